This design comes from an exercise in tuning for small area, a short achievable clock period and few clock cycles on the open sky130 flow, not from production work.
Where RTL was checked, it was by simulation tests only, not by an equivalence proof against the original.
The runs stand in the order in which they began. Some may have run side by side, so a run need not build on the results above it, and the first need not be the original design.
Some runs may be left out. An edit can pass the tests and still lose a function that they never use.
No functional check of the RTL was part of runs 4, 12, 15, 16, 20 and 23.

[flow/run.sh]
#!/bin/bash
# synth_recipe.tcl (not shown) runs the flow's synth.tcl, then flattens the netlist and writes it again
# the make line also repeats each setting of config.mk as NAME=value (left out here)
make -C /OpenROAD-flow-scripts/flow DESIGN_CONFIG=/design/flow/config.mk WORK_HOME=/design/flow/orfs CLKGATE_MAP_FILE= SYNTH_SCRIPT=/design/flow/synth_recipe.tcl finish
[flow/config.mk]
export PLATFORM = sky130hd
export DESIGN_NAME = core
export DESIGN_NICKNAME = core
export VERILOG_FILES = /design/flow/design.v
export SDC_FILE = /design/flow/constraint.sdc
export NUM_CORES = 8
export LEC_CHECK = 0
export CAP_MARGIN = 20
export CORE_MARGIN = 2
export CORE_UTILIZATION = 40
export SLEW_MARGIN = 20
[flow/constraint.sdc]
create_clock -name core_clock -period 13.0 [get_ports {CLK}]
set_input_delay 2.6000 -clock core_clock [delete_from_list [all_inputs] [get_ports {CLK}]]
set_output_delay 2.6000 -clock core_clock [all_outputs]
set_load 0.01 [all_outputs]
[flow/design.v]
module ctrl(
	input RST,
	input stallreq_from_if,
	input stallreq_from_id,
	input stallreq_from_ex,
	input stallreq_from_mem,
	output reg[5:0] stall
);
	always @ (*) begin
		if(RST == 1) begin
			stall <= 6'b000000;
		end else if (stallreq_from_mem == 1) begin
			stall <= 6'b011111;  
		end else if (stallreq_from_ex == 1) begin
			stall <= 6'b001111;
		end else if (stallreq_from_id == 1) begin
			stall <= 6'b000111;
		end else if (stallreq_from_if == 1) begin
			stall <= 6'b000011;
		end else begin
			stall <= 6'b000000;
		end
	end
endmodule
`timescale 1ns / 1ps
module pc_reg(
	input CLK,
	input RST,
	input wire[5:0] stall,
	input wire          branch_flag,
	input wire[31:0] branch_target_address,
	output reg[31:0] PC
);
	always @ (posedge CLK or posedge RST) begin
		if (RST) begin
			PC <= 32'h00000000;
		end else begin
			if(!stall[0]) begin
				if(branch_flag == 1) begin
					PC  <= branch_target_address;
				end else begin
					PC <= PC + 4;
				end
			end
		end
	end
endmodule
`timescale 1ns / 1ps
module IF_ID(
    input CLK,
    input RST,
    input [5:0] stall,
    input jmp_flag,
    input [31:0] if_pc,
    input [31:0] if_inst,
    output reg[31:0] id_pc,
    output reg[31:0] id_inst
);
    always @ (posedge CLK or posedge RST) begin
        if (RST) begin
            id_pc <= 32'h00000000;
            id_inst <= 32'h00000000;
        end else if((stall[1] == 1 && stall[2] == 0)) begin
            id_pc <= 32'h00000000;
            id_inst <= 32'h00000000;    
        end else if (stall[1] == 0 && jmp_flag) begin
            id_pc <= 32'h00000000;
            id_inst <= 32'h00000000;    
        end else if (stall[1] == 0) begin
            id_pc <= if_pc;
            id_inst <= if_inst;
        end
    end
endmodule
`timescale 1ns / 1ps
module ID
(
    input RST,
    input [31:0] addr, 
    input [31:0] inst_i,
    input [31:0] reg1_data, 
    input [31:0] reg2_data,
    input [4:0] ex_aluop,
    input               ex_reg_op,
	input [31:0] ex_data,
	input [4:0]  ex_rd,
    input               mem_reg_op,
	input [31:0] mem_data,
	input [4:0]  mem_rd,
    input is_in_delayslot_i,
    output reg [1:0]        reg1_op,                
    output reg [1:0]        reg2_op,
    output reg [4:0] reg1_addr,
    output reg [4:0] reg2_addr,
    output reg [4:0] ALU_op,
    output reg [31:0]   src_1,
    output reg [31:0]   src_2,
    output reg [4:0]    rd,
    output reg                 write_op,
    output wire[31:0]   inst_o,
    output reg [31:0]   mem_wdata,
    output reg                 next_inst_in_delayslot,
	output reg                 branch_flag,
	output reg [31:0]   branch_target_address,       
	output reg [31:0]   link_addr,
	output reg                 is_in_delayslot_o,
	output wire                stallreq
);
    reg instvalid;
    wire[31:0] pc_plus_8;
    wire[31:0] pc_plus_4;
    wire[31:0] imm_JAL;
    wire[31:0] imm_BRANCH;
    reg [31:0] imm;
    wire [6:0] funct7 = inst_i[31:25];
    wire [2:0] funct3 = inst_i[14:12];
    wire [6:0] opcode = inst_i[6:0];
    wire [4:0] rs1 = inst_i[19:15];
    wire [4:0] rs2 = inst_i[24:20];
    wire [4:0] rd_ = inst_i[11:7];
    reg stallreq_for_reg1_loadrelate;
    reg stallreq_for_reg2_loadrelate;
    wire pre_inst_is_load;
    assign pc_plus_8 = addr + 8;
    assign pc_plus_4 = addr + 4;
    assign imm_JAL = {{11{inst_i[31]}}, inst_i[31], inst_i[19:12], inst_i[20], inst_i[30:21], 1'b0};
    assign imm_BRANCH = {{19{inst_i[31]}}, inst_i[31], inst_i[7], inst_i[30:25], inst_i[11:8], 1'b0};
    assign stallreq = stallreq_for_reg1_loadrelate | stallreq_for_reg2_loadrelate;
    assign pre_inst_is_load = (ex_aluop == 5 || ex_aluop == 6 || ex_aluop == 7 || ex_aluop == 8 || ex_aluop == 9) ? 1 : 0;
    assign inst_o = inst_i;
    always @(*) begin
        ALU_op                 <= 0;
        rd                     <= 5'b00000;
        write_op               <= 1'b0;
        instvalid              <= 1'b0;
        reg1_op                <= 2'b00;
        reg2_op                <= 2'b00;
        reg1_addr              <= 5'b00000;
        reg2_addr              <= 5'b00000;
        imm                    <= 32'h0;
        link_addr              <= 32'h00000000;
        branch_target_address  <= 32'h00000000;
        branch_flag            <= 1'b0;
        next_inst_in_delayslot <= 1'b0;
        mem_wdata              <= 32'h00000000;
        if (RST) begin
            ALU_op                 <= 0;
			rd                     <= 5'b00000;
			write_op               <= 1'b0;
			instvalid              <= 1;
			reg1_op                <= 2'b00;
			reg2_op                <= 2'b00;
			reg1_addr              <= 5'b00000;
			reg2_addr              <= 5'b00000;
			imm                    <= 32'h0;	
			link_addr              <= 32'h00000000;
			branch_target_address  <= 32'h00000000;
			branch_flag            <= 1'b0;
			next_inst_in_delayslot <= 1'b0;	
            mem_wdata              <= 32'h00000000;
        end else begin
            case (opcode)
                7'b0110111: begin
                    ALU_op                 <= 1;
			        rd                     <= rd_;
			        write_op               <= 1'b1;
			        instvalid              <= 1;
			        reg1_op                <= 2'b10;
			        reg2_op                <= 2'b00;
			        reg1_addr              <= 5'b00000;
			        reg2_addr              <= 5'b00000;
			        imm                    <= {inst_i[31:12], 12'd0};	
			        link_addr              <= 32'h00000000;
			        branch_target_address  <= 32'h00000000;
			        branch_flag            <= 1'b0;
			        next_inst_in_delayslot <= 1'b0;
                    mem_wdata              <= 32'h00000000;
                end
                7'b0010111: begin
                    ALU_op                 <= 2;
			        rd                     <= rd_;
			        write_op               <= 1'b1;
			        instvalid              <= 1;
			        reg1_op                <= 2'b10;
			        reg2_op                <= 2'b11;
			        reg1_addr              <= 5'b00000;
			        reg2_addr              <= 5'b00000;
			        imm                    <= {inst_i[31:12], 12'd0};	
			        link_addr              <= 32'h00000000;
			        branch_target_address  <= 32'h00000000;
			        branch_flag            <= 1'b0;
			        next_inst_in_delayslot <= 1'b0;
                    mem_wdata              <= 32'h00000000;
                end
                7'b1101111: begin
                    ALU_op                 <= 3;
			        rd                     <= rd_;
			        write_op               <= 1'b1;
			        instvalid              <= 1;
			        reg1_op                <= 2'b00;
			        reg2_op                <= 2'b00;
			        reg1_addr              <= 5'b00000;
			        reg2_addr              <= 5'b00000;
			        imm                    <= 32'h00000000;	
			        link_addr              <= pc_plus_4;
			        branch_target_address  <= addr + imm_JAL;
			        branch_flag            <= 1'b1;
			        next_inst_in_delayslot <= 1'b0;
                    mem_wdata              <= 32'h00000000;
                end
                7'b1100111: begin
                    ALU_op                 <= 3;
			        rd                     <= rd_;
			        write_op               <= 1'b1;
			        instvalid              <= 1;
			        reg1_op                <= 2'b01;
			        reg2_op                <= 2'b00;
			        reg1_addr              <= rs1;
			        reg2_addr              <= 5'b00000;
			        imm                    <= 32'h00000000;	
			        link_addr              <= pc_plus_4;
			        branch_target_address  <= (src_1 + {{20{inst_i[31]}}, inst_i[31:20]}) & 32'hfffffffe;
			        branch_flag            <= 1'b1;
			        next_inst_in_delayslot <= 1'b0;
                    mem_wdata              <= 32'h00000000;
                end
                7'b1100011: begin
                    ALU_op                 <= 4;
			        rd                     <= rd_;
			        write_op               <= 1'b0;
			        instvalid              <= 1;
			        reg1_op                <= 2'b01;
			        reg2_op                <= 2'b01;
			        reg1_addr              <= rs1;
			        reg2_addr              <= rs2;
			        imm                    <= 32'h00000000;	
			        link_addr              <= 32'h00000000;
                    branch_target_address  <= addr + imm_BRANCH;
			        next_inst_in_delayslot <= 1'b0;
                    mem_wdata              <= 32'h00000000;
                    case (funct3)
                        3'b000: begin
                            branch_flag <= (src_1 == src_2) ? 1'b1 : 1'b0;
                        end
                        3'b001: begin
                            branch_flag <= (src_1 != src_2) ? 1'b1 : 1'b0;
                        end
                        3'b100: begin
                            branch_flag <= ($signed(src_1) < $signed(src_2)) ? 1'b1 : 1'b0;
                        end
                        3'b110: begin
                            branch_flag <= (src_1 < src_2) ? 1'b1 : 1'b0;
                        end
                        3'b101: begin
                            branch_flag <= ($signed(src_1) >= $signed(src_2)) ? 1'b1 : 1'b0;
                        end
                        3'b111: begin
                            branch_flag <= (src_1 >= src_2) ? 1'b1 : 1'b0;
                        end
                    endcase
                end
                7'b0000011: begin
			        write_op               <= 1'b1;
                    rd                     <= rd_;
			        instvalid              <= 1;
			        reg1_op                <= 2'b01;
			        reg2_op                <= 2'b00;
			        reg1_addr              <= rs1;
			        reg2_addr              <= 5'b00000;
			        imm                    <= 32'h00000000;
			        link_addr              <= 32'h00000000;
			        branch_target_address  <= 32'h00000000;
			        branch_flag            <= 1'b0;
			        next_inst_in_delayslot <= 1'b0;
                    mem_wdata              <= 32'h00000000;
                    case(funct3)
                        3'b000: begin
                            ALU_op  <= 5;
                        end
                        3'b001: begin
                            ALU_op  <= 6;
                        end
                        3'b010: begin
                            ALU_op  <= 7;
                        end
                        3'b100: begin
                            ALU_op  <= 8;
                        end
                        3'b101: begin
                            ALU_op  <= 9;
                        end
                    endcase
                end
                7'b0100011: begin
			        write_op               <= 1'b0;
                    rd                     <= rd_;
			        instvalid              <= 1;
			        reg1_op                <= 2'b01;
			        reg2_op                <= 2'b01;
			        reg1_addr              <= rs1;
			        reg2_addr              <= rs2;
			        imm                    <= 32'h00000000;
			        link_addr              <= 32'h00000000;
			        branch_target_address  <= 32'h00000000;
			        branch_flag            <= 1'b0;
			        next_inst_in_delayslot <= 1'b0;
                    mem_wdata              <= 32'h00000000;
                    case(funct3)
                        3'b000: begin
                            ALU_op  <= 10;
                        end
                        3'b001: begin
                            ALU_op  <= 11;
                        end
                        3'b010: begin
                            ALU_op  <= 12;
                        end
                    endcase
                end
                7'b0010011: begin
                    rd                     <= rd_;
			        write_op               <= 1'b1;
			        instvalid              <= 1;
			        reg1_op                <= 2'b01;
			        reg2_op                <= 2'b10;
			        reg1_addr              <= rs1;
			        reg2_addr              <= 5'b00000;
			        link_addr              <= 32'h00000000;
			        branch_target_address  <= 32'h00000000;
			        branch_flag            <= 1'b0;
			        next_inst_in_delayslot <= 1'b0;
                    mem_wdata              <= 32'h00000000;
                    case (funct3)
                        3'b000: begin
                            ALU_op                 <= 15;
                            imm                    <= {{20{inst_i[31]}}, inst_i[31:20]};	
                        end
                        3'b010: begin
                            ALU_op                 <= 22;
                            imm                    <= {{20{inst_i[31]}}, inst_i[31:20]};	
                        end
                        3'b011: begin
                            ALU_op                 <= 23;
                            imm                    <= {{20{inst_i[31]}}, inst_i[31:20]};	
                        end
                        3'b100: begin
                            ALU_op                 <= 16;
                            imm                    <= {{20{inst_i[31]}}, inst_i[31:20]};	
                        end
                        3'b110: begin
                            ALU_op                 <= 14;
                            imm                    <= {{20{inst_i[31]}}, inst_i[31:20]};	
                        end
                        3'b111: begin
                            ALU_op                 <= 13;
                            imm                    <= {{20{inst_i[31]}}, inst_i[31:20]};	
                        end
                        3'b001: begin
                            ALU_op                 <= 17;
                            imm                    <= {{20{inst_i[31]}}, inst_i[24:20]};	
                        end
                        3'b101: begin
                            case (funct7)
                                7'b0000000 :     ALU_op <= 18;
                                7'b0100000 :     ALU_op <= 19;
                            endcase
                            imm                    <= {27'd0, inst_i[24:20]};
                        end
                    endcase
                end
                7'b0110011: begin
                    rd                     <= rd_;
			        write_op               <= 1'b1;
			        instvalid              <= 1;
			        reg1_op                <= 2'b01;
			        reg2_op                <= 2'b01;
			        reg1_addr              <= rs1;
			        reg2_addr              <= rs2;
                    imm                    <= 32'h00000000;
			        link_addr              <= 32'h00000000;
			        branch_target_address  <= 32'h00000000;
			        branch_flag            <= 1'b0;
			        next_inst_in_delayslot <= 1'b0;
                    mem_wdata              <= 32'h00000000;
                    case (funct3)
                        3'b000: begin
                            case (funct7)
                                7'b0000000 :     ALU_op <= 15;
                                7'b0100000 :     ALU_op <= 20;
                            endcase
                        end
                        3'b001: begin
                            ALU_op                 <= 17;
                        end
                        3'b010: begin
                            ALU_op                 <= 22;
                        end
                        3'b011: begin
                            ALU_op                 <= 23;
                        end
                        3'b100: begin
                            ALU_op                 <= 16;
                        end
                        3'b110: begin
                            ALU_op                 <= 14;
                        end
                        3'b111: begin
                            ALU_op                 <= 13;
                        end
                        3'b101: begin
                            case (funct7)
                                7'b0000000 :     ALU_op <= 18;
                                7'b0100000 :     ALU_op <= 19;
                            endcase
                        end
                    endcase
                end
                default: begin
                    ALU_op                 <= 0;
                    rd                     <= 5'b00000;
                    write_op               <= 1'b0;
                    instvalid              <= 1'b0;
                    reg1_op                <= 2'b00;
                    reg2_op                <= 2'b00;
                    reg1_addr              <= 5'b00000;
                    reg2_addr              <= 5'b00000;
                    imm                    <= 32'h0;    
                    link_addr              <= 32'h00000000;
                    branch_target_address  <= 32'h00000000;
                    branch_flag            <= 1'b0;
                    next_inst_in_delayslot <= 1'b0;    
                end    
            endcase
        end
    end
    always @(*) begin
        stallreq_for_reg1_loadrelate <= 1'b0;
        src_1 <= reg1_data;
        if (RST) begin
            src_1 <= 5'b00000;
        end else begin
            case (reg1_op)
                2'b00: begin
                    src_1 <= 32'h00000000;
                end
                2'b01: begin
                    if (pre_inst_is_load && ex_reg_op && ex_rd == reg1_addr) begin
                        stallreq_for_reg1_loadrelate <= 1'b1;
                    end else if (ex_reg_op && (ex_rd == reg1_addr)&& (reg1_addr != 5'b00000)) begin
                        src_1 <= ex_data;
                    end else if (mem_reg_op && (mem_rd == reg1_addr)&& (reg1_addr != 5'b00000)) begin
                        src_1 <= mem_data;
                    end else begin
                        src_1 <= reg1_data;
                    end
                end
                2'b10: begin
                    src_1 <= imm;
                end
                2'b11: begin
                    src_1 <= addr;
                end
            endcase
		end
    end
    always @(*) begin
        stallreq_for_reg2_loadrelate <= 1'b0;
        src_2 <= reg2_data;
        if (RST) begin
            src_2 <= 5'b00000;
        end else begin
            case (reg2_op)
                2'b00: begin
                    src_2 <= 32'h00000000;
                end
                2'b01: begin
                    if (pre_inst_is_load && ex_reg_op && ex_rd == reg2_addr) begin
                        stallreq_for_reg2_loadrelate <= 1'b1;
                    end else if (ex_reg_op && (ex_rd == reg2_addr) && (reg2_addr != 5'b00000)) begin
                        src_2 <= ex_data;
                    end else if (mem_reg_op && (mem_rd == reg2_addr)&& (reg2_addr != 5'b00000)) begin
                        src_2 <= mem_data;
                    end else begin
                        src_2 <= reg2_data;
                    end
                end
                2'b10: begin
                    src_2 <= imm;
                end
                2'b11: begin
                    src_2 <= addr;
                end
            endcase
		end
    end
    always @(*) begin
		if(RST) begin
			is_in_delayslot_o <= 1'b0;
		end else begin
		    is_in_delayslot_o <= is_in_delayslot_i;		
	  end
	end
endmodule
`timescale 1ns / 1ps
module regist
(
    input CLK,
    input RST,
    input [1:0] read_op1, 
    input [1:0] read_op2,
    input [4:0] read_addr1, 
    input [4:0] read_addr2,
    input write_op,
    input [4:0] write_addr,
    input [31:0] write_data,
    output reg [31:0] read_data1, 
    output reg [31:0] read_data2
);
    reg [31:0] reg_val[31:0];
    integer i;
    always @(posedge CLK or posedge RST) begin
        if (RST) begin
            for (i = 0; i < 32; i = i + 1) begin
                reg_val[i] <= 32'h00000000;
            end
        end else begin
            if (write_op && write_addr != 5'b00000) begin
                reg_val[write_addr] <= write_data;
            end
        end
    end
    always @(*) begin
        if (RST) begin
            read_data1 <= 32'h00000000;
        end else begin
            if (read_op1 != 2'b00) begin
                if (write_op && write_addr == read_addr1 && write_addr != 5'b00000) begin
                    read_data1 <= write_data;
                end else begin
                    read_data1 <= reg_val[read_addr1];
                end
            end else begin
                read_data1 <= 32'h00000000;
            end
        end
    end
    always @(*) begin
        if (RST) begin
            read_data2 <= 32'h00000000;
        end else begin
            if (read_op2 != 2'b00) begin
                if (write_op && write_addr == read_addr2 && write_addr != 5'b00000) begin
                    read_data2 <= write_data;
                end else begin
                    read_data2 <= reg_val[read_addr2];
                end
            end else begin
                read_data2 <= 32'h00000000;
            end
        end
    end
endmodule
module ID_EX(
	input CLK,
	input RST,
	input [5:0] stall,
	input [4:0]          id_AluOp,
	input [31:0]            id_reg1,
	input [31:0]            id_reg2,
	input [4:0]             id_rd,
	input                          id_rd_op,
	input [31:0]            id_link_address,
	input                          id_delayslot,
	input                          next_delayslot,		
	input [31:0]            id_inst,
	input [31:0]            id_mem_wdata,
	output reg [4:0]     ex_AluOp,
	output reg [31:0]       ex_reg1,
	output reg [31:0]       ex_reg2,
	output reg [4:0]        ex_rd,
	output reg                     ex_rd_op,
	output reg [31:0]       ex_link_address,
    output reg                     ex_is_in_delayslot,
	output reg                     is_in_delayslot,
	output reg [31:0]       ex_inst,
	output reg [31:0]       ex_mem_wdata
);
	always @ (posedge CLK) begin
		if (RST) begin
			ex_AluOp           <= 0;
			ex_reg1            <= 32'h00000000;
			ex_reg2            <= 32'h00000000;
			ex_rd              <= 5'd0;
			ex_rd_op           <= 0;
			ex_link_address    <= 32'h00000000;
			ex_is_in_delayslot <= 0;
	        is_in_delayslot    <= 0;
	        ex_inst            <= 32'h00000000;
			ex_mem_wdata           <= 32'h00000000;
		end else if(stall[2] && !stall[3]) begin
			ex_AluOp           <= 0;
			ex_reg1            <= 32'h00000000;
			ex_reg2            <= 32'h00000000;
			ex_rd              <= 5'd0;
			ex_rd_op           <= 0;
			ex_link_address    <= 32'h00000000;
			ex_is_in_delayslot <= 0;
	        ex_inst            <= 32'h00000000;
			ex_mem_wdata           <= 32'h00000000;
		end else if(!stall[2]) begin
            ex_AluOp           <= id_AluOp;
			ex_reg1            <= id_reg1;
			ex_reg2            <= id_reg2;
			ex_rd              <= id_rd;
			ex_rd_op           <= id_rd_op;
			ex_link_address    <= id_link_address;
			ex_is_in_delayslot <= id_delayslot;
            is_in_delayslot    <= next_delayslot;
	        ex_inst            <= id_inst;
			ex_mem_wdata           <= id_mem_wdata;		
		end
	end
endmodule
`timescale 1ns / 1ps
module EX(
    input RST,
    input [4:0] AluOP,
    input [31:0]   src1,
    input [31:0]   src2,
    input [4:0]    rd,
    input                 rd_op,
    input [31:0]   inst_i,
    input [31:0]   mem_wdata_i,
    input [31:0]   link_address_i,
    input                 is_in_delayslot_i,    
    output reg[4:0]     rd_o,
    output reg                 rd_op_o,
    output reg[31:0]    rd_data,
    output wire[31:0]   mem_wdata_o,
    output wire[4:0] AluOP_o,
    output reg[31:0]    mem_addr_o,
    output reg                 stallreq  
    );
    assign AluOP_o = AluOP;
    assign mem_wdata_o = src2;
    wire [31:0] load_addr;
    wire [31:0] store_addr;
    assign load_addr = {{20{inst_i[31]}}, inst_i[31:20]};
    assign store_addr = {{20{inst_i[31]}}, inst_i[31:25], inst_i[11:7]};
    always @(*) begin
        rd_data    <= 32'h00000000;
        mem_addr_o <= 32'h00000000;
        stallreq   <= 1'b0;
        if(RST) begin
            rd_o       <= 5'b00000;
            rd_op_o    <= 1'b0;
            rd_data    <= 32'h00000000;
            mem_addr_o <= 32'h00000000;
        end else begin
            rd_o     <= rd;
            rd_op_o  <= rd_op;
            stallreq <= 1'b0;
            case(AluOP)
                1  :   rd_data <= src1;
                2:   rd_data <= src1 + src2;
                15  :   rd_data <= src1 + src2;
                20  :   rd_data <= src1 - src2;
                13  :   rd_data <= src1 & src2;
                14   :   rd_data <= src1 | src2;
                16  :   rd_data <= src1 ^ src2;
                17  :   rd_data <= src1 << src2[4:0];
                18  :   rd_data <= src1 >> src2[4:0];
                19  :   rd_data <= $signed(src1) >>> src2[4:0];
                21  :   rd_data <= src1 == src2 ? 32'b1 : 32'b0;
                22  :   rd_data <= $signed(src1) < $signed(src2) ? 32'b1 : 32'b0;
                23 :   rd_data <= src1 < src2 ? 32'b1 : 32'b0;
                5   :   mem_addr_o <= src1 + load_addr;
                6   :   mem_addr_o <= src1 + load_addr;
                7   :   mem_addr_o <= src1 + load_addr;
                8  :   mem_addr_o <= src1 + load_addr;
                9  :   mem_addr_o <= src1 + load_addr;
                10   :   mem_addr_o <= src1 + store_addr;
                11   :   mem_addr_o <= src1 + store_addr;
                12   :   mem_addr_o <= src1 + store_addr;
                default   :   rd_data <= link_address_i;
            endcase
        end
    end
endmodule
`timescale 1ns / 1ps
module EX_MEM(
	input CLK,
	input RST,
	input [5:0]	stall,	
	input [4:0]    ex_rd,
	input                 ex_rd_op,
	input [31:0]	  ex_rd_data, 	
    input [4:0] ex_aluop,
	input [31:0]   ex_mem_addr,
	input [31:0]   ex_mem_wdata,
	output reg[4:0]    mem_rd,
	output reg                mem_rd_op,
	output reg[31:0]   mem_rd_data,
    output reg[4:0] mem_aluop,
	output reg[31:0]   mem_mem_addr,
	output reg[31:0]   mem_mem_wdata
);
	always @ (posedge CLK or posedge RST) begin
		if(RST) begin
            mem_rd        <= 5'b00000;
			mem_rd_op     <= 1'b0;
		    mem_rd_data   <= 32'h00000000;	
  		    mem_aluop     <= 0;
			mem_mem_addr  <= 32'h00000000;
			mem_mem_wdata <= 32'h00000000;
		end else if(stall[3] && !stall[4]) begin
			mem_rd        <= 5'b00000;
			mem_rd_op     <= 1'b0;
		    mem_rd_data   <= 32'h00000000;
  		    mem_aluop     <= 0;
			mem_mem_addr  <= 32'h00000000;
			mem_mem_wdata <= 32'h00000000;
		end else if(!stall[3]) begin
			mem_rd        <= ex_rd;
			mem_rd_op     <= ex_rd_op;
			mem_rd_data   <= ex_rd_data;	
  		    mem_aluop     <= ex_aluop;
			mem_mem_addr  <= ex_mem_addr;
			mem_mem_wdata <= ex_mem_wdata;
	    end
	end
endmodule
module mem(
    input RST,
    input [4:0]      rd,
    input                   rd_op,
    input [31:0]     rd_data,
    input [4:0]   AluOP,
    input [31:0]     mem_addr,
    input [31:0]     mem_wdata_i,
    input [31:0]     mem_data,
    input busy,
    output reg[4:0]  rd_o,
    output reg              rd_op_o,
    output reg[31:0] rd_data_o,
    output reg[31:0] mem_addr_o,
    output reg              mem_write,
    output reg              mem_read,
    output reg[3:0]         mem_mask,
    output reg[31:0] mem_wdata,
    output reg              stallreq
);
    always @(*) begin
        rd_data_o <= 32'h00000000;
        if (RST) begin
            rd_o       <= 5'b00000;
            rd_op_o    <= 1'b0;
            rd_data_o  <= 32'h00000000;
            mem_addr_o <= 32'h00000000;
            mem_write  <= 1'b0;
            mem_read   <= 1'b0;
            mem_mask   <= 4'b0000;
            mem_wdata  <= 32'h00000000;
            stallreq   <= 1'b0;
        end
        else begin
            stallreq <= busy;
            rd_o     <= rd;
            rd_op_o  <= rd_op;
            case (AluOP)
                5: begin
                    mem_addr_o <= {mem_addr[31:2], 2'b00};
                    mem_write  <= 1'b0;
                    mem_read   <= 1'b1;
                    mem_mask   <= 4'b0000;
                    mem_wdata  <= 32'h00000000;
                    case (mem_addr[1:0])
                        2'b00: rd_data_o  <= {{24{mem_data[7]}}, mem_data[7:0]};
                        2'b01: rd_data_o  <= {{24{mem_data[15]}}, mem_data[15:8]};
                        2'b10: rd_data_o  <= {{24{mem_data[23]}}, mem_data[23:16]};
                        2'b11: rd_data_o  <= {{24{mem_data[31]}}, mem_data[31:24]};
                    endcase
                end
                8: begin
                    mem_addr_o <= {mem_addr[31:2], 2'b00};
                    mem_write  <= 1'b0;
                    mem_read   <= 1'b1;
                    mem_mask   <= 4'b0000;
                    mem_wdata  <= 32'h00000000;
                    case (mem_addr[1:0])
                        2'b00: rd_data_o  <= {24'b0, mem_data[7:0]};
                        2'b01: rd_data_o  <= {24'b0, mem_data[15:8]};
                        2'b10: rd_data_o  <= {24'b0, mem_data[23:16]};
                        2'b11: rd_data_o  <= {24'b0, mem_data[31:24]};
                    endcase
                end
                6: begin
                    mem_addr_o <= {mem_addr[31:2], 2'b00};
                    mem_write  <= 1'b0;
                    mem_read   <= 1'b1;
                    mem_mask   <= 4'b0000;
                    mem_wdata  <= 32'h00000000;
                    case (mem_addr[1:0])
                        2'b00: rd_data_o  <= {{16{mem_data[15]}}, mem_data[15:0]};
                        2'b10: rd_data_o  <= {{16{mem_data[31]}}, mem_data[31:16]};
                    endcase
                end
                9: begin
                    mem_addr_o <= {mem_addr[31:2], 2'b00};
                    mem_write  <= 1'b0;
                    mem_read   <= 1'b1;
                    mem_mask   <= 4'b0000;
                    mem_wdata  <= 32'h00000000;
                    case (mem_addr[1:0])
                        2'b00: rd_data_o  <= {16'b0, mem_data[15:0]};
                        2'b10: rd_data_o  <= {16'b0, mem_data[31:16]};
                    endcase
                end
                7: begin
                    mem_addr_o <= {mem_addr[31:2], 2'b00};
                    mem_write  <= 1'b0;
                    mem_read   <= 1'b1;
                    mem_mask   <= 4'b0000;
                    mem_wdata  <= 32'h00000000;
                    rd_data_o  <= mem_data;
                end
                10: begin
                    mem_addr_o <= {mem_addr[31:2], 2'b00};
                    mem_write  <= 1'b1;
                    mem_read   <= 1'b0;
                    mem_mask   <= 1'b1 << mem_addr[1:0];
                    mem_wdata  <= mem_wdata_i << (8 * mem_addr[1:0]);
                    rd_data_o  <= 32'h00000000;
                end
                11: begin
                    mem_addr_o <= {mem_addr[31:2], 2'b00};
                    mem_write  <= 1'b1;
                    mem_read   <= 1'b0;
                    mem_mask   <= 2'b11 << mem_addr[1:0];
                    mem_wdata  <= mem_wdata_i << (8 * mem_addr[1:0]);
                    rd_data_o  <= 32'h00000000;
                end
                12: begin
                    mem_addr_o <= {mem_addr[31:2], 2'b00};
                    mem_write  <= 1'b1;
                    mem_read   <= 1'b0;
                    mem_mask   <= 4'b1111;
                    mem_wdata  <= mem_wdata_i;
                    rd_data_o  <= 32'h00000000;
                end
                default: begin
                    rd_data_o  <= rd_data;
                    mem_addr_o <= 32'h00000000;
                    mem_write  <= 1'b0;
                    mem_read   <= 1'b0;
                    mem_mask   <= 4'b0000;
                    mem_wdata  <= 32'h00000000;
                end
            endcase
        end
    end
endmodule
module mem_wb(
	input CLK,
	input RST,
	input [5:0]             stall,	
	input [4:0]      mem_rd,
	input                   mem_rd_op,
	input [31:0]	    mem_rd_data,
	output reg[4:0]  wb_rd,
	output reg              wb_rd_op,
	output reg[31:0]	wb_rd_data
);
	always @ (posedge CLK) begin
		if(RST) begin
			wb_rd      <= 5'b00000;
			wb_rd_op   <= 1'b0;
		  	wb_rd_data <= 32'h00000000;
		end else if(stall[4] && !stall[5]) begin
			wb_rd      <= 5'b00000;
			wb_rd_op   <= 1'b0;
		  	wb_rd_data <= 32'h00000000;
		end else if(!stall[4]) begin
			wb_rd      <= mem_rd;
			wb_rd_op   <= mem_rd_op;
		  	wb_rd_data <= mem_rd_data;		
		end
	end
endmodule
`timescale 1ns / 1ps
module core(
	input CLK,
	input RST,
	output wire [31:0]   imem_addr,
	input       [31:0]   imem_data,
	output wire                 dmem_read,
	output wire                 dmem_write,
	output wire [31:0]   dmem_addr,
	output wire [31:0]   dmem_wdata,
	output wire [3:0]           dmem_mask,
	input       [31:0]   dmem_rdata
);
	wire[31:0] pc;
	wire[31:0] id_pc_i;
	wire[31:0] id_inst_i;
	wire[4:0] id_aluop_o;
	wire[31:0] id_reg1_o;
	wire[31:0] id_reg2_o;
	wire id_reg_op_o;
	wire[4:0] id_rd_o;
	wire id_is_in_delayslot_o;
	wire[31:0] id_link_address_o;
	wire[31:0] id_inst_o;
	wire[31:0] id_mem_wdata_o;
	wire[4:0] ex_aluop_i;
	wire[31:0] ex_reg1_i;
	wire[31:0] ex_reg2_i;
	wire ex_reg_op_i;
	wire[4:0] ex_rd_i;
	wire ex_is_in_delayslot_i;
	wire[31:0] ex_link_address_i;
	wire[31:0] ex_inst_i;
	wire[31:0] ex_mem_wdata_i;
	wire ex_reg_op_o;
	wire[4:0] ex_rd_o;
	wire[31:0] ex_data_o;
	wire[31:0] ex_mem_wdata_o;
	wire[4:0] ex_aluop_o;
	wire[31:0] ex_mem_addr_o;
	wire mem_reg_op_i;
	wire[4:0] mem_rd_i;
	wire[31:0] mem_data_i;
	wire[31:0] mem_mem_wdata_i;
	wire[4:0] mem_aluop_i;
	wire[31:0] mem_mem_addr_i;
	wire mem_reg_op_o;
	wire[4:0] mem_rd_o;
	wire[31:0] mem_data_o;
	wire wb_reg_op_i;
	wire[4:0] wb_rd_i;
	wire[31:0] wb_data_i;
	wire[1:0] reg1_read;
	wire[1:0] reg2_read;
	wire[31:0] reg1_data;
	wire[31:0] reg2_data;
	wire[4:0] reg1_addr;
	wire[4:0] reg2_addr;
	wire is_in_delayslot_i;
	wire next_inst_in_delayslot_o;
	wire id_branch_flag_o;
	wire[31:0] branch_target_address;
	wire [5:0] stall;
	wire stallreq_from_id;
	wire stallreq_from_ex;
	wire stallreq_from_mem;
	pc_reg pc_reg0(
		.CLK(CLK),
		.RST(RST),
		.stall(stall),
		.branch_flag(id_branch_flag_o),
		.branch_target_address(branch_target_address),
		.PC(pc)
	);
	assign imem_addr = pc;
	IF_ID if_id0(
		.CLK(CLK),
		.RST(RST),
		.stall(stall),
		.jmp_flag(id_branch_flag_o),
		.if_pc(pc),
		.if_inst(imem_data),
		.id_pc(id_pc_i),
		.id_inst(id_inst_i)
	);
	ID id0(
		.RST(RST),
		.addr(id_pc_i),
		.inst_i(id_inst_i),
		.reg1_data(reg1_data),
		.reg2_data(reg2_data),
		.ex_aluop(ex_aluop_o),
		.ex_reg_op(ex_reg_op_o),
		.ex_data(ex_data_o),
		.ex_rd(ex_rd_o),
		.mem_reg_op(mem_reg_op_o),
		.mem_data(mem_data_o),
		.mem_rd(mem_rd_o),
		.is_in_delayslot_i(is_in_delayslot_i),
		.reg1_op(reg1_read),
		.reg2_op(reg2_read),
		.reg1_addr(reg1_addr),
		.reg2_addr(reg2_addr),
		.ALU_op(id_aluop_o),
		.src_1(id_reg1_o),
		.src_2(id_reg2_o),
		.rd(id_rd_o),
		.write_op(id_reg_op_o),
		.inst_o(id_inst_o),
		.mem_wdata(id_mem_wdata_o),
		.next_inst_in_delayslot(next_inst_in_delayslot_o),
		.branch_flag(id_branch_flag_o),
		.branch_target_address(branch_target_address),
		.link_addr(id_link_address_o),
		.is_in_delayslot_o(id_is_in_delayslot_o),
		.stallreq(stallreq_from_id)
	);
	regist regfile(
		.CLK (CLK),
		.RST (RST),
		.write_op   (wb_reg_op_i),
		.write_addr (wb_rd_i),
		.write_data (wb_data_i),
		.read_op1   (reg1_read),
		.read_addr1 (reg1_addr),
		.read_data1 (reg1_data),
		.read_op2   (reg2_read),
		.read_addr2 (reg2_addr),
		.read_data2 (reg2_data)
	);
	ID_EX id_ex0(
		.CLK(CLK),
		.RST(RST),
		.stall(stall),
		.id_AluOp(id_aluop_o),
		.id_reg1(id_reg1_o),
		.id_reg2(id_reg2_o),
		.id_rd(id_rd_o),
		.id_rd_op(id_reg_op_o),
		.id_link_address(id_link_address_o),
		.id_delayslot(id_is_in_delayslot_o),
		.next_delayslot(next_inst_in_delayslot_o),
		.id_inst(id_inst_o),
		.id_mem_wdata(id_mem_wdata_o),
		.ex_AluOp(ex_aluop_i),
		.ex_reg1(ex_reg1_i),
		.ex_reg2(ex_reg2_i),
		.ex_rd(ex_rd_i),
		.ex_rd_op(ex_reg_op_i),
		.ex_link_address(ex_link_address_i),
		.ex_is_in_delayslot(ex_is_in_delayslot_i),
		.is_in_delayslot(is_in_delayslot_i),
		.ex_inst(ex_inst_i),
		.ex_mem_wdata(ex_mem_wdata_i)
	);
	EX ex0(
		.RST(RST),
		.AluOP(ex_aluop_i),
		.src1(ex_reg1_i),
		.src2(ex_reg2_i),
		.rd(ex_rd_i),
		.rd_op(ex_reg_op_i),
		.inst_i(ex_inst_i),
		.mem_wdata_i(ex_mem_wdata_i),
		.link_address_i(ex_link_address_i),
		.is_in_delayslot_i(ex_is_in_delayslot_i),
		.rd_o(ex_rd_o),
		.rd_op_o(ex_reg_op_o),
		.rd_data(ex_data_o),
		.mem_wdata_o(ex_mem_wdata_o),
		.AluOP_o(ex_aluop_o),
		.mem_addr_o(ex_mem_addr_o),
		.stallreq(stallreq_from_ex)
	);
	EX_MEM ex_mem0(
		.CLK(CLK),
		.RST(RST),
		.stall(stall),
		.ex_rd(ex_rd_o),
		.ex_rd_op(ex_reg_op_o),
		.ex_rd_data(ex_data_o),
		.ex_aluop(ex_aluop_o),
		.ex_mem_addr(ex_mem_addr_o),
		.ex_mem_wdata(ex_mem_wdata_o),
		.mem_rd(mem_rd_i),
		.mem_rd_op(mem_reg_op_i),
		.mem_rd_data(mem_data_i),
		.mem_aluop(mem_aluop_i),
		.mem_mem_addr(mem_mem_addr_i),
		.mem_mem_wdata(mem_mem_wdata_i)
	);
	mem mem0(
		.RST(RST),
		.rd(mem_rd_i),
		.rd_op(mem_reg_op_i),
		.rd_data(mem_data_i),
		.AluOP(mem_aluop_i),
		.mem_addr(mem_mem_addr_i),
		.mem_wdata_i(mem_mem_wdata_i),
		.mem_data(dmem_rdata),
		.busy(1'b0),
		.rd_o(mem_rd_o),
		.rd_op_o(mem_reg_op_o),
		.rd_data_o(mem_data_o),
		.mem_addr_o(dmem_addr),
		.mem_write(dmem_write),
		.mem_read(dmem_read),
		.mem_mask(dmem_mask),
		.mem_wdata(dmem_wdata),
		.stallreq(stallreq_from_mem)
	);
	mem_wb mem_wb0(
		.CLK(CLK),
		.RST(RST),
		.stall(stall),
		.mem_rd(mem_rd_o),
		.mem_rd_op(mem_reg_op_o),
		.mem_rd_data(mem_data_o),
		.wb_rd(wb_rd_i),
		.wb_rd_op(wb_reg_op_i),
		.wb_rd_data(wb_data_i)
	);
	ctrl ctrl0(
		.RST(RST),
		.stallreq_from_if(1'b0),
		.stallreq_from_id(stallreq_from_id),
		.stallreq_from_ex(stallreq_from_ex),
		.stallreq_from_mem(stallreq_from_mem),
		.stall(stall)
	);
endmodule
==> notes.md, run 1 <==
- fin worst setup slack: 2.022 ns
- post-route antenna net violation count: 0
- detail-routed net length per standard cell: 38.94 µm
- post-synth top area share: 37.05%
- routed wire length: 438600 µm
- worst rel slew slack: 12.05%
- detailed placement HPWL: 292400 µm
- fraction of final layout cells sized beyond drive strength 1: 22.03%
- number of synthesized flops with an enable pin: 0
- most frequent cell on the critical path: a21o_1
- total of cells resized after clock tree synthesis: 0
- full die area: 210800 µm²
- number of I/O port buffers: 165
- outcome: no timing/DRC/antenna violations
- final max-slew violation count: 0
- peak per-stage delay on the critical path: 1.02 ns
- final worst-path cycle share: 84.45%
- Critical Path Start: RST
- drt via density: 7.211
- worst-path maximum fanout: 50
- Worst Clk Skew: 0.07791 ns
- Setup-failing EPs final: 0
- proportion of synthesized flip-flops having asynchronous set or reset: 88.34%
- worst r2r src: id_ex0.ex_reg2[0]$_SDFFE_PP0N_
- critical path capture point: pc_reg0.PC[27]$_DFFE_PP0N_
- most numerous cell in the Yosys netlist: dfrtp_1
- endpoint class of the critical path: flip-flop
- Post-CTS Hold Fix Bufs: 0
- H-tree depth: 4
- number of flip-flops and latches in the synthesized netlist: 1389
- required time of the critical path: 13.74 ns
- top area cells in the synthesized netlist: dfrtp_1 (37%), mux2_2 (14%), a22oi_1 (4.1%), dfxtp_1 (3.9%), ha_1 (3.3%)
- iteration-0 DRC count of the detailed router: 15.17k
- startpoint kind of the worst setup timing path: input port
- per-instance average area after synthesis: 9.757 µm²
- starting density of the core: 40.14%
- layout overhead on the synthesized area: 13.72%
- upper clock frequency limit: 91.09 MHz
- netlist area before placement: 82870 µm²
- total track usage: 40.27%
- initial antenna violation count: 25
- synth warn: 11
- HP Class: reg2reg
- Die Span Y: 459.2 µm
- register clock-pin slew on the reported worst setup and hold paths: 0.06 ns
- maximum number of pins on one net before global-route repair: 196
- total number of nets in the final design: 8703
- post-route cell area: 94250 µm²
- standard cell area after detailed placement: 88610 µm²
- wire length of the first global-routing pass: 607300 µm
- leading register cell type out of synthesis: dfrtp_1
- clock insertion delay at the later pin of the skew report: 0.86 ns
- via count of the first global-routing pass: 77.59k
- fin crit period: 10.98 ns
- TritonCTS Buffers: 157
- Cell Rows: 167
- total number of clock tree sinks: 1389
- total count of hold-check failures in the final report: 0
- number of cells on the worst reg-to-reg path: 33
- unrepaired setup endpoints after global routing: no
- number of distinct library cell variants in the gate-level netlist after synthesis: 115
- top cell types by occurrence after synthesis: dfrtp_1 (1227), mux2_2 (1007), nand2_1 (667), clkbuf_1 (638), nor2_1 (605)
- final core utilization: 45.65%
- class of the most critical setup path: in2reg
- worst setup slack for register-to-register paths: 2.31 ns
- number of maximum-capacitance constraint violations: 0
- GP Congestion: 1.019
- RR Endpoint: pc_reg0.PC[27]$_DFFE_PP0N_
- portion of the post-synthesis area used by sequential elements: 40.96%
- synthesized netlist cell count: 8494
- maximum clock path buffer count: 3
- standard cell with the maximum stage delay on the critical path: nor3_1
- total iterations of the first detailed-routing run: 17
- transition at the pin with the smallest max-transition slack: 1.319 ns
- Setup WS pre-CTS: 1.761 ns
- setup TNS after final layout: 0 ns
- number of post-CTS setup repair buffers: 0
- root buffer selected by CTS: clkbuf_16
- die extent in x: 459.2 µm
- DRC violation count after routing: 0
- sum of overflow across all layers after global routing: 0
- library cell occupying the most area in the post-synthesis netlist: dfrtp_1
- crit path DAT: 11.72 ns
- floorplan core area: 206400 µm²
- Hold Crit Depth: 0
- # IOs: 168
- total via count in the routed design: 81.23k
- clock tree from TritonCTS: built
flip-flops by register name (all words and copies together), names as in the netlist, 17 cells and up:
signal	count
regfile.reg_val	1024
ex_mem0.mem_mem_addr	32
ex_mem0.mem_mem_wdata	32
ex_mem0.mem_rd_data	32
id_ex0.ex_link_address	32
id_ex0.ex_reg1	32
id_ex0.ex_reg2	32
if_id0.id_inst	32
if_id0.id_pc	32
mem_wb0.wb_rd_data	32
pc_reg0.PC	32
id_ex0.ex_inst	17
metrics by stage:
step / cells / hold slack [ns]
2_1_floorplan: 8495 / 0.3310
6_report: 11264 / 0.3710
4_1_cts: 11249 / 0.3736
3_3_place_gp: 10955 / 0.3664
5_1_grt: 11255 / 0.3823
3_5_place_dp: 10956 / 0.3652
cell type report:
cell class	count	area, µm²
multi-input combinational	6151	46040
clock inverter	78	1015
tap	2704	3383
timing repair buffer	532	4623
antenna	12	30.03
clock buffer	215	4491
inverter	183	694.4
fill	19545	112200
sequential	1389	33970
worst max-delay path, delay by kind of cell:
family          cells  cell delay [ns]
compound gates     16             4.17
fa+ha+maj           1             0.43
buf+inv             3             0.85
simple gates       11             3.57
worst min path at each step:
stage	from	to	slack, ns
floorplan	id_ex0.ex_AluOp[4]$_SDFFE_PP0N_	ex_mem0.mem_aluop[4]$_DFF_PP0_	0.33
global placement	id_ex0.ex_reg2[20]$_SDFFE_PP0N_	ex_mem0.mem_mem_wdata[20]$_DFF_PP0_	0.37
detailed placement	id_ex0.ex_reg2[20]$_SDFFE_PP0N_	ex_mem0.mem_mem_wdata[20]$_DFF_PP0_	0.37
CTS	id_ex0.ex_reg2[20]$_SDFFE_PP0N_	ex_mem0.mem_mem_wdata[20]$_DFF_PP0_	0.37
global route	id_ex0.ex_reg2[20]$_SDFFE_PP0N_	ex_mem0.mem_mem_wdata[20]$_DFF_PP0_	0.38
finish	id_ex0.ex_reg2[20]$_SDFFE_PP0N_	ex_mem0.mem_mem_wdata[20]$_DFF_PP0_	0.37
placed cells by master (no fill, tap or decap), types with 49 or more instances in the layout:
master	count
nand2_1	658
and2_1	107
o22ai_1	54
a21o_1	80
clkbuf_16	160
a22o_1	131
nor2_1	553
xor2_1	50
a221o_1	51
buf_4	350
dfrtp_1	1225
nand4_1	152
xnor2_1	67
dfxtp_1	148
o211ai_1	95
a21oi_1	338
nor3_1	124
a31oi_1	49
ha_1	219
a221oi_1	242
a22oi_1	453
mux2i_1	76
nand2b_1	50
nand3_1	229
a211oi_1	65
a222oi_1	131
nor2_4	50
mux2_2	1007
nor2b_1	64
clkdlybuf4s50_1	164
and3_1	53
o21ai_0	361
inv_1	178
cells by family after synthesis:
kind of cell             Yosys count  share of synthesized area [%]
flip-flops                      1389                          40.96
AND/OR/NAND/NOR                 2263                          12.96
AO/OA/AOI/OAI                   2426                          21.42
XOR/XNOR                         117                          1.236
other                              1                       0.004525
adder cells (fa/ha/maj)          224                          3.415
multiplexers                    1119                          15.58
buffers and inverters            955                          4.421
routing by layer:
layer / track usage [%] / vias to the layer above / wire length (µm)
li1: - / 31957 / -
met2: 60.28 / 6638 / 186600
met5: 0.9185 / - / 460
met1: 48.20 / 40358 / 157600
met4: 29.25 / 30 / 40910
met3: 13.50 / 2242 / 53090
Power of run 1 is not shown: the default activity estimate is doubtful for this run.
==> run 2, diff against run 1 <==
==> flow/design.v (replaced) <==
`timescale 1ns / 1ps
module core(
	input CLK,
	input RST,
	output wire [31:0]  imem_addr,
	input       [31:0]  imem_data,
	output wire         dmem_read,
	output wire         dmem_write,
	output wire [31:0]  dmem_addr,
	output wire [31:0]  dmem_wdata,
	output wire [3:0]   dmem_mask,
	input       [31:0]  dmem_rdata
);
	reg  [31:2] pc_f;              
	reg  [31:0] ir;                
	reg  [31:2] pc_d;              
	reg         v_d;               
	reg         x_v;               
	reg  [31:0] x_a, x_b, x_c;     
	reg         x_fa, x_fb, x_fc;  
	reg  [4:0]  x_rd;
	reg         x_we, x_ld, x_st, x_br, x_jalr, x_link, x_pred;
	reg  [2:0]  x_f3;              
	reg  [2:0]  x_rsel;            
	reg         x_sub, x_sra;
	reg  [31:0] m_res;             
	reg  [31:0] m_wd;              
	reg  [3:0]  m_mask;
	reg  [4:0]  m_rd;
	reg         m_we, m_ld, m_st;
	reg  [2:0]  m_f3;
	reg  [31:0] rf [1:31];
	assign imem_addr = {pc_f, 2'b00};
	assign dmem_read  = m_ld;
	assign dmem_write = m_st;
	assign dmem_addr  = {m_res[31:2], 2'b00};
	assign dmem_wdata = m_wd;
	assign dmem_mask  = m_mask;
	wire [7:0]  ld_b = m_res[1] ? (m_res[0] ? dmem_rdata[31:24] : dmem_rdata[23:16])
	                            : (m_res[0] ? dmem_rdata[15:8]  : dmem_rdata[7:0]);
	wire [15:0] ld_h = m_res[1] ? dmem_rdata[31:16] : dmem_rdata[15:0];
	wire [31:0] ld_v = m_f3[1] ? dmem_rdata :
	                   m_f3[0] ? {{16{~m_f3[2] & ld_h[15]}}, ld_h} :
	                             {{24{~m_f3[2] & ld_b[7]}}, ld_b};
	wire [31:0] wb = m_ld ? ld_v : m_res;
	always @(posedge CLK) begin
		if (m_we) rf[m_rd] <= wb;
	end
	wire [4:0] rs1 = ir[19:15];
	wire [4:0] rs2 = ir[24:20];
	wire [4:0] rd  = ir[11:7];
	wire [2:0] f3  = ir[14:12];
	wire d_jal  = ir[6] & ir[3];
	wire d_jalr = ir[6] & ir[2] & ~ir[3];
	wire d_br   = ir[6] & ~ir[2];
	wire d_u    = ~ir[6] & ir[2];
	wire d_lui  = d_u & ir[5];
	wire d_alu  = ~ir[6] & ~ir[2] & ir[4];
	wire d_op   = d_alu & ir[5];
	wire d_mem  = ~ir[6] & ~ir[2] & ~ir[4];
	wire d_st   = d_mem & ir[5];
	wire d_ld   = d_mem & ~ir[5];
	wire use1 = ~d_u & ~d_jal;
	wire use2 = d_br | d_st | d_op;
	wire d_we = ~d_br & ~d_st & (rd != 5'd0);
	reg [31:0] rf1, rf2;
	integer k;
	always @(*) begin
		rf1 = 32'd0;
		rf2 = 32'd0;
		for (k = 1; k < 32; k = k + 1) begin
			if (rs1 == k) rf1 = rf1 | rf[k];
			if (rs2 == k) rf2 = rf2 | rf[k];
		end
	end
	wire [31:0] r1 = (m_we && m_rd == rs1) ? wb : rf1;
	wire [31:0] r2 = (m_we && m_rd == rs2) ? wb : rf2;
	wire [31:0] imm_b = d_u  ? {ir[31:12], 12'd0} :
	                    d_st ? {{20{ir[31]}}, ir[31:25], ir[11:7]} :
	                           {{20{ir[31]}}, ir[31:20]};
	wire [31:2] imm_t = d_jal ? {{12{ir[31]}}, ir[19:12], ir[20], ir[30:22]}
	                          : {{20{ir[31]}}, ir[7], ir[30:25], ir[11:9]};
	wire [31:2] tgt_d = pc_d + imm_t;
	wire d_pred = d_br & ir[31];
	wire ld_use = x_v & x_ld & x_we & ((use1 & rs1 == x_rd) | (use2 & rs2 == x_rd));
	wire stall  = v_d & ld_use;
	wire [31:0] xa = x_fa ? m_res : x_a;
	wire [31:0] xb = x_fb ? m_res : x_b;
	wire [31:0] xc = x_fc ? m_res : x_c;
	wire [31:0] bb  = x_sub ? ~xb : xb;
	wire [32:0] sum = {1'b0, xa} + {1'b0, bb} + {32'd0, x_sub};
	wire ltu = ~sum[32];
	wire lt  = (xa[31] ^ xb[31]) ? xa[31] : sum[31];
	wire eq  = (xa == xb);
	wire left = ~x_rsel[2];
	reg [31:0] a_rev, s_rev;
	integer j;
	always @(*) for (j = 0; j < 32; j = j + 1) a_rev[j] = xa[31 - j];
	wire [31:0] s_in = left ? a_rev : xa;
	wire [32:0] s_ext = {x_sra & xa[31], s_in};
	wire [32:0] s_out = $signed(s_ext) >>> xb[4:0];
	always @(*) for (j = 0; j < 32; j = j + 1) s_rev[j] = s_out[31 - j];
	wire [31:0] shv = left ? s_rev : s_out[31:0];
	reg [31:0] res;
	always @(*) begin
		case (x_rsel)
			3'b000: res = sum[31:0];
			3'b001: res = shv;
			3'b010: res = {31'd0, lt};
			3'b011: res = {31'd0, ltu};
			3'b100: res = xa ^ xb;
			3'b101: res = shv;
			3'b110: res = xa | xb;
			default: res = xa & xb;
		endcase
		if (x_link) res = x_c;
	end
	wire cond  = x_f3[2] ? (x_f3[1] ? ltu : lt) : eq;
	wire taken = cond ^ x_f3[0];
	wire redirect_x = x_v & ((x_br & (taken ^ x_pred)) | x_jalr);
	wire [31:2] tgt_x = x_jalr ? sum[31:2] : x_c[31:2];
	wire redirect_d = v_d & (d_jal | d_pred) & ~stall & ~redirect_x;
	wire [1:0] lo = sum[1:0];
	wire [3:0] mask = x_f3[1] ? 4'b1111 :
	                  x_f3[0] ? (lo[1] ? 4'b1100 : 4'b0011) :
	                  (4'b0001 << lo);
	wire [31:0] wd = x_f3[1] ? xc : x_f3[0] ? {2{xc[15:0]}} : {4{xc[7:0]}};
	always @(posedge CLK or posedge RST) begin
		if (RST) begin
			pc_f <= 30'd0;
			v_d  <= 1'b0;
			x_v  <= 1'b0;
			m_we <= 1'b0;
			m_ld <= 1'b0;
			m_st <= 1'b0;
		end else begin
			if (redirect_x)      pc_f <= tgt_x;
			else if (stall)      pc_f <= pc_d;
			else if (redirect_d) pc_f <= tgt_d;
			else                 pc_f <= pc_f + 30'd1;
			v_d  <= ~(redirect_x | stall | redirect_d);
			x_v  <= v_d & ~stall & ~redirect_x;
			m_we <= x_v & x_we;
			m_ld <= x_v & x_ld;
			m_st <= x_v & x_st;
		end
	end
	always @(posedge CLK) begin
		ir   <= imem_data;
		pc_d <= pc_f;
		x_a    <= d_u ? (d_lui ? 32'd0 : {pc_d, 2'b00}) : r1;
		x_b    <= (d_op | d_br) ? r2 : imm_b;
		x_c    <= d_st ? r2 : ((d_br & ~ir[31]) ? {tgt_d, 2'b00} : {pc_f, 2'b00});
		x_fa   <= use1 & x_v & x_we & (rs1 == x_rd);
		x_fb   <= (d_op | d_br) & x_v & x_we & (rs2 == x_rd);
		x_fc   <= d_st & x_v & x_we & (rs2 == x_rd);
		x_rd   <= rd;
		x_we   <= d_we;
		x_ld   <= d_ld;
		x_st   <= d_st;
		x_br   <= d_br;
		x_jalr <= d_jalr;
		x_link <= d_jal | d_jalr;
		x_pred <= d_pred;
		x_f3   <= f3;
		x_rsel <= d_alu ? f3 : 3'b000;
		x_sub  <= d_br | (d_alu & f3[2:1] == 2'b01) | (d_op & f3 == 3'b000 & ir[30]);
		x_sra  <= ir[30];
		m_res  <= res;
		m_wd   <= wd;
		m_mask <= mask;
		m_rd   <= x_rd;
		m_f3   <= x_f3;
	end
endmodule
==> notes.md, run 2 <==
- top cell types by occurrence after synthesis: edfxtp_1 (992), a22oi_1 (461), nor2_1 (370), clkbuf_1 (342), nand2_1 (267)
- worst hold margin: 0.3973 ns, +0.02625 ns
- Reg with most FFs: rf
- number of maximum-capacitance constraint violations: 0, unchanged
- Setup-failing EPs final: 0, unchanged
- total via count in the routed design: 54.55k, -33%
- commonest non-fill, non-tap cell in the layout: edfxtp_1
- number of flip-flops and latches in the synthesized netlist: 1282, -7.7%
- sum of overflow across all layers after global routing: 0, unchanged
- transition at the pin with the smallest max-transition slack: 1.294 ns, -0.02484 ns
- synth warn: 1, -10
- Synth Area in Compound Gates: 20.40%, -1.0 points
- number of distinct library cell variants in the gate-level netlist after synthesis: 87, -24%
- netlist area before placement: 62130 µm², -25%
- # IOs: 168, unchanged
- post-synth top area share: 47.95%, +11 points
- final max-slew violation count: 0, unchanged
- total number of clock tree sinks: 1282, -7.7%
- most numerous cell in the Yosys netlist: edfxtp_1
- fraction of the mapped netlist area in adder cells: 2.582%, -0.83 points
- root buffer selected by CTS: clkbuf_16
- setup TNS after final layout: 0 ns, unchanged
- ordered cell list for the critical path: buf_4 > mux2i_1 > inv_1 > ha_1 > nand2_1 > o41ai_4 > a31oi_2 > o2111a_1 > o31ai_1 > a2111oi_0 > a41oi_1 > a31oi_1 > mux2_1
- full die area: 158500 µm², -25%
- number of cells on the worst reg-to-reg path: 13, -61%
- Setup WS pre-CTS: 6.934 ns, +5.173 ns
- total track usage: 38.71%, -1.6 points
- maximum clock path buffer count: 3, unchanged
- worst-path maximum fanout: 28, -44%
- peak per-stage delay on the critical path: 0.81 ns, -0.21 ns
- DRC violation count after routing: 0, unchanged
- GP Congestion: 1.016, -0.25%
- leading register cell type out of synthesis: edfxtp_1
- Cell Rows: 144, -14%
- total count of hold-check failures in the final report: 0, unchanged
- register clock-pin slew on the reported worst setup and hold paths: 0.06 ns, about the same
- detailed placement HPWL: 185500 µm, -37%
- crit path DAT: 6.91 ns, -4.81 ns
- endpoint class of the critical path: flip-flop
- detail-routed net length per standard cell: 42.59 µm, +9.4%
- number of flip-flops in the largest register: 992, -3.1%
- XOR/XNOR Fraction of Synth Area: 1.903%, +0.67 points
- die extent in x: 398.1 µm, -13%
- unrepaired setup endpoints after global routing: no
- per-instance average area after synthesis: 11.95 µm², +23%
- synthesized netlist cell count: 5197, -39%
- final core utilization: 46.38%, +0.73 points
- drt via density: 7.338, +1.8%
- routed wire length: 316600 µm, -28%
- initial antenna violation count: 15, -40%
- Post-CTS Hold Fix Bufs: 0, unchanged
- worst rel slew slack: 13.04%, +0.99 points
- clock insertion delay at the later pin of the skew report: 0.83 ns, -0.03 ns
- Worst Clk Skew: 0.06930 ns, -0.008615 ns
- portion of the post-synthesis area used by sequential elements: 57.58%, +17 points
- startpoint kind of the worst setup timing path: flip-flop
- HP Class: reg2reg
- via count of the first global-routing pass: 50.63k, -35%
- share of cell area taken by muxes after synthesis: 5.285%, -10 points
- fin crit period: 6.249 ns, -4.729 ns
- fraction of final layout cells sized beyond drive strength 1: 12.13%, -9.9 points
- fin worst setup slack: 6.751 ns, +4.729 ns
- upper clock frequency limit: 160.0 MHz, +76%
- total number of nets in the final design: 5469, -37%
- required time of the critical path: 13.66 ns, -0.08 ns
- TritonCTS Buffers: 142, -9.6%
- proportion of synthesized flip-flops having asynchronous set or reset: 2.730%, -86 points
- Die Span Y: 398.1 µm, -13%
- starting density of the core: 40.28%, +0.14 points
- outcome: no timing/DRC/antenna violations
- post-route antenna net violation count: 0, unchanged
- most frequent cells in the layout: edfxtp_1 (992), a22oi_1 (461), nor2_1 (275)
- H-tree depth: 4, unchanged
- total of cells resized after clock tree synthesis: 0, unchanged
- number of synthesized flops with an enable pin: 992, +992
- wire length of the first global-routing pass: 421200 µm, -31%
- final worst-path cycle share: 48.07%, -36 points
- iteration-0 DRC count of the detailed router: 11.47k, -24%
- top area cells in the synthesized netlist: edfxtp_1 (48%), dfxtp_1 (8.2%), a22oi_1 (5.6%), a221oi_1 (3.4%), a22o_1 (3.1%)
- number of I/O port buffers: 161, -2.4%
- Hold Crit Depth: 0, unchanged
- maximum number of pins on one net before global-route repair: 76, -61%
- number of post-CTS setup repair buffers: 0, unchanged
- standard cell with the maximum stage delay on the critical path: mux2i_1
- simple-gate share of the synthesized area: 8.606%, -4.4 points
- floorplan core area: 154200 µm², -25%
- library cell occupying the most area in the post-synthesis netlist: edfxtp_1
- layout overhead on the synthesized area: 15.13%
- clock tree from TritonCTS: built
- total iterations of the first detailed-routing run: 11, -6
- largest family of logic cells by synthesized area: compound AO/OA/AOI/OAI gates
- class of the most critical setup path: reg2reg
-- run 2: changes by cell type after synthesis, sizes merged, moves of 91 or more --
cell    change
a22o       +91
and2       -96
clkbuf    -296
dfrtp    -1192
dfxtp      +93
edfxtp    +992
ha         -94
mux2      -974
mux2i     +118
nand2     -400
nor2      -238
o21ai     -238
-- run 2: routing by layer --
layer	share of wire [%]	routed length (µm)	track usage [%]	up-vias
li1	-	-	-	20936
met1	33	104400	45.51	26443
met2	41	131200	55.91	5633
met3	17	52940	18.01	1519
met4	8.8	28000	26.81	16
met5	0.047	149	0.2421	-
-- run 2: cells by family after synthesis --
group | Yosys count
other | 1
and+or+nand+nor | 1135
adders and majority gates | 127
DFF | 1282
xor gates and xnor gates | 135
AOI/OAI and AO/OA | 1709
buffers and inverters | 539
muxes | 269
-- run 2: final timing paths --
| kind | start | endpoint | slack, ns |
|---|---|---|---|
| setup / recovery | x_fa$_DFF_P_ | pc_f[29]$_DFF_PP0_ | 6.75 |
| hold / removal | x_rd[2]$_DFF_P_ | m_rd[2]$_DFF_P_ | 0.40 |
| setup reg to reg | x_fa$_DFF_P_ | pc_f[29]$_DFF_PP0_ | 6.75 |
| hold reg to reg | x_rd[2]$_DFF_P_ | m_rd[2]$_DFF_P_ | 0.40 |
| max in group asynchronous | RST | pc_f[10]$_DFF_PP0_ | 10.33 |
| min in group asynchronous | RST | pc_f[25]$_DFF_PP0_ | 2.25 |
-- run 2: cell type report --
| class | count | area (µm²) |
|---|---|---|
| fillers | 14022 | 82700 |
| well taps | 2044 | 2557 |
| inverters | 118 | 442.9 |
| diodes | 6 | 15.01 |
| multi-input cells | 3379 | 25030 |
| clock buffers | 176 | 3762 |
| flip-flops and latches | 1282 | 35780 |
| clock inverters | 76 | 874.6 |
| repair buffers | 353 | 3058 |
-- run 2: critical path, delay by kind of cell (launching register included) --
kind                       cells  cell delay, ns
AOI/OAI and AO/OA              7            2.94
muxes                          2            1.17
buffers and inverters          2            0.78
DFF                            1            0.74
adders and majority gates      1            0.34
and+or+nand+nor                1            0.09
-- run 2: through the flow --
step | cell area (µm²) | instances
detailed placement | 66840 | 7175
global placement | 66830 | 7174
floorplan | 62140 | 5200
CTS | 71480 | 7427
global route | 71510 | 7428
finish | 71530 | 7434
Testbench counts for the RTL of run 2, summed over its fixed seeds: cycles 19,814.
Power of run 2 is not shown: the default activity estimate is doubtful for this run.
==> run 3, diff against run 2 <==
==> flow/flow/run.sh (new file) <==
#!/bin/bash
# Standard ORFS layout; timing repair aims well below the clock period.
bash standard.sh SETUP_SLACK_MARGIN=9.3 finish > standard.log 2>&1
==> flow/standard.sh (new file) <==
#!/bin/bash
# synth_recipe.tcl (not shown) runs the flow's synth.tcl, then flattens the netlist and writes it again
# the make line also repeats each setting of config.mk as NAME=value (left out here)
make -C /OpenROAD-flow-scripts/flow DESIGN_CONFIG=/design/flow/config.mk WORK_HOME=/design/flow/orfs CLKGATE_MAP_FILE= SYNTH_SCRIPT=/design/flow/synth_recipe.tcl "${@:-finish}"
--- a/flow/config.mk
+++ b/flow/config.mk
@@ -7,5 +7,5 @@
 export LEC_CHECK = 0
 export CAP_MARGIN = 20
 export CORE_MARGIN = 2
-export CORE_UTILIZATION = 40
+export CORE_UTILIZATION = 60
 export SLEW_MARGIN = 20
removed: flow/run.sh
==> notes.md, run 3 <==
- synth warn: 1, unchanged
- initial antenna violation count: 30, +15
- total number of clock tree sinks: 1282, unchanged
- worst setup slack for register-to-register paths: 8.67 ns, +1.92 ns
- required time of the critical path: 13.67 ns, about the same
- top cell types by occurrence after synthesis: edfxtp_1 (992), a22oi_1 (461), nor2_1 (370), clkbuf_1 (342), nand2_1 (267)
- Reg with most FFs: rf
- RR Endpoint: pc_f[28]$_DFF_PP0_
- proportion of synthesized flip-flops having asynchronous set or reset: 2.730%, unchanged
- register clock-pin slew on the reported worst setup and hold paths: 0.07 ns, about the same
- fin crit period: 4.328 ns, -1.921 ns
- worst r2r src: x_fb$_DFF_P_
- floorplan core area: 103100 µm², -33%
- Worst Clk Skew: 0.03502 ns, -0.03428 ns
- class of the most critical setup path: reg2reg
- via count of the first global-routing pass: 55.08k, +8.8%
- maximum clock path buffer count: 3, unchanged
- worst-path maximum fanout: 6, -79%
- post-synth top area share: 47.95%, unchanged
- Setup-failing EPs final: 0, unchanged
- sum of met3 wire segment lengths after detailed routing: 70110 µm, +32%
- full die area: 106100 µm², -33%
- final max-slew violation count: 8, +8
- die extent in x: 325.8 µm, -18%
- drt via density: 8.626, +18%
- critical path capture point: pc_f[28]$_DFF_PP0_
- most frequent cell on the critical path: buf_4
- number of flip-flops in the largest register: 992, unchanged
- number of I/O port buffers: 161, unchanged
- fraction of final layout cells sized beyond drive strength 1: 26.54%, +14 points
- wire length of the first global-routing pass: 454200 µm, +7.8%
- total placed cells including tap cells: 6480, -9.7%
- clock insertion delay at the later pin of the skew report: 0.82 ns, about the same
- ordered cell list for the critical path: buf_12 > mux2i_4 > buf_12 > nor3_4 > or3_4 > fa_2 > nor2b_4 > o31a_1 > o221ai_4 > o211ai_1 > buf_4 > a21oi_4 > buf_4 > buf_4 > xnor2_1 > mux2i_1 > mux2i_1
- most frequent cells in the layout: edfxtp_1 (992), a22oi_1 (460), buf_4 (373)
- startpoint kind of the worst setup timing path: flip-flop
- final worst-path cycle share: 33.29%, -15 points
- number of cells on the worst reg-to-reg path: 17, +4
- crit path DAT: 5.00 ns, -1.91 ns
- library cell occupying the most area in the post-synthesis netlist: edfxtp_1
- top area cells in the synthesized netlist: edfxtp_1 (48%), dfxtp_1 (8.2%), a22oi_1 (5.6%), a221oi_1 (3.4%), a22o_1 (3.1%)
- DRC violation count after routing: 0, unchanged
- peak per-stage delay on the critical path: 0.66 ns, -0.15 ns
- endpoint class of the critical path: flip-flop
- upper clock frequency limit: 231.1 MHz, +44%
- total count of hold-check failures in the final report: 0, unchanged
- Cell Rows: 118, -18%
- sum of overflow across all layers after global routing: 0, unchanged
- per-instance average area after synthesis: 11.95 µm², unchanged
- number of maximum-capacitance constraint violations: 2, +2
- outcome: failed layout checks
- leading register cell type out of synthesis: edfxtp_1
- number of distinct library cell variants in the gate-level netlist after synthesis: 87, unchanged
- # IOs: 168, unchanged
- unrepaired setup endpoints after global routing: yes
- checks failing in the layout checks: capacitance limit, slew limit
- detailed placement HPWL: 179500 µm, -3.2%
- Critical Path Start: x_fb$_DFF_P_
- TritonCTS Buffers: 135, -4.9%
- layout overhead on the synthesized area: 25.72%
- standard cell with the maximum stage delay on the critical path: mux2i_1
- commonest non-fill, non-tap cell in the layout: edfxtp_1
- most numerous cell in the Yosys netlist: edfxtp_1
- post-route antenna net violation count: 0, unchanged
- iteration-0 DRC count of the detailed router: 17.27k, +51%
- Max Used Layer: met5
- total number of nets in the final design: 5805, +6.1%
- H-tree depth: 4, unchanged
- met2 routed wirelength: 126400 µm, -3.6%
- HP Class: reg2reg
- total routed wire length on the met1 layer: 97800 µm, -6.3%
- maximum number of pins on one net before global-route repair: 77, +1.3%
- synthesized netlist cell count: 5197, unchanged
- Die Span Y: 325.8 µm, -18%
- transition at the pin with the smallest max-transition slack: 1.592 ns, +0.2980 ns
- fin cells: 7129, -4.1%
- number of synthesized flops with an enable pin: 992, unchanged
- total iterations of the first detailed-routing run: 17, +6
- root buffer selected by CTS: clkbuf_16
- starting density of the core: 60.28%, +20 points
- number of flip-flops and latches in the synthesized netlist: 1282, unchanged
- worst rel slew slack: -6.552%, -20 points
- routed wire length: 344100 µm, +8.7%
- total track usage: 62.94%, +24 points
- setup TNS after final layout: 0 ns, unchanged
- clock tree from TritonCTS: built
- detail-routed net length per standard cell: 48.27 µm, +13%
- portion of the post-synthesis area used by sequential elements: 57.58%, unchanged
- netlist area before placement: 62130 µm², unchanged
- total via count in the routed design: 61.49k, +13%
- GP Congestion: 1.104, +8.6%
-- run 3: timing repair --
action | in CTS | in global routing
buffers inserted | 227 | 87
endpoints found under the setup margin | 1125 | 723
pin swaps | 92 | 116
resized for setup | 987 | 341
cloned | 43 | 13
hold buffers | 0 | 0
-- run 3: layout make-up --
| cell class | instances | area, µm² |
|---|---|---|
| diodes | 30 | 75.07 |
| clock buffers | 174 | 3628 |
| clock inverters | 70 | 834.6 |
| fillers | 6775 | 24950 |
| inverters | 118 | 469.2 |
| multi-input cells | 3407 | 28310 |
| flip-flops and latches | 1282 | 35990 |
| well taps | 1380 | 1727 |
| repair buffers | 667 | 7068 |
| repair inverters | 1 | 5.005 |
-- run 3: cells by family (layout without fill, tap and decap cells) --
kind of cell	Yosys count	after routing	synth area share [%]
simple gates	1135	1135	8.606
xor+xnor	135	135	1.903
flops	1282	1282	57.58
other cells	1	34	0.006036
mux	269	269	5.285
buf+inv	539	1030	3.639
fa+ha+maj	127	127	2.582
compound gates	1709	1737	20.40
-- run 3: how the worst min path moves through the flow --
stage / endpoint / start / cells after the start
floorplan: m_f3[0]$_DFF_P_ / x_f3[0]$_DFF_P_ / 0
global placement: m_rd[2]$_DFF_P_ / x_rd[2]$_DFF_P_ / 0
detailed placement: m_rd[1]$_DFF_P_ / x_rd[1]$_DFF_P_ / 0
CTS: m_rd[3]$_DFF_P_ / x_rd[3]$_DFF_P_ / 0
global route: m_rd[3]$_DFF_P_ / x_rd[3]$_DFF_P_ / 0
finish: m_rd[1]$_DFF_P_ / x_rd[1]$_DFF_P_ / 0
-- run 3: per-stage QoR --
stage / cell area [µm²] / hold slack [ns] / worst slack, ns / util, %
finish: 78100 / 0.3989 / 8.672 / 75.79
detailed placement: 66080 / 0.3890 / 6.866 / 64.12
global placement: 66070 / 0.3878 / 6.982 / 64.11
global route: 78070 / 0.4075 / 8.676 / 75.76
CTS: 75340 / 0.3991 / 8.925 / 73.11
floorplan: 62710 / 0.3290 / 8.624 / -
-- run 3: worst max-delay path, delay by kind of cell (launching register included) --
family / cells / cell delay (ns)
flops: 1 / 0.39
buf+inv: 5 / 0.79
compound gates: 4 / 0.72
xor+xnor: 1 / 0.14
mux: 3 / 1.09
fa+ha+maj: 1 / 0.38
simple gates: 3 / 0.66
-- run 3: layer usage --
| metal | track usage, % | up-vias |
|---|---|---|
| met5 | 23.96 | - |
| met4 | 57.49 | 74 |
| met3 | 43.43 | 3082 |
| met2 | 79.69 | 7970 |
| met1 | 67.11 | 28624 |
| li1 | - | 21744 |
Power of run 3 is not shown: the default activity estimate is doubtful for this run.
==> run 4, diff against run 3 <==
--- a/flow/design.v
+++ b/flow/design.v
@@ -22,6 +22,8 @@
 	reg         x_we, x_ld, x_st, x_br, x_jalr, x_link, x_pred;
 	reg  [2:0]  x_f3;              
 	reg  [2:0]  x_rsel;            
+	reg  [5:0]  x_rdc;             
+	reg         x_rj;
 	reg         x_sub, x_sra;
 	reg  [31:0] m_res;             
 	reg  [31:0] m_wd;              
@@ -115,9 +117,8 @@
 		endcase
 		if (x_link) res = x_c;
 	end
-	wire cond  = x_f3[2] ? (x_f3[1] ? ltu : lt) : eq;
-	wire taken = cond ^ x_f3[0];
-	wire redirect_x = x_v & ((x_br & (taken ^ x_pred)) | x_jalr);
+	wire redirect_x = x_rj | (x_rdc[0] & eq) | (x_rdc[1] & ~eq) | (x_rdc[2] & lt) |
+	                  (x_rdc[3] & ~lt) | (x_rdc[4] & ltu) | (x_rdc[5] & ~ltu);
 	wire [31:2] tgt_x = x_jalr ? sum[31:2] : x_c[31:2];
 	wire redirect_d = v_d & (d_jal | d_pred) & ~stall & ~redirect_x;
 	wire [1:0] lo = sum[1:0];
@@ -130,6 +131,8 @@
 			pc_f <= 30'd0;
 			v_d  <= 1'b0;
 			x_v  <= 1'b0;
+			x_rj <= 1'b0;
+			x_rdc <= 6'b000000;
 			m_we <= 1'b0;
 			m_ld <= 1'b0;
 			m_st <= 1'b0;
@@ -140,6 +143,10 @@
 			else                 pc_f <= pc_f + 30'd1;
 			v_d  <= ~(redirect_x | stall | redirect_d);
 			x_v  <= v_d & ~stall & ~redirect_x;
+			x_rj <= v_d & ~stall & ~redirect_x & d_jalr;
+			x_rdc <= (v_d & ~stall & ~redirect_x & d_br) ?
+			         ({f3[2] & f3[1], f3[2] & f3[1], f3[2] & ~f3[1], f3[2] & ~f3[1], ~f3[2], ~f3[2]} &
+			          ((f3[0] ^ ir[31]) ? 6'b101010 : 6'b010101)) : 6'b000000;
 			m_we <= x_v & x_we;
 			m_ld <= x_v & x_ld;
 			m_st <= x_v & x_st;
==> flow/flow/run.sh (replaced) <==
#!/bin/bash
# Standard ORFS layout; timing repair aims well below the clock period.
bash standard.sh SETUP_SLACK_MARGIN=9.0 SKIP_GATE_CLONING=1 finish > standard.log 2>&1
--- a/flow/config.mk
+++ b/flow/config.mk
@@ -7,5 +7,7 @@
 export LEC_CHECK = 0
 export CAP_MARGIN = 20
 export CORE_MARGIN = 2
-export CORE_UTILIZATION = 60
+export CORE_UTILIZATION = 50
+export CTS_CLUSTER_DIAMETER = 100
+export CTS_CLUSTER_SIZE = 30
 export SLEW_MARGIN = 20
==> notes.md, run 4 <==
- clock tree from TritonCTS: built
- clock insertion delay at the later pin of the skew report: 0.79 ns, -0.03 ns
- total count of hold-check failures in the final report: 0, unchanged
- die extent in x: 357.0 µm, +9.6%
- transition at the pin with the smallest max-transition slack: 1.183 ns, -0.4094 ns
- worst r2r src: x_fa$_DFF_P_
- sum of overflow across all layers after global routing: 0, unchanged
- commonest non-fill, non-tap cell in the layout: edfxtp_1
- starting density of the core: 50.38%, -9.9 points
- maximum clock path buffer count: 3, unchanged
- total number of clock tree sinks: 1287, +0.39%
- HP Class: reg2reg
- Hold Crit Depth: 0, unchanged
- origin of the worst min-delay path: x_f3[2]$_DFF_P_
- most frequent cells in the layout: edfxtp_1 (992), a22oi_1 (451), buf_4 (368)
- fin cells: 7213, +1.2%
- full die area: 127400 µm², +20%
- standard cell area after detailed placement: 66890 µm², +1.2%
- outcome: no timing/DRC/antenna violations
- standard cell with the maximum stage delay on the critical path: a2111o_2
- worst hold margin: 0.3527 ns, -0.04621 ns
- register clock-pin slew on the reported worst setup and hold paths: 0.12 ns, +0.05 ns
- netlist area before placement: 62290 µm², +0.26%
- CP top delay family: buffers and inverters
- root buffer selected by CTS: clkbuf_16
- Worst Clk Skew: 0.04808 ns, +0.01306 ns
- layout overhead on the synthesized area: 18.34%
- floorplan core area: 123600 µm², +20%
- detailed placement HPWL: 200000 µm, +11%
- Cell Rows: 129, +9.3%
- proportion of synthesized flip-flops having asynchronous set or reset: 3.263%, +0.53 points
- Die Span Y: 357.0 µm, +9.6%
- total iterations of the first detailed-routing run: 12, -5
- top cell types by occurrence after synthesis: edfxtp_1 (992), a22oi_1 (451), nor2_1 (372), clkbuf_1 (343), nand2_1 (310)
- final worst-path cycle share: 35.30%, +2.0 points
- library cell occupying the most area in the post-synthesis netlist: edfxtp_1
- iteration-0 DRC count of the detailed router: 12.80k, -26%
- endpoint class of the critical path: flip-flop
- number of flip-flops and latches in the synthesized netlist: 1287, +0.39%
- leading register cell type out of synthesis: edfxtp_1
- # IOs: 168, unchanged
- class of the most critical setup path: reg2reg
- post-route antenna net violation count: 0, unchanged
- worst setup slack for register-to-register paths: 8.41 ns, -0.26 ns
- peak per-stage delay on the critical path: 0.52 ns, -0.14 ns
- startpoint kind of the worst setup timing path: flip-flop
- worst-path maximum fanout: 7, +1
- number of I/O port buffers: 161, unchanged
- most numerous cell in the Yosys netlist: edfxtp_1
- total track usage: 51.22%, -12 points
- number of maximum-capacitance constraint violations: 0, -2
- total buffers and inverters traversed by the critical path: 7, +2
- number of flip-flops in the largest register: 992, unchanged
- unrepaired setup endpoints after global routing: yes
- number of cells on the worst reg-to-reg path: 19, +2
- upper clock frequency limit: 217.9 MHz, -5.7%
- Reg with most FFs: rf
- maximum number of pins on one net before global-route repair: 79, +2.6%
- final max-slew violation count: 0, -8
- portion of the post-synthesis area used by sequential elements: 57.64%, +0.068 points
- number of synthesized flops with an enable pin: 992, unchanged
- routed wire length: 337900 µm, -1.8%
- DRC violation count after routing: 0, unchanged
- GP Congestion: 1.044, -5.4%
- wire length of the first global-routing pass: 442200 µm, -2.6%
- total via count in the routed design: 57.71k, -6.2%
- initial antenna violation count: 12, -60%
- H-tree depth: 2, -2
- detail-routed net length per standard cell: 46.85 µm, -2.9%
- TritonCTS Buffers: 55, -59%
- crit path DAT: 5.23 ns, +0.23 ns
- via count of the first global-routing pass: 52.22k, -5.2%
- top area cells in the synthesized netlist: edfxtp_1 (48%), dfxtp_1 (8.1%), a22oi_1 (5.4%), a221oi_1 (3.5%), a22o_1 (3.2%)
- required time of the critical path: 13.64 ns, -0.03 ns
- Setup-failing EPs final: 0, unchanged
- drt via density: 8.000, -7.3%
- synthesized netlist cell count: 5268, +1.4%
- post-synth top area share: 47.82%, -0.12 points
- synth warn: 1, unchanged
- RR Endpoint: pc_f[25]$_DFF_PP0_
- worst rel slew slack: 20.95%, +27 points
- ordered cell list for the critical path: clkbuf_16 > buf_16 > buf_12 > mux2i_4 > buf_6 > clkinvlp_4 > ha_4 > nand4_1 > nor4_2 > a32oi_1 > nand4b_1 > or3_4 > o2111ai_4 > mux2i_4 > a2111o_2 > buf_12 > buf_8 > or3_1 > o211a_1
- total placed cells including tap cells: 6848, +5.7%
- total number of nets in the final design: 5735, -1.2%
- Worst Hold End: m_f3[2]$_DFF_P_
- fin crit period: 4.589 ns, +0.2607 ns
- post-route cell area: 73710 µm², -5.6%
- fraction of final layout cells sized beyond drive strength 1: 21.13%, -5.4 points
- per-instance average area after synthesis: 11.82 µm², -1.1%
- number of distinct library cell variants in the gate-level netlist after synthesis: 80, -8.0%
- setup TNS after final layout: 0 ns, unchanged
run 4: changes by cell type after synthesis, sizes merged, moves of 10 or more:
cell,change
a21oi,-43
a221oi,+13
a22oi,-10
mux2i,-37
nand2,+43
nand3,-10
nand4,+10
nor3,+25
o21ai,+49
or3,+16
xnor2,-10
xor2,+11
run 4: worst max path at each step:
stage / start / end / slack, ns / cells past startpoint
2_1_floorplan: dmem_rdata[23] / x_b[16]$_DFF_P_ / 8.62 / 7
3_3_place_gp: x_fa$_DFF_P_ / x_rdc[3]$_DFF_PP0_ / 6.75 / 15
3_5_place_dp: x_fa$_DFF_P_ / x_rdc[3]$_DFF_PP0_ / 6.75 / 15
4_1_cts: x_fa$_DFF_P_ / pc_f[25]$_DFF_PP0_ / 8.57 / 18
5_1_grt: x_fa$_DFF_P_ / pc_f[25]$_DFF_PP0_ / 8.38 / 17
6_report: x_fa$_DFF_P_ / pc_f[25]$_DFF_PP0_ / 8.41 / 19
run 4: cell families after synthesis:
family                     count (synthesis)  synth area share (%)
xor gates and xnor gates                 136                 1.912
adders and majority gates                127                 2.575
DFF                                     1287                 57.64
and+or+nand+nor                         1235                 9.371
muxes                                    230                 4.602
AOI/OAI and AO/OA                       1717                 20.43
other                                      1              0.006020
buffers and inverters                    535                 3.457
run 4: per-layer routing:
metal / up-vias / track usage [%] / wire length, µm
met2: 6452 / 71.74 / 134400
met4: 12 / 43.11 / 38170
li1: 21500 / - / -
met1: 27802 / 60.09 / 107100
met3: 1939 / 22.61 / 57840
met5: - / 1.963 / 371
run 4: timing repair:
| action | CTS | global route |
|---|---|---|
| gates resized for setup | 643 | 232 |
| hold buffers | 0 | 0 |
| buffers inserted | 193 | 80 |
| pin swaps | 62 | 53 |
| endpoints found under the hold margin | 0 | 0 |
| setup endpoints to repair | 943 | 211 |
run 4: stage by stage:
stage	util (%)	setup slack (ns)
after floorplan	-	8.624
after global placement	54.09	6.750
after detailed placement	54.10	6.751
after CTS	58.21	8.566
after global routing	59.60	8.375
final	59.62	8.411
run 4: layout make-up:
cell class                 count  area [µm²]
multi-input combinational   3449       27430
fill                       10199       49930
timing repair buffer         633        5952
inverter                     116       454.2
clock inverter                16       297.8
tap                         1637        2048
sequential                  1287       36070
antenna                       11       27.53
clock buffer                  64        1431
Power of run 4 is not shown: the default activity estimate is doubtful for this run.
==> run 5, diff against run 4 <==
--- a/flow/design.v
+++ b/flow/design.v
@@ -17,7 +17,6 @@
 	reg         v_d;               
 	reg         x_v;               
 	reg  [31:0] x_a, x_b, x_c;     
-	reg         x_fa, x_fb, x_fc;  
 	reg  [4:0]  x_rd;
 	reg         x_we, x_ld, x_st, x_br, x_jalr, x_link, x_pred;
 	reg  [2:0]  x_f3;              
@@ -75,8 +74,12 @@
 			if (rs2 == k) rf2 = rf2 | rf[k];
 		end
 	end
-	wire [31:0] r1 = (m_we && m_rd == rs1) ? wb : rf1;
-	wire [31:0] r2 = (m_we && m_rd == rs2) ? wb : rf2;
+	wire [31:0] r1 = (m_we && !m_ld && m_rd == rs1) ? m_res : rf1;
+	wire [31:0] r2 = (m_we && !m_ld && m_rd == rs2) ? m_res : rf2;
+	wire x1 = x_v & x_we & (rs1 == x_rd);
+	wire x2 = x_v & x_we & (rs2 == x_rd);
+	wire l1 = m_ld & m_we & (rs1 == m_rd);
+	wire l2 = m_ld & m_we & (rs2 == m_rd);
 	wire [31:0] imm_b = d_u  ? {ir[31:12], 12'd0} :
 	                    d_st ? {{20{ir[31]}}, ir[31:25], ir[11:7]} :
 	                           {{20{ir[31]}}, ir[31:20]};
@@ -86,9 +89,9 @@
 	wire d_pred = d_br & ir[31];
 	wire ld_use = x_v & x_ld & x_we & ((use1 & rs1 == x_rd) | (use2 & rs2 == x_rd));
 	wire stall  = v_d & ld_use;
-	wire [31:0] xa = x_fa ? m_res : x_a;
-	wire [31:0] xb = x_fb ? m_res : x_b;
-	wire [31:0] xc = x_fc ? m_res : x_c;
+	wire [31:0] xa = x_a;
+	wire [31:0] xb = x_b;
+	wire [31:0] xc = x_c;
 	wire [31:0] bb  = x_sub ? ~xb : xb;
 	wire [32:0] sum = {1'b0, xa} + {1'b0, bb} + {32'd0, x_sub};
 	wire ltu = ~sum[32];
@@ -155,12 +158,12 @@
 	always @(posedge CLK) begin
 		ir   <= imem_data;
 		pc_d <= pc_f;
-		x_a    <= d_u ? (d_lui ? 32'd0 : {pc_d, 2'b00}) : r1;
-		x_b    <= (d_op | d_br) ? r2 : imm_b;
-		x_c    <= d_st ? r2 : ((d_br & ~ir[31]) ? {tgt_d, 2'b00} : {pc_f, 2'b00});
-		x_fa   <= use1 & x_v & x_we & (rs1 == x_rd);
-		x_fb   <= (d_op | d_br) & x_v & x_we & (rs2 == x_rd);
-		x_fc   <= d_st & x_v & x_we & (rs2 == x_rd);
+		x_a    <= (use1 & x1) ? res : (use1 & l1) ? ld_v :
+		          d_u ? (d_lui ? 32'd0 : {pc_d, 2'b00}) : r1;
+		x_b    <= ((d_op | d_br) & x2) ? res : ((d_op | d_br) & l2) ? ld_v :
+		          (d_op | d_br) ? r2 : imm_b;
+		x_c    <= (d_st & x2) ? res : (d_st & l2) ? ld_v :
+		          d_st ? r2 : ((d_br & ~ir[31]) ? {tgt_d, 2'b00} : {pc_f, 2'b00});
 		x_rd   <= rd;
 		x_we   <= d_we;
 		x_ld   <= d_ld;
==> flow/flow/run.sh (replaced) <==
#!/bin/bash
# Standard ORFS layout; timing repair aims well below the clock period.
bash standard.sh SETUP_SLACK_MARGIN=9.0  finish > standard.log 2>&1
--- a/flow/config.mk
+++ b/flow/config.mk
@@ -7,7 +7,5 @@
 export LEC_CHECK = 0
 export CAP_MARGIN = 20
 export CORE_MARGIN = 2
-export CORE_UTILIZATION = 50
-export CTS_CLUSTER_DIAMETER = 100
-export CTS_CLUSTER_SIZE = 30
+export CORE_UTILIZATION = 40
 export SLEW_MARGIN = 20
==> notes.md, run 5 <==
- detailed placement HPWL: 210900 µm, +5.5%
- H-tree depth: 4, +2
- netlist area before placement: 63630 µm², +2.2%
- transition at the pin with the smallest max-transition slack: 1.364 ns, +0.1806 ns
- proportion of synthesized flip-flops having asynchronous set or reset: 3.271%, +0.0076 points
- iteration-0 DRC count of the detailed router: 14.31k, +12%
- routed wire length: 357700 µm, +5.9%
- starting density of the core: 40.22%, -10 points
- library cell occupying the most area in the post-synthesis netlist: edfxtp_1
- number of flip-flops and latches in the synthesized netlist: 1284, -0.23%
- HP Class: reg2reg
- maximum clock path buffer count: 3, unchanged
- fin worst setup slack: 8.773 ns, +0.3620 ns
- total buffers and inverters traversed by the critical path: 1, -6
- Hold Crit Depth: 0, unchanged
- number of flip-flops in the largest register: 992, unchanged
- fraction of final layout cells sized beyond drive strength 1: 19.76%, -1.4 points
- total number of clock tree sinks: 1284, -0.23%
- synthesized netlist cell count: 5607, +6.4%
- GP Congestion: 1.041, -0.34%
- drt via density: 7.501, -6.2%
- worst setup slack for register-to-register paths: 8.77 ns, +0.36 ns
- clock tree from TritonCTS: built
- synth warn: 1, unchanged
- top area cells in the synthesized netlist: edfxtp_1 (47%), a22oi_1 (11%), dfxtp_1 (7.9%), nand2_1 (2.8%), ha_1 (2.5%)
- origin of the worst min-delay path: x_f3[2]$_DFF_P_
- worst rel slew slack: 8.133%, -13 points
- Worst Hold End: m_f3[2]$_DFF_P_
- startpoint kind of the worst setup timing path: flip-flop
- sum of overflow across all layers after global routing: 0, unchanged
- commonest non-fill, non-tap cell in the layout: edfxtp_1
- total number of nets in the final design: 6005, +4.7%
- die extent in x: 402.9 µm, +13%
- final max-slew violation count: 0, unchanged
- fraction of the mapped netlist area in adder cells: 2.521%, -0.054 points
- area occupied by registers: 36060 µm², about the same
- unrepaired setup endpoints after global routing: yes
- total via count in the routed design: 60.06k, +4.1%
- TritonCTS Buffers: 137, +150%
- most numerous cell in the Yosys netlist: edfxtp_1
- number of distinct library cell variants in the gate-level netlist after synthesis: 108, +35%
- multi-input combinational cell area: 27890 µm², +1.7%
- Synth Area in Compound Gates: 21.31%, +0.88 points
- portion of the post-synthesis area used by sequential elements: 56.33%, -1.3 points
- Post-CTS Hold Fix Bufs: 0, unchanged
- class of the most critical setup path: reg2reg
- Setup WS pre-CTS: 7.124 ns, +0.3733 ns
- most frequent cells in the layout: edfxtp_1 (992), a22oi_1 (907), nand2_1 (470)
- initial antenna violation count: 23, +11
- root buffer selected by CTS: clkbuf_16
- share of cell area taken by muxes after synthesis: 4.049%, -0.55 points
- layout overhead on the synthesized area: 19.38%
- final worst-path cycle share: 32.51%, -2.8 points
- setup TNS after final layout: 0 ns, unchanged
- simple-gate share of the synthesized area: 10.31%, +0.94 points
- standard cell with the maximum stage delay on the critical path: dfxtp_2
- total count of hold-check failures in the final report: 0, unchanged
- number of cells on the worst reg-to-reg path: 10, -9
- required time of the critical path: 13.67 ns, +0.03 ns
- fin crit period: 4.227 ns, -0.3620 ns
- maximum number of pins on one net before global-route repair: 61, -23%
- worst hold margin: 0.3303 ns, -0.02235 ns
- floorplan core area: 158200 µm², +28%
- worst r2r src: ir[17]$_DFF_P_
- number of maximum-capacitance constraint violations: 0, unchanged
- number of synthesized flops with an enable pin: 992, unchanged
- largest family of logic cells by synthesized area: compound AO/OA/AOI/OAI gates
- crit path DAT: 4.90 ns, -0.33 ns
- clock insertion delay at the later pin of the skew report: 0.81 ns, +0.02 ns
- RR Endpoint: x_a[4]$_DFF_P_
- standard cell area after detailed placement: 68330 µm², +2.2%
- total iterations of the first detailed-routing run: 13, +1
- top cell types by occurrence after synthesis: edfxtp_1 (992), a22oi_1 (908), nand2_1 (477), nor2_1 (381), clkbuf_1 (340)
- DRC violation count after routing: 0, unchanged
- full die area: 162300 µm², +27%
- detail-routed net length per standard cell: 44.68 µm, -4.6%
- total track usage: 42.54%, -8.7 points
- number of fill cells in the layout: 14.13k, +39%
- # IOs: 168, unchanged
- ordered cell list for the critical path: or3b_2 > nor2_4 > buf_6 > a22oi_1 > nand2_1 > nor3_1 > a311oi_4 > a31oi_1 > o21ai_0 > mux2_2
- upper clock frequency limit: 236.6 MHz, +8.6%
- XOR/XNOR Fraction of Synth Area: 1.831%, -0.082 points
- per-instance average area after synthesis: 11.35 µm², -4.0%
- Setup-failing EPs final: 0, unchanged
- Worst Clk Skew: 0.03867 ns, -0.009404 ns
- post-synth top area share: 46.81%, -1.0 points
- Cell Rows: 146, +13%
- post-route cell area: 75970 µm², +3.1%
- CP top delay family: simple AND/OR/NAND/NOR gates
- Reg with most FFs: rf
- register clock-pin slew on the reported worst setup and hold paths: 0.07 ns, -0.05 ns
- endpoint class of the critical path: flip-flop
- wire length of the first global-routing pass: 471700 µm, +6.7%
- worst-path maximum fanout: 25, +18
- leading register cell type out of synthesis: edfxtp_1
- post-route antenna net violation count: 0, unchanged
- outcome: no timing/DRC/antenna violations
- Die Span Y: 402.9 µm, +13%
- via count of the first global-routing pass: 54.83k, +5.0%
- peak per-stage delay on the critical path: 0.65 ns, +0.13 ns
- number of I/O port buffers: 161, unchanged
run 5: timing repair:
item / in CTS / in global routing
gates cloned: 20 / 3
hold endpoints to repair: 0 / 0
pin swaps: 42 / 43
gates resized for setup: 594 / 162
setup endpoints to repair: 1252 / 747
setup buffers: 119 / 28
run 5: worst max path at each step:
stage | startpoint | end | slack (ns) | cells past startpoint
final | ir[17]$_DFF_P_ | x_a[4]$_DFF_P_ | 8.77 | 10
after global routing | ir[6]$_DFF_P_ | x_c[20]$_DFF_P_ | 8.90 | 15
after CTS | dmem_rdata[15] | x_c[31]$_DFF_P_ | 8.80 | 10
after detailed placement | dmem_rdata[15] | x_c[31]$_DFF_P_ | 7.12 | 10
after global placement | dmem_rdata[15] | x_c[31]$_DFF_P_ | 7.16 | 10
after floorplan | dmem_rdata[15] | rf[10][22]$_DFFE_PP_ | 8.80 | 6
run 5: kinds of logic (layout without fill, tap and decap cells):
| family | count (synthesis) | in the layout |
|---|---|---|
| compound gates | 1890 | 1903 |
| simple gates | 1429 | 1429 |
| flops | 1284 | 1284 |
| buf+inv | 556 | 852 |
| mux | 187 | 188 |
| xor+xnor | 133 | 133 |
| fa+ha+maj | 127 | 127 |
| other cells | 1 | 18 |
run 5: through the flow:
stage               utilization, %  cells
finish                       48.02   8006
global route                 48.00   7992
CTS                          47.40   7958
detailed placement           43.19   7572
global placement             43.19   7572
floorplan                        -   5610
run 5: final cells by class:
| class | count | share of cell area [%] |
|---|---|---|
| Sequential cell | 1284 | 47.46 |
| Multi-Input combinational cell | 3784 | 36.72 |
| Timing Repair Buffer | 489 | 5.783 |
| Clock buffer | 170 | 4.910 |
| Tap cell | 2072 | 3.413 |
| Clock inverter | 77 | 1.084 |
| Inverter | 116 | 0.5831 |
| Antenna cell | 14 | 0.04612 |
run 5: routing by layer:
metal | vias up | GRT usage (%) | share of wire [%]
li1 | 22516 | - | -
met1 | 28752 | 50.69 | 33
met2 | 6847 | 58.83 | 39
met3 | 1906 | 20.72 | 18
met4 | 34 | 31.99 | 10
met5 | - | 0.2081 | 0.097
Testbench counts for the RTL of run 5, summed over its fixed seeds: cycles 19,814.
Power of run 5 is not shown: the default activity estimate is doubtful for this run.
==> run 6, diff against run 5 <==
--- a/flow/config.mk
+++ b/flow/config.mk
@@ -7,5 +7,7 @@
 export LEC_CHECK = 0
 export CAP_MARGIN = 20
 export CORE_MARGIN = 2
-export CORE_UTILIZATION = 40
+export CORE_UTILIZATION = 50
+export CTS_CLUSTER_DIAMETER = 70
+export CTS_CLUSTER_SIZE = 24
 export SLEW_MARGIN = 20
==> notes.md, run 6 <==
- total iterations of the first detailed-routing run: 12, -1
- number of flip-flops and latches in the synthesized netlist: 1284, unchanged
- setup TNS after final layout: 0 ns, unchanged
- H-tree depth: 3, -1
- transition at the pin with the smallest max-transition slack: 1.229 ns, -0.1345 ns
- DRC violation count after routing: 0, unchanged
- number of flip-flops in the largest register: 992, unchanged
- proportion of synthesized flip-flops having asynchronous set or reset: 3.271%, unchanged
- required time of the critical path: 13.76 ns, +0.09 ns
- number of maximum-capacitance constraint violations: 0, unchanged
- number of cells on the worst reg-to-reg path: 11, +1
- endpoint class of the critical path: flip-flop
- library cell occupying the most area in the post-synthesis netlist: edfxtp_1
- fin crit period: 4.298 ns, +0.07111 ns
- number of distinct library cell variants in the gate-level netlist after synthesis: 108, unchanged
- worst r2r src: x_b[9]$_DFF_P_
- standard cell with the maximum stage delay on the critical path: dfxtp_1
- wire length of the first global-routing pass: 447400 µm, -5.1%
- final max-slew violation count: 0, unchanged
- starting density of the core: 50.54%, +10 points
- Die Span Y: 360.7 µm, -10%
- Reg with most FFs: rf
- Hold Crit Depth: 0, unchanged
- per-instance average area after synthesis: 11.35 µm², unchanged
- routed wire length: 339200 µm, -5.2%
- clock tree from TritonCTS: built
- fraction of final layout cells sized beyond drive strength 1: 19.28%, -0.48 points
- most frequent cells in the layout: edfxtp_1 (992), a22oi_1 (905), nand2_1 (472)
- drt via density: 7.861, +4.8%
- most numerous cell in the Yosys netlist: edfxtp_1
- GP Congestion: 1.081, +3.8%
- sum of overflow across all layers after global routing: 0, unchanged
- unrepaired setup endpoints after global routing: yes
- top area cells in the synthesized netlist: edfxtp_1 (47%), a22oi_1 (11%), dfxtp_1 (7.9%), nand2_1 (2.8%), ha_1 (2.5%)
- RR Endpoint: x_b[10]$_DFF_P_
- crit path DAT: 5.05 ns, +0.15 ns
- worst setup slack for register-to-register paths: 8.70 ns, -0.07 ns
- HP Class: reg2reg
- floorplan core area: 125900 µm², -20%
- total buffers and inverters traversed by the critical path: 0, -1
- Setup-failing EPs final: 0, unchanged
- post-route cell area: 74120 µm², -2.4%
- full die area: 130100 µm², -20%
- # IOs: 168, unchanged
- iteration-0 DRC count of the detailed router: 13.78k, -3.7%
- register clock-pin slew on the reported worst setup and hold paths: 0.09 ns, +0.02 ns
- via count of the first global-routing pass: 53.56k, -2.3%
- post-route antenna net violation count: 0, unchanged
- Worst Clk Skew: 0.06604 ns, +0.02737 ns
- synth warn: 1, unchanged
- netlist area before placement: 63630 µm², unchanged
- synthesized netlist cell count: 5607, unchanged
- leading register cell type out of synthesis: edfxtp_1
- number of synthesized flops with an enable pin: 992, unchanged
- TritonCTS Buffers: 88, -36%
- detailed placement HPWL: 202400 µm, -4.1%
- final core utilization: 58.88%, +11 points
- total count of hold-check failures in the final report: 0, unchanged
- die extent in x: 360.7 µm, -10%
- startpoint kind of the worst setup timing path: flip-flop
- commonest non-fill, non-tap cell in the layout: edfxtp_1
- ordered cell list for the critical path: xor2_1 > ha_1 > and3_1 > a31oi_1 > a21boi_0 > o31ai_1 > a21oi_1 > o31ai_4 > a22o_2 > mux2_2 > a21o_1
- worst rel slew slack: 17.50%, +9.4 points
- layout overhead on the synthesized area: 16.48%
- detail-routed net length per standard cell: 45.30 µm, +1.4%
- Critical Path Start: x_b[9]$_DFF_P_
- number of I/O port buffers: 161, unchanged
- maximum clock path buffer count: 3, unchanged
- origin of the worst min-delay path: x_f3[2]$_DFF_P_
- maximum number of pins on one net before global-route repair: 62, +1.6%
- total number of nets in the final design: 5948, -0.95%
- root buffer selected by CTS: clkbuf_16
- final worst-path cycle share: 33.06%, +0.55 points
- outcome: no timing/DRC/antenna violations
- total track usage: 50.18%, +7.6 points
- peak per-stage delay on the critical path: 0.70 ns, +0.05 ns
- portion of the post-synthesis area used by sequential elements: 56.33%, unchanged
- CP top delay family: compound AO/OA/AOI/OAI gates
- initial antenna violation count: 26, +13%
- Post-CTS Hold Fix Bufs: 0, unchanged
- total via count in the routed design: 58.87k, -2.0%
- Cell Rows: 130, -11%
- top cell types by occurrence after synthesis: edfxtp_1 (992), a22oi_1 (908), nand2_1 (477), nor2_1 (381), clkbuf_1 (340)
- class of the most critical setup path: reg2reg
- upper clock frequency limit: 232.7 MHz, -1.7%
- clock insertion delay at the later pin of the skew report: 0.82 ns, about the same
- worst-path maximum fanout: 6, -76%
- standard cell area after detailed placement: 67830 µm², -0.74%
- total number of clock tree sinks: 1284, unchanged
- Worst Hold End: m_f3[2]$_DFF_P_
- post-synth top area share: 46.81%, unchanged
[run 6: layout make-up]
cell class              instances  area, µm²
fillers                     10470      51770
clock inverters                64      907.1
repair buffers                485       4188
clock buffers                  95       2292
multi-input cells            3780      28160
flip-flops and latches       1284      36030
inverters                     116      436.7
diodes                         15      37.54
well taps                    1650       2064
[run 6: logic make-up (layout without fill, tap and decap cells)]
kind of cell	after synthesis	count (layout)	share of synthesized area [%]
other cells	1	19	0.005893
xor+xnor	133	133	1.831
flops	1284	1284	56.33
mux	187	188	4.049
simple gates	1429	1429	10.31
buf+inv	556	760	3.642
fa+ha+maj	127	127	2.521
compound gates	1890	1899	21.31
[run 6: how the worst max path moves through the flow]
| stage | to | cells after the start | slack, ns |
|---|---|---|---|
| final | x_b[10]$_DFF_P_ | 11 | 8.70 |
| after global routing | x_c[10]$_DFF_P_ | 12 | 8.75 |
| after CTS | pc_f[19]$_DFF_PP0_ | 15 | 8.97 |
| after detailed placement | x_c[28]$_DFF_P_ | 10 | 7.24 |
| after global placement | x_c[28]$_DFF_P_ | 10 | 7.26 |
| after floorplan | rf[10][22]$_DFFE_PP_ | 6 | 8.80 |
[run 6: what timing repair did]
| action | in CTS | in global routing |
|---|---|---|
| pin swaps | 36 | 51 |
| setup buffers | 97 | 48 |
| gates cloned | 7 | 9 |
| setup endpoints to repair | 1247 | 526 |
| gates resized for setup | 531 | 188 |
[run 6: metrics by stage]
stage | cells | hold WS [ns] | setup WS [ns]
2_1_floorplan | 5610 | 0.3096 | 8.802
3_3_place_gp | 7153 | 0.3149 | 7.264
3_5_place_dp | 7154 | 0.3192 | 7.241
4_1_cts | 7417 | 0.3397 | 8.966
5_1_grt | 7475 | 0.3558 | 8.753
6_report | 7489 | 0.3474 | 8.702
[run 6: layer usage]
layer / share of wire, % / global-route usage [%] / vias to the layer above
li1: - / - / 22332
met1: 32 / 59.51 / 28277
met2: 40 / 69.16 / 6439
met3: 18 / 23.43 / 1800
met4: 11 / 40.36 / 24
met5: 0.16 / 3.256 / -
Power of run 6 is not shown: the default activity estimate is doubtful for this run.
==> run 7, diff against run 6 <==
--- a/flow/design.v
+++ b/flow/design.v
@@ -15,6 +15,7 @@
 	reg  [31:0] ir;                
 	reg  [31:2] pc_d;              
 	reg         v_d;               
+	reg  [31:1] s1, s2;            
 	reg         x_v;               
 	reg  [31:0] x_a, x_b, x_c;     
 	reg  [4:0]  x_rd;
@@ -65,13 +66,13 @@
 	wire use2 = d_br | d_st | d_op;
 	wire d_we = ~d_br & ~d_st & (rd != 5'd0);
 	reg [31:0] rf1, rf2;
-	integer k;
+	integer k, q;
 	always @(*) begin
 		rf1 = 32'd0;
 		rf2 = 32'd0;
 		for (k = 1; k < 32; k = k + 1) begin
-			if (rs1 == k) rf1 = rf1 | rf[k];
-			if (rs2 == k) rf2 = rf2 | rf[k];
+			if (s1[k]) rf1 = rf1 | rf[k];
+			if (s2[k]) rf2 = rf2 | rf[k];
 		end
 	end
 	wire [31:0] r1 = (m_we && !m_ld && m_rd == rs1) ? m_res : rf1;
@@ -99,12 +100,12 @@
 	wire eq  = (xa == xb);
 	wire left = ~x_rsel[2];
 	reg [31:0] a_rev, s_rev;
-	integer j;
+	integer j, j2;
 	always @(*) for (j = 0; j < 32; j = j + 1) a_rev[j] = xa[31 - j];
 	wire [31:0] s_in = left ? a_rev : xa;
 	wire [32:0] s_ext = {x_sra & xa[31], s_in};
 	wire [32:0] s_out = $signed(s_ext) >>> xb[4:0];
-	always @(*) for (j = 0; j < 32; j = j + 1) s_rev[j] = s_out[31 - j];
+	always @(*) for (j2 = 0; j2 < 32; j2 = j2 + 1) s_rev[j2] = s_out[31 - j2];
 	wire [31:0] shv = left ? s_rev : s_out[31:0];
 	reg [31:0] res;
 	always @(*) begin
@@ -157,6 +158,10 @@
 	end
 	always @(posedge CLK) begin
 		ir   <= imem_data;
+		for (q = 1; q < 32; q = q + 1) begin
+			s1[q] <= (imem_data[19:15] == q);
+			s2[q] <= (imem_data[24:20] == q);
+		end
 		pc_d <= pc_f;
 		x_a    <= (use1 & x1) ? res : (use1 & l1) ? ld_v :
 		          d_u ? (d_lui ? 32'd0 : {pc_d, 2'b00}) : r1;
==> notes.md, run 7 <==
- outcome: no timing/DRC/antenna violations
- class of the most critical setup path: reg2reg
- synthesized netlist cell count: 5481, -2.2%
- drt via density: 7.959, +1.3%
- Reg with most FFs: rf
- library cell occupying the most area in the post-synthesis netlist: edfxtp_1
- final core utilization: 58.40%, -0.47 points
- total number of nets in the final design: 5817, -2.2%
- clock insertion delay at the later pin of the skew report: 0.80 ns, -0.02 ns
- portion of the post-synthesis area used by sequential elements: 57.66%, +1.3 points
- most frequent cells in the layout: edfxtp_1 (992), a22oi_1 (422), nor2_1 (336)
- # IOs: 168, unchanged
- final worst-path cycle share: 31.19%, -1.9 points
- detail-routed net length per standard cell: 46.80 µm, +3.3%
- full die area: 131500 µm², +1.1%
- TritonCTS Buffers: 89, +1.1%
- fraction of final layout cells sized beyond drive strength 1: 18.61%, -0.67 points
- number of flip-flops in the largest register: 992, unchanged
- starting density of the core: 50.38%, -0.17 points
- total via count in the routed design: 58.71k, -0.28%
- total track usage: 50.96%, +0.78 points
- DRC violation count after routing: 0, unchanged
- most numerous cell in the Yosys netlist: edfxtp_1
- top area cells in the synthesized netlist: edfxtp_1 (46%), dfxtp_1 (9.7%), a22oi_1 (4.9%), a221oi_1 (3.8%), a22o_1 (3.5%)
- sum of overflow across all layers after global routing: 0, unchanged
- layout overhead on the synthesized area: 15.93%
- proportion of synthesized flip-flops having asynchronous set or reset: 3.120%, -0.15 points
- worst rel slew slack: 9.228%, -8.3 points
- commonest non-fill, non-tap cell in the layout: edfxtp_1
- worst-path maximum fanout: 16, +10
- final max-slew violation count: 0, unchanged
- via count of the first global-routing pass: 53.46k, -0.18%
- Setup-failing EPs final: 0, unchanged
- fin crit period: 4.055 ns, -0.2428 ns
- number of distinct library cell variants in the gate-level netlist after synthesis: 95, -12%
- total number of clock tree sinks: 1346, +4.8%
- top cell types by occurrence after synthesis: edfxtp_1 (992), a22oi_1 (423), nor2_1 (373), nand2_1 (326), clkbuf_1 (316)
- detailed placement HPWL: 205900 µm, +1.7%
- iteration-0 DRC count of the detailed router: 12.33k, -11%
- required time of the critical path: 13.58 ns, -0.18 ns
- total count of hold-check failures in the final report: 0, unchanged
- Cell Rows: 131, +0.77%
- floorplan core area: 127700 µm², +1.4%
- upper clock frequency limit: 246.6 MHz, +6.0%
- die extent in x: 362.7 µm, +0.53%
- transition at the pin with the smallest max-transition slack: 1.351 ns, +0.1221 ns
- routed wire length: 345200 µm, +1.8%
- endpoint class of the critical path: flip-flop
- post-route antenna net violation count: 0, unchanged
- register clock-pin slew on the reported worst setup and hold paths: 0.10 ns, about the same
- number of maximum-capacitance constraint violations: 0, unchanged
- per-instance average area after synthesis: 11.74 µm², +3.4%
- Post-CTS Hold Fix Bufs: 0, unchanged
- wire length of the first global-routing pass: 455400 µm, +1.8%
- root buffer selected by CTS: clkbuf_16
- Worst Clk Skew: 0.07160 ns, +0.005558 ns
- worst setup slack for register-to-register paths: 8.95 ns, +0.24 ns
- number of I/O port buffers: 161, unchanged
- number of synthesized flops with an enable pin: 992, unchanged
- netlist area before placement: 64320 µm², +1.1%
- clock tree from TritonCTS: built
- number of flip-flops and latches in the synthesized netlist: 1346, +4.8%
- total iterations of the first detailed-routing run: 12, unchanged
- leading register cell type out of synthesis: edfxtp_1
- initial antenna violation count: 24, -7.7%
- maximum number of pins on one net before global-route repair: 65, +4.8%
- number of fill cells in the layout: 10.59k, +1.1%
- setup TNS after final layout: 0 ns, unchanged
- maximum clock path buffer count: 3, unchanged
- crit path DAT: 4.63 ns, -0.42 ns
- post-synth top area share: 46.31%, -0.50 points
- H-tree depth: 3, unchanged
- synth warn: 1, unchanged
- HP Class: reg2reg
- Die Span Y: 362.7 µm, +0.53%
- startpoint kind of the worst setup timing path: flip-flop
- GP Congestion: 1.055, -2.4%
- unrepaired setup endpoints after global routing: yes
## run 7: layer usage
layer / share of wire (%) / vias to the layer above / GRT usage, %
li1: - / 22173 / -
met1: 32 / 28284 / 60.29
met2: 41 / 6341 / 72.12
met3: 16 / 1881 / 21.77
met4: 11 / 30 / 41.36
met5: 0.17 / - / 0.1110
## run 7: worst paths after layout
path	startpoint	endpoint	cells after the start
max reg2reg	x_b[0]$_DFF_P_	x_a[2]$_DFF_P_	11
max in group asynchronous	RST	m_ld$_DFF_PP0_	2
min	x_f3[2]$_DFF_P_	m_f3[2]$_DFF_P_	0
min reg2reg	x_f3[2]$_DFF_P_	m_f3[2]$_DFF_P_	0
max	x_b[0]$_DFF_P_	x_a[2]$_DFF_P_	11
min in group asynchronous	RST	pc_f[23]$_DFF_PP0_	2
## run 7: logic make-up (layout without fill, tap and decap cells)
family / Yosys count / in the layout / share of synthesized area (%)
other: 1 / 23 / 0.005830
buffers and inverters: 553 / 744 / 3.639
xor gates and xnor gates: 135 / 135 / 1.838
adders and majority gates: 127 / 127 / 2.494
and+or+nand+nor: 1243 / 1244 / 8.967
DFF: 1346 / 1346 / 57.66
AOI/OAI and AO/OA: 1902 / 1916 / 21.62
muxes: 174 / 179 / 3.783
## run 7: metrics by stage
step                      instances  setup slack, ns  hold WS, ns  area (µm²)
after global routing           7357            8.905       0.3428       74520
after CTS                      7303            8.705       0.3347       73260
after floorplan                5484            8.795       0.3096       64760
after detailed placement       7033            7.496       0.3200       68100
after global placement         7032            7.517       0.3146       68100
final                          7376            8.945       0.3380       74570
## run 7: critical path: stages, from the launching register on
cell and delay (ns):
dfxtp_4 0.42, buf_12 0.18, buf_4 0.13, mux4_1 0.60, mux4_2 0.52, mux2i_1 0.22, a221o_1 0.40, o211ai_1 0.12
a22oi_1 0.88, inv_1 0.14, nand2_1 0.09, o21ai_0 0.12
## run 7: final cells by class
cell class | instances | area [µm²] | area share (%)
inverter | 119 | 479.2 | 0.6426
timing repair buffer | 462 | 4212 | 5.648
clock inverter | 62 | 875.8 | 1.174
tap | 1662 | 2079 | 2.789
antenna | 19 | 47.55 | 0.06376
clock buffer | 100 | 2406 | 3.227
multi-input combinational | 3605 | 27080 | 36.31
timing repair inverter | 1 | 5.005 | 0.006711
sequential | 1346 | 37390 | 50.14
## run 7: what timing repair did
item                       4_1_cts  5_1_grt
buffers inserted                83       47
gates cloned                    25        6
setup endpoints to repair     1203      633
gates resized for setup        512      194
pin swaps                       34       41
Testbench counts for the RTL of run 7, summed over its fixed seeds: cycles 19,814.
Power of run 7 is not shown: the default activity estimate is doubtful for this run.
==> run 8, diff against run 7 <==
==> flow/flow/run.sh (replaced) <==
#!/bin/bash
# Standard ORFS layout; timing repair aims well below the clock period.
bash standard.sh SETUP_SLACK_MARGIN=8.6  finish > standard.log 2>&1
==> notes.md, run 8 <==
- Setup WS pre-CTS: 6.915 ns, -0.5819 ns
- final worst-path cycle share: 34.98%, +3.8 points
- synth warn: 1, unchanged
- total number of nets in the final design: 5705, -1.9%
- most numerous cell in the Yosys netlist: edfxtp_1
- H-tree depth: 3, unchanged
- Global Route met1 Usage: 57.29%, -3.0 points
- most frequent cells in the layout: edfxtp_1 (992), a22oi_1 (423), nor2_1 (339)
- total track usage: 48.49%, -2.5 points
- required time of the critical path: 13.44 ns, -0.14 ns
- worst rel slew slack: 7.864%, -1.4 points
- top area cells in the synthesized netlist: edfxtp_1 (46%), dfxtp_1 (9.7%), a22oi_1 (4.9%), a221oi_1 (3.8%), a22o_1 (3.5%)
- netlist area before placement: 64320 µm², unchanged
- DRC violation count after routing: 0, unchanged
- class of the most critical setup path: in2reg
- Setup-failing EPs final: 0, unchanged
- die extent in x: 362.7 µm, unchanged
- RR Endpoint: pc_f[27]$_DFF_PP0_
- number of synthesized flops with an enable pin: 992, unchanged
- TritonCTS Buffers: 92, +3.4%
- Cell Rows: 131, unchanged
- upper clock frequency limit: 219.9 MHz, -11%
- detailed placement HPWL: 194100 µm, -5.7%
- starting density of the core: 50.38%, unchanged
- portion of the post-synthesis area used by sequential elements: 57.66%, unchanged
- total count of hold-check failures in the final report: 0, unchanged
- maximum number of pins on one net before global-route repair: 66, +1.5%
- leading register cell type out of synthesis: edfxtp_1
- most utilized layer in the global route result: met2
- commonest non-fill, non-tap cell in the layout: edfxtp_1
- layout overhead on the synthesized area: 12.51%
- global-route track usage on met3: 21.54%, -0.24 points
- Hold Crit Depth: 0, unchanged
- number of flip-flops and latches in the synthesized netlist: 1346, unchanged
- transition at the pin with the smallest max-transition slack: 1.371 ns, +0.02030 ns
- number of maximum-capacitance constraint violations: 0, unchanged
- worst r2r src: x_a[6]$_DFF_P_
- root buffer selected by CTS: clkbuf_16
- number of flip-flops in the largest register: 992, unchanged
- fraction of final layout cells sized beyond drive strength 1: 13.70%, -4.9 points
- synthesized netlist cell count: 5481, unchanged
- iteration-0 DRC count of the detailed router: 12.56k, +1.8%
- total via count in the routed design: 58.00k, -1.2%
- via count of the first global-routing pass: 52.71k, -1.4%
- total iterations of the first detailed-routing run: 13, +1
- drt via density: 7.987, +0.35%
- startpoint kind of the worst setup timing path: input port
- per-instance average area after synthesis: 11.74 µm², unchanged
- maximum clock path buffer count: 3, unchanged
- worst-path maximum fanout: 31, +15
- Worst Hold End: m_f3[2]$_DFF_P_
- routed wire length: 328900 µm, -4.7%
- Reg with most FFs: rf
- met2 usage: 68.11%, -4.0 points
- worst setup slack for register-to-register paths: 8.55 ns, -0.40 ns
- sum of overflow across all layers after global routing: 0, unchanged
- setup TNS after final layout: 0 ns, unchanged
- clock tree from TritonCTS: built
- wire length of the first global-routing pass: 436700 µm, -4.1%
- fin crit period: 4.548 ns, +0.4928 ns
- fin worst setup slack: 8.452 ns, -0.4928 ns
- full die area: 131500 µm², unchanged
- HP Class: reg2reg
- Worst Clk Skew: 0.07283 ns, +0.001233 ns
- initial antenna violation count: 22, -8.3%
- floorplan core area: 127700 µm², unchanged
- detail-routed net length per standard cell: 45.30 µm, -3.2%
- post-synth top area share: 46.31%, unchanged
- total number of clock tree sinks: 1346, unchanged
- final max-slew violation count: 0, unchanged
- GP Congestion: 1.123, +6.5%
- outcome: no timing/DRC/antenna violations
- post-route antenna net violation count: 0, unchanged
- top cell types by occurrence after synthesis: edfxtp_1 (992), a22oi_1 (423), nor2_1 (373), nand2_1 (326), clkbuf_1 (316)
- proportion of synthesized flip-flops having asynchronous set or reset: 3.120%, unchanged
- register clock-pin slew on the reported worst setup and hold paths: 0.09 ns, about the same
- number of fill cells in the layout: 10.56k, -0.27%
- origin of the worst min-delay path: x_f3[2]$_DFF_P_
- endpoint class of the critical path: flip-flop
- number of cells on the worst reg-to-reg path: 13, +2
- clock insertion delay at the later pin of the skew report: 0.81 ns, about the same
- Die Span Y: 362.7 µm, unchanged
- library cell occupying the most area in the post-synthesis netlist: edfxtp_1
- number of distinct library cell variants in the gate-level netlist after synthesis: 95, unchanged
- unrepaired setup endpoints after global routing: yes
- worst hold margin: 0.3347 ns, -0.003275 ns
- # IOs: 168, unchanged
- crit path DAT: 4.99 ns, +0.36 ns
- number of I/O port buffers: 161, unchanged
==> run 8: cell count changes in the layout (fill, tap and decap cells not counted), moves of 11 or more <==
cell	change
buf_12	-20
dlygate4sd2_1	-23
clkbuf_2	-11
clkinv_4	-12
a21oi_1	+25
mux2_4	-11
dfxtp_4	-27
dfxtp_1	+19
o21ai_0	+16
buf_4	-71
clkdlybuf4s15_2	-11
a21oi_4	-33
clkdlybuf4s50_1	+90
buf_2	-40
==> run 8: layout make-up <==
cell class              count  area [µm²]  share of cell area [%]
repair buffers            364        3304                   4.566
multi-input cells        3588       25870                   35.74
clock inverters            67       933.4                   1.290
flip-flops and latches   1346       37300                   51.54
diodes                     14       35.03                 0.04841
clock buffers             100        2396                   3.311
repair inverters            1       5.005                0.006915
inverters                 119       454.2                  0.6276
well taps                1662        2079                   2.873
==> run 8: logic make-up (layout without fill, tap and decap cells) <==
kind of cell / Yosys count / count (layout) / share of synthesized area (%)
mux: 174 / 174 / 3.783
flops: 1346 / 1346 / 57.66
xor+xnor: 135 / 135 / 1.838
fa+ha+maj: 127 / 127 / 2.494
other cells: 1 / 18 / 0.005830
buf+inv: 553 / 651 / 3.639
compound gates: 1902 / 1905 / 21.62
simple gates: 1243 / 1243 / 8.967
==> run 8: what timing repair did <==
| item | in CTS | in global routing |
|---|---|---|
| setup endpoints to repair | 910 | 503 |
| setup buffers | 18 | 21 |
| pin swaps | 3 | 9 |
| resized for setup | 113 | 109 |
| hold buffers | 0 | 0 |
| cloned | 2 | 3 |
==> run 8: metal layers <==
layer / part of all wire [%] / vias to the layer above
met1: 32 / 27629
met4: 11 / 12
met3: 17 / 1960
met5: 0.039 / -
met2: 40 / 6493
li1: - / 21902
==> run 8: how the worst max path moves through the flow <==
stage                                from              endpoint  slack (ns)  cells after the start
after CTS                 x_b[22]$_DFF_P_    pc_f[28]$_DFF_PP0_        8.48                     13
after floorplan            dmem_rdata[31]  rf[10][18]$_DFFE_PP_        8.60                      6
after detailed placement   dmem_rdata[31]  rf[15][26]$_DFFE_PP_        6.91                      6
final                      dmem_rdata[23]  rf[29][24]$_DFFE_PP_        8.45                      6
after global routing       dmem_rdata[23]  rf[29][24]$_DFFE_PP_        8.49                      6
after global placement     dmem_rdata[31]  rf[18][26]$_DFFE_PP_        6.97                      6
==> run 8: stage by stage <==
step / cells / area, µm² / utilization, %
finish: 7261 / 72370 / 56.68
global route: 7249 / 72340 / 56.66
CTS: 7222 / 71640 / 56.11
detailed placement: 7035 / 67890 / 53.17
global placement: 7035 / 67870 / 53.16
floorplan: 5484 / 64490 / -
==> run 8: critical path, cell delays in order <==
cell	delay, ns
clkdlybuf4s50_1	0.70
mux2i_4	0.14
a2111oi_4	0.34
buf_4	0.24
a21oi_1	0.14
a21oi_4	0.80
Power of run 8 is not shown: the default activity estimate is doubtful for this run.
==> run 9, diff against run 8 <==
==> flow/flow/run.sh (replaced) <==
#!/bin/bash
# Standard ORFS layout; timing repair aims well below the clock period.
bash standard.sh SETUP_SLACK_MARGIN=8.8  finish > standard.log 2>&1
==> notes.md, run 9 <==
- post-route antenna net violation count: 0, unchanged
- number of distinct library cell variants in the gate-level netlist after synthesis: 95, unchanged
- clock tree from TritonCTS: built
- endpoint class of the critical path: flip-flop
- top area cells in the synthesized netlist: edfxtp_1 (46%), dfxtp_1 (9.7%), a22oi_1 (4.9%), a221oi_1 (3.8%), a22o_1 (3.5%)
- detail-routed net length per standard cell: 45.89 µm, +1.3%
- most numerous cell in the Yosys netlist: edfxtp_1
- upper clock frequency limit: 230.0 MHz, +4.6%
- outcome: no timing/DRC/antenna violations
- Die Span Y: 362.7 µm, unchanged
- drt via density: 7.962, -0.31%
- initial antenna violation count: 25, +14%
- layout overhead on the synthesized area: 13.85%
- maximum clock path buffer count: 3, unchanged
- final max-slew violation count: 0, unchanged
- per-instance average area after synthesis: 11.74 µm², unchanged
- number of flip-flops in the largest register: 992, unchanged
- synthesized netlist cell count: 5481, unchanged
- number of flip-flops and latches in the synthesized netlist: 1346, unchanged
- number of synthesized flops with an enable pin: 992, unchanged
- Post-CTS Hold Fix Bufs: 0, unchanged
- proportion of synthesized flip-flops having asynchronous set or reset: 3.120%, unchanged
- full die area: 131500 µm², unchanged
- Reg with most FFs: rf
- transition at the pin with the smallest max-transition slack: 1.327 ns, -0.04465 ns
- Setup-failing EPs final: 0, unchanged
- total track usage: 49.63%, +1.1 points
- worst-path maximum fanout: 31, unchanged
- total count of hold-check failures in the final report: 0, unchanged
- # IOs: 168, unchanged
- via count of the first global-routing pass: 52.77k, +0.12%
- worst rel slew slack: 10.86%, +3.0 points
- root buffer selected by CTS: clkbuf_16
- synth warn: 1, unchanged
- leading register cell type out of synthesis: edfxtp_1
- iteration-0 DRC count of the detailed router: 12.70k, +1.1%
- required time of the critical path: 13.47 ns, +0.03 ns
- routed wire length: 336200 µm, +2.2%
- clock insertion delay at the later pin of the skew report: 0.77 ns, -0.04 ns
- class of the most critical setup path: in2reg
- crit path DAT: 4.81 ns, -0.18 ns
- detailed placement HPWL: 202700 µm, +4.4%
- wire length of the first global-routing pass: 444900 µm, +1.9%
- total via count in the routed design: 58.33k, +0.58%
- maximum number of pins on one net before global-route repair: 65, -1.5%
- total iterations of the first detailed-routing run: 12, -1
- portion of the post-synthesis area used by sequential elements: 57.66%, unchanged
- top cell types by occurrence after synthesis: edfxtp_1 (992), a22oi_1 (423), nor2_1 (373), nand2_1 (326), clkbuf_1 (316)
- Cell Rows: 131, unchanged
- Worst Clk Skew: 0.03751 ns, -0.03532 ns
- commonest non-fill, non-tap cell in the layout: edfxtp_1
- starting density of the core: 50.38%, unchanged
- unrepaired setup endpoints after global routing: yes
- number of I/O port buffers: 161, unchanged
- library cell occupying the most area in the post-synthesis netlist: edfxtp_1
- post-synth top area share: 46.31%, unchanged
- floorplan core area: 127700 µm², unchanged
- H-tree depth: 3, unchanged
- netlist area before placement: 64320 µm², unchanged
- most frequent cells in the layout: edfxtp_1 (992), a22oi_1 (423), nor2_1 (337)
- sum of overflow across all layers after global routing: 0, unchanged
- die extent in x: 362.7 µm, unchanged
- total number of clock tree sinks: 1346, unchanged
- TritonCTS Buffers: 92, unchanged
- GP Congestion: 1.080, -3.9%
- number of maximum-capacitance constraint violations: 0, unchanged
- DRC violation count after routing: 0, unchanged
- fin crit period: 4.347 ns, -0.2004 ns
- register clock-pin slew on the reported worst setup and hold paths: 0.10 ns, about the same
- HP Class: reg2reg
- number of cells on the worst reg-to-reg path: 14, +1
- startpoint kind of the worst setup timing path: input port
- fraction of final layout cells sized beyond drive strength 1: 15.47%, +1.8 points
- setup TNS after final layout: 0 ns, unchanged
- Hold Crit Depth: 0, unchanged
- total number of nets in the final design: 5767, +1.1%
- final worst-path cycle share: 33.44%, -1.5 points
## run 9: cell counts after synthesis
No cell type changed its count.
## run 9: cell families after synthesis
family / after synthesis / synth area share, %
other: 1 / 0.005830
flip-flops: 1346 / 57.66
XOR/XNOR: 135 / 1.838
AND/OR/NAND/NOR: 1243 / 8.967
AO/OA/AOI/OAI: 1902 / 21.62
adder cells (fa/ha/maj): 127 / 2.494
multiplexers: 174 / 3.783
buffers and inverters: 553 / 3.639
## run 9: worst paths after layout
kind | start | endpoint | slack (ns)
worst min register to register | x_f3[2]$_DFF_P_ | m_f3[2]$_DFF_P_ | 0.36
min in group asynchronous | RST | pc_f[20]$_DFF_PP0_ | 2.31
worst max register to register | x_sub$_DFF_P_ | x_c[22]$_DFF_P_ | 8.76
max in group asynchronous | RST | m_ld$_DFF_PP0_ | 10.19
worst max-delay path | dmem_rdata[25] | rf[2][1]$_DFFE_PP_ | 8.65
worst min-delay path | x_f3[2]$_DFF_P_ | m_f3[2]$_DFF_P_ | 0.36
## run 9: critical path, cell delays in order
cell and delay (ns):
clkdlybuf4s50_1 0.75, mux2_2 0.26, a22oi_1 0.08, o21ai_0 0.37, mux2_2 0.71
## run 9: area by class of cell
| cell class | instances | area [µm²] |
|---|---|---|
| Fill cell | 10696 | 54450 |
| Sequential cell | 1346 | 37300 |
| Multi-Input combinational cell | 3596 | 26430 |
| Timing Repair Buffer | 418 | 3593 |
| Clock buffer | 104 | 2454 |
| Tap cell | 1662 | 2079 |
| Clock inverter | 66 | 880.8 |
| Inverter | 119 | 454.2 |
| Antenna cell | 14 | 35.03 |
| Timing Repair inverter | 1 | 5.005 |
## run 9: metrics by stage
step | util [%] | worst slack, ns | instances | instance area [µm²] | hold WS, ns
floorplan | - | 8.809 | 5484 | 64520 | 0.3096
global placement | 53.27 | 7.001 | 7053 | 68020 | 0.3153
detailed placement | 53.27 | 7.007 | 7053 | 68020 | 0.3135
CTS | 56.57 | 8.765 | 7273 | 72240 | 0.3520
global route | 57.33 | 8.714 | 7313 | 73200 | 0.3585
finish | 57.35 | 8.653 | 7326 | 73230 | 0.3555
## run 9: per-layer routing
metal	GRT usage, %	share of wire [%]
met4	41.01	11
met3	18.54	16
met5	0	0.14
met2	70.19	41
met1	60.24	33
## run 9: repair_timing
item	in CTS	in global routing
gates resized for setup	274	117
pin swaps	16	31
setup endpoints to repair	997	437
gates cloned	9	5
setup buffers	41	31
hold endpoints to repair	0	0
Power of run 9 is not shown: the default activity estimate is doubtful for this run.
==> run 10, diff against run 9 <==
==> flow/flow/run.sh (replaced) <==
#!/bin/bash
# Standard ORFS layout; timing repair aims well below the clock period.
bash standard.sh SETUP_SLACK_MARGIN=9.0  finish > standard.log 2>&1
--- a/flow/config.mk
+++ b/flow/config.mk
@@ -7,7 +7,7 @@
 export LEC_CHECK = 0
 export CAP_MARGIN = 20
 export CORE_MARGIN = 2
-export CORE_UTILIZATION = 50
+export CORE_UTILIZATION = 56
 export CTS_CLUSTER_DIAMETER = 70
 export CTS_CLUSTER_SIZE = 24
 export SLEW_MARGIN = 20
==> notes.md, run 10 <==
- outcome: no timing/DRC/antenna violations
- full die area: 117600 µm², -11%
- H-tree depth: 3, unchanged
- class of the most critical setup path: reg2reg
- worst r2r src: x_sub$_DFF_P_
- number of maximum-capacitance constraint violations: 0, unchanged
- most frequent cells in the layout: edfxtp_1 (992), a22oi_1 (421), nor2_1 (333)
- detailed placement HPWL: 193500 µm, -4.5%
- clock tree from TritonCTS: built
- fraction of final layout cells sized beyond drive strength 1: 18.28%, +2.8 points
- Post-CTS Hold Fix Bufs: 0, unchanged
- initial antenna violation count: 19, -24%
- transition at the pin with the smallest max-transition slack: 1.399 ns, +0.07238 ns
- TritonCTS Buffers: 83, -9.8%
- total number of clock tree sinks: 1346, unchanged
- via count of the first global-routing pass: 54.32k, +2.9%
- maximum clock path buffer count: 3, unchanged
- setup TNS after final layout: 0 ns, unchanged
- total count of hold-check failures in the final report: 0, unchanged
- root buffer selected by CTS: clkbuf_16
- # IOs: 168, unchanged
- post-synth top area share: 46.31%, unchanged
- leading register cell type out of synthesis: edfxtp_1
- maximum number of pins on one net before global-route repair: 65, unchanged
- netlist area before placement: 64320 µm², unchanged
- critical path capture point: x_b[18]$_DFF_P_
- total iterations of the first detailed-routing run: 14, +2
- number of cells on the worst reg-to-reg path: 13, -1
- Die Span Y: 342.9 µm, -5.4%
- number of flip-flops in the largest register: 992, unchanged
- worst setup slack for register-to-register paths: 8.89 ns, +0.13 ns
- Reg with most FFs: rf
- number of I/O port buffers: 161, unchanged
- synthesized netlist cell count: 5481, unchanged
- peak per-stage delay on the critical path: 0.64 ns, -0.11 ns
- startpoint kind of the worst setup timing path: flip-flop
- standard cell with the maximum stage delay on the critical path: o211ai_1
- wire length of the first global-routing pass: 439700 µm, -1.2%
- Critical Path Start: x_sub$_DFF_P_
- total track usage: 54.57%, +4.9 points
- ordered cell list for the critical path: bufbuf_16 > xor2_1 > ha_1 > nand4_1 > nor3_2 > o211ai_1 > a41oi_2 > buf_4 > xor2_1 > a22oi_1 > o211ai_1 > nor2_1 > nor2_1
- Hold Crit Depth: 0, unchanged
- endpoint class of the critical path: flip-flop
- final worst-path cycle share: 31.62%, -1.8 points
- number of synthesized flops with an enable pin: 992, unchanged
- iteration-0 DRC count of the detailed router: 13.74k, +8.2%
- GP Congestion: 1.080, about the same
- upper clock frequency limit: 243.3 MHz, +5.8%
- number of flip-flops and latches in the synthesized netlist: 1346, unchanged
- top area cells in the synthesized netlist: edfxtp_1 (46%), dfxtp_1 (9.7%), a22oi_1 (4.9%), a221oi_1 (3.8%), a22o_1 (3.5%)
- commonest non-fill, non-tap cell in the layout: edfxtp_1
- HP Class: reg2reg
- final max-slew violation count: 0, unchanged
- portion of the post-synthesis area used by sequential elements: 57.66%, unchanged
- RR Endpoint: x_b[18]$_DFF_P_
- unrepaired setup endpoints after global routing: yes
- starting density of the core: 56.33%, +6.0 points
- worst rel slew slack: 6.001%, -4.9 points
- per-instance average area after synthesis: 11.74 µm², unchanged
- number of distinct library cell variants in the gate-level netlist after synthesis: 95, unchanged
- routed wire length: 332200 µm, -1.2%
- Worst Clk Skew: 0.06891 ns, +0.03140 ns
- drt via density: 8.213, +3.2%
- layout overhead on the synthesized area: 16.05%
- most numerous cell in the Yosys netlist: edfxtp_1
- total via count in the routed design: 59.43k, +1.9%
- Cell Rows: 124, -5.3%
- Setup-failing EPs final: 0, unchanged
- clock insertion delay at the later pin of the skew report: 0.74 ns, -0.03 ns
- register clock-pin slew on the reported worst setup and hold paths: 0.09 ns, about the same
- detail-routed net length per standard cell: 45.90 µm, about the same
- worst-path maximum fanout: 8, -74%
- crit path DAT: 4.76 ns, -0.05 ns
- post-route antenna net violation count: 0, unchanged
- die extent in x: 342.9 µm, -5.4%
- number of fill cells in the layout: 8824, -18%
- top cell types by occurrence after synthesis: edfxtp_1 (992), a22oi_1 (423), nor2_1 (373), nand2_1 (326), clkbuf_1 (316)
- DRC violation count after routing: 0, unchanged
- floorplan core area: 114200 µm², -11%
- sum of overflow across all layers after global routing: 0, unchanged
- required time of the critical path: 13.65 ns, +0.18 ns
- proportion of synthesized flip-flops having asynchronous set or reset: 3.120%, unchanged
- total number of nets in the final design: 5842, +1.3%
- fin crit period: 4.111 ns, -0.2367 ns
- synth warn: 1, unchanged
- library cell occupying the most area in the post-synthesis netlist: edfxtp_1
[run 10: cell counts after synthesis]
Identical to the previous run, type by type.
[run 10: timing repair]
action                     4_1_cts  5_1_grt
pin swaps                       36       58
gates cloned                    27        9
resized for setup              479      185
buffers inserted                79       69
setup endpoints to repair     1207      466
[run 10: per-layer routing]
layer / up-vias / global-route usage (%) / wire (µm)
li1: 22219 / - / -
met5: - / 1.603 / 566
met4: 30 / 45.54 / 38090
met1: 28020 / 63.82 / 102600
met2: 6887 / 75.61 / 131800
met3: 2275 / 25.90 / 59100
[run 10: area by class of cell]
| type | instances | area (µm²) | area share (%) |
|---|---|---|---|
| Clock inverter | 49 | 683.2 | 0.9152 |
| Timing Repair Buffer | 493 | 4826 | 6.465 |
| Antenna cell | 17 | 42.54 | 0.05699 |
| Timing Repair inverter | 1 | 5.005 | 0.006705 |
| Clock buffer | 94 | 2140 | 2.866 |
| Tap cell | 1512 | 1892 | 2.534 |
| Multi-Input combinational cell | 3605 | 27190 | 36.42 |
| Inverter | 119 | 474.2 | 0.6353 |
| Sequential cell | 1346 | 37400 | 50.10 |
[run 10: worst min path at each step]
stage / from / endpoint / slack, ns
2_1_floorplan: x_f3[2]$_DFF_P_ / m_f3[2]$_DFF_P_ / 0.31
3_3_place_gp: x_f3[2]$_DFF_P_ / m_f3[2]$_DFF_P_ / 0.31
3_5_place_dp: x_f3[2]$_DFF_P_ / m_f3[2]$_DFF_P_ / 0.32
4_1_cts: x_f3[2]$_DFF_P_ / m_f3[2]$_DFF_P_ / 0.33
5_1_grt: x_f3[2]$_DFF_P_ / m_f3[2]$_DFF_P_ / 0.34
6_report: x_f3[2]$_DFF_P_ / m_f3[2]$_DFF_P_ / 0.34
[run 10: cell families (layout without fill, tap and decap cells)]
| family | Yosys count | after routing | synth area share [%] |
|---|---|---|---|
| adder cells (fa/ha/maj) | 127 | 127 | 2.494 |
| XOR/XNOR | 135 | 135 | 1.838 |
| buffers and inverters | 553 | 756 | 3.639 |
| multiplexers | 174 | 180 | 3.783 |
| AO/OA/AOI/OAI | 1902 | 1916 | 21.62 |
| other | 1 | 21 | 0.005830 |
| flip-flops | 1346 | 1346 | 57.66 |
| AND/OR/NAND/NOR | 1243 | 1243 | 8.967 |
[run 10: worst max-delay path, delay by kind of cell (launching register included)]
kind | cells | cell delay [ns]
and+or+nand+nor | 4 | 0.78
buffers and inverters | 2 | 0.47
xor gates and xnor gates | 2 | 0.65
AOI/OAI and AO/OA | 4 | 1.29
DFF | 1 | 0.41
adders and majority gates | 1 | 0.44
[run 10: metrics by stage]
step | hold WS [ns] | setup WS, ns | util [%] | std cells | area [µm²]
after global routing | 0.3413 | 8.783 | 65.34 | 7223 | 74620
after detailed placement | 0.3221 | 7.532 | 59.54 | 6892 | 67990
after floorplan | 0.3096 | 8.795 | - | 5484 | 64760
after CTS | 0.3335 | 8.856 | 63.93 | 7141 | 73000
after global placement | 0.3121 | 7.541 | 59.54 | 6892 | 67990
final | 0.3357 | 8.889 | 65.37 | 7236 | 74650
Power of run 10 is not shown: the default activity estimate is doubtful for this run.
==> run 11, diff against run 10 <==
==> flow/flow/run.sh (replaced) <==
#!/bin/bash
# Standard ORFS layout; timing repair aims well below the clock period.
bash standard.sh SETUP_SLACK_MARGIN=9.1  finish > standard.log 2>&1
--- a/flow/config.mk
+++ b/flow/config.mk
@@ -7,7 +7,7 @@
 export LEC_CHECK = 0
 export CAP_MARGIN = 20
 export CORE_MARGIN = 2
-export CORE_UTILIZATION = 56
+export CORE_UTILIZATION = 50
 export CTS_CLUSTER_DIAMETER = 70
 export CTS_CLUSTER_SIZE = 24
 export SLEW_MARGIN = 20
==> notes.md, run 11 <==
- Die Span Y: 362.7 µm, +5.8%
- worst setup slack for register-to-register paths: 8.72 ns, -0.17 ns
- area occupied by registers: 37420 µm², about the same
- most numerous cell in the Yosys netlist: edfxtp_1
- number of flip-flops in the largest register: 992, unchanged
- total count of hold-check failures in the final report: 0, unchanged
- critical path capture point: x_b[13]$_DFF_P_
- number of synthesized flops with an enable pin: 992, unchanged
- post-route antenna net violation count: 0, unchanged
- library cell occupying the most area in the post-synthesis netlist: edfxtp_1
- top cell types by occurrence after synthesis: edfxtp_1 (992), a22oi_1 (423), nor2_1 (373), nand2_1 (326), clkbuf_1 (316)
- worst rel slew slack: 9.256%, +3.3 points
- startpoint kind of the worst setup timing path: flip-flop
- starting density of the core: 50.38%, -6.0 points
- total number of nets in the final design: 5821, -0.36%
- clock insertion delay at the later pin of the skew report: 0.79 ns, +0.05 ns
- commonest non-fill, non-tap cell in the layout: edfxtp_1
- layout overhead on the synthesized area: 15.98%, about the same
- via count of the first global-routing pass: 53.78k, -0.98%
- total track usage: 50.97%, -3.6 points
- Reg with most FFs: rf
- number of distinct library cell variants in the gate-level netlist after synthesis: 95, unchanged
- standard cell with the maximum stage delay on the critical path: nor3_1
- worst-path maximum fanout: 17, +9
- final worst-path cycle share: 32.92%, +1.3 points
- DRC violation count after routing: 0, unchanged
- endpoint class of the critical path: flip-flop
- iteration-0 DRC count of the detailed router: 13.32k, -3.0%
- Worst Clk Skew: 0.06620 ns, -0.002710 ns
- routed wire length: 344400 µm, +3.7%
- Critical Path Start: s2[27]$_DFF_P_
- outcome: no timing/DRC/antenna violations
- proportion of synthesized flip-flops having asynchronous set or reset: 3.120%, unchanged
- per-instance average area after synthesis: 11.74 µm², unchanged
- transition at the pin with the smallest max-transition slack: 1.351 ns, -0.04845 ns
- register clock-pin slew on the reported worst setup and hold paths: 0.09 ns, about the same
- number of I/O port buffers: 161, unchanged
- initial antenna violation count: 22, +3
- wire length of the first global-routing pass: 456400 µm, +3.8%
- clock tree from TritonCTS: built
- final core utilization: 58.43%, -6.9 points
- post-synth top area share: 46.31%, unchanged
- synth warn: 1, unchanged
- peak per-stage delay on the critical path: 1.09 ns, +0.45 ns
- # IOs: 168, unchanged
- synthesized netlist cell count: 5481, unchanged
- crit path DAT: 4.89 ns, +0.13 ns
- Setup-failing EPs final: 0, unchanged
- number of fill cells in the layout: 10.68k, +21%
- GP Congestion: 1.113, +3.1%
- number of cells on the worst reg-to-reg path: 9, -4
- sum of overflow across all layers after global routing: 0, unchanged
- TritonCTS Buffers: 91, +9.6%
- class of the most critical setup path: reg2reg
- total number of clock tree sinks: 1346, unchanged
- required time of the critical path: 13.62 ns, -0.03 ns
- worst hold margin: 0.3359 ns, +0.0002040 ns
- most frequent cells in the layout: edfxtp_1 (992), a22oi_1 (420), nor2_1 (335)
- detail-routed net length per standard cell: 46.66 µm, +1.7%
- maximum clock path buffer count: 3, unchanged
- unrepaired setup endpoints after global routing: yes
- H-tree depth: 3, unchanged
- final max-slew violation count: 0, unchanged
- number of flip-flops and latches in the synthesized netlist: 1346, unchanged
- floorplan core area: 127700 µm², +12%
- total via count in the routed design: 59.38k, -0.081%
- RR Endpoint: x_b[13]$_DFF_P_
- netlist area before placement: 64320 µm², unchanged
- Setup WS pre-CTS: 7.339 ns, -0.1925 ns
- portion of the post-synthesis area used by sequential elements: 57.66%, unchanged
- die extent in x: 362.7 µm, +5.8%
- total iterations of the first detailed-routing run: 13, -1
- fin worst setup slack: 8.721 ns, -0.1686 ns
- number of maximum-capacitance constraint violations: 0, unchanged
- fin crit period: 4.279 ns, +0.1686 ns
- setup TNS after final layout: 0 ns, unchanged
- leading register cell type out of synthesis: edfxtp_1
- multi-input combinational cell area: 27200 µm², about the same
- HP Class: reg2reg
- Cell Rows: 131, +5.6%
- worst r2r src: s2[27]$_DFF_P_
- ordered cell list for the critical path: buf_4 > a22o_1 > a221oi_1 > nand4_1 > nor3_1 > a21oi_1 > o21ai_0 > a221oi_2 > a21o_1
- maximum number of pins on one net before global-route repair: 65, unchanged
- full die area: 131500 µm², +12%
- top area cells in the synthesized netlist: edfxtp_1 (46%), dfxtp_1 (9.7%), a22oi_1 (4.9%), a221oi_1 (3.8%), a22o_1 (3.5%)
- upper clock frequency limit: 233.7 MHz, -3.9%
- detailed placement HPWL: 200000 µm, +3.3%
- root buffer selected by CTS: clkbuf_16
- fraction of final layout cells sized beyond drive strength 1: 19.91%, +1.6 points
- drt via density: 8.046, -2.0%
run 11: cell types whose count changed in the layout (fill, tap and decap cells not counted), moves of 8 or more:
cell             previous run  this run
buf_4                     272       251
dlygate4sd2_1              51         4
buf_2                       8        46
o21ai_0                   196       185
clkbuf_16                  90        98
clkbuf_2                    4        13
o21ai_1                    16        24
clkdlybuf4s15_2            14         0
buf_12                     35        27
buf_6                       6        47
clkdlybuf4s15_1            27         2
run 11: metrics by stage:
stage | area, µm² | cells
6_report | 74600 | 7380
5_1_grt | 74550 | 7360
4_1_cts | 73460 | 7322
3_5_place_dp | 68050 | 7030
3_3_place_gp | 68050 | 7030
2_1_floorplan | 64730 | 5484
run 11: critical path: cells and delay by family (launching register included):
family	cells	cell delay, ns
DFF	1	0.66
and+or+nand+nor	2	1.22
buffers and inverters	1	0.48
AOI/OAI and AO/OA	6	1.73
run 11: how the worst min path moves through the flow:
stage                         start         endpoint  slack, ns  cells after the start
global placement    x_f3[2]$_DFF_P_  m_f3[2]$_DFF_P_       0.32                      0
finish              x_f3[2]$_DFF_P_  m_f3[2]$_DFF_P_       0.34                      0
CTS                 x_f3[2]$_DFF_P_  m_f3[2]$_DFF_P_       0.34                      0
global route        x_f3[2]$_DFF_P_  m_f3[2]$_DFF_P_       0.35                      0
detailed placement  x_f3[2]$_DFF_P_  m_f3[2]$_DFF_P_       0.32                      0
floorplan           x_f3[2]$_DFF_P_  m_f3[2]$_DFF_P_       0.31                      0
run 11: per-layer routing:
layer | GRT usage (%) | wire (µm) | up-vias
li1 | - | - | 22201
met1 | 60.86 | 111200 | 28632
met2 | 70.48 | 136300 | 6516
met3 | 23.90 | 58810 | 2016
met4 | 40.06 | 37840 | 18
met5 | 0 | 254 | -
run 11: layout make-up:
| cell class | count | share of cell area [%] |
|---|---|---|
| Antenna cell | 21 | 0.07044 |
| Sequential cell | 1346 | 50.16 |
| Clock inverter | 64 | 0.9996 |
| Timing Repair Buffer | 460 | 5.697 |
| Multi-Input combinational cell | 3609 | 36.47 |
| Clock buffer | 98 | 3.178 |
| Inverter | 119 | 0.6373 |
| Tap cell | 1662 | 2.788 |
| Timing Repair inverter | 1 | 0.006709 |
run 11: timing repair:
item | in CTS | in global routing
hold buffers | 0 | 0
buffers inserted | 101 | 29
pin swaps | 31 | 34
endpoints found under the setup margin | 1253 | 431
gates resized for setup | 730 | 195
gates cloned | 29 | 6
run 11: logic make-up (layout without fill, tap and decap cells):
family          after synthesis  in the layout  share of synthesized area (%)
compound gates             1902           1916                          21.62
other cells                   1             25                       0.005830
simple gates               1243           1243                          8.967
mux                         174            184                          3.783
xor+xnor                    135            135                          1.838
fa+ha+maj                   127            127                          2.494
flops                      1346           1346                          57.66
buf+inv                     553            742                          3.639
Power of run 11 is not shown: the default activity estimate is doubtful for this run.
==> run 12, diff against run 11 <==
--- a/flow/design.v
+++ b/flow/design.v
@@ -22,6 +22,7 @@
 	reg         x_we, x_ld, x_st, x_br, x_jalr, x_link, x_pred;
 	reg  [2:0]  x_f3;              
 	reg  [2:0]  x_rsel;            
+	reg  [7:0]  x_rs;              
 	reg  [5:0]  x_rdc;             
 	reg         x_rj;
 	reg         x_sub, x_sra;
@@ -107,20 +108,13 @@
 	wire [32:0] s_out = $signed(s_ext) >>> xb[4:0];
 	always @(*) for (j2 = 0; j2 < 32; j2 = j2 + 1) s_rev[j2] = s_out[31 - j2];
 	wire [31:0] shv = left ? s_rev : s_out[31:0];
-	reg [31:0] res;
-	always @(*) begin
-		case (x_rsel)
-			3'b000: res = sum[31:0];
-			3'b001: res = shv;
-			3'b010: res = {31'd0, lt};
-			3'b011: res = {31'd0, ltu};
-			3'b100: res = xa ^ xb;
-			3'b101: res = shv;
-			3'b110: res = xa | xb;
-			default: res = xa & xb;
-		endcase
-		if (x_link) res = x_c;
-	end
+	wire [31:0] res = ({32{x_rs[0]}} & sum[31:0]) |
+	                  ({32{x_rs[1]}} & shv) |
+	                  {31'd0, (x_rs[2] & lt) | (x_rs[3] & ltu)} |
+	                  ({32{x_rs[4]}} & (xa ^ xb)) |
+	                  ({32{x_rs[5]}} & (xa | xb)) |
+	                  ({32{x_rs[6]}} & (xa & xb)) |
+	                  ({32{x_rs[7]}} & x_c);
 	wire redirect_x = x_rj | (x_rdc[0] & eq) | (x_rdc[1] & ~eq) | (x_rdc[2] & lt) |
 	                  (x_rdc[3] & ~lt) | (x_rdc[4] & ltu) | (x_rdc[5] & ~ltu);
 	wire [31:2] tgt_x = x_jalr ? sum[31:2] : x_c[31:2];
@@ -179,6 +173,14 @@
 		x_pred <= d_pred;
 		x_f3   <= f3;
 		x_rsel <= d_alu ? f3 : 3'b000;
+		x_rs   <= (d_jal | d_jalr) ? 8'b1000_0000 :
+		          ~d_alu           ? 8'b0000_0001 :
+		          (f3 == 3'b000)   ? 8'b0000_0001 :
+		          (f3 == 3'b001 || f3 == 3'b101) ? 8'b0000_0010 :
+		          (f3 == 3'b010)   ? 8'b0000_0100 :
+		          (f3 == 3'b011)   ? 8'b0000_1000 :
+		          (f3 == 3'b100)   ? 8'b0001_0000 :
+		          (f3 == 3'b110)   ? 8'b0010_0000 : 8'b0100_0000;
 		x_sub  <= d_br | (d_alu & f3[2:1] == 2'b01) | (d_op & f3 == 3'b000 & ir[30]);
 		x_sra  <= ir[30];
 		m_res  <= res;
==> flow/flow/run.sh (replaced) <==
#!/bin/bash
# Standard ORFS layout; timing repair aims well below the clock period.
bash standard.sh SETUP_SLACK_MARGIN=9.0  finish > standard.log 2>&1
==> notes.md, run 12 <==
- total number of nets in the final design: 5680, -2.4%
- full die area: 130900 µm², -0.44%
- # IOs: 168, unchanged
- Setup-failing EPs final: 0, unchanged
- total number of clock tree sinks: 1351, +0.37%
- via count of the first global-routing pass: 53.77k, -0.020%
- number of fill cells in the layout: 10.55k, -1.2%
- number of distinct library cell variants in the gate-level netlist after synthesis: 86, -9.5%
- proportion of synthesized flip-flops having asynchronous set or reset: 3.109%, -0.012 points
- total track usage: 50.67%, -0.30 points
- number of flip-flops and latches in the synthesized netlist: 1351, +0.37%
- most frequent cells in the layout: edfxtp_1 (992), a22oi_1 (412), a221oi_1 (288)
- fin cells: 7245, -1.8%
- fraction of final layout cells sized beyond drive strength 1: 17.61%, -2.3 points
- largest family of logic cells by synthesized area: compound AO/OA/AOI/OAI gates
- clock tree from TritonCTS: built
- RR Endpoint: x_c[11]$_DFF_P_
- total count of hold-check failures in the final report: 0, unchanged
- iteration-0 DRC count of the detailed router: 12.54k, -5.9%
- upper clock frequency limit: 240.3 MHz, +2.8%
- maximum clock path buffer count: 3, unchanged
- unrepaired setup endpoints after global routing: yes
- worst setup slack for register-to-register paths: 8.90 ns, +0.18 ns
- number of flip-flops in the largest register: 992, unchanged
- crit path DAT: 4.73 ns, -0.16 ns
- Worst Hold End: m_f3[2]$_DFF_P_
- worst-path maximum fanout: 5, -12
- register clock-pin slew on the reported worst setup and hold paths: 0.08 ns, about the same
- HP Class: reg2reg
- class of the most critical setup path: in2reg
- outcome: no timing/DRC/antenna violations
- post-route antenna net violation count: 0, unchanged
- total via count in the routed design: 58.10k, -2.2%
- required time of the critical path: 13.57 ns, -0.05 ns
- root buffer selected by CTS: clkbuf_16
- transition at the pin with the smallest max-transition slack: 1.375 ns, +0.02426 ns
- Cell Rows: 131, unchanged
- post-synth top area share: 46.52%, +0.21 points
- startpoint kind of the worst setup timing path: input port
- final max-slew violation count: 0, unchanged
- fin worst setup slack: 8.839 ns, +0.1180 ns
- TritonCTS Buffers: 96, +5.5%
- Reg with most FFs: rf
- initial antenna violation count: 20, -9.1%
- top area cells in the synthesized netlist: edfxtp_1 (47%), dfxtp_1 (9.9%), a22oi_1 (4.9%), a221oi_1 (4.0%), a22o_1 (3.6%)
- worst r2r src: s2[27]$_DFF_P_
- most numerous cell in the Yosys netlist: edfxtp_1
- total placed cells including tap cells: 6895, -1.9%
- layout overhead on the synthesized area: 15.21%
- detail-routed net length per standard cell: 47.15 µm, +1.0%
- setup TNS after final layout: 0 ns, unchanged
- routed wire length: 341600 µm, -0.82%
- share of cell area taken by muxes after synthesis: 4.860%, +1.1 points
- Worst Clk Skew: 0.06494 ns, -0.001258 ns
- fraction of the mapped netlist area in adder cells: 2.505%, +0.011 points
- wire length of the first global-routing pass: 452400 µm, -0.87%
- H-tree depth: 3, unchanged
- simple-gate share of the synthesized area: 8.066%, -0.90 points
- commonest non-fill, non-tap cell in the layout: edfxtp_1
- top cell types by occurrence after synthesis: edfxtp_1 (992), a22oi_1 (414), dfxtp_1 (317), clkbuf_1 (315), nor2_1 (298)
- Hold Crit Depth: 0, unchanged
- die extent in x: 361.9 µm, -0.22%
- clock insertion delay at the later pin of the skew report: 0.79 ns, about the same
- drt via density: 8.019, -0.34%
- number of I/O port buffers: 161, unchanged
- maximum number of pins on one net before global-route repair: 85, +31%
- endpoint class of the critical path: flip-flop
- synth warn: 1, unchanged
- Setup WS pre-CTS: 7.478 ns, +0.1391 ns
- XOR/XNOR Fraction of Synth Area: 1.858%, +0.020 points
- fin crit period: 4.161 ns, -0.1180 ns
- sum of overflow across all layers after global routing: 0, unchanged
- final worst-path cycle share: 32.01%, -0.91 points
- worst rel slew slack: 8.332%, -0.92 points
- floorplan core area: 127400 µm², -0.26%
- total iterations of the first detailed-routing run: 12, -1
- origin of the worst min-delay path: x_f3[2]$_DFF_P_
- number of synthesized flops with an enable pin: 992, unchanged
- leading register cell type out of synthesis: edfxtp_1
- portion of the post-synthesis area used by sequential elements: 58.07%, +0.42 points
- Synth Area in Compound Gates: 21.10%, -0.52 points
- starting density of the core: 50.28%, -0.097 points
- DRC violation count after routing: 0, unchanged
- number of maximum-capacitance constraint violations: 0, unchanged
- number of cells on the worst reg-to-reg path: 9, unchanged
- netlist area before placement: 64030 µm², -0.45%
- synthesized netlist cell count: 5316, -3.0%
- per-instance average area after synthesis: 12.05 µm², +2.6%
- GP Congestion: 1.037, -6.9%
- library cell occupying the most area in the post-synthesis netlist: edfxtp_1
- Die Span Y: 361.9 µm, -0.22%
- detailed placement HPWL: 200800 µm, +0.43%
## run 12: cell type report
type	count	area (µm²)	area share, %
Clock inverter	70	933.4	1.265
Timing Repair inverter	1	5.005	0.006784
Timing Repair Buffer	452	3940	5.341
Tap cell	1662	2079	2.819
Clock buffer	107	2517	3.412
Multi-Input combinational cell	3454	26330	35.70
Sequential cell	1351	37420	50.73
Antenna cell	17	42.54	0.05766
Inverter	131	499.2	0.6767
## run 12: kinds of logic (layout without fill, tap and decap cells)
group | Yosys count | after routing
compound gates | 1823 | 1839
flops | 1351 | 1351
simple gates | 1096 | 1096
buf+inv | 546 | 761
mux | 237 | 253
xor+xnor | 135 | 135
fa+ha+maj | 127 | 127
other cells | 1 | 21
## run 12: per-layer routing
layer	track usage (%)	up-vias	share of wire [%]
met5	1.554	-	0.13
met4	40.61	22	11
met3	22.30	1965	17
met2	70.31	6386	40
met1	60.81	28001	33
li1	-	21727	-
## run 12: repair_timing
action	CTS	global route
setup endpoints to repair	1196	551
pin swaps	33	18
buffers inserted	100	21
cloned	33	0
hold endpoints to repair	0	0
hold buffers	0	0
resized for setup	460	74
## run 12: through the flow
step / area (µm²) / util, % / hold WS, ns
after floorplan: 64460 / - / 0.3096
after global placement: 67980 / 53.38 / 0.3110
after detailed placement: 67980 / 53.38 / 0.3143
after CTS: 73140 / 57.43 / 0.3327
after global routing: 73740 / 57.90 / 0.3390
final: 73770 / 57.93 / 0.3450
## run 12: worst max-delay path, stage by stage
cell and delay, ns:
clkdlybuf4s50_1 0.68, mux2_2 0.26, a22oi_1 0.09, o21ai_2 0.50, o211ai_1 0.17, o21ai_1 0.41
## run 12: worst max path at each step
| stage | from | to | slack (ns) | cells past startpoint |
|---|---|---|---|---|
| 3_3_place_gp | dmem_rdata[23] | rf[3][16]$_DFFE_PP_ | 7.49 | 6 |
| 3_5_place_dp | dmem_rdata[23] | rf[12][16]$_DFFE_PP_ | 7.48 | 6 |
| 4_1_cts | ir[6]$_DFF_P_ | x_c[28]$_DFF_P_ | 8.95 | 13 |
| 5_1_grt | dmem_rdata[7] | rf[24][16]$_DFFE_PP_ | 8.91 | 7 |
| 2_1_floorplan | dmem_rdata[15] | rf[10][22]$_DFFE_PP_ | 8.83 | 6 |
| 6_report | dmem_rdata[25] | x_b[1]$_DFF_P_ | 8.84 | 6 |
Power of run 12 is not shown: the default activity estimate is doubtful for this run.
==> run 13, diff against run 12 <==
--- a/flow/design.v
+++ b/flow/design.v
@@ -22,7 +22,6 @@
 	reg         x_we, x_ld, x_st, x_br, x_jalr, x_link, x_pred;
 	reg  [2:0]  x_f3;              
 	reg  [2:0]  x_rsel;            
-	reg  [7:0]  x_rs;              
 	reg  [5:0]  x_rdc;             
 	reg         x_rj;
 	reg         x_sub, x_sra;
@@ -108,13 +107,20 @@
 	wire [32:0] s_out = $signed(s_ext) >>> xb[4:0];
 	always @(*) for (j2 = 0; j2 < 32; j2 = j2 + 1) s_rev[j2] = s_out[31 - j2];
 	wire [31:0] shv = left ? s_rev : s_out[31:0];
-	wire [31:0] res = ({32{x_rs[0]}} & sum[31:0]) |
-	                  ({32{x_rs[1]}} & shv) |
-	                  {31'd0, (x_rs[2] & lt) | (x_rs[3] & ltu)} |
-	                  ({32{x_rs[4]}} & (xa ^ xb)) |
-	                  ({32{x_rs[5]}} & (xa | xb)) |
-	                  ({32{x_rs[6]}} & (xa & xb)) |
-	                  ({32{x_rs[7]}} & x_c);
+	reg [31:0] res;
+	always @(*) begin
+		case (x_rsel)
+			3'b000: res = sum[31:0];
+			3'b001: res = shv;
+			3'b010: res = {31'd0, lt};
+			3'b011: res = {31'd0, ltu};
+			3'b100: res = xa ^ xb;
+			3'b101: res = shv;
+			3'b110: res = xa | xb;
+			default: res = xa & xb;
+		endcase
+		if (x_link) res = x_c;
+	end
 	wire redirect_x = x_rj | (x_rdc[0] & eq) | (x_rdc[1] & ~eq) | (x_rdc[2] & lt) |
 	                  (x_rdc[3] & ~lt) | (x_rdc[4] & ltu) | (x_rdc[5] & ~ltu);
 	wire [31:2] tgt_x = x_jalr ? sum[31:2] : x_c[31:2];
@@ -173,14 +179,6 @@
 		x_pred <= d_pred;
 		x_f3   <= f3;
 		x_rsel <= d_alu ? f3 : 3'b000;
-		x_rs   <= (d_jal | d_jalr) ? 8'b1000_0000 :
-		          ~d_alu           ? 8'b0000_0001 :
-		          (f3 == 3'b000)   ? 8'b0000_0001 :
-		          (f3 == 3'b001 || f3 == 3'b101) ? 8'b0000_0010 :
-		          (f3 == 3'b010)   ? 8'b0000_0100 :
-		          (f3 == 3'b011)   ? 8'b0000_1000 :
-		          (f3 == 3'b100)   ? 8'b0001_0000 :
-		          (f3 == 3'b110)   ? 8'b0010_0000 : 8'b0100_0000;
 		x_sub  <= d_br | (d_alu & f3[2:1] == 2'b01) | (d_op & f3 == 3'b000 & ir[30]);
 		x_sra  <= ir[30];
 		m_res  <= res;
--- a/flow/config.mk
+++ b/flow/config.mk
@@ -11,3 +11,4 @@
 export CTS_CLUSTER_DIAMETER = 70
 export CTS_CLUSTER_SIZE = 24
 export SLEW_MARGIN = 20
+export TNS_END_PERCENT = 40
==> notes.md, run 13 <==
- total track usage: 49.63%, -1.0 points
- netlist area before placement: 64320 µm², +0.45%
- crit path DAT: 4.92 ns, +0.19 ns
- unrepaired setup endpoints after global routing: yes
- setup TNS after final layout: 0 ns, unchanged
- root buffer selected by CTS: clkbuf_16
- clock tree from TritonCTS: built
- startpoint kind of the worst setup timing path: input port
- global-route track usage on met3: 21.28%, -1.0 points
- total iterations of the first detailed-routing run: 13, +1
- upper clock frequency limit: 232.2 MHz, -3.4%
- most frequent cells in the layout: edfxtp_1 (992), a22oi_1 (422), nor2_1 (335)
- drt via density: 7.998, -0.27%
- Hold Crit Depth: 0, unchanged
- clock insertion delay at the later pin of the skew report: 0.76 ns, -0.03 ns
- top area cells in the synthesized netlist: edfxtp_1 (46%), dfxtp_1 (9.7%), a22oi_1 (4.9%), a221oi_1 (3.8%), a22o_1 (3.5%)
- detail-routed net length per standard cell: 45.90 µm, -2.6%
- number of flip-flops in the largest register: 992, unchanged
- layout overhead on the synthesized area: 15.51%
- post-synth top area share: 46.31%, -0.21 points
- via count of the first global-routing pass: 53.40k, -0.69%
- Setup-failing EPs final: 0, unchanged
- endpoint class of the critical path: flip-flop
- number of cells on the worst reg-to-reg path: 12, +3
- initial antenna violation count: 25, +25%
- maximum clock path buffer count: 3, unchanged
- leading register cell type out of synthesis: edfxtp_1
- HP Class: reg2reg
- register clock-pin slew on the reported worst setup and hold paths: 0.09 ns, about the same
- total via count in the routed design: 58.90k, +1.4%
- per-instance average area after synthesis: 11.74 µm², -2.6%
- DRC violation count after routing: 0, unchanged
- Cell Rows: 131, unchanged
- Die Span Y: 362.7 µm, +0.22%
- worst-path maximum fanout: 3, -2
- # IOs: 168, unchanged
- Worst Clk Skew: 0.05197 ns, -0.01297 ns
- die extent in x: 362.7 µm, +0.22%
- sum of overflow across all layers after global routing: 0, unchanged
- post-route antenna net violation count: 0, unchanged
- met2 usage: 70.08%, -0.22 points
- routed wire length: 338100 µm, -1.0%
- transition at the pin with the smallest max-transition slack: 1.309 ns, -0.06598 ns
- final worst-path cycle share: 33.14%, +1.1 points
- synthesized netlist cell count: 5481, +3.1%
- top cell types by occurrence after synthesis: edfxtp_1 (992), a22oi_1 (423), nor2_1 (373), nand2_1 (326), clkbuf_1 (316)
- number of synthesized flops with an enable pin: 992, unchanged
- fin crit period: 4.308 ns, +0.1463 ns
- Global Route met1 Usage: 58.32%, -2.5 points
- fin worst setup slack: 8.692 ns, -0.1463 ns
- full die area: 131500 µm², +0.45%
- fraction of final layout cells sized beyond drive strength 1: 16.96%, -0.65 points
- class of the most critical setup path: in2reg
- floorplan core area: 127700 µm², +0.26%
- most utilized layer in the global route result: met2
- H-tree depth: 3, unchanged
- number of flip-flops and latches in the synthesized netlist: 1346, -0.37%
- TritonCTS Buffers: 90, -6.3%
- starting density of the core: 50.38%, +0.097 points
- portion of the post-synthesis area used by sequential elements: 57.66%, -0.42 points
- final max-slew violation count: 0, unchanged
- commonest non-fill, non-tap cell in the layout: edfxtp_1
- synth warn: 1, unchanged
- iteration-0 DRC count of the detailed router: 12.53k, -0.056%
- proportion of synthesized flip-flops having asynchronous set or reset: 3.120%, +0.012 points
- number of I/O port buffers: 161, unchanged
- wire length of the first global-routing pass: 446300 µm, -1.4%
- outcome: no timing/DRC/antenna violations
- worst rel slew slack: 12.06%, +3.7 points
- total number of clock tree sinks: 1346, -0.37%
- total number of nets in the final design: 5804, +2.2%
- Reg with most FFs: rf
- Setup WS pre-CTS: 7.160 ns, -0.3183 ns
- GP Congestion: 1.076, +3.8%
- number of distinct library cell variants in the gate-level netlist after synthesis: 95, +10%
- library cell occupying the most area in the post-synthesis netlist: edfxtp_1
- number of maximum-capacitance constraint violations: 0, unchanged
- total count of hold-check failures in the final report: 0, unchanged
- maximum number of pins on one net before global-route repair: 65, -24%
- detailed placement HPWL: 200000 µm, -0.41%
- required time of the critical path: 13.61 ns, +0.04 ns
- most numerous cell in the Yosys netlist: edfxtp_1
[run 13: cell count changes after synthesis, sizes merged, moves of 17 or more]
cell and change:
nor2 +74, a21o +20, o211ai +24, mux2i -61, a21oi +47, nand2 +54, a211oi -24, buf +17
[run 13: worst max-delay path, stage by stage]
cell,delay [ns]
clkdlybuf4s50_1,0.66
mux2_2,0.23
a22oi_1,0.08
o21ai_0,0.53
a21oi_1,0.17
a2bb2oi_2,0.35
o2bb2ai_1,0.29
[run 13: path summary, 6_finish.rpt]
| path | startpoint | to | slack (ns) |
|---|---|---|---|
| min | x_f3[2]$_DFF_P_ | m_f3[2]$_DFF_P_ | 0.36 |
| max reg2reg | x_b[6]$_DFF_P_ | x_c[15]$_DFF_P_ | 8.82 |
| max | dmem_rdata[11] | x_b[3]$_DFF_P_ | 8.69 |
| max in group asynchronous | RST | m_ld$_DFF_PP0_ | 10.09 |
| min in group asynchronous | RST | pc_f[31]$_DFF_PP0_ | 2.32 |
| min reg2reg | x_f3[2]$_DFF_P_ | m_f3[2]$_DFF_P_ | 0.36 |
[run 13: kinds of logic (layout without fill, tap and decap cells)]
group           count (synthesis)  in the layout  synth area share (%)
simple gates                 1243           1243                 8.967
buf+inv                       553            739                 3.639
flops                        1346           1346                 57.66
fa+ha+maj                     127            127                 2.494
xor+xnor                      135            135                 1.838
compound gates               1902           1915                 21.62
mux                           174            175                 3.783
other cells                     1             23              0.005830
[run 13: routing by layer]
metal / vias to the layer above / wire length [µm]
met2: 6327 / 136400
met1: 28428 / 107800
met4: 16 / 37290
li1: 22146 / -
met5: - / 457
met3: 1985 / 56120
[run 13: what timing repair did]
action | 4_1_cts | 5_1_grt
hold buffers | 0 | 0
setup endpoints to repair | 1155 | 937
endpoints found under the hold margin | 0 | 0
resized for setup | 364 | 116
setup buffers | 69 | 37
cloned | 14 | 10
pin swaps | 41 | 44
[run 13: per-stage QoR]
step	std cells	util [%]	cell area, µm²	hold slack (ns)
6_report	7365	58.19	74300	0.3564
4_1_cts	7295	57.31	73170	0.3543
5_1_grt	7351	58.16	74270	0.3562
3_3_place_gp	7047	53.33	68100	0.3147
3_5_place_dp	7047	53.34	68100	0.3193
2_1_floorplan	5484	-	64640	0.3096
[run 13: area by class of cell]
class | instances | area (µm²)
clock buffers | 102 | 2381
multi-input cells | 3599 | 26780
flip-flops and latches | 1346 | 37360
fillers | 10565 | 53380
diodes | 19 | 47.55
well taps | 1662 | 2079
clock inverters | 63 | 857.1
repair buffers | 455 | 4337
inverters | 119 | 456.7
Testbench counts for the RTL of run 13, summed over its fixed seeds: cycles 19,814.
Power of run 13 is not shown: the default activity estimate is doubtful for this run.
==> run 14, diff against run 13 <==
--- a/flow/config.mk
+++ b/flow/config.mk
@@ -11,4 +11,4 @@
 export CTS_CLUSTER_DIAMETER = 70
 export CTS_CLUSTER_SIZE = 24
 export SLEW_MARGIN = 20
-export TNS_END_PERCENT = 40
+export TNS_END_PERCENT = 10
==> notes.md, run 14 <==
- outcome: no timing/DRC/antenna violations
- number of flip-flops and latches in the synthesized netlist: 1346, unchanged
- iteration-0 DRC count of the detailed router: 12.83k, +2.4%
- clock insertion delay at the later pin of the skew report: 0.81 ns, +0.05 ns
- simple-gate share of the synthesized area: 8.967%, unchanged
- maximum clock path buffer count: 3, unchanged
- number of maximum-capacitance constraint violations: 0, unchanged
- Die Span Y: 362.7 µm, unchanged
- ordered cell list for the critical path: clkdlybuf4s50_1 > mux2_2 > a22oi_1 > o21ai_1 > a21oi_1 > a2bb2oi_2 > o2bb2ai_1
- DRC violation count after routing: 0, unchanged
- GP Congestion: 1.072, -0.40%
- per-instance average area after synthesis: 11.74 µm², unchanged
- number of synthesized flops with an enable pin: 992, unchanged
- fin cells: 7289, -1.0%
- fin crit period: 4.305 ns, -0.002240 ns
- library cell occupying the most area in the post-synthesis netlist: edfxtp_1
- total number of clock tree sinks: 1346, unchanged
- routed wire length: 337600 µm, -0.14%
- synth warn: 1, unchanged
- total routed wire length on the met1 layer: 109100 µm, +1.2%
- full die area: 131500 µm², unchanged
- TritonCTS Buffers: 92, +2.2%
- endpoint class of the critical path: flip-flop
- sum of overflow across all layers after global routing: 0, unchanged
- fraction of final layout cells sized beyond drive strength 1: 15.07%, -1.9 points
- total count of hold-check failures in the final report: 0, unchanged
- worst-path maximum fanout: 3, unchanged
- top cell types by occurrence after synthesis: edfxtp_1 (992), a22oi_1 (423), nor2_1 (373), nand2_1 (326), clkbuf_1 (316)
- number of distinct library cell variants in the gate-level netlist after synthesis: 95, unchanged
- portion of the post-synthesis area used by sequential elements: 57.66%, unchanged
- wire length of the first global-routing pass: 447700 µm, +0.32%
- HP Class: reg2reg
- Synth Area in Compound Gates: 21.62%, unchanged
- most numerous cell in the Yosys netlist: edfxtp_1
- required time of the critical path: 13.58 ns, -0.03 ns
- final max-slew violation count: 0, unchanged
- total buffers and inverters traversed by the critical path: 1, unchanged
- unrepaired setup endpoints after global routing: yes
- via count of the first global-routing pass: 52.76k, -1.2%
- initial antenna violation count: 22, -12%
- total via count in the routed design: 58.28k, -1.1%
- layout overhead on the synthesized area: 13.43%
- final worst-path cycle share: 33.12%, about the same
- number of I/O port buffers: 161, unchanged
- total track usage: 49.96%, +0.33 points
- sum of met3 wire segment lengths after detailed routing: 57340 µm, +2.2%
- root buffer selected by CTS: clkbuf_16
- post-route antenna net violation count: 0, unchanged
- clock tree from TritonCTS: built
- most frequent cells in the layout: edfxtp_1 (992), a22oi_1 (423), nor2_1 (338)
- number of flip-flops in the largest register: 992, unchanged
- leading register cell type out of synthesis: edfxtp_1
- CP top delay family: compound AO/OA/AOI/OAI gates
- die extent in x: 362.7 µm, unchanged
- startpoint kind of the worst setup timing path: input port
- synthesized netlist cell count: 5481, unchanged
- peak per-stage delay on the critical path: 0.68 ns, +0.02 ns
- proportion of synthesized flip-flops having asynchronous set or reset: 3.120%, unchanged
- floorplan core area: 127700 µm², unchanged
- share of cell area taken by muxes after synthesis: 3.783%, unchanged
- # IOs: 168, unchanged
- post-synth top area share: 46.31%, unchanged
- netlist area before placement: 64320 µm², unchanged
- total number of nets in the final design: 5734, -1.2%
- upper clock frequency limit: 232.3 MHz, about the same
- fraction of the mapped netlist area in adder cells: 2.494%, unchanged
- Reg with most FFs: rf
- met2 routed wirelength: 134600 µm, -1.3%
- Cell Rows: 131, unchanged
- drt via density: 7.995, about the same
- Worst Clk Skew: 0.07575 ns, +0.02378 ns
- Setup-failing EPs final: 0, unchanged
- detailed placement HPWL: 197800 µm, -1.1%
- detail-routed net length per standard cell: 46.32 µm, +0.91%
- class of the most critical setup path: in2reg
- XOR/XNOR Fraction of Synth Area: 1.838%, unchanged
- worst rel slew slack: 10.29%, -1.8 points
- register clock-pin slew on the reported worst setup and hold paths: 0.10 ns, about the same
- largest family of logic cells by synthesized area: compound AO/OA/AOI/OAI gates
- total placed cells including tap cells: 7040, -0.099%
- Post-CTS Hold Fix Bufs: 0, unchanged
- starting density of the core: 50.38%, unchanged
- crit path DAT: 4.89 ns, -0.03 ns
- standard cell with the maximum stage delay on the critical path: clkdlybuf4s50_1
- Max Used Layer: met5
- H-tree depth: 3, unchanged
- transition at the pin with the smallest max-transition slack: 1.335 ns, +0.02640 ns
- maximum number of pins on one net before global-route repair: 65, unchanged
- total iterations of the first detailed-routing run: 12, -1
- commonest non-fill, non-tap cell in the layout: edfxtp_1
- top area cells in the synthesized netlist: edfxtp_1 (46%), dfxtp_1 (9.7%), a22oi_1 (4.9%), a221oi_1 (3.8%), a22o_1 (3.5%)
- setup TNS after final layout: 0 ns, unchanged
run 14: final cells by class:
type,instances,area [µm²]
Antenna cell,13,32.53
Clock buffer,99,2371
Clock inverter,68,843.3
Fill cell,10679,54730
Inverter,119,465.4
Multi-Input combinational cell,3596,26320
Sequential cell,1346,37300
Tap cell,1662,2079
Timing Repair Buffer,385,3542
Timing Repair inverter,1,5.005
run 14: kinds of logic (layout without fill, tap and decap cells):
logic type      count (synthesis)  count (layout)
mux                           174             176
fa+ha+maj                     127             127
buf+inv                       553             672
simple gates                 1243            1243
compound gates               1902            1911
xor+xnor                      135             135
flops                        1346            1346
other cells                     1              17
run 14: final timing paths:
path | start | end | slack, ns | cells after the start
worst max register to register | x_sub$_DFF_P_ | x_c[23]$_DFF_P_ | 8.72 | 13
worst max-delay path | dmem_rdata[27] | x_b[3]$_DFF_P_ | 8.69 | 7
worst min register to register | x_f3[2]$_DFF_P_ | m_f3[2]$_DFF_P_ | 0.33 | 0
min in group asynchronous | RST | m_we$_DFF_PP0_ | 2.30 | 2
max in group asynchronous | RST | m_ld$_DFF_PP0_ | 10.10 | 2
worst min-delay path | x_f3[2]$_DFF_P_ | m_f3[2]$_DFF_P_ | 0.33 | 0
run 14: what timing repair did:
action,4_1_cts,5_1_grt
gates cloned,18,0
setup buffers,44,5
gates resized for setup,304,69
pin swaps,29,14
setup endpoints to repair,1153,949
run 14: through the flow:
stage / hold slack, ns / utilization, % / worst slack, ns / cell area (µm²)
floorplan: 0.3096 / - / 8.692 / 64550
global placement: 0.3157 / 53.22 / 7.066 / 67950
detailed placement: 0.3161 / 53.23 / 7.362 / 67960
CTS: 0.3318 / 56.81 / 8.736 / 72540
global route: 0.3304 / 57.11 / 8.732 / 72930
finish: 0.3297 / 57.14 / 8.695 / 72960
run 14: worst register-to-register path: stages, from the launching register on:
cell       delay [ns]
dfxtp_4          0.45
buf_4            0.17
buf_16           0.20
xor2_1           0.32
ha_2             0.31
nand4_1          0.18
nor3_2           0.30
nand3_4          0.16
a31oi_1          0.37
nor2_1           0.17
nor4_1           0.19
a2111oi_0        0.14
a311oi_1         0.96
a22o_1           0.28
run 14: layer usage:
metal / track usage [%] / up-vias
met3: 21.81 / 1963
met4: 39.27 / 30
met5: 1.665 / -
li1: - / 21979
met2: 69.82 / 6394
met1: 59.92 / 27911
Power of run 14 is not shown: the default activity estimate is doubtful for this run.
==> run 15, diff against run 14 <==
--- a/flow/design.v
+++ b/flow/design.v
@@ -18,6 +18,7 @@
 	reg  [31:1] s1, s2;            
 	reg         x_v;               
 	reg  [31:0] x_a, x_b, x_c;     
+	reg         x_fc;              
 	reg  [4:0]  x_rd;
 	reg         x_we, x_ld, x_st, x_br, x_jalr, x_link, x_pred;
 	reg  [2:0]  x_f3;              
@@ -92,7 +93,7 @@
 	wire stall  = v_d & ld_use;
 	wire [31:0] xa = x_a;
 	wire [31:0] xb = x_b;
-	wire [31:0] xc = x_c;
+	wire [31:0] xc = x_fc ? m_res : x_c;
 	wire [31:0] bb  = x_sub ? ~xb : xb;
 	wire [32:0] sum = {1'b0, xa} + {1'b0, bb} + {32'd0, x_sub};
 	wire ltu = ~sum[32];
@@ -167,7 +168,8 @@
 		          d_u ? (d_lui ? 32'd0 : {pc_d, 2'b00}) : r1;
 		x_b    <= ((d_op | d_br) & x2) ? res : ((d_op | d_br) & l2) ? ld_v :
 		          (d_op | d_br) ? r2 : imm_b;
-		x_c    <= (d_st & x2) ? res : (d_st & l2) ? ld_v :
+		x_fc   <= d_st & x2;
+		x_c    <= (d_st & l2) ? ld_v :
 		          d_st ? r2 : ((d_br & ~ir[31]) ? {tgt_d, 2'b00} : {pc_f, 2'b00});
 		x_rd   <= rd;
 		x_we   <= d_we;
--- a/flow/config.mk
+++ b/flow/config.mk
@@ -11,4 +11,3 @@
 export CTS_CLUSTER_DIAMETER = 70
 export CTS_CLUSTER_SIZE = 24
 export SLEW_MARGIN = 20
-export TNS_END_PERCENT = 10
==> notes.md, run 15 <==
- upper clock frequency limit: 236.0 MHz, +1.6%
- Worst Clk Skew: 0.05776 ns, -0.01799 ns
- number of synthesized flops with an enable pin: 992, unchanged
- post-synth top area share: 46.04%, -0.27 points
- portion of the post-synthesis area used by sequential elements: 57.35%, -0.30 points
- total number of clock tree sinks: 1347, +0.074%
- unrepaired setup endpoints after global routing: yes
- register clock-pin slew on the reported worst setup and hold paths: 0.09 ns, about the same
- maximum clock path buffer count: 3, unchanged
- number of maximum-capacitance constraint violations: 0, unchanged
- iteration-0 DRC count of the detailed router: 13.56k, +5.7%
- full die area: 132300 µm², +0.58%
- CP top delay family: compound AO/OA/AOI/OAI gates
- post-route antenna net violation count: 0, unchanged
- per-instance average area after synthesis: 11.83 µm², +0.84%
- required time of the critical path: 13.58 ns, about the same
- outcome: no timing/DRC/antenna violations
- number of distinct library cell variants in the gate-level netlist after synthesis: 94, -1.1%
- crit path DAT: 4.81 ns, -0.08 ns
- total count of hold-check failures in the final report: 0, unchanged
- detailed placement HPWL: 210700 µm, +6.5%
- worst-path maximum fanout: 17, +14
- starting density of the core: 50.54%, +0.16 points
- simple-gate share of the synthesized area: 8.919%, -0.048 points
- Setup-failing EPs final: 0, unchanged
- leading register cell type out of synthesis: edfxtp_1
- # IOs: 168, unchanged
- TritonCTS Buffers: 94, +2.2%
- root buffer selected by CTS: clkbuf_16
- most frequent cells in the layout: edfxtp_1 (992), a22oi_1 (397), nor2_1 (331)
- endpoint class of the critical path: flip-flop
- Post-CTS Hold Fix Bufs: 0, unchanged
- commonest non-fill, non-tap cell in the layout: edfxtp_1
- most frequent cell on the critical path: buf_4
- total via count in the routed design: 59.85k, +2.7%
- synthesized netlist cell count: 5467, -0.26%
- final max-slew violation count: 0, unchanged
- top cell types by occurrence after synthesis: edfxtp_1 (992), a22oi_1 (398), nor2_1 (369), clkbuf_1 (326), dfxtp_1 (313)
- clock insertion delay at the later pin of the skew report: 0.78 ns, -0.03 ns
- netlist area before placement: 64700 µm², +0.58%
- Synth Area in Compound Gates: 21.07%, -0.55 points
- initial antenna violation count: 15, -32%
- standard cell with the maximum stage delay on the critical path: nor3_1
- number of flip-flops in the largest register: 992, unchanged
- fin crit period: 4.238 ns, -0.06752 ns
- Cell Rows: 131, unchanged
- proportion of synthesized flip-flops having asynchronous set or reset: 3.118%, about the same
- share of cell area taken by muxes after synthesis: 4.893%, +1.1 points
- Die Span Y: 363.7 µm, +0.29%
- DRC violation count after routing: 0, unchanged
- wire length of the first global-routing pass: 458900 µm, +2.5%
- top area cells in the synthesized netlist: edfxtp_1 (46%), dfxtp_1 (9.7%), a22oi_1 (4.6%), a221oi_1 (3.9%), a22o_1 (3.5%)
- number of I/O port buffers: 161, unchanged
- layout overhead on the synthesized area: 15.70%
- HP Class: reg2reg
- via count of the first global-routing pass: 54.15k, +2.6%
- drt via density: 8.047, +0.65%
- die extent in x: 363.7 µm, +0.29%
- final worst-path cycle share: 32.60%, -0.52 points
- startpoint kind of the worst setup timing path: flip-flop
- setup TNS after final layout: 0 ns, unchanged
- sum of overflow across all layers after global routing: 0, unchanged
- clock tree from TritonCTS: built
- routed wire length: 349500 µm, +3.5%
- total track usage: 51.24%, +1.3 points
- worst rel slew slack: 11.67%, +1.4 points
- transition at the pin with the smallest max-transition slack: 1.315 ns, -0.02063 ns
- ordered cell list for the critical path: buf_4 > buf_4 > a22o_1 > a221oi_1 > nand4_1 > nor3_1 > a21oi_1 > a211oi_1 > a31oi_1
- largest family of logic cells by synthesized area: compound AO/OA/AOI/OAI gates
- class of the most critical setup path: reg2reg
- fraction of final layout cells sized beyond drive strength 1: 18.45%, +3.4 points
- most numerous cell in the Yosys netlist: edfxtp_1
- maximum number of pins on one net before global-route repair: 65, unchanged
- total number of nets in the final design: 5811, +1.3%
- library cell occupying the most area in the post-synthesis netlist: edfxtp_1
- peak per-stage delay on the critical path: 0.99 ns, +0.31 ns
- fraction of the mapped netlist area in adder cells: 2.479%, -0.014 points
- total iterations of the first detailed-routing run: 10, -2
- number of fill cells in the layout: 10.64k, -0.37%
- detail-routed net length per standard cell: 46.99 µm, +1.5%
- XOR/XNOR Fraction of Synth Area: 1.760%, -0.078 points
- GP Congestion: 1.058, -1.4%
- Reg with most FFs: rf
- floorplan core area: 128000 µm², +0.26%
- total buffers and inverters traversed by the critical path: 2, +1
- synth warn: 1, unchanged
- H-tree depth: 3, unchanged
- number of flip-flops and latches in the synthesized netlist: 1347, +0.074%
==> run 15: layout make-up <==
type	instances	area [µm²]	share of cell area [%]
flip-flops and latches	1347	37350	49.89
diodes	12	30.03	0.04012
inverters	119	450.4	0.6017
clock inverters	59	719.4	0.9611
multi-input cells	3581	27370	36.56
well taps	1729	2163	2.890
repair buffers	475	4200	5.611
clock buffers	115	2579	3.445
==> run 15: worst paths after layout <==
kind	startpoint	endpoint	slack (ns)	depth (start not counted)
worst max-delay path	s2[30]$_DFF_P_	x_c[27]$_DFF_P_	8.76	9
worst min-delay path	x_f3[2]$_DFF_P_	m_f3[2]$_DFF_P_	0.33	0
worst max register to register	s2[30]$_DFF_P_	x_c[27]$_DFF_P_	8.76	9
worst min register to register	x_f3[2]$_DFF_P_	m_f3[2]$_DFF_P_	0.33	0
max in group asynchronous	RST	m_ld$_DFF_PP0_	10.05	2
min in group asynchronous	RST	pc_f[28]$_DFF_PP0_	2.32	2
==> run 15: worst register-to-register path: cells and delay by family (launching register included) <==
kind,cells,cell delay [ns]
compound gates,5,1.86
flops,1,0.32
simple gates,2,1.19
buf+inv,2,0.68
==> run 15: stage by stage <==
| step | setup WS (ns) | hold WS [ns] | cell area [µm²] | util (%) | std cells |
|---|---|---|---|---|---|
| 2_1_floorplan | 8.763 | 0.3096 | 65140 | - | 5470 |
| 3_3_place_gp | 7.316 | 0.3139 | 68880 | 53.81 | 7115 |
| 3_5_place_dp | 7.301 | 0.3136 | 68890 | 53.81 | 7115 |
| 4_1_cts | 8.885 | 0.3316 | 74160 | 57.93 | 7403 |
| 5_1_grt | 8.894 | 0.3426 | 74830 | 58.45 | 7426 |
| 6_report | 8.762 | 0.3286 | 74860 | 58.48 | 7437 |
==> run 15: timing repair <==
item	4_1_cts	5_1_grt
resized for setup	526	101
hold endpoints to repair	0	0
buffers inserted	95	19
endpoints found under the setup margin	1205	489
pin swaps	34	26
gates cloned	19	3
==> run 15: logic make-up (layout without fill, tap and decap cells) <==
| kind of cell | count (synthesis) | count (layout) |
|---|---|---|
| adder cells (fa/ha/maj) | 127 | 127 |
| XOR/XNOR | 130 | 130 |
| buffers and inverters | 559 | 768 |
| AO/OA/AOI/OAI | 1847 | 1862 |
| other | 1 | 16 |
| flip-flops | 1347 | 1347 |
| multiplexers | 233 | 235 |
| AND/OR/NAND/NOR | 1223 | 1223 |
==> run 15: per-layer routing <==
metal / wire length [µm] / global-route usage [%]
met1: 123200 / 68.11
met2: 129800 / 65.87
met3: 67290 / 25.84
met4: 28920 / 30.79
met5: 277 / 0.2542
Power of run 15 is not shown: the default activity estimate is doubtful for this run.
==> run 16, diff against run 15 <==
--- a/flow/config.mk
+++ b/flow/config.mk
@@ -7,7 +7,7 @@
 export LEC_CHECK = 0
 export CAP_MARGIN = 20
 export CORE_MARGIN = 2
-export CORE_UTILIZATION = 50
+export CORE_UTILIZATION = 45
 export CTS_CLUSTER_DIAMETER = 70
 export CTS_CLUSTER_SIZE = 24
 export SLEW_MARGIN = 20
==> notes.md, run 16 <==
- number of synthesized flops with an enable pin: 992, unchanged
- number of distinct library cell variants in the gate-level netlist after synthesis: 94, unchanged
- sum of overflow across all layers after global routing: 0, unchanged
- Die Span Y: 383.2 µm, +5.4%
- synth warn: 1, unchanged
- total iterations of the first detailed-routing run: 11, +1
- floorplan core area: 143100 µm², +12%
- standard cell with the maximum stage delay on the critical path: a21oi_1
- ordered cell list for the critical path: buf_8 > inv_2 > mux2i_1 > mux2_2 > a21oi_1 > nor2_1 > a21oi_1 > o21ai_0 > a21oi_1 > o21a_1
- DRC violation count after routing: 0, unchanged
- detailed placement HPWL: 210000 µm, -0.31%
- endpoint class of the critical path: flip-flop
- total number of nets in the final design: 5796, -0.26%
- total via count in the routed design: 59.57k, -0.46%
- maximum clock path buffer count: 3, unchanged
- upper clock frequency limit: 242.7 MHz, +2.9%
- Cell Rows: 139, +6.1%
- clock insertion delay at the later pin of the skew report: 0.77 ns, about the same
- iteration-0 DRC count of the detailed router: 14.32k, +5.6%
- root buffer selected by CTS: clkbuf_16
- commonest non-fill, non-tap cell in the layout: edfxtp_1
- most frequent cell on the critical path: a21oi_1
- most frequent cells in the layout: edfxtp_1 (992), a22oi_1 (398), nor2_1 (333)
- transition at the pin with the smallest max-transition slack: 1.333 ns, +0.01864 ns
- number of flip-flops and latches in the synthesized netlist: 1347, unchanged
- most numerous cell in the Yosys netlist: edfxtp_1
- outcome: no timing/DRC/antenna violations
- total count of hold-check failures in the final report: 0, unchanged
- H-tree depth: 3, unchanged
- peak per-stage delay on the critical path: 0.89 ns, -0.10 ns
- setup TNS after final layout: 0 ns, unchanged
- number of flip-flops in the largest register: 992, unchanged
- GP Congestion: 1.055, -0.22%
- total buffers and inverters traversed by the critical path: 2, unchanged
- proportion of synthesized flip-flops having asynchronous set or reset: 3.118%, unchanged
- clock tree from TritonCTS: built
- routed wire length: 353200 µm, +1.1%
- layout overhead on the synthesized area: 15.26%
- post-synth top area share: 46.04%, unchanged
- unrepaired setup endpoints after global routing: yes
- initial antenna violation count: 26, +11
- worst-path maximum fanout: 27, +10
- crit path DAT: 4.82 ns, about the same
- fraction of final layout cells sized beyond drive strength 1: 18.10%, -0.35 points
- CP top delay family: compound AO/OA/AOI/OAI gates
- TritonCTS Buffers: 88, -6.4%
- starting density of the core: 45.20%, -5.3 points
- final worst-path cycle share: 31.69%, -0.91 points
- leading register cell type out of synthesis: edfxtp_1
- Setup-failing EPs final: 0, unchanged
- number of maximum-capacitance constraint violations: 0, unchanged
- # IOs: 168, unchanged
- number of I/O port buffers: 161, unchanged
- required time of the critical path: 13.70 ns, +0.12 ns
- class of the most critical setup path: reg2reg
- netlist area before placement: 64700 µm², unchanged
- detail-routed net length per standard cell: 46.56 µm, -0.91%
- Worst Clk Skew: 0.05740 ns, -0.0003602 ns
- HP Class: reg2reg
- library cell occupying the most area in the post-synthesis netlist: edfxtp_1
- post-route antenna net violation count: 0, unchanged
- final max-slew violation count: 0, unchanged
- per-instance average area after synthesis: 11.83 µm², unchanged
- Reg with most FFs: rf
- via count of the first global-routing pass: 54.28k, +0.26%
- fin crit period: 4.120 ns, -0.1178 ns
- top area cells in the synthesized netlist: edfxtp_1 (46%), dfxtp_1 (9.7%), a22oi_1 (4.6%), a221oi_1 (3.9%), a22o_1 (3.5%)
- startpoint kind of the worst setup timing path: flip-flop
- synthesized netlist cell count: 5467, unchanged
- die extent in x: 383.2 µm, +5.4%
- drt via density: 7.853, -2.4%
- top cell types by occurrence after synthesis: edfxtp_1 (992), a22oi_1 (398), nor2_1 (369), clkbuf_1 (326), dfxtp_1 (313)
- worst rel slew slack: 10.42%, -1.3 points
- register clock-pin slew on the reported worst setup and hold paths: 0.09 ns, about the same
- total track usage: 46.52%, -4.7 points
- wire length of the first global-routing pass: 464500 µm, +1.2%
- total number of clock tree sinks: 1347, unchanged
- maximum number of pins on one net before global-route repair: 65, unchanged
- portion of the post-synthesis area used by sequential elements: 57.35%, unchanged
- full die area: 146800 µm², +11%
## run 16: cell type report
type | count | area, µm²
fillers | 12579 | 68560
flip-flops and latches | 1347 | 37370
multi-input cells | 3583 | 27170
repair buffers | 463 | 4084
well taps | 1903 | 2381
clock buffers | 103 | 2365
clock inverters | 58 | 719.4
inverters | 119 | 459.2
diodes | 9 | 22.52
repair inverters | 1 | 5.005
## run 16: metrics by stage
step                      util (%)  hold WS [ns]  cells  cell area [µm²]  setup WS (ns)
final                        52.10        0.3411   7586            74570          8.880
after detailed placement     48.21        0.3186   7275            69000          7.417
after CTS                    51.60        0.3407   7558            73850          8.938
after global placement       48.20        0.3135   7274            68990          7.492
after floorplan                  -        0.3096   5470            65140          8.763
after global routing         52.08        0.3562   7577            74550          8.950
## run 16: worst paths after layout
check,start,end,slack (ns),cells after the start
max,x_rsel[2]$_SDFF_PN0_,x_b[2]$_DFF_P_,8.88,10
min,x_f3[2]$_DFF_P_,m_f3[2]$_DFF_P_,0.34,0
max reg2reg,x_rsel[2]$_SDFF_PN0_,x_b[2]$_DFF_P_,8.88,10
min reg2reg,x_f3[2]$_DFF_P_,m_f3[2]$_DFF_P_,0.34,0
max in group asynchronous,RST,m_ld$_DFF_PP0_,10.01,2
min in group asynchronous,RST,x_rj$_DFF_PP0_,2.32,2
## run 16: kinds of logic (layout without fill, tap and decap cells)
kind of cell    count (synthesis)  in the layout  synth area share [%]
simple gates                 1223           1223                 8.919
xor+xnor                      130            130                 1.760
buf+inv                       559            744                 3.524
fa+ha+maj                     127            127                 2.479
other cells                     1             13              0.005796
compound gates               1847           1863                 21.07
mux                           233            236                 4.893
flops                        1347           1347                 57.35
## run 16: timing repair
| action | 4_1_cts | 5_1_grt |
|---|---|---|
| buffers inserted | 102 | 11 |
| hold buffers | 0 | 0 |
| gates resized for setup | 519 | 110 |
| pin swaps | 28 | 10 |
| setup endpoints to repair | 1147 | 466 |
| cloned | 20 | 7 |
## run 16: per-layer routing
layer  wire length (µm)  global-route usage [%]  vias up
met1             123300                   60.39    29197
met3              66010                   22.19     1690
li1                   -                       -    22162
met4              29420                   29.89       32
met2             134100                   61.24     6491
met5                402                  0.9259        -
Power of run 16 is not shown: the default activity estimate is doubtful for this run.
==> run 17, diff against run 16 <==
--- a/flow/design.v
+++ b/flow/design.v
@@ -18,7 +18,6 @@
 	reg  [31:1] s1, s2;            
 	reg         x_v;               
 	reg  [31:0] x_a, x_b, x_c;     
-	reg         x_fc;              
 	reg  [4:0]  x_rd;
 	reg         x_we, x_ld, x_st, x_br, x_jalr, x_link, x_pred;
 	reg  [2:0]  x_f3;              
@@ -93,7 +92,7 @@
 	wire stall  = v_d & ld_use;
 	wire [31:0] xa = x_a;
 	wire [31:0] xb = x_b;
-	wire [31:0] xc = x_fc ? m_res : x_c;
+	wire [31:0] xc = x_c;
 	wire [31:0] bb  = x_sub ? ~xb : xb;
 	wire [32:0] sum = {1'b0, xa} + {1'b0, bb} + {32'd0, x_sub};
 	wire ltu = ~sum[32];
@@ -168,8 +167,7 @@
 		          d_u ? (d_lui ? 32'd0 : {pc_d, 2'b00}) : r1;
 		x_b    <= ((d_op | d_br) & x2) ? res : ((d_op | d_br) & l2) ? ld_v :
 		          (d_op | d_br) ? r2 : imm_b;
-		x_fc   <= d_st & x2;
-		x_c    <= (d_st & l2) ? ld_v :
+		x_c    <= (d_st & x2) ? res : (d_st & l2) ? ld_v :
 		          d_st ? r2 : ((d_br & ~ir[31]) ? {tgt_d, 2'b00} : {pc_f, 2'b00});
 		x_rd   <= rd;
 		x_we   <= d_we;
--- a/flow/config.mk
+++ b/flow/config.mk
@@ -7,7 +7,8 @@
 export LEC_CHECK = 0
 export CAP_MARGIN = 20
 export CORE_MARGIN = 2
-export CORE_UTILIZATION = 45
+export CORE_UTILIZATION = 50
 export CTS_CLUSTER_DIAMETER = 70
 export CTS_CLUSTER_SIZE = 24
+export PLACE_DENSITY = 0.72
 export SLEW_MARGIN = 20
==> notes.md, run 17 <==
- netlist area before placement: 64320 µm², -0.58%
- global-route track usage on met3: 28.91%, +6.7 points
- number of synthesized flops with an enable pin: 992, unchanged
- HP Class: reg2reg
- number of flip-flops and latches in the synthesized netlist: 1346, -0.074%
- Reg with most FFs: rf
- detail-routed net length per standard cell: 44.82 µm, -3.7%
- clock tree from TritonCTS: built
- layout overhead on the synthesized area: 14.73%
- total number of nets in the final design: 5801, +0.086%
- ordered cell list for the critical path: clkdlybuf4s50_1 > mux2_2 > a22oi_1 > o21ai_0 > mux2_4
- startpoint kind of the worst setup timing path: input port
- unrepaired setup endpoints after global routing: yes
- total track usage: 48.37%, +1.8 points
- routed wire length: 330000 µm, -6.6%
- fin crit period: 4.195 ns, +0.07456 ns
- wire length of the first global-routing pass: 438700 µm, -5.6%
- Hold Crit Depth: 0, unchanged
- commonest non-fill, non-tap cell in the layout: edfxtp_1
- synth warn: 1, unchanged
- die extent in x: 362.7 µm, -5.4%
- endpoint class of the critical path: flip-flop
- full die area: 131500 µm², -10%
- top cell types by occurrence after synthesis: edfxtp_1 (992), a22oi_1 (423), nor2_1 (373), nand2_1 (326), clkbuf_1 (316)
- most numerous cell in the Yosys netlist: edfxtp_1
- maximum clock path buffer count: 3, unchanged
- RR Endpoint: x_b[7]$_DFF_P_
- clock insertion delay at the later pin of the skew report: 0.82 ns, +0.05 ns
- sum of overflow across all layers after global routing: 0, unchanged
- number of I/O port buffers: 161, unchanged
- setup TNS after final layout: 0 ns, unchanged
- total buffers and inverters traversed by the critical path: 1, -1
- starting density of the core: 50.38%, +5.2 points
- class of the most critical setup path: in2reg
- Die Span Y: 362.7 µm, -5.4%
- multi-input combinational cell area: 26700 µm², -1.7%
- upper clock frequency limit: 238.4 MHz, -1.8%
- maximum number of pins on one net before global-route repair: 65, unchanged
- required time of the critical path: 13.57 ns, -0.13 ns
- Global Route met1 Usage: 56.54%, -3.8 points
- checks failing in the layout checks: capacitance limit
- synthesized netlist cell count: 5481, +0.26%
- post-route antenna net violation count: 0, unchanged
- H-tree depth: 3, unchanged
- most frequent cells in the layout: edfxtp_1 (992), a22oi_1 (422), nor2_1 (334)
- top area cells in the synthesized netlist: edfxtp_1 (46%), dfxtp_1 (9.7%), a22oi_1 (4.9%), a221oi_1 (3.8%), a22o_1 (3.5%)
- worst rel slew slack: -1.013%, -11 points
- worst hold margin: 0.3368 ns, -0.004262 ns
- DRC violation count after routing: 0, unchanged
- outcome: failed layout checks
- total placed cells including tap cells: 7025, -3.4%
- worst-path maximum fanout: 31, +15%
- GP Congestion: 1.174, +11%
- number of fill cells in the layout: 10.24k, -19%
- iteration-0 DRC count of the detailed router: 16.48k, +15%
- total iterations of the first detailed-routing run: 17, +6
- Worst Clk Skew: 0.06481 ns, +0.007412 ns
- number of cells on the worst reg-to-reg path: 14, +4
- Worst Hold End: m_f3[2]$_DFF_P_
- post-synth top area share: 46.31%, +0.27 points
- number of distinct library cell variants in the gate-level netlist after synthesis: 95, +1.1%
- drt via density: 8.259, +5.2%
- library cell occupying the most area in the post-synthesis netlist: edfxtp_1
- final max-slew violation count: 2, +2
- CP top delay family: multiplexers
- area occupied by registers: 37360 µm², about the same
- register clock-pin slew on the reported worst setup and hold paths: 0.09 ns, about the same
- root buffer selected by CTS: clkbuf_16
- worst setup slack for register-to-register paths: 8.91 ns, +0.03 ns
- initial antenna violation count: 24, -7.7%
- portion of the post-synthesis area used by sequential elements: 57.66%, +0.30 points
- fraction of final layout cells sized beyond drive strength 1: 17.34%, -0.76 points
- final worst-path cycle share: 32.27%, +0.57 points
- peak per-stage delay on the critical path: 0.78 ns, -0.11 ns
- number of maximum-capacitance constraint violations: 1, +1
- leading register cell type out of synthesis: edfxtp_1
- # IOs: 168, unchanged
- origin of the worst min-delay path: x_f3[2]$_DFF_P_
- Setup-failing EPs final: 0, unchanged
- fin cells: 7363, -2.9%
- standard cell with the maximum stage delay on the critical path: clkdlybuf4s50_1
- transition at the pin with the smallest max-transition slack: 1.504 ns, +0.1702 ns
- total number of clock tree sinks: 1346, -0.074%
- per-instance average area after synthesis: 11.74 µm², -0.83%
- Cell Rows: 131, -5.8%
- number of flip-flops in the largest register: 992, unchanged
- via count of the first global-routing pass: 54.98k, +1.3%
- proportion of synthesized flip-flops having asynchronous set or reset: 3.120%, about the same
- met2 usage: 62.20%, +0.96 points
- detailed placement HPWL: 195300 µm, -7.0%
- floorplan core area: 127700 µm², -11%
- most utilized layer in the global route result: met2
- total count of hold-check failures in the final report: 0, unchanged
- worst r2r src: x_sub$_DFF_P_
- Post-CTS Hold Fix Bufs: 0, unchanged
- total via count in the routed design: 60.81k, +2.1%
- TritonCTS Buffers: 87, -1.1%
- crit path DAT: 4.76 ns, -0.06 ns
[run 17: cell count changes in the layout (fill, tap and decap cells not counted), moves of 16 or more]
cell / previous run / this run
buf_2: 48 / 29
a211oi_1: 60 / 37
mux4_2: 50 / 28
diode_2: 9 / 26
nand2_1: 282 / 321
o21ai_0: 173 / 202
a21oi_1: 236 / 265
a22oi_1: 398 / 422
mux2i_1: 105 / 59
o211ai_1: 27 / 74
a31oi_1: 35 / 19
[run 17: worst max path at each step]
| stage | start | endpoint | slack [ns] | cells past startpoint |
|---|---|---|---|---|
| detailed placement | x_sub$_DFF_P_ | x_c[24]$_DFF_P_ | 7.49 | 13 |
| floorplan | dmem_rdata[15] | rf[10][20]$_DFFE_PP_ | 8.80 | 6 |
| global placement | x_sub$_DFF_P_ | x_b[24]$_DFF_P_ | 7.49 | 13 |
| global route | dmem_rdata[12] | rf[30][4]$_DFFE_PP_ | 8.81 | 5 |
| CTS | dmem_rdata[29] | x_c[5]$_DFF_P_ | 8.97 | 9 |
| finish | dmem_rdata[12] | rf[30][4]$_DFFE_PP_ | 8.81 | 5 |
[run 17: cell families (layout without fill, tap and decap cells)]
kind of cell,count (synthesis),in the layout,share of synthesized area [%]
other cells,1,30,0.005830
compound gates,1902,1916,21.62
mux,174,177,3.783
xor+xnor,135,135,1.838
fa+ha+maj,127,127,2.494
flops,1346,1346,57.66
simple gates,1243,1243,8.967
buf+inv,553,727,3.639
[run 17: final cells by class]
type                            count  share of cell area (%)
Antenna cell                       26                 0.08817
Inverter                          119                  0.6426
Multi-Input combinational cell   3602                   36.18
Clock buffer                      102                   3.127
Timing Repair Buffer              451                   5.493
Timing Repair inverter              1                0.006782
Tap cell                         1662                   2.818
Clock inverter                     54                   1.016
Sequential cell                  1346                   50.63
[run 17: stage by stage]
stage               worst slack [ns]  utilization (%)  instance area (µm²)
detailed placement             7.488            53.30                68050
floorplan                      8.795                -                64760
finish                         8.805            57.79                73790
global route                   8.811            57.76                73740
global placement               7.494            53.30                68050
CTS                            8.970            57.06                72860
[run 17: worst reg2reg max path: stages, from the launching register on]
cell      delay (ns)
dfxtp_4         0.41
buf_6           0.14
buf_16          0.14
xor2_1          0.14
ha_2            0.39
nand3_1         0.10
nor2_1          0.21
o21ai_0         0.20
and2_1          0.22
o31ai_1         0.27
xnor2_1         0.23
o211a_1         0.27
o311ai_2        0.59
o21ai_1         0.39
o21ai_0         0.26
[run 17: layer usage]
metal	share of wire [%]	wire, µm
met1	31	100900
met2	37	122000
met3	21	68150
met4	12	38320
met5	0.20	652
[run 17: repair_timing]
action                     4_1_cts  5_1_grt
resized for setup              523      140
setup endpoints to repair     1233      561
pin swaps                       30       29
gates cloned                    24        3
setup buffers                   80       48
Testbench counts for the RTL of run 17, summed over its fixed seeds: cycles 19,814.
Power of run 17 is not shown: the default activity estimate is doubtful for this run.
==> run 18, diff against run 17 <==
==> flow/flow/run.sh (replaced) <==
#!/bin/bash
# Standard ORFS layout; timing repair aims well below the clock period.
bash standard.sh SETUP_SLACK_MARGIN=9.0 "BUFFER_PORTS_ARGS=-buffer_cell sky130_fd_sc_hd__buf_4" finish > standard.log 2>&1
==> flow/config.mk (replaced) <==
export PLATFORM = sky130hd
export DESIGN_NAME = core
export DESIGN_NICKNAME = core
export VERILOG_FILES = /design/flow/design.v
export SDC_FILE = /design/flow/constraint.sdc
export NUM_CORES = 8
export LEC_CHECK = 0
export CAP_MARGIN = 30
export CORE_MARGIN = 2
export CORE_UTILIZATION = 50
export CTS_CLUSTER_DIAMETER = 70
export CTS_CLUSTER_SIZE = 24
export SLEW_MARGIN = 30
==> notes.md, run 18 <==
- final max-slew violation count: 0, -2
- routed wire length: 342600 µm, +3.8%
- TritonCTS Buffers: 92, +5.7%
- Worst Clk Skew: 0.09073 ns, +0.02591 ns
- root buffer selected by CTS: clkbuf_16
- worst rel slew slack: 19.82%, +21 points
- transition at the pin with the smallest max-transition slack: 1.194 ns, -0.3101 ns
- area occupied by registers: 37300 µm², -0.17%
- most frequent cells in the layout: edfxtp_1 (992), a22oi_1 (423), buf_4 (402)
- multi-input combinational cell area: 26710 µm², about the same
- wire length of the first global-routing pass: 450800 µm, +2.7%
- outcome: no timing/DRC/antenna violations
- number of maximum-capacitance constraint violations: 0, -1
- die extent in x: 362.7 µm, unchanged
- leading register cell type out of synthesis: edfxtp_1
- H-tree depth: 3, unchanged
- commonest non-fill, non-tap cell in the layout: edfxtp_1
- number of I/O port buffers: 161, unchanged
- proportion of synthesized flip-flops having asynchronous set or reset: 3.120%, unchanged
- fin crit period: 4.173 ns, -0.02112 ns
- via count of the first global-routing pass: 53.43k, -2.8%
- portion of the post-synthesis area used by sequential elements: 57.66%, unchanged
- sum of overflow across all layers after global routing: 0, unchanged
- worst-path maximum fanout: 3, -90%
- number of flip-flops in the largest register: 992, unchanged
- total iterations of the first detailed-routing run: 11, -6
- GP Congestion: 1.033, -12%
- ordered cell list for the critical path: buf_4 > mux2_2 > a22oi_1 > o21ai_0 > a21oi_1 > a2bb2oi_1 > o2bb2ai_1
- initial antenna violation count: 18, -25%
- total buffers and inverters traversed by the critical path: 1, unchanged
- class of the most critical setup path: in2reg
- post-synth top area share: 46.31%, unchanged
- Cell Rows: 131, unchanged
- crit path DAT: 4.71 ns, -0.05 ns
- CP top delay family: compound AO/OA/AOI/OAI gates
- register clock-pin slew on the reported worst setup and hold paths: 0.09 ns, about the same
- full die area: 131500 µm², unchanged
- setup TNS after final layout: 0 ns, unchanged
- number of distinct library cell variants in the gate-level netlist after synthesis: 95, unchanged
- post-route cell area: 73470 µm², -0.44%
- library cell occupying the most area in the post-synthesis netlist: edfxtp_1
- number of fill cells in the layout: 10.65k, +4.0%
- most numerous cell in the Yosys netlist: edfxtp_1
- iteration-0 DRC count of the detailed router: 12.45k, -24%
- netlist area before placement: 64320 µm², unchanged
- detailed placement HPWL: 207100 µm, +6.0%
- total via count in the routed design: 58.24k, -4.2%
- per-instance average area after synthesis: 11.74 µm², unchanged
- floorplan core area: 127700 µm², unchanged
- Global Route met1 Usage: 59.74%, +3.2 points
- post-route antenna net violation count: 0, unchanged
- total count of hold-check failures in the final report: 0, unchanged
- Die Span Y: 362.7 µm, unchanged
- final worst-path cycle share: 32.10%, -0.16 points
- total number of clock tree sinks: 1346, unchanged
- layout overhead on the synthesized area: 14.22%
- total number of nets in the final design: 5779, -0.38%
- unrepaired setup endpoints after global routing: yes
- most utilized layer in the global route result: met2
- HP Class: reg2reg
- top area cells in the synthesized netlist: edfxtp_1 (46%), dfxtp_1 (9.7%), a22oi_1 (4.9%), a221oi_1 (3.8%), a22o_1 (3.5%)
- # IOs: 168, unchanged
- total track usage: 50.26%, +1.9 points
- upper clock frequency limit: 239.6 MHz, +0.51%
- standard cell with the maximum stage delay on the critical path: o21ai_0
- endpoint class of the critical path: flip-flop
- peak per-stage delay on the critical path: 0.56 ns, -0.22 ns
- number of synthesized flops with an enable pin: 992, unchanged
- synthesized netlist cell count: 5481, unchanged
- top cell types by occurrence after synthesis: edfxtp_1 (992), a22oi_1 (423), nor2_1 (373), nand2_1 (326), clkbuf_1 (316)
- fraction of final layout cells sized beyond drive strength 1: 19.24%, +1.9 points
- maximum clock path buffer count: 3, unchanged
- synth warn: 1, unchanged
- Reg with most FFs: rf
- clock insertion delay at the later pin of the skew report: 0.78 ns, -0.04 ns
- drt via density: 7.936, -3.9%
- clock tree from TritonCTS: built
- met2 usage: 72.94%, +11 points
- startpoint kind of the worst setup timing path: input port
- detail-routed net length per standard cell: 46.69 µm, +4.2%
- global-route track usage on met3: 18.90%, -10 points
- required time of the critical path: 13.53 ns, -0.04 ns
- DRC violation count after routing: 0, unchanged
- starting density of the core: 50.38%, unchanged
- standard cell area after detailed placement: 67840 µm², -0.32%
- maximum number of pins on one net before global-route repair: 65, unchanged
- number of flip-flops and latches in the synthesized netlist: 1346, unchanged
- Setup-failing EPs final: 0, unchanged
run 18: cell counts after synthesis:
No cell type changed its count.
run 18: layout make-up:
class,count,share of cell area [%]
Sequential cell,1346,50.77
Clock buffer,109,3.265
Tap cell,1662,2.830
Timing Repair Buffer,434,4.966
Antenna cell,15,0.05109
Inverter,119,0.6301
Clock inverter,60,1.139
Multi-Input combinational cell,3593,36.35
run 18: logic make-up after synthesis:
kind of cell / synth area share [%]
other: 0.005830
DFF: 57.66
and+or+nand+nor: 8.967
buffers and inverters: 3.639
muxes: 3.783
AOI/OAI and AO/OA: 21.62
adders and majority gates: 2.494
xor gates and xnor gates: 1.838
run 18: path summary, 6_finish.rpt:
check | start | to | slack, ns | cells past startpoint
min in group asynchronous | RST | pc_f[22]$_DFF_PP0_ | 1.93 | 2
setup reg to reg | x_b[0]$_DFF_P_ | x_b[1]$_DFF_P_ | 8.84 | 11
max in group asynchronous | RST | m_ld$_DFF_PP0_ | 10.58 | 2
hold / removal | x_f3[2]$_DFF_P_ | m_f3[2]$_DFF_P_ | 0.33 | 0
hold reg to reg | x_f3[2]$_DFF_P_ | m_f3[2]$_DFF_P_ | 0.33 | 0
setup / recovery | dmem_rdata[27] | x_b[3]$_DFF_P_ | 8.83 | 7
run 18: per-layer routing:
metal / part of all wire (%) / up-vias / routed length (µm)
li1: - / 22069 / -
met4: 11 / 30 / 36100
met2: 42 / 6124 / 142600
met3: 15 / 1839 / 52650
met5: 0.085 / - / 292
met1: 32 / 28174 / 111000
run 18: through the flow:
step	util, %	std cells	hold WS, ns	setup WS, ns
2_1_floorplan	-	5484	0.3096	8.795
3_3_place_gp	53.09	7043	0.3118	7.639
3_5_place_dp	53.13	7044	0.3196	7.622
4_1_cts	56.65	7262	0.3346	8.977
5_1_grt	57.51	7323	0.3550	8.854
6_report	57.54	7338	0.3334	8.827
run 18: timing repair:
item / 4_1_cts / 5_1_grt
cloned: 7 / 10
endpoints found under the hold margin: 0 / 0
hold buffers: 0 / 0
pin swaps: 22 / 50
setup buffers: 42 / 49
endpoints found under the setup margin: 310 / 471
resized for setup: 218 / 101
Power of run 18 is not shown: the default activity estimate is doubtful for this run.
==> run 19, diff against run 18 <==
==> flow/flow/run.sh (replaced) <==
#!/bin/bash
# Standard ORFS layout; timing repair aims well below the clock period.
bash standard.sh SETUP_SLACK_MARGIN=9.0 "BUFFER_PORTS_ARGS=-buffer_cell sky130_fd_sc_hd__buf_2" finish > standard.log 2>&1
==> notes.md, run 19 <==
- total track usage: 50.19%, -0.067 points
- setup TNS after final layout: 0 ns, unchanged
- # IOs: 168, unchanged
- fin crit period: 4.162 ns, -0.01161 ns
- required time of the critical path: 10.40 ns, -3.13 ns
- floorplan core area: 127700 µm², unchanged
- full die area: 131500 µm², unchanged
- Setup-failing EPs final: 0, unchanged
- total iterations of the first detailed-routing run: 13, +2
- synthesized netlist cell count: 5481, unchanged
- netlist area before placement: 64320 µm², unchanged
- synth warn: 1, unchanged
- iteration-0 DRC count of the detailed router: 13.05k, +4.8%
- Worst Clk Skew: 0.09186 ns, +0.001133 ns
- unrepaired setup endpoints after global routing: yes
- sum of overflow across all layers after global routing: 0, unchanged
- worst-path maximum fanout: 2, -1
- class of the most critical setup path: reg2out
- post-synth top area share: 46.31%, unchanged
- Die Span Y: 362.7 µm, unchanged
- total number of nets in the final design: 5776, -0.052%
- ordered cell list for the critical path: buf_12 > buf_6
- number of I/O port buffers: 161, unchanged
- most frequent cells in the layout: edfxtp_1 (992), a22oi_1 (421), nor2_1 (333)
- Reg with most FFs: rf
- top cell types by occurrence after synthesis: edfxtp_1 (992), a22oi_1 (423), nor2_1 (373), nand2_1 (326), clkbuf_1 (316)
- standard cell with the maximum stage delay on the critical path: dfrtp_4
- fraction of final layout cells sized beyond drive strength 1: 19.81%, +0.57 points
- library cell occupying the most area in the post-synthesis netlist: edfxtp_1
- via count of the first global-routing pass: 53.38k, -0.097%
- starting density of the core: 50.38%, unchanged
- maximum number of pins on one net before global-route repair: 65, unchanged
- register clock-pin slew on the reported worst setup and hold paths: 0.10 ns, about the same
- final max-slew violation count: 0, unchanged
- TritonCTS Buffers: 90, -2.2%
- initial antenna violation count: 19, +1
- commonest non-fill, non-tap cell in the layout: edfxtp_1
- clock insertion delay at the later pin of the skew report: 0.80 ns, +0.02 ns
- number of flip-flops and latches in the synthesized netlist: 1346, unchanged
- worst rel slew slack: 21.87%, +2.1 points
- fin cells: 7331, -0.095%
- leading register cell type out of synthesis: edfxtp_1
- layout overhead on the synthesized area: 14.30%, about the same
- total placed cells including tap cells: 7034, -0.14%
- endpoint class of the critical path: output port
- number of flip-flops in the largest register: 992, unchanged
- transition at the pin with the smallest max-transition slack: 1.163 ns, -0.03056 ns
- peak per-stage delay on the critical path: 0.52 ns, -0.04 ns
- upper clock frequency limit: 240.3 MHz, +0.28%
- detailed placement HPWL: 209200 µm, +1.0%
- drt via density: 7.942, about the same
- per-instance average area after synthesis: 11.74 µm², unchanged
- portion of the post-synthesis area used by sequential elements: 57.66%, unchanged
- Cell Rows: 131, unchanged
- crit path DAT: 1.56 ns, -3.15 ns
- number of synthesized flops with an enable pin: 992, unchanged
- routed wire length: 343800 µm, +0.35%
- clock tree from TritonCTS: built
- HP Class: reg2reg
- H-tree depth: 3, unchanged
- wire length of the first global-routing pass: 449500 µm, -0.29%
- total via count in the routed design: 58.22k, -0.024%
- total number of clock tree sinks: 1346, unchanged
- GP Congestion: 1.022, -1.0%
- maximum clock path buffer count: 3, unchanged
- startpoint kind of the worst setup timing path: flip-flop
- die extent in x: 362.7 µm, unchanged
- root buffer selected by CTS: clkbuf_16
- top area cells in the synthesized netlist: edfxtp_1 (46%), dfxtp_1 (9.7%), a22oi_1 (4.9%), a221oi_1 (3.8%), a22o_1 (3.5%)
- number of distinct library cell variants in the gate-level netlist after synthesis: 95, unchanged
- number of fill cells in the layout: 10.54k, -1.1%
- final worst-path cycle share: 32.01%, -0.089 points
- outcome: no timing/DRC/antenna violations
- proportion of synthesized flip-flops having asynchronous set or reset: 3.120%, unchanged
- DRC violation count after routing: 0, unchanged
- total count of hold-check failures in the final report: 0, unchanged
- most numerous cell in the Yosys netlist: edfxtp_1
- detail-routed net length per standard cell: 46.90 µm, +0.45%
- post-route antenna net violation count: 0, unchanged
- number of maximum-capacitance constraint violations: 0, unchanged
==> run 19: cell counts after synthesis <==
No cell type changed its count.
==> run 19: critical path, delay by kind of cell, from the launching register on <==
family | cells | cell delay, ns
buffers and inverters | 2 | 0.26
flip-flops | 1 | 0.52
==> run 19: final timing paths <==
path	cells past startpoint	slack [ns]	to	from
min reg2reg	0	0.33	m_f3[2]$_DFF_P_	x_f3[2]$_DFF_P_
max in group asynchronous	2	10.63	m_ld$_DFF_PP0_	RST
min in group asynchronous	2	1.89	pc_f[21]$_DFF_PP0_	RST
min	0	0.33	m_f3[2]$_DFF_P_	x_f3[2]$_DFF_P_
max reg2reg	14	8.99	x_c[15]$_DFF_P_	x_sub$_DFF_P_
max	2	8.84	dmem_read	m_ld$_DFF_PP0_
==> run 19: metrics by stage <==
| stage | setup WS (ns) | util, % | hold WS (ns) | area (µm²) |
|---|---|---|---|---|
| CTS | 8.814 | 56.45 | 0.3356 | 72080 |
| global route | 8.820 | 57.55 | 0.3612 | 73480 |
| detailed placement | 7.616 | 52.76 | 0.3182 | 67370 |
| floorplan | 8.795 | - | 0.3096 | 64760 |
| global placement | 7.651 | 52.70 | 0.3136 | 67290 |
| finish | 8.838 | 57.58 | 0.3345 | 73520 |
==> run 19: logic make-up (layout without fill, tap and decap cells) <==
family                     after synthesis  in the layout  share of synthesized area, %
DFF                                   1346           1346                         57.66
xor gates and xnor gates               135            135                         1.838
adders and majority gates              127            127                         2.494
buffers and inverters                  553            714                         3.639
muxes                                  174            175                         3.783
other                                    1             19                      0.005830
AOI/OAI and AO/OA                     1902           1910                         21.62
and+or+nand+nor                       1243           1243                         8.967
==> run 19: per-layer routing <==
| layer | global-route usage (%) | vias up | share of wire, % |
|---|---|---|---|
| met4 | 41.15 | 30 | 10 |
| met5 | 1.517 | - | 0.14 |
| li1 | - | 22070 | - |
| met1 | 59.96 | 28103 | 33 |
| met2 | 71.27 | 6202 | 41 |
| met3 | 19.85 | 1817 | 16 |
==> run 19: area by class of cell <==
type / instances / area (µm²) / area share [%]
sequential: 1346 / 37310 / 50.74
clock inverter: 59 / 862.1 / 1.173
clock buffer: 104 / 2377 / 3.234
tap: 1662 / 2079 / 2.829
timing repair buffer: 431 / 3405 / 4.631
inverter: 119 / 469.2 / 0.6382
multi-input combinational: 3594 / 26980 / 36.69
antenna: 15 / 37.54 / 0.05106
timing repair inverter: 1 / 5.005 / 0.006808
==> run 19: repair_timing <==
item,4_1_cts,5_1_grt
setup buffers,51,40
pin swaps,26,52
cloned,9,14
setup endpoints to repair,469,312
resized for setup,234,145
hold buffers,0,0
Power of run 19 is not shown: the default activity estimate is doubtful for this run.
==> run 20, diff against run 19 <==
--- a/flow/design.v
+++ b/flow/design.v
@@ -30,6 +30,7 @@
 	reg  [3:0]  m_mask;
 	reg  [4:0]  m_rd;
 	reg         m_we, m_ld, m_st;
+	reg         m_ldi;             
 	reg  [2:0]  m_f3;
 	reg  [31:0] rf [1:31];
 	assign imem_addr = {pc_f, 2'b00};
@@ -44,7 +45,7 @@
 	wire [31:0] ld_v = m_f3[1] ? dmem_rdata :
 	                   m_f3[0] ? {{16{~m_f3[2] & ld_h[15]}}, ld_h} :
 	                             {{24{~m_f3[2] & ld_b[7]}}, ld_b};
-	wire [31:0] wb = m_ld ? ld_v : m_res;
+	wire [31:0] wb = m_ldi ? ld_v : m_res;
 	always @(posedge CLK) begin
 		if (m_we) rf[m_rd] <= wb;
 	end
@@ -75,12 +76,12 @@
 			if (s2[k]) rf2 = rf2 | rf[k];
 		end
 	end
-	wire [31:0] r1 = (m_we && !m_ld && m_rd == rs1) ? m_res : rf1;
-	wire [31:0] r2 = (m_we && !m_ld && m_rd == rs2) ? m_res : rf2;
+	wire [31:0] r1 = (m_we && !m_ldi && m_rd == rs1) ? m_res : rf1;
+	wire [31:0] r2 = (m_we && !m_ldi && m_rd == rs2) ? m_res : rf2;
 	wire x1 = x_v & x_we & (rs1 == x_rd);
 	wire x2 = x_v & x_we & (rs2 == x_rd);
-	wire l1 = m_ld & m_we & (rs1 == m_rd);
-	wire l2 = m_ld & m_we & (rs2 == m_rd);
+	wire l1 = m_ldi & m_we & (rs1 == m_rd);
+	wire l2 = m_ldi & m_we & (rs2 == m_rd);
 	wire [31:0] imm_b = d_u  ? {ir[31:12], 12'd0} :
 	                    d_st ? {{20{ir[31]}}, ir[31:25], ir[11:7]} :
 	                           {{20{ir[31]}}, ir[31:20]};
@@ -185,6 +186,7 @@
 		m_wd   <= wd;
 		m_mask <= mask;
 		m_rd   <= x_rd;
+		m_ldi  <= x_ld;
 		m_f3   <= x_f3;
 	end
 endmodule
==> notes.md, run 20 <==
- fraction of final layout cells sized beyond drive strength 1: 19.09%, -0.72 points
- outcome: no timing/DRC/antenna violations
- post-synth top area share: 46.30%, about the same
- startpoint kind of the worst setup timing path: flip-flop
- top cell types by occurrence after synthesis: edfxtp_1 (992), a22oi_1 (423), nor2_1 (373), nand2_1 (326), clkbuf_1 (316)
- portion of the post-synthesis area used by sequential elements: 57.67%, about the same
- Reg with most FFs: rf
- maximum number of pins on one net before global-route repair: 65, unchanged
- standard cell with the maximum stage delay on the critical path: xor2_1
- number of distinct library cell variants in the gate-level netlist after synthesis: 95, unchanged
- starting density of the core: 50.39%, about the same
- floorplan core area: 127700 µm², unchanged
- GP Congestion: 1.092, +6.8%
- number of I/O port buffers: 161, unchanged
- most numerous cell in the Yosys netlist: edfxtp_1
- sum of overflow across all layers after global routing: 0, unchanged
- detail-routed net length per standard cell: 46.00 µm, -1.9%
- commonest non-fill, non-tap cell in the layout: edfxtp_1
- total count of hold-check failures in the final report: 0, unchanged
- Post-CTS Hold Fix Bufs: 0, unchanged
- Setup-failing EPs final: 0, unchanged
- number of synthesized flops with an enable pin: 992, unchanged
- H-tree depth: 3, unchanged
- number of flip-flops and latches in the synthesized netlist: 1347, +0.074%
- detailed placement HPWL: 196000 µm, -6.3%
- leading register cell type out of synthesis: edfxtp_1
- die extent in x: 362.7 µm, about the same
- library cell occupying the most area in the post-synthesis netlist: edfxtp_1
- number of fill cells in the layout: 10.62k, +0.80%
- total iterations of the first detailed-routing run: 13, unchanged
- iteration-0 DRC count of the detailed router: 13.51k, +3.5%
- crit path DAT: 4.60 ns, +3.04 ns
- routed wire length: 335700 µm, -2.4%
- total number of nets in the final design: 5738, -0.66%
- Die Span Y: 362.7 µm, about the same
- fin crit period: 4.139 ns, -0.02278 ns
- unrepaired setup endpoints after global routing: yes
- post-route antenna net violation count: 0, unchanged
- transition at the pin with the smallest max-transition slack: 1.185 ns, +0.02187 ns
- TritonCTS Buffers: 95, +5.6%
- maximum clock path buffer count: 3, unchanged
- setup TNS after final layout: 0 ns, unchanged
- final worst-path cycle share: 31.84%, -0.18 points
- final max-slew violation count: 0, unchanged
- fin cells: 7298, -0.45%
- upper clock frequency limit: 241.6 MHz, +0.55%
- synth warn: 1, unchanged
- root buffer selected by CTS: clkbuf_16
- top area cells in the synthesized netlist: edfxtp_1 (46%), dfxtp_1 (9.7%), a22oi_1 (4.9%), a221oi_1 (3.8%), a22o_1 (3.5%)
- class of the most critical setup path: reg2reg
- full die area: 131600 µm², about the same
- number of flip-flops in the largest register: 992, unchanged
- wire length of the first global-routing pass: 443300 µm, -1.4%
- clock insertion delay at the later pin of the skew report: 0.77 ns, -0.03 ns
- HP Class: reg2reg
- initial antenna violation count: 19, unchanged
- endpoint class of the critical path: flip-flop
- Worst Clk Skew: 0.07157 ns, -0.02029 ns
- layout overhead on the synthesized area: 13.46%
- Cell Rows: 131, unchanged
- worst rel slew slack: 20.40%, -1.5 points
- total track usage: 49.33%, -0.87 points
- netlist area before placement: 64340 µm², about the same
- proportion of synthesized flip-flops having asynchronous set or reset: 3.118%, about the same
- via count of the first global-routing pass: 53.13k, -0.46%
- total placed cells including tap cells: 7026, -0.11%
- peak per-stage delay on the critical path: 0.87 ns, +0.35 ns
- most frequent cell on the critical path: nand2b_1
- final core utilization: 57.17%, -0.40 points
- drt via density: 7.968, +0.33%
- total number of clock tree sinks: 1347, +0.074%
- worst hold margin: 0.3387 ns, +0.004168 ns
- DRC violation count after routing: 0, unchanged
- most frequent cells in the layout: edfxtp_1 (992), a22oi_1 (422), nor2_1 (333)
- required time of the critical path: 13.46 ns, +3.06 ns
- register clock-pin slew on the reported worst setup and hold paths: 0.09 ns, about the same
- # IOs: 168, unchanged
- synthesized netlist cell count: 5482, +0.018%
- ordered cell list for the critical path: buf_12 > mux2i_2 > fa_1 > nand2b_1 > nand2b_1 > a21oi_1 > xor2_1 > o21ai_0 > a211oi_1 > o21bai_1 > buf_4 > nand2_1 > o21ai_1
- worst-path maximum fanout: 19, +17
- clock tree from TritonCTS: built
- per-instance average area after synthesis: 11.74 µm², about the same
- number of maximum-capacitance constraint violations: 0, unchanged
- total via count in the routed design: 58.15k, -0.12%
run 20: cell count changes in the layout (fill, tap and decap cells not counted), moves of 4 or more:
cell / before / now
a21oi_2: 30 / 25
clkinvlp_4: 2 / 7
buf_4: 230 / 199
a21oi_1: 255 / 259
o21ai_0: 196 / 203
clkinv_2: 2 / 7
clkbuf_16: 96 / 101
ha_4: 12 / 18
clkinv_16: 6 / 1
o31ai_1: 7 / 11
ha_1: 104 / 100
buf_16: 9 / 3
o31ai_2: 6 / 2
o21ai_1: 19 / 13
run 20: layout make-up:
class                           count  area, µm²  area share, %
Sequential cell                  1347      37320          51.12
Multi-Input combinational cell   3596      26940          36.90
Timing Repair Buffer              386       2840          3.891
Clock buffer                      107       2527          3.462
Tap cell                         1662       2079          2.849
Clock inverter                     67      795.8          1.090
Inverter                          119      462.9         0.6341
Antenna cell                       14      35.03        0.04799
run 20: cell families after synthesis:
family / share of synthesized area [%]
other: 0.005828
AOI/OAI and AO/OA: 21.61
and+or+nand+nor: 8.965
muxes: 3.782
DFF: 57.67
adders and majority gates: 2.493
buffers and inverters: 3.638
xor gates and xnor gates: 1.838
run 20: repair_timing:
action,4_1_cts,5_1_grt
pin swaps,26,35
resized for setup,192,142
cloned,12,6
setup endpoints to repair,498,414
buffers inserted,36,29
run 20: worst max-delay path, delay by kind of cell, from the launching register on:
| kind | cells | cell delay, ns |
|---|---|---|
| simple gates | 3 | 0.34 |
| xor+xnor | 1 | 0.87 |
| fa+ha+maj | 1 | 0.25 |
| flops | 1 | 0.46 |
| compound gates | 5 | 1.12 |
| buf+inv | 2 | 0.43 |
| mux | 1 | 0.33 |
run 20: layer usage:
layer	GRT usage (%)	vias to the layer above	part of all wire, %
li1	-	21992	-
met1	58.62	27916	32
met2	69.51	6327	40
met3	21.65	1886	17
met4	38.79	30	11
met5	1.221	-	0.13
run 20: metrics by stage:
step	setup slack [ns]	instance area, µm²
2_1_floorplan	8.795	64780
3_3_place_gp	7.923	67260
3_5_place_dp	7.910	67300
4_1_cts	8.976	71850
5_1_grt	8.923	72970
6_report	8.861	73000
run 20: worst paths after layout:
kind | endpoint | slack, ns | cells past startpoint | from
max | x_a[4]$_DFF_P_ | 8.86 | 13 | x_b[0]$_DFF_P_
min | m_f3[2]$_DFF_P_ | 0.34 | 0 | x_f3[2]$_DFF_P_
max reg2reg | x_a[4]$_DFF_P_ | 8.86 | 13 | x_b[0]$_DFF_P_
min reg2reg | m_f3[2]$_DFF_P_ | 0.34 | 0 | x_f3[2]$_DFF_P_
max in group asynchronous | pc_f[3]$_DFF_PP0_ | 10.62 | 2 | RST
min in group asynchronous | pc_f[24]$_DFF_PP0_ | 1.92 | 2 | RST
Power of run 20 is not shown: the default activity estimate is doubtful for this run.
==> run 21, diff against run 20 <==
--- a/flow/design.v
+++ b/flow/design.v
@@ -24,6 +24,8 @@
 	reg  [2:0]  x_rsel;            
 	reg  [5:0]  x_rdc;             
 	reg         x_rj;
+	reg  [5:0]  x_sk;              
+	wire        squash;            
 	reg         x_sub, x_sra;
 	reg  [31:0] m_res;             
 	reg  [31:0] m_wd;              
@@ -88,9 +90,11 @@
 	wire [31:2] imm_t = d_jal ? {{12{ir[31]}}, ir[19:12], ir[20], ir[30:22]}
 	                          : {{20{ir[31]}}, ir[7], ir[30:25], ir[11:9]};
 	wire [31:2] tgt_d = pc_d + imm_t;
+	wire d_to4 = (imm_t == 30'd1);
+	wire d_to8 = (imm_t == 30'd2);
 	wire d_pred = d_br & ir[31];
 	wire ld_use = x_v & x_ld & x_we & ((use1 & rs1 == x_rd) | (use2 & rs2 == x_rd));
-	wire stall  = v_d & ld_use;
+	wire stall  = v_d & ld_use & ~squash;
 	wire [31:0] xa = x_a;
 	wire [31:0] xb = x_b;
 	wire [31:0] xc = x_c;
@@ -122,10 +126,12 @@
 		endcase
 		if (x_link) res = x_c;
 	end
+	assign squash = (x_sk[0] & eq) | (x_sk[1] & ~eq) | (x_sk[2] & lt) |
+	              (x_sk[3] & ~lt) | (x_sk[4] & ltu) | (x_sk[5] & ~ltu);
 	wire redirect_x = x_rj | (x_rdc[0] & eq) | (x_rdc[1] & ~eq) | (x_rdc[2] & lt) |
 	                  (x_rdc[3] & ~lt) | (x_rdc[4] & ltu) | (x_rdc[5] & ~ltu);
 	wire [31:2] tgt_x = x_jalr ? sum[31:2] : x_c[31:2];
-	wire redirect_d = v_d & (d_jal | d_pred) & ~stall & ~redirect_x;
+	wire redirect_d = v_d & ((d_jal & ~d_to4) | d_pred) & ~stall & ~redirect_x & ~squash;
 	wire [1:0] lo = sum[1:0];
 	wire [3:0] mask = x_f3[1] ? 4'b1111 :
 	                  x_f3[0] ? (lo[1] ? 4'b1100 : 4'b0011) :
@@ -138,6 +144,7 @@
 			x_v  <= 1'b0;
 			x_rj <= 1'b0;
 			x_rdc <= 6'b000000;
+			x_sk <= 6'b000000;
 			m_we <= 1'b0;
 			m_ld <= 1'b0;
 			m_st <= 1'b0;
@@ -147,11 +154,14 @@
 			else if (redirect_d) pc_f <= tgt_d;
 			else                 pc_f <= pc_f + 30'd1;
 			v_d  <= ~(redirect_x | stall | redirect_d);
-			x_v  <= v_d & ~stall & ~redirect_x;
-			x_rj <= v_d & ~stall & ~redirect_x & d_jalr;
-			x_rdc <= (v_d & ~stall & ~redirect_x & d_br) ?
+			x_v  <= v_d & ~stall & ~redirect_x & ~squash;
+			x_rj <= v_d & ~stall & ~redirect_x & ~squash & d_jalr;
+			x_rdc <= (v_d & ~stall & ~redirect_x & ~squash & d_br & ~d_to4 & ~d_to8) ?
 			         ({f3[2] & f3[1], f3[2] & f3[1], f3[2] & ~f3[1], f3[2] & ~f3[1], ~f3[2], ~f3[2]} &
 			          ((f3[0] ^ ir[31]) ? 6'b101010 : 6'b010101)) : 6'b000000;
+			x_sk <= (v_d & ~stall & ~redirect_x & ~squash & d_br & d_to8) ?
+			         ({f3[2] & f3[1], f3[2] & f3[1], f3[2] & ~f3[1], f3[2] & ~f3[1], ~f3[2], ~f3[2]} &
+			          (f3[0] ? 6'b101010 : 6'b010101)) : 6'b000000;
 			m_we <= x_v & x_we;
 			m_ld <= x_v & x_ld;
 			m_st <= x_v & x_st;
==> flow/flow/run.sh (replaced) <==
#!/bin/bash
# Standard ORFS layout; timing repair aims well below the clock period.
bash standard.sh SETUP_SLACK_MARGIN=9.1 "BUFFER_PORTS_ARGS=-buffer_cell sky130_fd_sc_hd__buf_2" finish > standard.log 2>&1
==> notes.md, run 21 <==
- number of maximum-capacitance constraint violations: 0, unchanged
- ordered cell list for the critical path: buf_12 > mux2_2 > inv_1 > fa_1 > nor2b_2 > o31a_1 > o21a_1 > a31oi_1 > xor2_2 > o22ai_1 > nand2_1 > a211oi_4 > a21oi_4 > a22oi_2
- maximum number of pins on one net before global-route repair: 65, unchanged
- clock insertion delay at the later pin of the skew report: 0.79 ns, +0.02 ns
- total via count in the routed design: 57.93k, -0.39%
- # IOs: 168, unchanged
- number of distinct library cell variants in the gate-level netlist after synthesis: 83, -13%
- Reg with most FFs: rf
- worst hold margin: 0.3342 ns, -0.004480 ns
- outcome: no timing/DRC/antenna violations
- startpoint kind of the worst setup timing path: flip-flop
- via count of the first global-routing pass: 53.02k, -0.21%
- final worst-path cycle share: 32.39%, +0.55 points
- fraction of final layout cells sized beyond drive strength 1: 21.99%, +2.9 points
- GP Congestion: 1.068, -2.2%
- final max-slew violation count: 0, unchanged
- worst-path maximum fanout: 16, -3
- total iterations of the first detailed-routing run: 13, unchanged
- crit path DAT: 4.79 ns, +0.19 ns
- DRC violation count after routing: 0, unchanged
- HP Class: reg2reg
- Post-CTS Hold Fix Bufs: 0, unchanged
- root buffer selected by CTS: clkbuf_16
- required time of the critical path: 13.58 ns, +0.12 ns
- class of the most critical setup path: reg2reg
- top area cells in the synthesized netlist: edfxtp_1 (46%), dfxtp_1 (9.8%), a22oi_1 (4.5%), a221oi_1 (4.1%), a22o_1 (3.6%)
- total buffers and inverters traversed by the critical path: 2, unchanged
- number of synthesized flops with an enable pin: 992, unchanged
- synthesized netlist cell count: 5414, -1.2%
- sum of overflow across all layers after global routing: 0, unchanged
- top cell types by occurrence after synthesis: edfxtp_1 (992), a22oi_1 (387), nor2_1 (373), dfxtp_1 (313), clkbuf_1 (307)
- register clock-pin slew on the reported worst setup and hold paths: 0.09 ns, about the same
- total count of hold-check failures in the final report: 0, unchanged
- clock tree from TritonCTS: built
- detail-routed net length per standard cell: 46.15 µm, +0.33%
- maximum clock path buffer count: 3, unchanged
- starting density of the core: 50.34%, about the same
- Worst Clk Skew: 0.07248 ns, +0.0009080 ns
- standard cell with the maximum stage delay on the critical path: a211oi_4
- commonest non-fill, non-tap cell in the layout: edfxtp_1
- Critical Path Start: x_sub$_DFF_P_
- synth warn: 1, unchanged
- per-instance average area after synthesis: 11.86 µm², +1.0%
- netlist area before placement: 64200 µm², -0.23%
- total track usage: 50.00%, +0.68 points
- Setup WS pre-CTS: 6.920 ns, -0.9899 ns
- TritonCTS Buffers: 92, -3.2%
- number of I/O port buffers: 161, unchanged
- setup TNS after final layout: 0 ns, unchanged
- Cell Rows: 131, unchanged
- detailed placement HPWL: 198700 µm, +1.4%
- Setup-failing EPs final: 0, unchanged
- fin crit period: 4.211 ns, +0.07162 ns
- number of flip-flops in the largest register: 992, unchanged
- CP top delay family: compound AO/OA/AOI/OAI gates
- H-tree depth: 3, unchanged
- global-route track usage on met3: 20.32%, -1.3 points
- post-synth top area share: 46.40%, +0.10 points
- met2 usage: 70.94%, +1.4 points
- post-route antenna net violation count: 0, unchanged
- upper clock frequency limit: 237.5 MHz, -1.7%
- most numerous cell in the Yosys netlist: edfxtp_1
- iteration-0 DRC count of the detailed router: 12.11k, -10%
- drt via density: 7.879, -1.1%
- worst r2r src: x_sub$_DFF_P_
- origin of the worst min-delay path: x_f3[2]$_DFF_P_
- layout overhead on the synthesized area: 16.37%
- floorplan core area: 127500 µm², -0.13%
- fin worst setup slack: 8.789 ns, -0.07162 ns
- number of flip-flops and latches in the synthesized netlist: 1353, +0.45%
- worst rel slew slack: 18.53%, -1.9 points
- wire length of the first global-routing pass: 447100 µm, +0.85%
- transition at the pin with the smallest max-transition slack: 1.222 ns, +0.03722 ns
- peak per-stage delay on the critical path: 0.73 ns, -0.14 ns
- total number of nets in the final design: 5799, +1.1%
- total number of clock tree sinks: 1353, +0.45%
- proportion of synthesized flip-flops having asynchronous set or reset: 3.548%, +0.43 points
- initial antenna violation count: 23, +4
- routed wire length: 339300 µm, +1.1%
- most utilized layer in the global route result: met2
- portion of the post-synthesis area used by sequential elements: 58.03%, +0.36 points
- die extent in x: 362.3 µm, -0.11%
- Global Route met1 Usage: 60.09%, +1.5 points
- endpoint class of the critical path: flip-flop
- most frequent cells in the layout: edfxtp_1 (992), a22oi_1 (386), nor2_1 (331)
- library cell occupying the most area in the post-synthesis netlist: edfxtp_1
- leading register cell type out of synthesis: edfxtp_1
- full die area: 131300 µm², -0.22%
- unrepaired setup endpoints after global routing: yes
- Die Span Y: 362.3 µm, -0.11%
- final core utilization: 58.59%, +1.4 points
[run 21: cell types whose count changed after synthesis, sizes merged, moves of 14 or more]
| cell | previous run | this run |
|---|---|---|
| a22oi | 423 | 387 |
| nand2 | 326 | 276 |
| o211ai | 74 | 31 |
| a221oi | 280 | 304 |
| o21ai | 225 | 239 |
| a211oi | 46 | 31 |
| mux2i | 65 | 102 |
[run 21: area by class of cell]
class	instances	area, µm²
antenna	11	27.53
sequential	1353	37520
multi-input combinational	3542	27200
tap	1662	2079
clock buffer	100	2405
timing repair buffer	493	4074
inverter	123	471.7
fill	10519	52810
clock inverter	67	918.4
timing repair inverter	1	5.005
[run 21: through the flow]
stage / instance area, µm² / cells
after floorplan: 64650 / 5417
after global routing: 74680 / 7341
after detailed placement: 67320 / 6977
after global placement: 67280 / 6977
after CTS: 73280 / 7265
final: 74710 / 7352
[run 21: worst register-to-register path: stages (launching register included)]
cell and delay (ns):
dfxtp_4 0.38, buf_12 0.17, mux2_2 0.22, inv_1 0.06, fa_1 0.44, nor2b_2 0.15, o31a_1 0.29, o21a_1 0.23
a31oi_1 0.14, xor2_2 0.24, o22ai_1 0.17, nand2_1 0.12, a211oi_4 0.73, a21oi_4 0.11, a22oi_2 0.59
[run 21: path summary, 6_finish.rpt]
path / end / slack [ns] / cells after the start
setup / recovery: x_a[14]$_DFF_P_ / 8.79 / 14
hold / removal: m_f3[2]$_DFF_P_ / 0.33 / 0
setup reg to reg: x_a[14]$_DFF_P_ / 8.79 / 14
hold reg to reg: m_f3[2]$_DFF_P_ / 0.33 / 0
max in group asynchronous: pc_f[27]$_DFF_PP0_ / 10.45 / 3
min in group asynchronous: pc_f[20]$_DFF_PP0_ / 2.03 / 3
[run 21: logic make-up after synthesis]
family / share of synthesized area, %
and+or+nand+nor: 8.661
other: 0.005841
adders and majority gates: 2.499
DFF: 58.03
buffers and inverters: 3.454
muxes: 4.485
xor gates and xnor gates: 1.855
AOI/OAI and AO/OA: 21.01
[run 21: per-layer routing]
layer | part of all wire [%] | vias up
li1 | - | 21988
met1 | 33 | 27967
met2 | 41 | 6163
met3 | 16 | 1781
met4 | 10 | 26
met5 | 0.12 | -
[run 21: timing repair]
item / in CTS / in global routing
endpoints found under the setup margin: 572 / 523
cloned: 16 / 11
pin swaps: 63 / 46
gates resized for setup: 386 / 117
buffers inserted: 105 / 60
Testbench counts for the RTL of run 21, summed over its fixed seeds: cycles 19,536.
Power of run 21 is not shown: the default activity estimate is doubtful for this run.
==> run 22, diff against run 21 <==
==> flow/flow/run.sh (replaced) <==
#!/bin/bash
# Standard ORFS layout; timing repair aims well below the clock period.
bash standard.sh SETUP_SLACK_MARGIN=9.0 "BUFFER_PORTS_ARGS=-buffer_cell sky130_fd_sc_hd__buf_2" finish > standard.log 2>&1
==> notes.md, run 22 <==
- most numerous cell in the Yosys netlist: edfxtp_1
- final max-slew violation count: 0, unchanged
- Worst Clk Skew: 0.07734 ns, +0.004860 ns
- number of fill cells in the layout: 10.66k, +1.3%
- total iterations of the first detailed-routing run: 10, -3
- root buffer selected by CTS: clkbuf_16
- total count of hold-check failures in the final report: 0, unchanged
- post-synth top area share: 46.40%, unchanged
- proportion of synthesized flip-flops having asynchronous set or reset: 3.548%, unchanged
- total buffers and inverters traversed by the critical path: 3, +1
- via count of the first global-routing pass: 52.60k, -0.79%
- detail-routed net length per standard cell: 46.18 µm, about the same
- unrepaired setup endpoints after global routing: yes
- worst rel slew slack: 19.87%, +1.3 points
- Die Span Y: 362.3 µm, unchanged
- final worst-path cycle share: 31.67%, -0.72 points
- H-tree depth: 3, unchanged
- total via count in the routed design: 58.20k, +0.47%
- fin crit period: 4.118 ns, -0.09318 ns
- crit path DAT: 4.75 ns, -0.04 ns
- upper clock frequency limit: 242.9 MHz, +2.3%
- top cell types by occurrence after synthesis: edfxtp_1 (992), a22oi_1 (387), nor2_1 (373), dfxtp_1 (313), clkbuf_1 (307)
- total number of clock tree sinks: 1353, unchanged
- number of flip-flops in the largest register: 992, unchanged
- Reg with most FFs: rf
- endpoint class of the critical path: flip-flop
- standard cell with the maximum stage delay on the critical path: or4_4
- number of distinct library cell variants in the gate-level netlist after synthesis: 83, unchanged
- worst hold margin: 0.3404 ns, +0.006207 ns
- per-instance average area after synthesis: 11.86 µm², unchanged
- worst r2r src: x_sub$_DFF_P_
- synth warn: 1, unchanged
- commonest non-fill, non-tap cell in the layout: edfxtp_1
- number of maximum-capacitance constraint violations: 0, unchanged
- total track usage: 49.27%, -0.73 points
- sum of overflow across all layers after global routing: 0, unchanged
- ordered cell list for the critical path: buf_12 > xor2_1 > ha_2 > and2_1 > nand2_1 > or4_4 > a31oi_4 > nor3_4 > a2111o_1 > nor3b_4 > buf_12 > buf_4 > nand3_4 > or2_1 > o221a_1
- maximum clock path buffer count: 3, unchanged
- outcome: no timing/DRC/antenna violations
- number of synthesized flops with an enable pin: 992, unchanged
- worst setup slack for register-to-register paths: 8.88 ns, +0.09 ns
- synthesized netlist cell count: 5414, unchanged
- clock insertion delay at the later pin of the skew report: 0.79 ns, about the same
- worst-path maximum fanout: 8, -8
- # IOs: 168, unchanged
- fraction of final layout cells sized beyond drive strength 1: 20.50%, -1.5 points
- class of the most critical setup path: reg2reg
- detailed placement HPWL: 199600 µm, +0.48%
- startpoint kind of the worst setup timing path: flip-flop
- clock tree from TritonCTS: built
- setup TNS after final layout: 0 ns, unchanged
- Setup-failing EPs final: 0, unchanged
- initial antenna violation count: 24, +4.3%
- top area cells in the synthesized netlist: edfxtp_1 (46%), dfxtp_1 (9.8%), a22oi_1 (4.5%), a221oi_1 (4.1%), a22o_1 (3.6%)
- transition at the pin with the smallest max-transition slack: 1.193 ns, -0.02926 ns
- floorplan core area: 127500 µm², unchanged
- peak per-stage delay on the critical path: 0.53 ns, -0.20 ns
- Critical Path Start: x_sub$_DFF_P_
- portion of the post-synthesis area used by sequential elements: 58.03%, unchanged
- RR Endpoint: pc_f[21]$_DFF_PP0_
- CP top delay family: simple AND/OR/NAND/NOR gates
- standard cell area after detailed placement: 67430 µm², +0.17%
- number of cells on the worst reg-to-reg path: 15, +1
- starting density of the core: 50.34%, unchanged
- post-route antenna net violation count: 0, unchanged
- required time of the critical path: 13.63 ns, +0.05 ns
- critical path capture point: pc_f[21]$_DFF_PP0_
- iteration-0 DRC count of the detailed router: 12.57k, +3.8%
- total number of nets in the final design: 5740, -1.0%
- most frequent cells in the layout: edfxtp_1 (992), a22oi_1 (386), nor2_1 (333)
- drt via density: 7.978, +1.3%
- total number of cells along the worst setup path: 15, +1
- post-route cell area: 73540 µm², -1.6%
- library cell occupying the most area in the post-synthesis netlist: edfxtp_1
- number of flip-flops and latches in the synthesized netlist: 1353, unchanged
- layout overhead on the synthesized area: 14.55%
- register clock-pin slew on the reported worst setup and hold paths: 0.09 ns, about the same
- DRC violation count after routing: 0, unchanged
- most frequent cell on the critical path: buf_12
- HP Class: reg2reg
- full die area: 131300 µm², unchanged
- die extent in x: 362.3 µm, unchanged
- number of I/O port buffers: 161, unchanged
- leading register cell type out of synthesis: edfxtp_1
- wire length of the first global-routing pass: 441600 µm, -1.2%
- GP Congestion: 1.059, -0.80%
- netlist area before placement: 64200 µm², unchanged
- Cell Rows: 131, unchanged
- routed wire length: 336900 µm, -0.71%
- TritonCTS Buffers: 90, -2.2%
- maximum number of pins on one net before global-route repair: 65, unchanged
run 22: final cells by class:
class	instances	area, µm²	area share [%]
Antenna cell	14	35.03	0.04764
Clock buffer	98	2303	3.132
Multi-Input combinational cell	3538	26850	36.51
Tap cell	1662	2079	2.828
Sequential cell	1353	37460	50.94
Timing Repair Buffer	440	3421	4.652
Inverter	123	471.7	0.6415
Timing Repair inverter	1	5.005	0.006806
Clock inverter	66	913.4	1.242
run 22: logic make-up (layout without fill, tap and decap cells):
logic type / after synthesis / after routing / share of synthesized area (%)
flops: 1353 / 1353 / 58.03
buf+inv: 542 / 728 / 3.454
compound gates: 1846 / 1860 / 21.01
mux: 222 / 222 / 4.485
simple gates: 1187 / 1189 / 8.661
fa+ha+maj: 127 / 127 / 2.499
xor+xnor: 136 / 136 / 1.855
other cells: 1 / 18 / 0.005841
run 22: layer usage:
layer	track usage [%]	up-vias	part of all wire, %
met1	58.15	27952	32
met2	70.49	6339	40
met3	20.69	2001	17
met5	0.2590	-	0.15
met4	39.30	33	11
li1	-	21872	-
run 22: worst register-to-register path, stage by stage (launching register included):
cell	delay [ns]
dfxtp_4	0.41
buf_12	0.17
xor2_1	0.19
ha_2	0.41
and2_1	0.18
nand2_1	0.07
or4_4	0.53
a31oi_4	0.26
nor3_4	0.09
a2111o_1	0.46
nor3b_4	0.25
buf_12	0.16
buf_4	0.16
nand3_4	0.20
or2_1	0.32
o221a_1	0.13
run 22: per-stage QoR:
stage	utilization (%)	cells	setup WS [ns]
3_5_place_dp	52.88	6992	7.205
6_report	57.67	7295	8.882
2_1_floorplan	-	5417	8.779
5_1_grt	57.64	7281	8.844
4_1_cts	56.54	7218	8.845
3_3_place_gp	52.84	6990	7.163
run 22: repair_timing:
item,in CTS,in global routing
setup buffers,50,47
gates cloned,12,14
hold buffers,0,0
gates resized for setup,215,149
endpoints found under the setup margin,583,531
pin swaps,37,45
run 22: how the worst min path moves through the flow:
stage | startpoint | end | cells after the start
after floorplan | x_f3[2]$_DFF_P_ | m_f3[2]$_DFF_P_ | 0
after global placement | x_f3[2]$_DFF_P_ | m_f3[2]$_DFF_P_ | 0
after detailed placement | x_f3[2]$_DFF_P_ | m_f3[2]$_DFF_P_ | 0
after CTS | x_f3[2]$_DFF_P_ | m_f3[2]$_DFF_P_ | 0
after global routing | x_f3[2]$_DFF_P_ | m_f3[2]$_DFF_P_ | 0
final | x_f3[2]$_DFF_P_ | m_f3[2]$_DFF_P_ | 0
Power of run 22 is not shown: the default activity estimate is doubtful for this run.
==> run 23, diff against run 22 <==
--- a/flow/design.v
+++ b/flow/design.v
@@ -15,7 +15,6 @@
 	reg  [31:0] ir;                
 	reg  [31:2] pc_d;              
 	reg         v_d;               
-	reg  [31:1] s1, s2;            
 	reg         x_v;               
 	reg  [31:0] x_a, x_b, x_c;     
 	reg  [4:0]  x_rd;
@@ -69,13 +68,13 @@
 	wire use2 = d_br | d_st | d_op;
 	wire d_we = ~d_br & ~d_st & (rd != 5'd0);
 	reg [31:0] rf1, rf2;
-	integer k, q;
+	integer k;
 	always @(*) begin
 		rf1 = 32'd0;
 		rf2 = 32'd0;
 		for (k = 1; k < 32; k = k + 1) begin
-			if (s1[k]) rf1 = rf1 | rf[k];
-			if (s2[k]) rf2 = rf2 | rf[k];
+			if (rs1 == k) rf1 = rf1 | rf[k];
+			if (rs2 == k) rf2 = rf2 | rf[k];
 		end
 	end
 	wire [31:0] r1 = (m_we && !m_ldi && m_rd == rs1) ? m_res : rf1;
@@ -169,10 +168,6 @@
 	end
 	always @(posedge CLK) begin
 		ir   <= imem_data;
-		for (q = 1; q < 32; q = q + 1) begin
-			s1[q] <= (imem_data[19:15] == q);
-			s2[q] <= (imem_data[24:20] == q);
-		end
 		pc_d <= pc_f;
 		x_a    <= (use1 & x1) ? res : (use1 & l1) ? ld_v :
 		          d_u ? (d_lui ? 32'd0 : {pc_d, 2'b00}) : r1;
==> notes.md, run 23 <==
- outcome: no timing/DRC/antenna violations
- peak per-stage delay on the critical path: 0.76 ns, +0.23 ns
- most frequent cells in the layout: edfxtp_1 (992), a22oi_1 (788), nand2_1 (338)
- leading register cell type out of synthesis: edfxtp_1
- Worst Clk Skew: 0.08161 ns, +0.004270 ns
- floorplan core area: 125700 µm², -1.4%
- Hold Crit Depth: 0, unchanged
- number of flip-flops in the largest register: 992, unchanged
- fin crit period: 4.200 ns, +0.08269 ns
- GP Congestion: 1.079, +1.9%
- iteration-0 DRC count of the detailed router: 14.11k, +12%
- # IOs: 168, unchanged
- root buffer selected by CTS: clkbuf_16
- fin cells: 7416, +1.7%
- full die area: 129600 µm², -1.2%
- total number of nets in the final design: 5873, +2.3%
- register clock-pin slew on the reported worst setup and hold paths: 0.09 ns, about the same
- total number of clock tree sinks: 1291, -4.6%
- synthesized netlist cell count: 5475, +1.1%
- detailed placement HPWL: 200400 µm, +0.41%
- unrepaired setup endpoints after global routing: yes
- total buffers and inverters traversed by the critical path: 2, -1
- post-route cell area: 74090 µm², +0.76%
- number of distinct library cell variants in the gate-level netlist after synthesis: 99, +19%
- Cell Rows: 130, -0.76%
- Reg with most FFs: rf
- TritonCTS Buffers: 89, -1.1%
- layout overhead on the synthesized area: 16.88%
- proportion of synthesized flip-flops having asynchronous set or reset: 3.718%, +0.17 points
- setup TNS after final layout: 0 ns, unchanged
- Die Span Y: 360.1 µm, -0.62%
- endpoint class of the critical path: flip-flop
- standard cell with the maximum stage delay on the critical path: a21oi_4
- Worst Hold End: m_f3[2]$_DFF_P_
- fraction of final layout cells sized beyond drive strength 1: 21.70%, +1.2 points
- via count of the first global-routing pass: 53.07k, +0.89%
- detail-routed net length per standard cell: 45.78 µm, -0.86%
- synth warn: 1, unchanged
- sum of overflow across all layers after global routing: 0, unchanged
- starting density of the core: 50.42%, +0.075 points
- number of fill cells in the layout: 10.45k, -2.0%
- origin of the worst min-delay path: x_f3[2]$_DFF_P_
- clock insertion delay at the later pin of the skew report: 0.79 ns, about the same
- startpoint kind of the worst setup timing path: input port
- number of maximum-capacitance constraint violations: 0, unchanged
- HP Class: reg2reg
- crit path DAT: 4.65 ns, -0.10 ns
- CP top delay family: compound AO/OA/AOI/OAI gates
- top cell types by occurrence after synthesis: edfxtp_1 (992), a22oi_1 (790), nor2_1 (382), clkbuf_1 (349), nand2_1 (348)
- commonest non-fill, non-tap cell in the layout: edfxtp_1
- number of synthesized flops with an enable pin: 992, unchanged
- required time of the critical path: 13.45 ns, -0.18 ns
- post-synth top area share: 46.99%, +0.59 points
- total placed cells including tap cells: 7046, +0.77%
- total via count in the routed design: 58.45k, +0.43%
- number of I/O port buffers: 161, unchanged
- Setup-failing EPs final: 0, unchanged
- die extent in x: 360.1 µm, -0.62%
- library cell occupying the most area in the post-synthesis netlist: edfxtp_1
- DRC violation count after routing: 0, unchanged
- upper clock frequency limit: 238.1 MHz, -2.0%
- H-tree depth: 3, unchanged
- post-route antenna net violation count: 0, unchanged
- maximum number of pins on one net before global-route repair: 80, +23%
- maximum clock path buffer count: 3, unchanged
- netlist area before placement: 63390 µm², -1.3%
- transition at the pin with the smallest max-transition slack: 1.203 ns, +0.01001 ns
- standard cell area after detailed placement: 67070 µm², -0.54%
- routed wire length: 339500 µm, +0.79%
- initial antenna violation count: 16, -33%
- clock tree from TritonCTS: built
- wire length of the first global-routing pass: 443800 µm, +0.50%
- portion of the post-synthesis area used by sequential elements: 56.81%, -1.2 points
- most numerous cell in the Yosys netlist: edfxtp_1
- RR Endpoint: x_b[4]$_DFF_P_
- class of the most critical setup path: in2reg
- number of cells on the worst reg-to-reg path: 13, -2
- total iterations of the first detailed-routing run: 13, +3
- final max-slew violation count: 0, unchanged
- worst r2r src: ir[23]$_DFF_P_
- worst-path maximum fanout: 31, +23
- number of flip-flops and latches in the synthesized netlist: 1291, -4.6%
- Post-CTS Hold Fix Bufs: 0, unchanged
- drt via density: 7.881, -1.2%
- per-instance average area after synthesis: 11.58 µm², -2.4%
- total track usage: 49.90%, +0.63 points
- top area cells in the synthesized netlist: edfxtp_1 (47%), a22oi_1 (9.4%), dfxtp_1 (7.9%), ha_1 (2.5%), nor2_1 (2.3%)
- worst setup slack for register-to-register paths: 8.85 ns, -0.03 ns
- worst rel slew slack: 18.96%, -0.90 points
- total count of hold-check failures in the final report: 0, unchanged
- final worst-path cycle share: 32.31%, +0.64 points
- ordered cell list for the critical path: buf_2 > mux2i_4 > a2111oi_4 > buf_4 > a21oi_2 > a21oi_4
[run 23: changes by cell type in the layout (fill, tap and decap cells not counted), sizes merged, moves of 26 or more]
cell,previous run,this run
o21ai,239,208
a22o,262,63
a21oi,309,238
nor4,15,41
dfxtp,313,251
buf,432,511
nand2,276,349
nand4,145,114
o211ai,31,57
a22oi,387,791
a221oi,304,85
a211oi,31,61
[run 23: worst max-delay path by stage]
stage,startpoint,to,cells past startpoint
2_1_floorplan,dmem_rdata[15],rf[10][28]$_DFFE_PP_,6
3_3_place_gp,x_sub$_DFF_P_,pc_f[9]$_DFF_PP0_,14
3_5_place_dp,x_sub$_DFF_P_,pc_f[9]$_DFF_PP0_,14
4_1_cts,ir[6]$_DFF_P_,x_c[29]$_DFF_P_,15
5_1_grt,ir[6]$_DFF_P_,x_c[29]$_DFF_P_,15
6_report,dmem_rdata[23],rf[11][31]$_DFFE_PP_,6
[run 23: through the flow]
stage | hold WS, ns | setup slack (ns) | util [%]
2_1_floorplan | 0.3096 | 8.815 | -
3_3_place_gp | 0.3157 | 7.377 | 53.28
3_5_place_dp | 0.3203 | 7.331 | 53.34
4_1_cts | 0.3403 | 8.920 | 57.35
5_1_grt | 0.3517 | 8.705 | 58.90
6_report | 0.3388 | 8.800 | 58.93
[run 23: final cells by class]
class                           instances  area (µm²)  share of cell area [%]
Sequential cell                      1291       36150                   48.79
Clock inverter                         69       937.1                   1.265
Timing Repair Buffer                  520        4310                   5.818
Clock buffer                           94        2246                   3.031
Multi-Input combinational cell       3641       27830                   37.57
Tap cell                             1650        2064                   2.786
Antenna cell                           14       35.03                 0.04728
Inverter                              137       519.2                  0.7008
[run 23: kinds of logic after synthesis]
| group | share of synthesized area (%) |
|---|---|
| AOI/OAI and AO/OA | 21.13 |
| xor gates and xnor gates | 1.713 |
| adders and majority gates | 2.530 |
| buffers and inverters | 3.701 |
| DFF | 56.81 |
| muxes | 4.398 |
| other | 0.005916 |
| and+or+nand+nor | 9.715 |
[run 23: worst register-to-register path, cell delays in order, from the launching register on]
cell and delay [ns]:
dfxtp_1 0.32, buf_4 0.28, or3b_2 0.64, nor2_4 0.49, buf_6 0.48, a22oi_1 0.21
nand2_1 0.10, nor3_1 0.06, nand3_1 0.27, o211ai_1 0.17, a21oi_1 0.18, a21o_1 0.32
nand2_1 0.09, o21ai_0 0.32
[run 23: routing by layer]
metal	GRT usage (%)	vias up	part of all wire [%]	routed length, µm
li1	-	22135	-	-
met1	58.37	28203	32	107800
met2	72.21	6241	41	139800
met3	20.95	1835	17	56380
met4	39.31	32	10	34760
met5	0.03700	-	0.23	775
[run 23: repair_timing]
action                                  in CTS  in global routing
buffers inserted                            85                 70
resized for setup                          259                189
endpoints found under the hold margin        0                  0
endpoints found under the setup margin     421                639
gates cloned                                12                 20
pin swaps                                   72                 95
Power of run 23 is not shown: the default activity estimate is doubtful for this run.
==> run 24, diff against run 23 <==
--- a/flow/design.v
+++ b/flow/design.v
@@ -15,6 +15,7 @@
 	reg  [31:0] ir;                
 	reg  [31:2] pc_d;              
 	reg         v_d;               
+	reg  [31:1] s1, s2;            
 	reg         x_v;               
 	reg  [31:0] x_a, x_b, x_c;     
 	reg  [4:0]  x_rd;
@@ -68,13 +69,13 @@
 	wire use2 = d_br | d_st | d_op;
 	wire d_we = ~d_br & ~d_st & (rd != 5'd0);
 	reg [31:0] rf1, rf2;
-	integer k;
+	integer k, q;
 	always @(*) begin
 		rf1 = 32'd0;
 		rf2 = 32'd0;
 		for (k = 1; k < 32; k = k + 1) begin
-			if (rs1 == k) rf1 = rf1 | rf[k];
-			if (rs2 == k) rf2 = rf2 | rf[k];
+			if (s1[k]) rf1 = rf1 | rf[k];
+			if (s2[k]) rf2 = rf2 | rf[k];
 		end
 	end
 	wire [31:0] r1 = (m_we && !m_ldi && m_rd == rs1) ? m_res : rf1;
@@ -168,6 +169,10 @@
 	end
 	always @(posedge CLK) begin
 		ir   <= imem_data;
+		for (q = 1; q < 32; q = q + 1) begin
+			s1[q] <= (imem_data[19:15] == q);
+			s2[q] <= (imem_data[24:20] == q);
+		end
 		pc_d <= pc_f;
 		x_a    <= (use1 & x1) ? res : (use1 & l1) ? ld_v :
 		          d_u ? (d_lui ? 32'd0 : {pc_d, 2'b00}) : r1;
--- a/flow/config.mk
+++ b/flow/config.mk
@@ -7,7 +7,7 @@
 export LEC_CHECK = 0
 export CAP_MARGIN = 30
 export CORE_MARGIN = 2
-export CORE_UTILIZATION = 50
+export CORE_UTILIZATION = 55
 export CTS_CLUSTER_DIAMETER = 70
 export CTS_CLUSTER_SIZE = 24
 export SLEW_MARGIN = 30
==> notes.md, run 24 <==
- transition at the pin with the smallest max-transition slack: 1.215 ns, +0.01232 ns
- Setup-failing EPs final: 0, unchanged
- standard cell with the maximum stage delay on the critical path: dfxtp_1
- HP Class: reg2reg
- iteration-0 DRC count of the detailed router: 12.62k, -11%
- floorplan core area: 116000 µm², -7.7%
- portion of the post-synthesis area used by sequential elements: 58.03%, +1.2 points
- setup TNS after final layout: 0 ns, unchanged
- clock tree from TritonCTS: built
- unrepaired setup endpoints after global routing: yes
- endpoint class of the critical path: flip-flop
- final worst-path cycle share: 32.26%, -0.045 points
- met2 routed wirelength: 131200 µm, -6.2%
- number of flip-flops in the largest register: 992, unchanged
- synthesized netlist cell count: 5414, -1.1%
- detailed placement HPWL: 198200 µm, -1.1%
- drt via density: 8.165, +3.6%
- ordered cell list for the critical path: xor2_1 > ha_1 > nand3_1 > or4_4 > a31oi_4 > nor3_4 > a2111o_1 > nor3b_4 > buf_12 > nand3_4 > buf_16 > mux2_2 > a211oi_2
- fraction of final layout cells sized beyond drive strength 1: 21.07%, -0.62 points
- total via count in the routed design: 58.49k, +0.068%
- clock insertion delay at the later pin of the skew report: 0.78 ns, about the same
- worst-path maximum fanout: 7, -77%
- total count of hold-check failures in the final report: 0, unchanged
- outcome: no timing/DRC/antenna violations
- top area cells in the synthesized netlist: edfxtp_1 (46%), dfxtp_1 (9.8%), a22oi_1 (4.5%), a221oi_1 (4.1%), a22o_1 (3.6%)
- per-instance average area after synthesis: 11.86 µm², +2.4%
- total iterations of the first detailed-routing run: 10, -3
- multi-input combinational cell area: 27010 µm², -3.0%
- post-route cell area: 73440 µm², -0.88%
- Hold Crit Depth: 0, unchanged
- standard cell area after detailed placement: 67280 µm², +0.31%
- detail-routed net length per standard cell: 46.06 µm, +0.60%
- number of flip-flops and latches in the synthesized netlist: 1353, +4.8%
- Cell Rows: 125, -3.8%
- post-synth top area share: 46.40%, -0.59 points
- peak per-stage delay on the critical path: 0.67 ns, -0.09 ns
- maximum number of pins on one net before global-route repair: 67, -16%
- total routed wire length on the met1 layer: 103000 µm, -4.4%
- worst rel slew slack: 18.37%, -0.60 points
- netlist area before placement: 64200 µm², +1.3%
- number of I/O port buffers: 161, unchanged
- Worst Clk Skew: 0.09961 ns, +0.01800 ns
- Reg with most FFs: rf
- top cell types by occurrence after synthesis: edfxtp_1 (992), a22oi_1 (387), nor2_1 (373), dfxtp_1 (313), clkbuf_1 (307)
- routed wire length: 329900 µm, -2.8%
- full die area: 119500 µm², -7.8%
- number of maximum-capacitance constraint violations: 0, unchanged
- library cell occupying the most area in the post-synthesis netlist: edfxtp_1
- number of distinct library cell variants in the gate-level netlist after synthesis: 83, -16%
- number of cells on the worst reg-to-reg path: 13, unchanged
- total track usage: 52.86%, +3.0 points
- starting density of the core: 55.32%, +4.9 points
- upper clock frequency limit: 238.4 MHz, +0.14%
- fin worst setup slack: 8.806 ns, +0.005810 ns
- final core utilization: 63.29%, +4.4 points
- Post-CTS Hold Fix Bufs: 0, unchanged
- sum of met3 wire segment lengths after detailed routing: 58200 µm, +3.2%
- TritonCTS Buffers: 91, +2.2%
- Max Used Layer: met5
- most numerous cell in the Yosys netlist: edfxtp_1
- wire length of the first global-routing pass: 435300 µm, -1.9%
- Die Span Y: 345.6 µm, -4.0%
- layout overhead on the synthesized area: 14.40%
- root buffer selected by CTS: clkbuf_16
- fin crit period: 4.194 ns, -0.005810 ns
- number of synthesized flops with an enable pin: 992, unchanged
- GP Congestion: 1.045, -3.1%
- startpoint kind of the worst setup timing path: flip-flop
- maximum clock path buffer count: 3, unchanged
- initial antenna violation count: 23, +7
- sum of overflow across all layers after global routing: 0, unchanged
- required time of the critical path: 13.68 ns, +0.23 ns
- total number of nets in the final design: 5745, -2.2%
- # IOs: 168, unchanged
- post-route antenna net violation count: 0, unchanged
- total number of clock tree sinks: 1353, +4.8%
- register clock-pin slew on the reported worst setup and hold paths: 0.09 ns, about the same
- proportion of synthesized flip-flops having asynchronous set or reset: 3.548%, -0.17 points
- crit path DAT: 4.87 ns, +0.22 ns
- die extent in x: 345.6 µm, -4.0%
- number of fill cells in the layout: 9139, -13%
- final max-slew violation count: 0, unchanged
- area occupied by registers: 37460 µm², +3.6%
- DRC violation count after routing: 0, unchanged
- class of the most critical setup path: reg2reg
- most frequent cells in the layout: edfxtp_1 (992), a22oi_1 (385), nor2_1 (336)
- Setup WS pre-CTS: 7.328 ns, -0.003140 ns
- commonest non-fill, non-tap cell in the layout: edfxtp_1
- H-tree depth: 3, unchanged
- via count of the first global-routing pass: 52.93k, -0.27%
- synth warn: 1, unchanged
- leading register cell type out of synthesis: edfxtp_1
-- run 24: layer usage --
metal	vias to the layer above	global-route usage, %
met5	-	1.361
met4	32	42.92
met3	2030	23.30
met2	6586	73.90
met1	27965	62.94
li1	21873	-
-- run 24: area by class of cell --
type | count | share of cell area (%)
Timing Repair inverter | 1 | 0.006815
Clock inverter | 59 | 1.010
Multi-Input combinational cell | 3533 | 36.78
Inverter | 123 | 0.6423
Tap cell | 1524 | 2.596
Clock buffer | 105 | 3.199
Antenna cell | 16 | 0.05452
Sequential cell | 1353 | 51.00
Timing Repair Buffer | 449 | 4.712
-- run 24: worst max-delay path: cells and delay by family (launching register included) --
| kind | cells | cell delay, ns |
|---|---|---|
| DFF | 1 | 0.67 |
| xor gates and xnor gates | 1 | 0.17 |
| muxes | 1 | 0.28 |
| adders and majority gates | 1 | 0.45 |
| buffers and inverters | 2 | 0.37 |
| and+or+nand+nor | 5 | 1.21 |
| AOI/OAI and AO/OA | 3 | 0.96 |
-- run 24: worst paths after layout --
path	from	end	slack (ns)
max in group asynchronous	RST	x_sk[3]$_DFF_PP0_	10.45
min in group asynchronous	RST	pc_f[12]$_DFF_PP0_	2.03
worst max register to register	x_b[28]$_DFF_P_	pc_f[29]$_DFF_PP0_	8.81
worst max-delay path	x_b[28]$_DFF_P_	pc_f[29]$_DFF_PP0_	8.81
worst min-delay path	x_f3[2]$_DFF_P_	m_f3[2]$_DFF_P_	0.33
worst min register to register	x_f3[2]$_DFF_P_	m_f3[2]$_DFF_P_	0.33
-- run 24: what timing repair did --
action / 4_1_cts / 5_1_grt
cloned: 8 / 12
gates resized for setup: 256 / 166
endpoints found under the setup margin: 371 / 551
buffers inserted: 51 / 61
pin swaps: 41 / 69
-- run 24: through the flow --
stage	hold WS [ns]	instances
final	0.3320	7163
after global routing	0.3514	7149
after CTS	0.3360	7073
after detailed placement	0.3171	6850
after global placement	0.3134	6846
after floorplan	0.3096	5417
-- run 24: kinds of logic (layout without fill, tap and decap cells) --
group | count (synthesis) | after routing | synth area share [%]
compound gates | 1846 | 1854 | 21.01
flops | 1353 | 1353 | 58.03
simple gates | 1187 | 1189 | 8.661
buf+inv | 542 | 737 | 3.454
mux | 222 | 223 | 4.485
xor+xnor | 136 | 136 | 1.855
fa+ha+maj | 127 | 127 | 2.499
other cells | 1 | 20 | 0.005841
Testbench counts for the RTL of run 24, summed over its fixed seeds: cycles 19,536.
Power of run 24 is not shown: the default activity estimate is doubtful for this run.

afterwards: timing with drivers on the ports:
No port has a modelled driver above. Below, the same layouts with a new extraction and two added sets of constraints. Step 1 sets driving cells, clkbuf_16 on the clock port and buf_2 on the other inputs (assumed; they add their load-dependent delay and slew). Step 2 also shifts input and output timing later by t, the mid clock arrival at the registers, as if the neighbouring blocks saw the same clock. Three values: ideal, step 1, step 2; two values: the first two.
run | shift t [ns] | setup WS [ns] | slew at the worst register clock pin (ns)
run 1 | 0.913 | 2.022 / 2.068 / 1.155 | 0.08 / 0.08
run 2 | 0.868 | 6.751 / 6.751 / 6.751 | 0.07 / 0.07
run 3 | 0.885 | 8.672 / 8.672 / 8.165 | 0.07 / 0.07
run 4 | 0.839 | 8.411 / 8.411 / 8.127 | 0.12 / 0.12
run 5 | 0.869 | 8.773 / 8.773 / 8.071 | 0.08 / 0.08
run 6 | 0.863 | 8.702 / 8.702 / 8.034 | 0.10 / 0.10
run 7 | 0.848 | 8.945 / 8.903 / 8.176 | 0.10 / 0.10
run 8 | 0.849 | 8.452 / 8.498 / 7.649 | 0.10 / 0.10
run 9 | 0.829 | 8.653 / 8.699 / 7.870 | 0.10 / 0.10
run 10 | 0.787 | 8.889 / 8.889 / 8.166 | 0.10 / 0.10
run 11 | 0.842 | 8.721 / 8.721 / 8.203 | 0.10 / 0.10
run 12 | 0.838 | 8.839 / 8.892 / 8.054 | 0.10 / 0.10
run 13 | 0.819 | 8.692 / 8.695 / 7.920 | 0.10 / 0.10
run 14 | 0.849 | 8.695 / 8.677 / 7.899 | 0.10 / 0.10
run 15 | 0.843 | 8.762 / 8.762 / 8.057 | 0.10 / 0.10
run 16 | 0.835 | 8.880 / 8.880 / 8.166 | 0.10 / 0.10
run 17 | 0.862 | 8.805 / 8.858 / 7.996 | 0.10 / 0.10
run 18 | 0.820 | 8.827 / 8.837 / 8.054 | 0.10 / 0.10
run 19 | 0.831 | 8.838 / 8.757 / 8.103 | 0.10 / 0.10
run 20 | 0.822 | 8.861 / 8.861 / 8.166 | 0.10 / 0.10
run 21 | 0.834 | 8.789 / 8.789 / 8.093 | 0.10 / 0.10
run 22 | 0.825 | 8.882 / 8.882 / 8.132 | 0.11 / 0.11
run 23 | 0.827 | 8.800 / 8.842 / 8.015 | 0.10 / 0.10
run 24 | 0.807 | 8.806 / 8.806 / 8.089 | 0.10 / 0.10
For run 1, which loses most, drivers alone change the setup slack by +0.046 ns; drivers and shift together by -0.867 ns.
